This is an optimization exercise on Yosys and OpenROAD, whose aim is small area, not a production implementation.
In this exercise RTL edits were held to simulation tests only and were not proved equivalent to the original.
Order is by start time. A run may have started before the one above it ended, and the first run may already hold edits.
Not every run is shown, and edits may drop behaviour that the tests do not exercise.
No activity file was given, so power comes from the tool's default toggle rates.

### run.sh
#!/bin/bash
# synth_recipe.tcl (not shown) runs the flow's synth.tcl, then flattens the netlist and writes it again
# the make line also repeats each setting of config.mk as NAME=value (left out here)
make -C /OpenROAD-flow-scripts/flow DESIGN_CONFIG=/design/flow/config.mk WORK_HOME=/design/flow/orfs CLKGATE_MAP_FILE= SYNTH_SCRIPT=/design/flow/synth_recipe.tcl finish
### config.mk
export PLATFORM = sky130hd
export DESIGN_NAME = UNIT_FINAL
export DESIGN_NICKNAME = UNIT_FINAL
export VERILOG_FILES = /design/flow/design.v
export SDC_FILE = /design/flow/constraint.sdc
export NUM_CORES = 4
export LEC_CHECK = 0
export CAP_MARGIN = 20
export CORE_MARGIN = 2
export CORE_UTILIZATION = 40
export SLEW_MARGIN = 20
### constraint.sdc
create_clock -name core_clock -period 6.0 [get_ports {clk}]
set_input_delay 1.2000 -clock core_clock [delete_from_list [all_inputs] [get_ports {clk}]]
set_output_delay 1.2000 -clock core_clock [all_outputs]
set_load 0.01 [all_outputs]
### design.v
module ad(clk, reset, t_data, ad_in, adclk, cs_n, volt);
    input	clk;
    input	reset;
    input	[15:0]t_data;  
    input	ad_in;
    output	adclk;
    output	cs_n;
    output	[15:0]volt;
    reg		cs_n;
    reg		adclk;
    reg		[15:0]volt;
    reg		[15:0]rsr;
    reg		[5:0]clk_div;
    reg		[4:0]ad_count;
    always@(posedge clk)
    begin
    if(reset)
        cs_n <= 1'b1;
    else if(t_data >= 16'd1 && t_data <= 16'd700)
        cs_n <= 1'b0;
    else
        cs_n <= 1'b1;
    end
    always@(posedge clk)
    begin
    if(reset || cs_n)
        clk_div <= 6'b0;
    else
        begin
        if(clk_div < 6'd39) 
            clk_div <= clk_div + 1'b1;
        else
            clk_div <= 6'b0;
        end
    end
    always@(posedge clk) 
    begin
    if(reset || cs_n)
		adclk <= 1'b1;
    else if(clk_div == 6'd19)
        adclk <= 1'b1;
    else if(clk_div == 6'd39)
        begin
        if(ad_count >= 6'd16)
            adclk <= 1'b1;
        else
            adclk <= 1'b0;
        end
    end
    always@(posedge clk)
    begin
    if(reset)
        begin
        volt <= 16'b0;
        ad_count <= 5'b0;
        end
    else if(cs_n)
        begin
        volt <= rsr;
        ad_count <= 5'b0;
        end
    else if(clk_div == 6'd39)
        begin
        if(ad_count < 5'd16)
            ad_count <= ad_count + 1'b1;
        else
            ad_count <= 5'd16;
        end
    end
    always@(posedge clk)
    begin
    if(reset)
        rsr <= 16'b0;
    else if(clk_div == 6'd19)
        begin
        if(ad_count < 5'd16)
            begin
            rsr[0] <= ad_in;
            rsr[15:1] <= rsr[14:0];
            end
        end
    end
endmodule
module rcvr(clk, reset, t, rcvd, over, tsr, clk_div, no_bits_rcvd, clk1x_en);
    input	clk;
    input	reset;
    input	[9:0]t;
    input	rcvd;
    output	over;
    output	[19:0]tsr;
    output	[1:0]clk_div;
    output	[4:0]no_bits_rcvd;
    output	clk1x_en;
    reg		over;
    reg		[19:0]tsr;
    reg		[1:0]clk_div;
    reg		[4:0]no_bits_rcvd;
    reg		clk1x_en;
    reg		error;
    reg		parity;
    reg		[11:0]tt;
    always@(posedge clk or negedge clk1x_en)
    begin
    if(!clk1x_en)
        clk_div <= 2'b0;
    else
        clk_div <= clk_div + 1'b1;
    end
	always@(posedge clk)
	begin
	if (reset)
		tt <= 12'b0;
	else if (t == 10'h3FF)
		begin
		if (tt < 12'hFFF)
			tt <= tt + 1'b1;
		else
			tt <= 12'hFFF;
		end
	else
		tt <= 12'b0;
	end
    always@(posedge clk)
    begin
    if(reset)
        clk1x_en <= 1'b0;
    else if(rcvd && tt == 12'hFFF)
        clk1x_en <= 1'b1;
    else if(error || over)
        clk1x_en <= 1'b0;
    else if(no_bits_rcvd == 5'd22 && clk_div == 2'b11)
        clk1x_en <= 1'b0;
    end
    always@(posedge clk or negedge clk1x_en)
    begin
    if(!clk1x_en)
        no_bits_rcvd <= 5'b0;
    else if(clk_div == 2'b11)
        no_bits_rcvd <= no_bits_rcvd + 1'b1;
    end
    always@(posedge clk or negedge clk1x_en)
    begin
    if(!clk1x_en)
        begin
        parity <= 1'b1;
        error <= 1'b0;
        over <= 1'b0;
        tsr <= 20'b0;
        end
    else if(clk_div == 2'b01)
        begin
        if(no_bits_rcvd == 5'b0)
            begin
            if(!rcvd)
                error <= 1'b1;
            end
        else if(no_bits_rcvd >= 5'd1 && no_bits_rcvd <= 5'd4)
            begin
            tsr[19:1] <= tsr[18:0];
            tsr[0] <= ~rcvd;
            parity <= parity^(~rcvd);
            end
        else if(no_bits_rcvd == 5'd5)
            begin
            if(tsr[3:0] == 4'b1100 || tsr[3:0] == 4'b1000)
                over <= 1'b1;
            else
                begin
                tsr[19:1] <= tsr[18:0];
                tsr[0] <= ~rcvd;
                parity <= parity^(~rcvd);
                end
            end
        else if(no_bits_rcvd >= 5'd5 && no_bits_rcvd <= 5'd20)
            begin
            tsr[19:1] <= tsr[18:0];
            tsr[0] <= ~rcvd;
            parity <= parity^(~rcvd);
            end
        else if(no_bits_rcvd == 5'd21)
            begin
            parity <= parity^(~rcvd);
            end
        else if(no_bits_rcvd == 5'd22)
            begin
            if(rcvd || parity)
                error <= 1'b1;
            end
        end
    else
        begin
        over <= 1'b0;
        error <= 1'b0;
        end
    end
endmodule
module down_deal(clk, reset, comp_tri, over, tsr, clk_div, no_bits_rcvd, clk1x_en, fault,
			start, stop, rst, check, pass,
			syn, Lockn, fre_data, pose, nege);
	input	clk;
	input	reset;
	input	[15:0]comp_tri;
	input	over;
	input	[19:0]tsr;
	input	[1:0]clk_div;
	input	[4:0]no_bits_rcvd;
	input	clk1x_en;
	input	fault;
	output	start, stop, rst, check, pass;
	output	syn;
	output	Lockn;
	output	[15:0]fre_data;
	output	[15:0]pose, nege;
	reg		start, stop, rst, check, pass;
	reg		syn;
	reg		Lockn;
	reg		[15:0]fre_data;
	reg		[15:0]pose, nege;
	reg		lock_delay;
	reg		[1:0]syn_error;
	reg		[15:0]ref_data, cmd_data;
	reg		ref_over, cmd_over;
	reg		[19:0]rsr1, rsr2;
	reg		[1:0]cs;
	reg		[15:0]cnt;
    always@(posedge clk or posedge rst)
    begin
    if(rst)
        Lockn <= 1'b1;
    else if(reset)
        Lockn <= 1'b1;
    else if(over && tsr[3:0] == 4'b1100)
        begin
        if(!(!lock_delay && Lockn))
            Lockn <= 1'b0;
        end
    end
    always@(posedge clk)
    begin
    if(reset)
        lock_delay <= 1'b0;
    else if(!rst)
        begin
        if(over && tsr[3:0] == 4'b1100)
            begin
            if(!lock_delay && Lockn)
                lock_delay <= 1'b1;
            else
                lock_delay <= 1'b0;
            end
        else if(cnt >= 16'd400)
            lock_delay <= 1'b0;
        end
    end
    always@(posedge clk)
    begin
    if(reset)
        begin
        syn_error <= 2'b0;
        syn <= 1'b0;
        end
    else if(over && tsr[3:0] == 4'b1000)
        begin
        if(!start || comp_tri <= 16'd10 || syn_error == 2'b11)
            begin
            syn_error <= 2'b0;
            syn <= 1'b1;
            end
        else
            syn_error <= syn_error + 1'b1;
        end
    else
        syn <= 1'b0;
    end
    always@(posedge clk)
    begin
    if(reset)
        begin
        cs <= 2'b0;
        ref_data <= 16'b0;
        ref_over <= 1'b0;
        cmd_data <= 16'b0;
        cmd_over <= 1'b0;
        fre_data <= 16'd40000;
        rsr1 <= 20'b0;
        rsr2 <= 20'b0;
        end
    else if(no_bits_rcvd == 5'd22 && clk_div == 2'b11)
        begin
        if(tsr == rsr1 || tsr == rsr2)
            begin
            cs <= 2'b0;
            if(tsr[19:16] == 4'b1001)
                begin
                ref_data <= tsr[15:0];
                ref_over <= 1'b1;
                end
            else if(tsr[19:16] == 4'b1010)
                begin
                cmd_data <= tsr[15:0];
                cmd_over <= 1'b1;
                end
            else if(tsr[19:16] == 4'b1011 && !start)
                begin
                fre_data <= tsr[15:0];
                end
            end
		else 
            begin
            if(cs == 2'b0)
                begin
                cs <= 2'b01;
                rsr1 <= tsr;
                end
            else if(cs == 2'b01)
                begin
                cs <= 2'b10;
                rsr2 <= tsr;
                end
            else if(cs == 2'b10)
                begin
                cs <= 2'b0;
                rsr1 <= tsr;
                end
            end
        end
    else
        begin
        ref_over <= 1'b0;
        cmd_over <= 1'b0;
        if(cnt >= 16'd400)
            begin
            cs <= 2'b0;
            rsr1 <= 20'b0;
            rsr2 <= 20'b0;
            end
        end
    end
    always@(posedge clk)
    begin
    if(reset || clk1x_en)
        cnt <= 16'd0;
    else
        begin
        if(cnt < 16'd400)
            cnt <= cnt + 1'b1;
        else
            cnt <= 16'd400;
        end
    end
	always@(posedge clk)
	begin
	if(reset || !start)
		begin
		pose <= 16'b0;
		nege <= 16'b0;
		end
	else if(ref_over)
		begin
		if(ref_data >= fre_data)
			begin
			pose <= 16'b0;
			nege <= 16'b0;
			end
		else
			begin
			pose <= fre_data - ref_data;
			nege <= ref_data;
			end
		end
	end
    always@(posedge clk)
    begin
    if(reset)
        start <= 1'b0;
    else if(cmd_over)
        begin
        if(cmd_data == 16'h1111 && !fault && Lockn)
            start <= 1'b1;
        else if(cmd_data == 16'h2222 || cmd_data == 16'h6666)
            start <= 1'b0;
        end
    else if(fault || !Lockn)
        start <= 1'b0;
    end
    always@(posedge clk)
    begin
    if(reset)
        stop <= 1'b0;
    else if(cmd_over)
        begin
        if(cmd_data == 16'h2222)
            stop <= 1'b1;
        else if(cmd_data == 16'h1111 || cmd_data == 16'h4444 || cmd_data == 16'h6666)
            stop <= 1'b0;
        end
    else if(fault || !Lockn)
        stop <= 1'b1;
    end
    always@(posedge clk)
    begin
    if(reset)
        rst <= 1'b0;
    else if(cmd_over)
        begin
        if(cmd_data == 16'h4444 && !start)
            rst <= 1'b1;
        end
    else
        rst <= 1'b0;
    end
    always@(posedge clk)
    begin
    if(reset)
        check <= 1'b0;
    else if(cmd_over)
        begin
        if(cmd_data == 16'h8888 && !start && Lockn)
            check <= 1'b1;
        else if(cmd_data == 16'h1111 || cmd_data == 16'h2222 ||
				cmd_data == 16'h4444 || cmd_data == 16'h6666)
			check <= 1'b0;
        end
    else if(!Lockn)
        check <= 1'b0;
    end
    always@(posedge clk)
    begin
    if(reset)
        pass <= 1'b0;
    else if(cmd_over)
        begin
        if(cmd_data == 16'h6666 && Lockn)
            pass <= 1'b1;
        else if(cmd_data == 16'h1111 || cmd_data == 16'h2222 || cmd_data == 16'h4444)
			pass <= 1'b0;
        end
    else if(!Lockn)
        pass <= 1'b0;
    end
endmodule
module PWM(clk, reset, syn, start, check, pass, pose, nege, fre,
            fault, fault1, fault2, fault3, fault4,
            col1, col2, col3, col4,
            K_1, K_2, K_3, K_4, comp_tri, check_data);
    input	clk;
    input	reset;
    input	syn;                   
    input	start, check, pass;
    input	[15:0]pose;        
    input	[15:0]nege;
    input	[15:0]fre;
    input	fault;
    input	fault1, fault2, fault3, fault4;
    input	col1, col2, col3, col4;
    output	K_1, K_2, K_3, K_4;
    output	[15:0]comp_tri;
    output	[15:0]check_data;
    reg		K_1, K_2, K_3, K_4;
    reg		[15:0]comp_tri;            
    reg		[15:0]check_data;
    reg		[15:0]bypass;
    reg		PA1;
    reg		PA2;
    reg		[9:0]d_data1;
    reg		[9:0]d_data2;
    reg		DIR;                     
    always@(posedge clk)
    begin
    if(reset)
        begin
        comp_tri <= 16'b0;
        DIR <= 1'b0;
        end
    else if(syn)                       
        begin
        comp_tri <= 16'b0;
        DIR <= 1'b1;
        end
    else if(DIR)                          
        begin
        if(comp_tri == fre)           
            begin
            DIR <= 1'b0;
            comp_tri <= comp_tri - 1'b1;
            end
        else
            comp_tri <= comp_tri + 1'b1;
        end
    else                             
        begin
        if(comp_tri == 16'b0)         
            begin
            DIR <= 1'b1;
            comp_tri <= comp_tri + 1'b1;
            end
        else
            comp_tri <= comp_tri - 1'b1;
        end
    end
    always@(posedge clk)
    begin
    if(reset)
        PA1 <= 1'b0;
    else if(pose < fre[15:1])
        begin
        if(DIR)
            begin
            if(comp_tri[15:1] > pose)
                PA1 <= 1'b1;
            end
        else
            begin
            if(comp_tri[15:1] < pose)
                PA1 <= 1'b0;
            end
        end
    else
        PA1 <= 1'b0;
    end
    always@(posedge clk)
    begin
    if(reset)
        PA2 <= 1'b0;
    else if(nege < fre[15:1])
        begin
        if(DIR)
            begin
            if(comp_tri[15:1] > nege)
                PA2 <= 1'b1;
            end
        else
            begin
            if(comp_tri[15:1] < nege)
                PA2 <= 1'b0;
            end
        end
    else
        PA2 <= 1'b0;
    end
    always@(posedge clk)
    begin
    if(reset || !fault)
        bypass <= 16'b0;
    else if(bypass < 16'd20000)
        bypass <= bypass + 1'b1;
    else
		bypass <= 16'd20000;
    end
    always@(posedge clk)
    begin
	if(reset)
		d_data1 <= 10'b0;
	else if(PA1)
		begin
        if(d_data1 < 10'd280)
            d_data1 <= d_data1 + 1'b1;
        else
            d_data1 <= 10'd280;
        end
    else
        begin
        if(d_data1 != 10'b0)
            d_data1 <= d_data1 - 1'b1;
        else
            d_data1 <= 10'b0;
        end
    end
    always@(posedge clk)
    begin
	if(reset)
		d_data2 <= 10'b0;
	else if(PA2)
		begin
        if(d_data2 < 10'd280)
            d_data2 <= d_data2 + 1'b1;
        else
            d_data2 <= 10'd280;
        end
    else
        begin
        if(d_data2 != 10'b0)
            d_data2 <= d_data2 - 1'b1;
        else
            d_data2 <= 10'b0;
        end
    end
    always@(posedge clk)
    begin
    if(reset)
        begin
        K_1 <= 1'b0;
        K_2 <= 1'b0;
        end
    else if(start && pose != 16'b0 && nege != 16'b0)
        begin
        if(d_data1 == 10'd280) 
			K_1 <= 1'b1;
		else
			K_1 <= 1'b0;
		if(d_data1 == 10'b0)
			K_2 <= 1'b1;
		else
			K_2 <= 1'b0;
		end
    else
        begin
        if(check)
            begin
            if(check_data <= 16'd9500 && col2)
                K_1 <= 1'b1;
            else
                K_1 <= 1'b0;
            if(check_data >= 16'd10000 && check_data <= 16'd19500 && col1)
                K_2 <= 1'b1;
            else
                K_2 <= 1'b0;
            end
        else if((bypass > 16'b0 && bypass < 16'd20000) || pass)
            begin
            if(!fault1 && !fault3 && col2 && col4)
                K_1 <= 1'b1;
            else
				begin
                K_1 <= 1'b0;
				if(!fault2 && !fault4 && col1 && col3)
					K_2 <= 1'b1;
                else
                    K_2 <= 1'b0;
                end
            end
        else
            begin
            K_1 <= 1'b0;
            K_2 <= 1'b0;
            end
        end
    end
    always@(posedge clk)
    begin
    if(reset)
        begin
        K_3 <= 1'b0;
        K_4 <= 1'b0;
        end
    else if(start && pose != 16'b0 && nege != 16'b0)
        begin
        if(d_data2 == 10'd280)
			K_3 <= 1'b1;
		else
			K_3 <= 1'b0;
		if(d_data2 == 10'b0)
			K_4 <= 1'b1;
		else
			K_4 <= 1'b0;
		end
    else
        begin
        if(check)
            begin
            if(check_data >= 16'd20000 && check_data <= 29500 && col4)
                K_3 <= 1'b1;
            else
                K_3 <= 1'b0;
            if(check_data >= 16'd30000 && check_data <= 16'd39500 && col3)
                K_4 <= 1'b1;
            else
                K_4 <= 1'b0;
            end
        else if((bypass > 16'b0 && bypass < 16'd20000) || pass)
            begin
            if(!fault1 && !fault3 && col2 && col4)
                K_3 <= 1'b1;
            else
				begin
                K_3 <= 1'b0;
				if(!fault2 && !fault4 && col1 && col3)
					K_4 <= 1'b1;
                else
                    K_4 <= 1'b0;
                end
            end
        else
            begin
            K_3 <= 1'b0;
            K_4 <= 1'b0;
            end
        end
    end
    always@(posedge clk)
    begin
    if(reset || !check)
        check_data <= 16'd0;
    else if(check_data < 16'd60000)
        check_data <= check_data + 1'b1;
    else
        check_data <= 16'd60000;
    end
endmodule
module pwm_down(clk, reset, t, rcvd,
            fault, fault1, fault2, fault3, fault4,
            col1, col2, col3, col4,
            start, stop, rst, check, pass,
			check_data, comp_tri,
			syn, Lockn, fre_data,
			K_1, K_2, K_3, K_4);
	input	clk;
	input	reset;
    input	[9:0]t;
    input	rcvd;
    input	fault;
    input	fault1, fault2, fault3, fault4;
    input	col1, col2, col3, col4;
    output	start, stop, rst, check, pass;
    output	[15:0]check_data;
	output	syn;
	output	Lockn;
	output	[15:0]fre_data;
    output	K_1, K_2, K_3, K_4;
    output	[15:0]comp_tri;
    wire	over;
    wire	[19:0]tsr;
    wire	[1:0]clk_div;
    wire	[4:0]no_bits_rcvd;
    wire	clk1x_en;
    wire	[15:0]pose, nege;
    rcvr rcvr(clk, reset, t, rcvd, over, tsr, clk_div, no_bits_rcvd, clk1x_en);
    down_deal down_deal(clk, reset, comp_tri, over, tsr, clk_div, no_bits_rcvd, clk1x_en, fault,
			start, stop, rst, check, pass,
			syn, Lockn, fre_data, pose, nege);
	PWM PWM(clk, reset, syn, start, check, pass, pose, nege, fre_data,
            fault, fault1, fault2, fault3, fault4,
            col1, col2, col3, col4,
            K_1, K_2, K_3, K_4, comp_tri, check_data);
endmodule
module sign_deal(clk, reset, start, stop, rst, check, pass, Lockn, syn, rcvd,
			tr1, tr2, tr3, tr4, ov, uv, TEM, db, col1, col2, col3, col4,
			check_data, fre_data, state, comp_tri,
            fault, fault1, fault2, fault3, fault4, call_fault,
            ov_fault, uv_fault, db_fault, TEM_fault);
	input	clk;
	input	reset;
	input	start, stop, rst, check, pass, Lockn, syn; 
	input	rcvd;
	input	[15:0]comp_tri; 
	input	tr1, tr2, tr3, tr4;
	input	ov, uv, TEM, db;
	input	col1, col2, col3, col4;
	input	[15:0]check_data, fre_data;
	output	[15:0]state;
	output	fault;
	output	fault1, fault2, fault3, fault4, call_fault;
	output	ov_fault, uv_fault, db_fault, TEM_fault;   
	wire	[15:0]state;
	wire	fault;
	reg		fault1, fault2, fault3, fault4;
	reg		[9:0]call_count1;
	reg		[3:0]call_count2;
	reg		connect;
	reg		call_fault;
	reg		ready;
	wire	switch_fault1, switch_fault2, switch_fault3, switch_fault4;
	wire	tr1_n, tr2_n, tr3_n, tr4_n;
	always@(posedge clk or posedge rst)
    begin
    if(rst)
        ready <= 1'b0;
    else if(reset)
        ready <= 1'b0;
    else if(syn || start || check)
        ready <= 1'b1;
    end
    always@(posedge clk)
    begin
    if(reset)
        call_count1 <= 10'b0;
    else if(ready)
        begin
        if(!rcvd)
            call_count1 <= 10'b0;
        else if(call_count1 < 10'd400)
            call_count1 <= call_count1 + 1'b1;
        else
            call_count1 <= 10'd400;
        end
    else
        call_count1 <= 10'b0;
    end
    always@(posedge clk)
    begin
	if(reset)
		begin
		connect <= 1'b0;
		call_count2 <= 4'b0;
		end
	else if(ready)
		begin
		if(syn)
			connect <= 1'b1;
		else if(comp_tri == fre_data)
			begin
			connect <= 1'b0;
			if(connect)
				call_count2 <= 4'b0;
			else if(call_count2 < 4'b0100)
				call_count2 <= call_count2 + 1'b1;
			else
				call_count2 <= 4'b0100;
			end
		end
	else
		call_count2 <= 4'b0;
	end
    always@(posedge clk)
    begin
    if(reset || !ready)
        call_fault <= 1'b0;
    else if(call_count1 >= 10'd400 || 
			call_count2 >= 4'b0100)
        call_fault <= 1'b1;
    end
	always@(posedge clk or posedge rst)
	begin
	if(rst)
		begin
		fault1 <= 1'b0;
		fault2 <= 1'b0;
		fault3 <= 1'b0;
		fault4 <= 1'b0;
		end
	else if(reset)
		begin
		fault1 <= 1'b0;
		fault2 <= 1'b0;
		fault3 <= 1'b0;
		fault4 <= 1'b0;
		end
	else if(check_data == 16'd5000)
        begin
        if(col1 && col2)
            fault1 <= 1'b1;
        if(!col2)
            fault2 <= 1'b1;
        if(!col3)
            fault3 <= 1'b1;
        if(!col4)
            fault4 <= 1'b1;
        end
    else if(check_data == 16'd15000)
        begin
        if(!col1)
            fault1 <= 1'b1;
        if(col2 && col1)
            fault2 <= 1'b1;
        if(!col3)
            fault3 <= 1'b1;
        if(!col4)
            fault4 <= 1'b1;
        end
    else if(check_data == 16'd25000)
        begin
        if(!col1)
            fault1 <= 1'b1;
        if(!col2)
            fault2 <= 1'b1;
        if(col3 && col4)
            fault3 <= 1'b1;
        if(!col4)
            fault4 <= 1'b1;
        end
    else if(check_data == 16'd35000)
        begin
        if(!col1)
            fault1 <= 1'b1;
        if(!col2)
            fault2 <= 1'b1;
        if(!col3)
            fault3 <= 1'b1;
        if(col4 && col3)
            fault4 <= 1'b1;
        end
    else
		begin
		if(switch_fault1)
			fault1 <= 1'b1;
		if(switch_fault2)
			fault2 <= 1'b1;
		if(switch_fault3)
			fault3 <= 1'b1;
		if(switch_fault4)
			fault4 <= 1'b1;
		end
    end
    assign state = {2'b0, pass, check, ov_fault, uv_fault, TEM_fault, db_fault,
					fault1, fault2, fault3, fault4, start, (~Lockn), 1'b0, call_fault};
    assign tr1_n = ~tr1;
    assign tr2_n = ~tr2;
    assign tr3_n = ~tr3;
    assign tr4_n = ~tr4;
    error t1(clk, reset, rst, tr1_n, switch_fault1);
    error t2(clk, reset, rst, tr2_n, switch_fault2);
    error t3(clk, reset, rst, tr3_n, switch_fault3);
    error t4(clk, reset, rst, tr4_n, switch_fault4);
 error ov_f(clk, reset, rst, ov, ov_fault);  
    alarm uv_f(clk, reset, rst, uv, uv_fault);
  error  TEM_f(clk, reset, rst, TEM, TEM_fault); 
   alarm db_f(clk, reset, rst, db, db_fault);  
    assign fault = (call_fault || ov_fault || TEM_fault || fault1 || fault2 || fault3 || fault4);
endmodule
module error(clk, reset, rst, in, out);
    input	clk;
    input	reset;
    input	rst;
    input	in;
    output	out;
    reg		out;
    reg		[3:0]count;
    always@(posedge clk)
    begin
    if(rst || reset)
        begin
        count <= 4'b0;
        out <= 1'b0;
        end
    else if(in)
        begin
        if(count < 4'b1000)
            count <= count + 1'b1;
        else
			begin
			count <= 4'b1000;
            out <= 1'b1;
            end
        end
    else begin
		count <= 4'b0;
		 out <= 1'b0;  
		end
    end
endmodule
module alarm(clk, reset, rst, in, out);
    input	clk;
    input	reset;
    input	rst;
    input	in;
    output	out;
    reg		out;
    reg		[3:0]count;
    always@(posedge clk)
    begin
    if(rst || reset)
        begin
        count <= 4'b0;
        out <= 1'b0;
        end
    else if(in)
        begin
        if(count < 4'b1000)
            count <= count + 1'b1;
        else
            begin
			count <= 4'b1000;
            out <= 1'b1;
            end
        end
    else
		begin
        if(count != 4'b0)
            count <= count - 1'b1;
        else
            begin
			count <= 4'b0;
            out <= 1'b0;
            end
        end
    end
endmodule
module up_sign(clk, reset, t_data, clk1x_en, fault,
			fault_en, fre_en, volt_en, state_en);
    input	clk;
    input	reset;
    input	[15:0]t_data;
    input	clk1x_en;
    input	fault;
    output	fault_en, fre_en, volt_en, state_en;
    reg		fault_en, fre_en, volt_en, state_en;
    reg		fault_delay1, fault_delay2, fre_en_delay, volt_en_delay, state_en_delay;
    always@(posedge clk)
    begin
    if(reset)
        begin
        fault_delay1 <= 1'b0;
        fault_delay2 <= 1'b0;
        fault_en <= 1'b0;
        end
    else
        begin
        fault_delay1 <= fault;
        fault_delay2 <= fault_delay1;
        if(fault_delay1 && !fault_delay2)
        fault_en <= 1'b1;
    else
        fault_en <= 1'b0;
        end
    end
    always@(posedge clk)
    begin
    if(reset)
        begin
        volt_en <= 1'b0;
        volt_en_delay <= 1'b0;
        end
    else if(t_data == 16'd1000)
        begin
        if(!clk1x_en)
            begin
            volt_en <= 1'b1;
            volt_en_delay <= 1'b0;
            end
        else
            volt_en_delay <= 1'b1;
        end
    else if(volt_en_delay && !clk1x_en)
        begin
        volt_en <= 1'b1;
        volt_en_delay <= 1'b0;
        end
    else
        volt_en <= 1'b0;
    end
    always@(posedge clk)
    begin
    if(reset)
        begin
        state_en <= 1'b0;
        state_en_delay <= 1'b0;
        end
    else if(t_data == 16'd2000)
        begin
        if(!clk1x_en)
            begin
            state_en <= 1'b1;
            state_en_delay <= 1'b0;
            end
        else
            state_en_delay <= 1'b1;
        end
    else if(state_en_delay && !clk1x_en)
        begin
        state_en <= 1'b1;
        state_en_delay <= 1'b0;
        end
    else
        state_en <= 1'b0;
    end
    always@(posedge clk)
    begin
    if(reset)
        begin
        fre_en <= 1'b0;
        fre_en_delay <= 1'b0;
        end
    else if(t_data == 16'd3000)
        begin
        if(!clk1x_en)
            begin
            fre_en <= 1'b1;
            fre_en_delay <= 1'b0;
            end
        else
            fre_en_delay <= 1'b1;
        end
    else if(fre_en_delay && !clk1x_en)
        begin
        fre_en <= 1'b1;
        fre_en_delay <= 1'b0;
        end
    else
        fre_en <= 1'b0;
    end
endmodule
module send(clk, reset, fault_en, fre_en, volt_en, state_en,
			fre_data, volt, state, clk1x_en, sent);
    input	clk;
    input	reset;
    input	fault_en, fre_en, volt_en, state_en;
    input	[15:0]fre_data, volt, state;
    output	clk1x_en;
    output	sent;
    reg		clk1x_en;
    reg		sent;
    reg		[7:0]no_bits_sent;
    reg		[1:0]cs;
    reg		[2:0]clk_div;
    reg		[20:0]rsr;
    reg		parity;
    reg		[20:0]tsr;
    reg		en;
    always@(posedge clk)
    begin
    if(reset || !clk1x_en)
        clk_div <= 3'b0;
    else
        clk_div <= clk_div + 1'b1;
    end
    always@(posedge clk)
    begin
    if(reset)
        begin
        cs <= 2'b0;
        clk1x_en <= 1'b0;
        rsr <= 21'b0;
        end
    else if(fault_en)
        begin
        cs <= 2'b01;
        clk1x_en <= 1'b1;
        rsr <= {5'b00101, 3'b111, 5'b00101, 3'b111, 5'b00101};
        end
    else if(fre_en)
		begin
		cs <= 2'b10;
		clk1x_en <= 1'b1;
		rsr <= {5'b00010, fre_data};
		end
    else if(state_en)
        begin
        cs <= 2'b10;
        clk1x_en <= 1'b1;
        rsr <= {5'b00100, state};
        end
    else if(volt_en)
        begin
        cs <= 2'b10;
        clk1x_en <= 1'b1;
        rsr <= {5'b00001, volt};
        end
    else if((cs == 2'b10 && no_bits_sent == 8'd75)||(cs == 2'b01 && no_bits_sent == 8'd150))
        begin
        cs <= 2'b0;
        clk1x_en <= 1'b0;
        end
    end
    always@(posedge clk)
    begin
    if(reset)
        en <= 1'b0;
    else if(clk_div == 3'b011 && (no_bits_sent == 8'b0 || no_bits_sent == 8'd25 ||
		no_bits_sent == 8'd50 || no_bits_sent == 8'd75 || no_bits_sent == 8'd100 ||
		no_bits_sent == 8'd125))
        en <= 1'b1;
    else
        en <= 1'b0;
    end
    always@(posedge clk or negedge clk1x_en)
    begin
    if(!clk1x_en)
        no_bits_sent <= 8'b0;
    else if(clk_div == 3'b111)
        no_bits_sent <= no_bits_sent + 1'b1;
    end
    always@(posedge clk or negedge clk1x_en)
    begin
    if(!clk1x_en)
        begin
        parity <= 1'b1;
        sent <= 1'b1;
        end
    else if(en)
        begin
        parity <= 1'b1;
        end
    else if(clk_div == 3'b011)
        begin
        if((no_bits_sent >= 8'd1 && no_bits_sent <= 8'd21) ||
			(no_bits_sent >= 8'd26 && no_bits_sent <= 8'd46) ||
			(no_bits_sent >= 8'd51 && no_bits_sent <= 8'd71) ||
			(no_bits_sent >= 8'd76 && no_bits_sent <= 8'd96) ||
			(no_bits_sent >= 8'd101 && no_bits_sent <= 8'd121) ||
			(no_bits_sent >= 8'd126 && no_bits_sent <= 8'd146))
            begin
            sent <= tsr[20];
            parity <= parity^tsr[20];
            end
        else if(no_bits_sent == 8'd22 || no_bits_sent == 8'd47 ||
				no_bits_sent == 8'd72 || no_bits_sent == 8'd97 ||
				no_bits_sent == 8'd122 || no_bits_sent == 8'd147)
            sent <= parity;
        else
            sent <= 1'b1;
        end
    end
    always@(posedge clk)
    begin
    if(reset)
        tsr <= 21'b0;
    else if(clk1x_en)
        begin
        if(en)
            tsr <= rsr;
        else if(clk_div == 3'b011 &&
			((no_bits_sent >= 8'd1 && no_bits_sent <= 8'd21) ||
			(no_bits_sent >= 8'd26 && no_bits_sent <= 8'd46) ||
			(no_bits_sent >= 8'd51 && no_bits_sent <= 8'd71) ||
			(no_bits_sent >= 8'd76 && no_bits_sent <= 8'd96) ||
			(no_bits_sent >= 8'd101 && no_bits_sent <= 8'd121) ||
			(no_bits_sent >= 8'd126 && no_bits_sent <= 8'd146)))
            tsr[20:1] <= tsr[19:0];
        end
    end
endmodule
module pwm_up(clk, reset, start, stop, rst, check, pass, Lockn, syn, sent, rcvd, comp_tri,
            tr1, tr2, tr3, tr4, ov, uv, TEM, db, col1, col2, col3, col4,
            check_data, volt, t_data, fre_data,
            fault, fault1, fault2, fault3, fault4, call_fault,
            ov_fault, uv_fault, db_fault, TEM_fault);
	input	clk;
	input	reset;
	input	start, stop, rst, check, pass, Lockn, syn;
	input	rcvd;
	input	[15:0]comp_tri;
	input	tr1, tr2, tr3, tr4;
	input	ov, uv, TEM, db;
	input	col1, col2, col3, col4;
	input	[15:0]check_data, volt, t_data, fre_data;
	output	sent;
	output	fault;
	output	fault1, fault2, fault3, fault4, call_fault;
	output	ov_fault, uv_fault, db_fault, TEM_fault;
	wire	[15:0]state;
	wire	clk1x_en;
	wire	fault_en, fre_en, volt_en, state_en;
	sign_deal sign_deal(clk, reset, start, stop, rst, check, pass, Lockn, syn, rcvd,
			tr1, tr2, tr3, tr4, ov, uv, TEM, db, col1, col2, col3, col4,
			check_data, fre_data, state, comp_tri,
            fault, fault1, fault2, fault3, fault4, call_fault,
            ov_fault, uv_fault, db_fault, TEM_fault);
	up_sign up_sign(clk, reset, t_data, clk1x_en, fault,
			fault_en, fre_en, volt_en, state_en);
	send send(clk, reset, fault_en, fre_en, volt_en, state_en,
			fre_data, volt, state, clk1x_en, sent);
endmodule
module UNIT_FINAL(clk, reset, tr1, tr2, tr3, tr4, ov, uv, TEM, db, col1, col2, col3, col4,
            ad_in, adclk, cs_n, K_1, K_2, K_3, K_4, K_5, rcvd, sent,
            LED1, LED2, LED3, LED4, LED5, LED6, LED7, LED8, LED9, LED10);
	input	clk;
	input	reset;
	input	tr1, tr2, tr3, tr4;
	input	ov, db, uv, TEM;
	input	col1, col2, col3, col4;
	input	rcvd;
	input	ad_in;
	output	adclk, cs_n;
	output	sent;
	output	K_1, K_2, K_3, K_4, K_5;
	output	LED1, LED2, LED3, LED4, LED5, LED6, LED7, LED8, LED9, LED10;
	wire	[15:0]check_data;
	wire	[15:0]comp_tri;
	wire	fault;
	wire	fault1, fault2, fault3, fault4, call_fault;
	wire	syn;
	wire	start, stop, rst, check, pass;
	wire	Lockn;
	wire	[15:0]fre_data;
	wire	[15:0]volt;
	wire	ov_fault, uv_fault, db_fault, TEM_fault;
	reg		LED1, LED2, LED3, LED4, LED5, LED6, LED7, LED8, LED9, LED10;
	reg		[9:0]t;
	reg		[15:0]tri_200us;
	reg		[4:0]tri_count;
	wire	K_5;
	assign	K_5 = 1'b0;
	always@(posedge clk)
	begin
	if(reset)
		begin
		LED1 <= 1'b0;
		LED2 <= 1'b0;
		LED3 <= 1'b0;
		LED4 <= 1'b0;
		LED5 <= 1'b0;
		LED6 <= 1'b0;
		LED7 <= 1'b0;
		LED8 <= 1'b0;
		LED9 <= 1'b0;
		LED10 <= 1'b0;
		end
	else if(tri_count >= 5'd30) 
		begin
		LED1 <= ~fault1;
		LED2 <= ~fault2;
		LED3 <= ~fault3;
		LED4 <= ~fault4;
		LED5 <= ~ov_fault; 
		LED6 <= ~uv_fault; 
		LED7 <= ~TEM_fault; 
		LED8 <= ~call_fault;
		LED9 <= ~start;
		LED10 <= ~stop;
		end
	else if(tri_count <= 5'd5) 
		begin
		LED1 <= 1'b0;
		LED2 <= 1'b0;
		LED3 <= 1'b0;
		LED4 <= 1'b0;
		LED5 <= 1'b0;
		LED6 <= 1'b0;
		LED7 <= 1'b0;
		LED8 <= 1'b0;
		LED9 <= 1'b0;
		LED10 <= 1'b0;
		end
	else if(tri_count <= 5'd10) 
		begin
		LED1 <= 1'b1;
		LED2 <= 1'b1;
		LED3 <= 1'b1;
		LED4 <= 1'b1;
		LED5 <= 1'b1;
		LED6 <= 1'b1;
		LED7 <= 1'b1;
		LED8 <= 1'b1;
		LED9 <= 1'b1;
		LED10 <= 1'b1;
		end
	else if(tri_count <= 5'd20) 
		begin
		LED1 <= 1'b0;
		LED2 <= 1'b0;
		LED3 <= 1'b0;
		LED4 <= 1'b0;
		LED5 <= 1'b0;
		LED6 <= 1'b0;
		LED7 <= 1'b0;
		LED8 <= 1'b0;
		LED9 <= 1'b0;
		LED10 <= 1'b0;
		end
	else
		begin
		LED1 <= 1'b1;
		LED2 <= 1'b1;
		LED3 <= 1'b1;
		LED4 <= 1'b1;
		LED5 <= 1'b1;
		LED6 <= 1'b1;
		LED7 <= 1'b1;
		LED8 <= 1'b1;
		LED9 <= 1'b1;
		LED10 <= 1'b1;
		end
	end
	always@(posedge clk)
	begin
	if(reset)
		t <= 10'b0;
	else if(t < 10'h3FF)
		t <= t + 1'b1;
	else
		t <= 10'h3FF;
	end
	always@(posedge clk)
	begin
	if(reset)
		begin
		tri_200us <= 16'b0;
		tri_count <= 5'b0;
		end
	else if(t < 10'h3FF)
		tri_200us <= 16'b0;
	else if(tri_200us < 16'd7999)
		tri_200us <= tri_200us + 1'b1;    
	else
		begin
		tri_200us <= 16'b0;
		if(tri_count < 5'd30)
			tri_count <= tri_count + 1'b1;
		else
			tri_count <= 5'd30;
		end
	end
	ad ad(clk, reset, tri_200us, ad_in, adclk, cs_n, volt);
	pwm_down pwm_down(clk, reset, t, rcvd,
            fault, fault1, fault2, fault3, fault4,
            col1, col2, col3, col4,
            start, stop, rst, check, pass,
			check_data, comp_tri,
			syn, Lockn, fre_data,
			K_1, K_2, K_3, K_4);
	pwm_up pwm_up(clk, reset, start, stop, rst, check, pass, Lockn, syn, sent, rcvd, comp_tri,
            tr1, tr2, tr3, tr4, ov, uv, TEM, db, col1, col2, col3, col4,
            check_data, volt, tri_200us, fre_data,
            fault, fault1, fault2, fault3, fault4, call_fault,
            ov_fault, uv_fault, db_fault, TEM_fault);
endmodule
==> results by group, run 1 <==
Synth
  – Async SR Flop Fraction: 0.0956
  – Synth top area share: 0.361
  – Cell taking the most area after synthesis: dfxtp_1
  – Area contributors post-synth: dfxtp_1, ha_1, mux2i_1, nor2_1, dfrtp_1
  – EDFF count, synth: 0
  – Primary FF master, synth: dfxtp_1
  – Post-Synthesis Cell Area: 24100 um^2
  – Main combinational cell family by area after synthesis: simple AND/OR/NAND/NOR gates
  – Synth Area in Compound Gates: 0.128
  – Mean Syn Cell Area: 8.71 um^2
  – Xor/xnor share of the synthesized area: 0.0647
  – Synth Instances: 2767
  – Yosys reg bits: 481
  – Post-Synth Adder-Cell Area: 0.0683
  – Yosys warning total: 10
  – Sequential area share after synthesis: 0.409
  – Simple-gate portion of the synthesized area: 0.210
  – Multiplexer share of the synthesized area: 0.0689
  – Unique masters post-synth: 87

Power
  – Logic gate share of total power: 0.153
  – Int Power: 5.95 mW
  – PD cells: 308 nW/um^2
  – Leak: 10.3 nW
  – Switching Fraction: 0.277
  – Overall power: 8.22 mW
  – Reg power frac: 0.439
  – Net Sw Power: 2.28 mW
  – Clock power frac: 0.408
  – Peak supply drop: 0.000203 V

Layout
  – Most common cell after layout, fill and taps aside: dfxtp_1
  – Synthesis-to-layout area growth: 10.9%
  – Most frequent cells in the layout: dfxtp_1, nor2_1, nand2_1
  – Net count, final: 2863
  – Ant diodes: 0
  – Ratio of cells with drive above 1 in the final layout: 0.0620
  – FILL cells: 5729

Floorplanning
  – Ports: 34
  – FP Rows: 89
  – Die Height: 249 um
  – Die Footprint: 62200 um^2
  – Die extent in x: 249 um
  – Initial Utilization: 0.407
  – Core ar.: 59200 um^2

Clock tree
  – CTS tree: built
  – CTS Root Cell: clkbuf_16
  – Htree depth: 2
  – Hold-fix buffers at CTS: 0
  – TritonCTS Buffers: 52
  – Post-CTS setup buffers: 0
  – # clock sinks: 481
  – Clk latency of the worst-skew pair: 610 ps
  – Clock slew at reported path FFs: 60 ps
  – Clk buf depth: 3
  – Post-CTS Resized: 0

Setup path
  – CP Max Fanout: 15
  – Critical Path RT: 6500 ps
  – Crit Path Class: reg2reg
  – CP most frequent cell: a211oi_1
  – Slowest stage delay, CP: 790 ps
  – Slowest cell on crit path: nor2_1
  – CP bufs+invs: 1
  – CP endpoint kind: flop
  – CP Data Arrival Time: 3760 ps
  – Cell Chain, Critical Path: ha_1 -> nand4_1 -> or3_1 -> a211oi_1 -> a211oi_1 -> nor2_1 -> buf_4 -> o311ai_0 -> o32ai_1
  – CP Launch Type: flop
  – Crit path max-delay family: simple AND/OR/NAND/NOR gates

Timing
  – Sum Neg Setup Slack: 0 ps
  – Worst Tran Pin Value: 1080 ps
  – Final hold viol count: 0
  – Final clock skew: 21.3 ps
  – Rel. slew slack: 0.276
  – Setup Viol. Count Final: 0
  – FMAX: 306 MHz
  – RSZ-0062 raised after global routing: no
  – Max-slew violation count: 0
  – Final WS setup: 2740 ps
  – Min cycle time layout: 3260 ps
  – Fin crit share: 0.544

Placed design
  – Dpl hpwl: 43900 um
  – Buffers added on ports: 32
  – Final Wtd Congestion: 0.901
  – Post-place setup slack: 2790 ps

Min path
  – Hold WC Path Type: reg2async

Detailed routing
  – Drt initial violations: 1276
  – Via density: 5.49
  – Routed WL per cell: 17.4 um
  – First-pass DRT Iterations: 5
  – # DRC: 0
  – Antenna-violating nets left: 0
  – Vias: 19404
  – WL final: 61400 um

Run
  – Max-cap violations: 0

Global route
  – Overall routing resource usage: 0.194
  – Largest net degree at the start of global routing: 125
  – Vias in the first global route: 18660
  – Grt ovf: 0
  – Global-route wire length before repair: 99300 um
  – Initial antenna violation count: 1

Run status
  – Status: finished clean
path summary, 6_finish.rpt:
check | startpoint | to | slack (ps) | cells past startpoint
max reg2reg | pwm_down.down_deal.fre_data[12]$_SDFFE_PP1P_ | pwm_down.down_deal.pose[13]$_SDFFE_PP0P_ | 2740 | 9
max | pwm_down.down_deal.fre_data[12]$_SDFFE_PP1P_ | pwm_down.down_deal.pose[13]$_SDFFE_PP0P_ | 2740 | 9
min | pwm_down.rcvr.clk1x_en$_SDFFE_PP0P_ | pwm_down.rcvr.tsr[19]$_DFFE_PN0P_ | 70 | 0
min reg2reg | pwm_down.rcvr.clk1x_en$_SDFFE_PP0P_ | pwm_down.rcvr.tsr[19]$_DFFE_PN0P_ | 70 | 0
max in group asynchronous | pwm_up.send.clk1x_en$_SDFFE_PP0P_ | pwm_up.send.no_bits_sent[0]$_DFFE_PN0N_ | 5230 | 0
min in group core_clock | pwm_up.up_sign.fault_delay2$_SDFF_PP0_ | pwm_up.up_sign.fault_en$_SDFF_PP0_ | 390 | 1
cells in the mapped netlist, types with 39 or more instances:
master and count:
nand3_1 82, o21ai_0 63, clkbuf_1 136, a211oi_1 39
xnor2_1 73, a21oi_1 167, ha_1 130, dfrtp_1 42
nor2_1 359, nor3_1 71, nand2_1 208, nand4_1 58
inv_1 141, xor2_1 105, nor4_1 52, nand2b_1 45
mux2i_1 141, dfxtp_1 435
power groups by stage:
| stage | combinational [mW] | clock (mW) | sequential (mW) |
|---|---|---|---|
| 6_report | 1.26 | 3.36 | 3.61 |
| 5_1_grt | 1.41 | 3.58 | 3.63 |
| 4_1_cts | 1.25 | 3.44 | 3.60 |
| 3_5_place_dp | 1.24 | 0 | 3.67 |
| 3_3_place_gp | 1.21 | 0 | 3.67 |
| 2_1_floorplan | 1.17 | 0 | 3.51 |
per-layer routing:
metal,up-vias,share of wire,track usage,wire length (um)
li1,9566,-,-,-
met1,9275,0.46,0.257,28100
met2,458,0.46,0.319,28000
met3,103,0.062,0.0389,3830
met4,2,0.024,0.0592,1480
met5,-,0.00020,0,12
flip-flops by register name, summed over array words and instances, names as in the netlist, 19 cells and up:
register / flops
pwm_down.rcvr.tsr: 20
pwm_down.down_deal.rsr1: 20
pwm_up.send.rsr: 19
pwm_up.send.tsr: 21
pwm_down.down_deal.rsr2: 20
metrics by stage:
stage | hold WS [ps] | std cells | util | instance area (um^2)
6_report | 65.2 | 3532 | 0.451 | 26700
5_1_grt | 90.2 | 3532 | 0.451 | 26700
4_1_cts | 70.2 | 3530 | 0.450 | 26700
3_5_place_dp | 60.3 | 3433 | 0.420 | 24900
3_3_place_gp | 64.4 | 3433 | 0.420 | 24900
2_1_floorplan | 124 | 2779 | - | 24100
area by class of cell:
class | count | area, um^2 | area share
inverter | 141 | 529 | 0.0198
sequential | 481 | 9860 | 0.369
clock inverter | 16 | 195 | 0.00731
multi-input combinational | 1993 | 13100 | 0.489
clock buffer | 81 | 1630 | 0.0612
tap | 773 | 967 | 0.0362
timing repair buffer | 47 | 454 | 0.0170
logic make-up (layout without fill, tap and decap cells):
family / count (synthesis) / after routing
DFF: 481 / 481
other: 1 / 13
buffers and inverters: 305 / 285
and+or+nand+nor: 1034 / 1034
AOI/OAI and AO/OA: 474 / 474
adders and majority gates: 131 / 131
xor gates and xnor gates: 178 / 178
muxes: 163 / 163
==> run 2: changes to the inputs <==
==> design.v (replaced) <==
module UNIT_FINAL(clk, reset, tr1, tr2, tr3, tr4, ov, uv, TEM, db, col1, col2, col3, col4,
            ad_in, adclk, cs_n, K_1, K_2, K_3, K_4, K_5, rcvd, sent,
            LED1, LED2, LED3, LED4, LED5, LED6, LED7, LED8, LED9, LED10);
	input	clk;
	input	reset;
	input	tr1, tr2, tr3, tr4;
	input	ov, db, uv, TEM;
	input	col1, col2, col3, col4;
	input	rcvd;
	input	ad_in;
	output	adclk, cs_n;
	output	sent;
	output	K_1, K_2, K_3, K_4, K_5;
	output	LED1, LED2, LED3, LED4, LED5, LED6, LED7, LED8, LED9, LED10;
	reg		LED1, LED2, LED3, LED4, LED5, LED6, LED7, LED8, LED9, LED10;
	reg		K_1, K_2, K_3, K_4;
	assign	K_5 = 1'b0;
	reg		[7:0]fh;
	reg		[5:0]fl;
	reg		[4:0]fc;         
	reg		rx_rdy;          
	always@(posedge clk)
	begin
	if(reset)
		begin
		fh <= 8'd174;
		fl <= 6'd15;
		fc <= 5'd31;
		rx_rdy <= 1'b0;
		end
	else
		begin
		if(fl == 6'd39)
			begin
			fl <= 6'd0;
			if(fh == 8'd199)
				fh <= 8'd0;
			else
				fh <= fh + 1'b1;
			end
		else
			fl <= fl + 1'b1;
		if(fh == 8'd199 && fl == 6'd37)           
			begin
			if(fc != 5'd30)
				fc <= fc + 1'b1;
			end
		if(fh == 8'd102 && fl == 6'd12)           
			rx_rdy <= 1'b1;
		end
	end
	wire	t1000 = (fh == 8'd24) && (fl == 6'd38);
	wire	t2000 = (fh == 8'd49) && (fl == 6'd38);
	wire	t3000 = (fh == 8'd74) && (fl == 6'd38);
	reg		[15:0]ad_sr;
	reg		[15:0]volt;
	assign	cs_n = ~((fh < 8'd17) || (fh == 8'd17 && fl < 6'd20));
	assign	adclk = ~((fh != 8'd0) && (fh < 8'd17) && (fl < 6'd20));
	always@(posedge clk)
	begin
	if(fh < 8'd16 && fl == 6'd19)
		ad_sr <= {ad_sr[14:0], ad_in};
	end
	always@(posedge clk)
	begin
	if(cs_n)
		volt <= ad_sr;
	end
	reg		rx_en;
	reg		[1:0]rcd;
	reg		[4:0]nb;
	reg		rx_err, over, rx_par;
	reg		[19:0]tsr;
	always@(posedge clk or negedge rx_en)
	begin
	if(!rx_en)
		rcd <= 2'b0;
	else
		rcd <= rcd + 1'b1;
	end
	always@(posedge clk or negedge rx_en)
	begin
	if(!rx_en)
		nb <= 5'b0;
	else if(rcd == 2'b11)
		nb <= nb + 1'b1;
	end
	wire	cap = (nb == 5'd22) && (rcd == 2'b11);
	wire	short_fr = (tsr[3:0] == 4'b1100 || tsr[3:0] == 4'b1000);
	wire	rx_shift = (rcd == 2'b01) &&
			((nb >= 5'd1 && nb <= 5'd4) || (nb == 5'd5 && !short_fr) ||
			 (nb >= 5'd6 && nb <= 5'd20));
	always@(posedge clk)
	begin
	if(reset)
		rx_en <= 1'b0;
	else if(rcvd && rx_rdy)
		rx_en <= 1'b1;
	else if(rx_err || over)
		rx_en <= 1'b0;
	else if(cap)
		rx_en <= 1'b0;
	end
	always@(posedge clk or negedge rx_en)
	begin
	if(!rx_en)
		begin
		rx_par <= 1'b1;
		rx_err <= 1'b0;
		over <= 1'b0;
		end
	else if(rcd == 2'b01)
		begin
		if(nb == 5'd0)
			begin
			if(!rcvd)
				rx_err <= 1'b1;
			end
		else if(nb == 5'd5 && short_fr)
			over <= 1'b1;
		else if(rx_shift || nb == 5'd21)
			rx_par <= rx_par ^ (~rcvd);
		else if(nb == 5'd22)
			begin
			if(rcvd || rx_par)
				rx_err <= 1'b1;
			end
		end
	else
		begin
		over <= 1'b0;
		rx_err <= 1'b0;
		end
	end
	always@(posedge clk)
	begin
	if(!rx_en)
		tsr <= 20'b0;
	else if(rx_shift)
		tsr <= {tsr[18:0], ~rcvd};
	end
	reg		start, stop, rst, check, pass;
	reg		syn;
	reg		Lockn;
	reg		[15:0]fre_data;
	reg		[15:0]nege;
	reg		pv;              
	reg		lock_delay;
	reg		[1:0]syn_error;
	reg		acc;             
	reg		[19:0]rsr1, rsr2;
	reg		[1:0]cs;
	reg		[8:0]cnt;
	reg		[15:0]comp_tri;
	wire	fault;
	wire	cnt_full = (cnt == 9'd400);
	wire	lock_fr = over && tsr[3:0] == 4'b1100;
	wire	syn_fr = over && tsr[3:0] == 4'b1000;
	wire	match = (tsr == rsr1) || (tsr == rsr2);
	wire	ref_over = acc && tsr[19:16] == 4'b1001;
	wire	cmd_over = acc && tsr[19:16] == 4'b1010;
	wire	[15:0]wd = tsr[15:0];
	wire	c1111 = (wd == 16'h1111);
	wire	c2222 = (wd == 16'h2222);
	wire	c4444 = (wd == 16'h4444);
	wire	c6666 = (wd == 16'h6666);
	wire	c8888 = (wd == 16'h8888);
	always@(posedge clk or posedge rst)
	begin
	if(rst)
		Lockn <= 1'b1;
	else if(reset)
		Lockn <= 1'b1;
	else if(lock_fr)
		begin
		if(!(!lock_delay && Lockn))
			Lockn <= 1'b0;
		end
	end
	always@(posedge clk)
	begin
	if(reset)
		lock_delay <= 1'b0;
	else if(!rst)
		begin
		if(lock_fr)
			lock_delay <= (!lock_delay && Lockn);
		else if(cnt_full)
			lock_delay <= 1'b0;
		end
	end
	always@(posedge clk)
	begin
	if(reset)
		begin
		syn_error <= 2'b0;
		syn <= 1'b0;
		end
	else if(syn_fr)
		begin
		if(!start || comp_tri <= 16'd10 || syn_error == 2'b11)
			begin
			syn_error <= 2'b0;
			syn <= 1'b1;
			end
		else
			syn_error <= syn_error + 1'b1;
		end
	else
		syn <= 1'b0;
	end
	always@(posedge clk)
	begin
	if(reset)
		begin
		cs <= 2'b0;
		fre_data <= 16'd40000;
		rsr1 <= 20'b0;
		rsr2 <= 20'b0;
		acc <= 1'b0;
		end
	else
		begin
		acc <= cap && match;
		if(cap)
			begin
			if(match)
				begin
				cs <= 2'b0;
				if(tsr[19:16] == 4'b1011 && !start)
					fre_data <= tsr[15:0];
				end
			else if(cs == 2'b00)
				begin
				cs <= 2'b01;
				rsr1 <= tsr;
				end
			else if(cs == 2'b01)
				begin
				cs <= 2'b10;
				rsr2 <= tsr;
				end
			else if(cs == 2'b10)
				begin
				cs <= 2'b00;
				rsr1 <= tsr;
				end
			end
		else if(cnt_full)
			begin
			cs <= 2'b0;
			rsr1 <= 20'b0;
			rsr2 <= 20'b0;
			end
		end
	end
	always@(posedge clk)
	begin
	if(reset || rx_en)
		cnt <= 9'd0;
	else if(!cnt_full)
		cnt <= cnt + 1'b1;
	end
	always@(posedge clk)
	begin
	if(reset || !start)
		begin
		nege <= 16'b0;
		pv <= 1'b0;
		end
	else if(ref_over)
		begin
		if(wd >= fre_data)
			begin
			nege <= 16'b0;
			pv <= 1'b0;
			end
		else
			begin
			nege <= wd;
			pv <= 1'b1;
			end
		end
	end
	wire	[15:0]pose = pv ? (fre_data - nege) : 16'd0;
	always@(posedge clk)
	begin
	if(reset)
		start <= 1'b0;
	else if(cmd_over)
		begin
		if(c1111 && !fault && Lockn)
			start <= 1'b1;
		else if(c2222 || c6666)
			start <= 1'b0;
		end
	else if(fault || !Lockn)
		start <= 1'b0;
	end
	always@(posedge clk)
	begin
	if(reset)
		stop <= 1'b0;
	else if(cmd_over)
		begin
		if(c2222)
			stop <= 1'b1;
		else if(c1111 || c4444 || c6666)
			stop <= 1'b0;
		end
	else if(fault || !Lockn)
		stop <= 1'b1;
	end
	always@(posedge clk)
	begin
	if(reset)
		rst <= 1'b0;
	else if(cmd_over)
		begin
		if(c4444 && !start)
			rst <= 1'b1;
		end
	else
		rst <= 1'b0;
	end
	always@(posedge clk)
	begin
	if(reset)
		check <= 1'b0;
	else if(cmd_over)
		begin
		if(c8888 && !start && Lockn)
			check <= 1'b1;
		else if(c1111 || c2222 || c4444 || c6666)
			check <= 1'b0;
		end
	else if(!Lockn)
		check <= 1'b0;
	end
	always@(posedge clk)
	begin
	if(reset)
		pass <= 1'b0;
	else if(cmd_over)
		begin
		if(c6666 && Lockn)
			pass <= 1'b1;
		else if(c1111 || c2222 || c4444)
			pass <= 1'b0;
		end
	else if(!Lockn)
		pass <= 1'b0;
	end
	reg		[15:0]check_data;
	reg		[14:0]bypass;
	reg		PA1, PA2;
	reg		[8:0]d_data1, d_data2;
	reg		DIR;
	reg		fault1, fault2, fault3, fault4;
	always@(posedge clk)
	begin
	if(reset)
		begin
		comp_tri <= 16'b0;
		DIR <= 1'b0;
		end
	else if(syn)
		begin
		comp_tri <= 16'b0;
		DIR <= 1'b1;
		end
	else if(DIR)
		begin
		if(comp_tri == fre_data)
			begin
			DIR <= 1'b0;
			comp_tri <= comp_tri - 1'b1;
			end
		else
			comp_tri <= comp_tri + 1'b1;
		end
	else
		begin
		if(comp_tri == 16'b0)
			begin
			DIR <= 1'b1;
			comp_tri <= comp_tri + 1'b1;
			end
		else
			comp_tri <= comp_tri - 1'b1;
		end
	end
	always@(posedge clk)
	begin
	if(reset)
		PA1 <= 1'b0;
	else if(pose < fre_data[15:1])
		begin
		if(DIR)
			begin
			if(comp_tri[15:1] > pose)
				PA1 <= 1'b1;
			end
		else
			begin
			if(comp_tri[15:1] < pose)
				PA1 <= 1'b0;
			end
		end
	else
		PA1 <= 1'b0;
	end
	always@(posedge clk)
	begin
	if(reset)
		PA2 <= 1'b0;
	else if(nege < fre_data[15:1])
		begin
		if(DIR)
			begin
			if(comp_tri[15:1] > nege)
				PA2 <= 1'b1;
			end
		else
			begin
			if(comp_tri[15:1] < nege)
				PA2 <= 1'b0;
			end
		end
	else
		PA2 <= 1'b0;
	end
	always@(posedge clk)
	begin
	if(reset || !fault)
		bypass <= 15'b0;
	else if(bypass != 15'd20000)
		bypass <= bypass + 1'b1;
	end
	always@(posedge clk)
	begin
	if(reset)
		d_data1 <= 9'b0;
	else if(PA1)
		begin
		if(d_data1 != 9'd280)
			d_data1 <= d_data1 + 1'b1;
		end
	else if(d_data1 != 9'b0)
		d_data1 <= d_data1 - 1'b1;
	end
	always@(posedge clk)
	begin
	if(reset)
		d_data2 <= 9'b0;
	else if(PA2)
		begin
		if(d_data2 != 9'd280)
			d_data2 <= d_data2 + 1'b1;
		end
	else if(d_data2 != 9'b0)
		d_data2 <= d_data2 - 1'b1;
	end
	wire	pwm_on = start && pv && (nege != 16'b0);
	wire	byp_on = (bypass != 15'b0 && bypass != 15'd20000) || pass;
	always@(posedge clk)
	begin
	if(reset)
		begin
		K_1 <= 1'b0;
		K_2 <= 1'b0;
		end
	else if(pwm_on)
		begin
		K_1 <= (d_data1 == 9'd280);
		K_2 <= (d_data1 == 9'd0);
		end
	else if(check)
		begin
		K_1 <= (check_data <= 16'd9500 && col2);
		K_2 <= (check_data >= 16'd10000 && check_data <= 16'd19500 && col1);
		end
	else if(byp_on)
		begin
		if(!fault1 && !fault3 && col2 && col4)
			K_1 <= 1'b1;
		else
			begin
			K_1 <= 1'b0;
			K_2 <= (!fault2 && !fault4 && col1 && col3);
			end
		end
	else
		begin
		K_1 <= 1'b0;
		K_2 <= 1'b0;
		end
	end
	always@(posedge clk)
	begin
	if(reset)
		begin
		K_3 <= 1'b0;
		K_4 <= 1'b0;
		end
	else if(pwm_on)
		begin
		K_3 <= (d_data2 == 9'd280);
		K_4 <= (d_data2 == 9'd0);
		end
	else if(check)
		begin
		K_3 <= (check_data >= 16'd20000 && check_data <= 16'd29500 && col4);
		K_4 <= (check_data >= 16'd30000 && check_data <= 16'd39500 && col3);
		end
	else if(byp_on)
		begin
		if(!fault1 && !fault3 && col2 && col4)
			K_3 <= 1'b1;
		else
			begin
			K_3 <= 1'b0;
			K_4 <= (!fault2 && !fault4 && col1 && col3);
			end
		end
	else
		begin
		K_3 <= 1'b0;
		K_4 <= 1'b0;
		end
	end
	always@(posedge clk)
	begin
	if(reset || !check)
		check_data <= 16'd0;
	else if(check_data != 16'd60000)
		check_data <= check_data + 1'b1;
	end
	reg		[8:0]call_count1;
	reg		[2:0]call_count2;
	reg		connect;
	reg		call_fault;
	reg		ready;
	wire	switch_fault1, switch_fault2, switch_fault3, switch_fault4;
	wire	ov_fault, uv_fault, TEM_fault, db_fault;
	always@(posedge clk or posedge rst)
	begin
	if(rst)
		ready <= 1'b0;
	else if(reset)
		ready <= 1'b0;
	else if(syn || start || check)
		ready <= 1'b1;
	end
	always@(posedge clk)
	begin
	if(reset || !ready || !rcvd)
		call_count1 <= 9'b0;
	else if(call_count1 != 9'd400)
		call_count1 <= call_count1 + 1'b1;
	end
	always@(posedge clk)
	begin
	if(reset)
		begin
		connect <= 1'b0;
		call_count2 <= 3'b0;
		end
	else if(ready)
		begin
		if(syn)
			connect <= 1'b1;
		else if(comp_tri == fre_data)
			begin
			connect <= 1'b0;
			if(connect)
				call_count2 <= 3'b0;
			else if(call_count2 != 3'd4)
				call_count2 <= call_count2 + 1'b1;
			end
		end
	else
		call_count2 <= 3'b0;
	end
	always@(posedge clk)
	begin
	if(reset || !ready)
		call_fault <= 1'b0;
	else if(call_count1 == 9'd400 || call_count2 == 3'd4)
		call_fault <= 1'b1;
	end
	always@(posedge clk or posedge rst)
	begin
	if(rst)
		begin
		fault1 <= 1'b0;
		fault2 <= 1'b0;
		fault3 <= 1'b0;
		fault4 <= 1'b0;
		end
	else if(reset)
		begin
		fault1 <= 1'b0;
		fault2 <= 1'b0;
		fault3 <= 1'b0;
		fault4 <= 1'b0;
		end
	else if(check_data == 16'd5000)
		begin
		if(col1 && col2)
			fault1 <= 1'b1;
		if(!col2)
			fault2 <= 1'b1;
		if(!col3)
			fault3 <= 1'b1;
		if(!col4)
			fault4 <= 1'b1;
		end
	else if(check_data == 16'd15000)
		begin
		if(!col1)
			fault1 <= 1'b1;
		if(col2 && col1)
			fault2 <= 1'b1;
		if(!col3)
			fault3 <= 1'b1;
		if(!col4)
			fault4 <= 1'b1;
		end
	else if(check_data == 16'd25000)
		begin
		if(!col1)
			fault1 <= 1'b1;
		if(!col2)
			fault2 <= 1'b1;
		if(col3 && col4)
			fault3 <= 1'b1;
		if(!col4)
			fault4 <= 1'b1;
		end
	else if(check_data == 16'd35000)
		begin
		if(!col1)
			fault1 <= 1'b1;
		if(!col2)
			fault2 <= 1'b1;
		if(!col3)
			fault3 <= 1'b1;
		if(col4 && col3)
			fault4 <= 1'b1;
		end
	else
		begin
		if(switch_fault1)
			fault1 <= 1'b1;
		if(switch_fault2)
			fault2 <= 1'b1;
		if(switch_fault3)
			fault3 <= 1'b1;
		if(switch_fault4)
			fault4 <= 1'b1;
		end
	end
	wire	fclr = rst || reset;
	uf_error t1(clk, fclr, ~tr1, switch_fault1);
	uf_error t2(clk, fclr, ~tr2, switch_fault2);
	uf_error t3(clk, fclr, ~tr3, switch_fault3);
	uf_error t4(clk, fclr, ~tr4, switch_fault4);
	uf_error ov_f(clk, fclr, ov, ov_fault);
	uf_error TEM_f(clk, fclr, TEM, TEM_fault);
	uf_alarm uv_f(clk, fclr, uv, uv_fault);
	uf_alarm db_f(clk, fclr, db, db_fault);
	assign	fault = (call_fault || ov_fault || TEM_fault || fault1 || fault2 || fault3 || fault4);
	wire	[15:0]state = {2'b0, pass, check, ov_fault, uv_fault, TEM_fault, db_fault,
					fault1, fault2, fault3, fault4, start, (~Lockn), 1'b0, call_fault};
	reg		fault_en, fre_en, volt_en, state_en;
	reg		fault_delay1, fault_delay2, fre_en_delay, volt_en_delay, state_en_delay;
	reg		tx_en;
	always@(posedge clk)
	begin
	if(reset)
		begin
		fault_delay1 <= 1'b0;
		fault_delay2 <= 1'b0;
		fault_en <= 1'b0;
		end
	else
		begin
		fault_delay1 <= fault;
		fault_delay2 <= fault_delay1;
		fault_en <= fault_delay1 && !fault_delay2;
		end
	end
	always@(posedge clk)
	begin
	if(reset)
		begin
		volt_en <= 1'b0;
		volt_en_delay <= 1'b0;
		end
	else if(t1000)
		begin
		if(!tx_en)
			begin
			volt_en <= 1'b1;
			volt_en_delay <= 1'b0;
			end
		else
			volt_en_delay <= 1'b1;
		end
	else if(volt_en_delay && !tx_en)
		begin
		volt_en <= 1'b1;
		volt_en_delay <= 1'b0;
		end
	else
		volt_en <= 1'b0;
	end
	always@(posedge clk)
	begin
	if(reset)
		begin
		state_en <= 1'b0;
		state_en_delay <= 1'b0;
		end
	else if(t2000)
		begin
		if(!tx_en)
			begin
			state_en <= 1'b1;
			state_en_delay <= 1'b0;
			end
		else
			state_en_delay <= 1'b1;
		end
	else if(state_en_delay && !tx_en)
		begin
		state_en <= 1'b1;
		state_en_delay <= 1'b0;
		end
	else
		state_en <= 1'b0;
	end
	always@(posedge clk)
	begin
	if(reset)
		begin
		fre_en <= 1'b0;
		fre_en_delay <= 1'b0;
		end
	else if(t3000)
		begin
		if(!tx_en)
			begin
			fre_en <= 1'b1;
			fre_en_delay <= 1'b0;
			end
		else
			fre_en_delay <= 1'b1;
		end
	else if(fre_en_delay && !tx_en)
		begin
		fre_en <= 1'b1;
		fre_en_delay <= 1'b0;
		end
	else
		fre_en <= 1'b0;
	end
	reg		sent;
	reg		[7:0]nbs;
	reg		[2:0]tcd;
	reg		ta, tb;          
	reg		[15:0]trd;       
	reg		tx_par;
	reg		[20:0]txr;
	wire	tx_fault = ta & tb;
	wire	[20:0]rsr_w = {2'b00, ta, ~(ta | tb), tb, trd};
	wire	slot0 = (nbs == 8'd0 || nbs == 8'd25 || nbs == 8'd50 ||
			nbs == 8'd75 || nbs == 8'd100 || nbs == 8'd125);
	wire	en = (tcd == 3'd4) && slot0;
	wire	tx_bit = (nbs >= 8'd1 && nbs <= 8'd21) ||
			(nbs >= 8'd26 && nbs <= 8'd46) ||
			(nbs >= 8'd51 && nbs <= 8'd71) ||
			(nbs >= 8'd76 && nbs <= 8'd96) ||
			(nbs >= 8'd101 && nbs <= 8'd121) ||
			(nbs >= 8'd126 && nbs <= 8'd146);
	wire	tx_pb = (nbs == 8'd22 || nbs == 8'd47 || nbs == 8'd72 ||
			nbs == 8'd97 || nbs == 8'd122 || nbs == 8'd147);
	always@(posedge clk)
	begin
	if(reset || !tx_en)
		tcd <= 3'b0;
	else
		tcd <= tcd + 1'b1;
	end
	always@(posedge clk)
	begin
	if(reset)
		tx_en <= 1'b0;
	else if(fault_en || fre_en || state_en || volt_en)
		tx_en <= 1'b1;
	else if(tx_en && (tx_fault ? (nbs == 8'd150) : (nbs == 8'd75)))
		tx_en <= 1'b0;
	end
	always@(posedge clk)
	begin
	if(fault_en)
		begin
		ta <= 1'b1;
		tb <= 1'b1;
		trd <= 16'hE5E5;
		end
	else if(fre_en)
		begin
		ta <= 1'b0;
		tb <= 1'b0;
		trd <= fre_data;
		end
	else if(state_en)
		begin
		ta <= 1'b1;
		tb <= 1'b0;
		trd <= state;
		end
	else if(volt_en)
		begin
		ta <= 1'b0;
		tb <= 1'b1;
		trd <= volt;
		end
	end
	always@(posedge clk or negedge tx_en)
	begin
	if(!tx_en)
		nbs <= 8'b0;
	else if(tcd == 3'b111)
		nbs <= nbs + 1'b1;
	end
	always@(posedge clk or negedge tx_en)
	begin
	if(!tx_en)
		begin
		tx_par <= 1'b1;
		sent <= 1'b1;
		end
	else if(en)
		tx_par <= 1'b1;
	else if(tcd == 3'b011)
		begin
		if(tx_bit)
			begin
			sent <= txr[20];
			tx_par <= tx_par ^ txr[20];
			end
		else if(tx_pb)
			sent <= tx_par;
		else
			sent <= 1'b1;
		end
	end
	always@(posedge clk)
	begin
	if(tx_en)
		begin
		if(en)
			txr <= rsr_w;
		else if(tcd == 3'b011 && tx_bit)
			txr[20:1] <= txr[19:0];
		end
	end
	wire	led_st = (fc == 5'd30);
	wire	led_on = (fc >= 5'd6 && fc <= 5'd10) || (fc >= 5'd21 && fc <= 5'd29);
	always@(posedge clk)
	begin
	if(reset)
		begin
		{LED1, LED2, LED3, LED4, LED5, LED6, LED7, LED8, LED9, LED10} <= 10'b0;
		end
	else if(led_st)
		begin
		LED1 <= ~fault1;
		LED2 <= ~fault2;
		LED3 <= ~fault3;
		LED4 <= ~fault4;
		LED5 <= ~ov_fault;
		LED6 <= ~uv_fault;
		LED7 <= ~TEM_fault;
		LED8 <= ~call_fault;
		LED9 <= ~start;
		LED10 <= ~stop;
		end
	else
		{LED1, LED2, LED3, LED4, LED5, LED6, LED7, LED8, LED9, LED10} <= {10{led_on}};
	end
endmodule
module uf_error(clk, clr, in, out);
	input	clk;
	input	clr;
	input	in;
	output	out;
	reg		[3:0]e;
	always@(posedge clk)
	begin
	if(clr || !in)
		e <= 4'b0;
	else if(e != 4'd9)
		e <= e + 1'b1;
	end
	assign	out = (e == 4'd9);
endmodule
module uf_alarm(clk, clr, in, out);
	input	clk;
	input	clr;
	input	in;
	output	out;
	reg		out;
	reg		[3:0]count;
	always@(posedge clk)
	begin
	if(clr)
		begin
		count <= 4'b0;
		out <= 1'b0;
		end
	else if(in)
		begin
		if(count != 4'd8)
			count <= count + 1'b1;
		else
			out <= 1'b1;
		end
	else
		begin
		if(count != 4'b0)
			count <= count - 1'b1;
		else
			out <= 1'b0;
		end
	end
endmodule
==> run 2 against run 1 <==
Clock-buffer cell count shrank 24. Combinational power grew 39%. Clock skew shrank 4.1 ps. Still clean. Die area shrank 12%.
==> results by group, run 2 <==
Setup path
  – CP endpoint kind: output pin
  – CP bufs+invs: 2 (+1)
  – Crit path max-delay family: buffers and inverters
  – Reg2reg path depth: 15 (+6)
  – Slowest stage delay, CP: 720 ps (-70 ps)
  – CP Data Arrival Time: 2770 ps (-990 ps)
  – Cell Chain, Critical Path: inv_1 -> ha_1 -> a21oi_1 -> o31ai_1 -> nand2_1 -> clkdlybuf4s50_1
  – Critical Path RT: 4800 ps (-1700 ps)
  – CP Launch Type: flop
  – WP depth: 6 (-3)
  – R2r endpoint: PA1$_SDFFE_PP0P_
  – Critical path launch point: fh[0]$_SDFFE_PP0P_
  – CP Max Fanout: 17 (+2)
  – R2R setup slack: 2040 ps (-700 ps)
  – Setup crit end: cs_n
  – Crit Path Class: reg2out
  – Slowest cell on crit path: clkdlybuf4s50_1
  – FF-to-FF Start: nege[0]$_SDFFE_PP0P_

Detailed routing
  – WL final: 53500 um (-13%)
  – First-pass DRT Iterations: 6 (+1)
  – Via density: 5.56 (+1.2%)
  – Vias: 16927 (-13%)
  – Routed WL per cell: 17.6 um (+1.0%)
  – # DRC: 0 (unchanged)
  – Drt initial violations: 1203 (-5.7%)
  – Antenna-violating nets left: 0 (unchanged)

Synth
  – Mean Syn Cell Area: 9.01 um^2 (+3.4%)
  – Cell taking the most area after synthesis: dfxtp_1
  – Yosys reg bits: 375 (-22%)
  – Post-Synthesis Cell Area: 21200 um^2 (-12%)
  – Most numerous cell in the Yosys netlist: dfxtp_1
  – Synth Instances: 2349 (-15%)
  – Async SR Flop Fraction: 0.0693 (-0.0263)
  – EDFF count, synth: 53 (+53)
  – Area contributors post-synth: dfxtp_1, ha_1, edfxtp_1, mux2i_1, nor2_1
  – Synth cell count leaders: dfxtp_1, nor2_1, nand2_1
  – Primary FF master, synth: dfxtp_1
  – Yosys warning total: 3 (-7)
  – Synth top area share: 0.280 (-0.0814)
  – Unique masters post-synth: 82 (-5.7%)
  – Sequential area share after synthesis: 0.386 (-0.0232)

Layout
  – Synthesis-to-layout area growth: 10.7%
  – Ratio of cells with drive above 1 in the final layout: 0.0666 (+0.00466)
  – Most frequent cells in the layout: dfxtp_1, nor2_1, nand2_1
  – Reg with most FFs: txr
  – Most common cell after layout, fill and taps aside: dfxtp_1
  – Final instance area: 23400 um^2 (-12%)
  – Max FFs per register: 21 (unchanged)
  – Net count, final: 2504 (-13%)
  – Ant diodes: 0 (unchanged)

Timing
  – FMAX: 252 MHz (-18%)
  – Fin crit share: 0.662 (+0.118)
  – RSZ-0062 raised after global routing: no
  – Rel. slew slack: 0.372 (+0.0961)
  – Setup Viol. Count Final: 0 (unchanged)
  – Max-slew violation count: 0 (unchanged)
  – Worst Tran Pin Value: 934 ps (-149 ps)
  – Final hold viol count: 0 (unchanged)
  – Sum Neg Setup Slack: 0 ps (unchanged)
  – Min cycle time layout: 3970 ps (+707 ps)
  – Final clock skew: 17.3 ps (-4.07 ps)

Clock tree
  – CTS tree: built
  – # clock sinks: 375 (-22%)
  – Post-CTS setup buffers: 0 (unchanged)
  – Clock slew at reported path FFs: 60 ps (about the same)
  – Htree depth: 2 (unchanged)
  – Hold-fix buffers at CTS: 0 (unchanged)
  – CTS Root Cell: clkbuf_16
  – Clk buf depth: 3 (unchanged)
  – Post-CTS Resized: 0 (unchanged)
  – Clk latency of the worst-skew pair: 560 ps (-50 ps)
  – TritonCTS Buffers: 43 (-17%)

Floorplanning
  – Die extent in x: 234 um (-6.2%)
  – Core ar.: 52400 um^2 (-11%)
  – Die Footprint: 54700 um^2 (-12%)
  – Initial Utilization: 0.403 (-0.00325)
  – Die Height: 234 um (-6.2%)
  – FP Rows: 84 (-5.6%)
  – Ports: 34 (unchanged)

Power
  – Peak supply drop: 0.000230 V (+14%)
  – Leak: 9.57 nW (-7.0%)
  – PD cells: 310 nW/um^2 (+0.73%)

Placed design
  – Buffers added on ports: 32 (unchanged)
  – Dpl hpwl: 39200 um (-11%)
  – Final Wtd Congestion: 0.932 (+3.5%)
  – DP Area: 22000 um^2 (-11%)

Run status
  – Status: finished clean

Global route
  – Grt ovf: 0 (unchanged)
  – Overall routing resource usage: 0.195 (+0.000663)
  – Global-route wire length before repair: 85900 um (-13%)
  – Initial antenna violation count: 0 (-1)
  – Largest net degree at the start of global routing: 72 (-42%)
  – Vias in the first global route: 16305 (-13%)

Run
  – Max-cap violations: 0 (unchanged)

Min path
  – Hold WC Path Type: reg2async
run 2: final cells by class:
class	instances	area, um^2
Timing Repair Buffer	53	473
Tap cell	688	861
Sequential cell	375	8170
Multi-Input combinational cell	1737	12100
Clock inverter	21	179
Fill cell	4997	29000
Inverter	113	424
Clock buffer	57	1210
run 2: worst register-to-register path, stage by stage (launching register included):
cell and delay [ps]:
dfxtp_1 430, ha_1 240, fa_1 240, inv_1 50, a21o_1 180, a211o_1 320, a31o_2 290, a21boi_0 370
mux2i_1 150, ha_1 320, nor2_1 50, maj3_1 340, or3_1 320, a221oi_1 260, o31ai_1 120, nor3_1 200
run 2: worst min path at each step:
stage,depth (start not counted),slack [ps],to
after detailed placement,0,120,rx_err$_DFFE_PN0P_
after CTS,0,130,rcd[0]$_DFF_PN0_
after floorplan,0,140,nb[0]$_DFFE_PN0N_
after global routing,0,150,rcd[0]$_DFF_PN0_
after global placement,0,120,rx_err$_DFFE_PN0P_
final,0,120,rcd[0]$_DFF_PN0_
run 2: per-stage QoR:
stage               hold WS [ps]   util  power (mW)  instances  worst slack [ps]
floorplan                    141      -        4.25       2349              2490
global placement             120  0.420        4.63       2965              2260
detailed placement           125  0.420        4.69       2965              2160
CTS                          129  0.446        7.32       3043              1940
global route                 150  0.447        7.68       3044              1850
finish                       119  0.447        7.27       3044              2030
run 2: power by group:
| part | switching (mW) | internal, mW |
|---|---|---|
| Sequential | 0.215 | 2.71 |
| Combinational | 0.985 | 0.764 |
| Clock | 1.08 | 1.51 |
| Total | 2.28 | 4.98 |
run 2: per-layer routing:
metal,GRT usage,wire length (um),vias to the layer above
li1,-,-,8290
met1,0.259,24800,8110
met2,0.322,24500,419
met3,0.0260,2370,108
met4,0.0714,1830,0
met5,0,0,-
run 2: cells by family after synthesis:
logic type      count (synthesis)  synth area share
compound gates                408             0.131
fa+ha+maj                     166            0.0998
buf+inv                       237            0.0438
mux                           119            0.0579
flops                         375             0.386
xor+xnor                      168            0.0695
simple gates                  875             0.212
other cells                     1          0.000177
==> run 3: changes to the inputs <==
--- a/config.mk
+++ b/config.mk
@@ -7,5 +7,8 @@
 export LEC_CHECK = 0
 export CAP_MARGIN = 20
 export CORE_MARGIN = 2
-export CORE_UTILIZATION = 40
+export CORE_UTILIZATION = 55
+export CTS_BUF_LIST = sky130_fd_sc_hd__clkbuf_8
+export CTS_CLUSTER_DIAMETER = 60
+export CTS_CLUSTER_SIZE = 16
 export SLEW_MARGIN = 20
==> run 3 against run 2 <==
Still clean. Synthesized cell count stayed put. Combinational power is 5% lower. Design area is 3.7% lower. Clock power is 35% lower. Sequential power is 1% higher. Global-route usage is 6.6 points higher. Utilization is 15 points higher. Critical path depth stayed put. Hold slack better by 210 ps. Clock-buffer cell count is 16 lower. Critical path type unchanged. Largest cell class unchanged.
==> results by group, run 3 <==
Layout
  – Final instance area: 22600 um^2 (-3.7%)
  – Net count, final: 2495 (-0.36%)
  – Most common cell after layout, fill and taps aside: dfxtp_1
  – Ratio of cells with drive above 1 in the final layout: 0.0602 (-0.00643)
  – Reg with most FFs: txr
  – Max FFs per register: 21 (unchanged)
  – Post-Layout Cell Count: 2853 (-6.3%)
  – Post-layout util: 0.598 (+0.151)
  – Most frequent cells in the layout: dfxtp_1, nor2_1, nand2_1
  – Synthesis-to-layout area growth: 6.65%
  – Ant diodes: 0 (unchanged)
  – FILL cells: 3348 (-33%)

Synth
  – Post-Synthesis Cell Area: 21200 um^2 (unchanged)
  – Primary FF master, synth: dfxtp_1
  – Most numerous cell in the Yosys netlist: dfxtp_1
  – Synth top area share: 0.280 (unchanged)
  – Sequential area share after synthesis: 0.386 (unchanged)
  – Async SR Flop Fraction: 0.0693 (unchanged)
  – Synth Instances: 2349 (unchanged)
  – Synth cell count leaders: dfxtp_1, nor2_1, nand2_1
  – Yosys reg bits: 375 (unchanged)
  – Unique masters post-synth: 82 (unchanged)
  – Yosys warning total: 3 (unchanged)
  – Area contributors post-synth: dfxtp_1, ha_1, edfxtp_1, mux2i_1, nor2_1
  – Mean Syn Cell Area: 9.01 um^2 (unchanged)
  – EDFF count, synth: 53 (unchanged)
  – Cell taking the most area after synthesis: dfxtp_1

Floorplanning
  – Die Footprint: 40100 um^2 (-27%)
  – Die Height: 200 um (-14%)
  – Die extent in x: 200 um (-14%)
  – Initial Utilization: 0.560 (+0.157)
  – Ports: 34 (unchanged)
  – FP Rows: 71 (-15%)
  – Core ar.: 37800 um^2 (-28%)

Timing
  – Setup Viol. Count Final: 0 (unchanged)
  – Rel. slew slack: 0.443 (+0.0711)
  – Max-slew violation count: 0 (unchanged)
  – Sum Neg Setup Slack: 0 ps (unchanged)
  – Final WS setup: 1960 ps (-65.8 ps)
  – Final hold viol count: 0 (unchanged)
  – FMAX: 248 MHz (-1.6%)
  – RSZ-0062 raised after global routing: no
  – Hold Slack: 331 ps (+213 ps)
  – Min cycle time layout: 4040 ps (+65.8 ps)
  – Fin crit share: 0.673 (+0.0110)
  – Final clock skew: 29.6 ps (+12.3 ps)
  – Worst Tran Pin Value: 834 ps (-100 ps)

Setup path
  – Slowest cell on crit path: clkdlybuf4s50_1
  – Reg2reg path depth: 16 (+1)
  – Slowest stage delay, CP: 680 ps (-40 ps)
  – CP Data Arrival Time: 2840 ps (+70 ps)
  – CP endpoint kind: output pin
  – CP Max Fanout: 17 (unchanged)
  – Crit Path Class: reg2out
  – Critical Path RT: 4800 ps (about the same)
  – CP Launch Type: flop
  – Cell Chain, Critical Path: inv_1 -> ha_1 -> a21oi_1 -> o31ai_1 -> nand2_1 -> clkdlybuf4s50_1

Global route
  – Vias in the first global route: 16063 (-1.5%)
  – Global-route wire length before repair: 85400 um (-0.66%)
  – Busiest grt layer: met2
  – Met3 Use GR: 0.0314 (+0.00538)
  – Met1 Use GR: 0.359 (+0.0996)
  – Initial antenna violation count: 0 (unchanged)
  – Met2 GRT Util: 0.429 (+0.107)
  – Grt ovf: 0 (unchanged)
  – Overall routing resource usage: 0.261 (+0.0661)
  – Largest net degree at the start of global routing: 47 (-35%)

Detailed routing
  – Drt initial violations: 1216 (+1.1%)
  – WL final: 52200 um (-2.4%)
  – # DRC: 0 (unchanged)
  – Antenna-violating nets left: 0 (unchanged)
  – Vias: 16764 (-0.96%)
  – First-pass DRT Iterations: 6 (unchanged)
  – Routed WL per cell: 18.3 um (+4.1%)
  – Via density: 5.88 (+5.7%)

Clock tree
  – CTS tree: built
  – CTS Root Cell: clkbuf_8
  – # clock sinks: 375 (unchanged)
  – Clock slew at reported path FFs: 90 ps (+30 ps)
  – Htree depth: 2 (unchanged)
  – TritonCTS Buffers: 37 (-14%)
  – Post-CTS setup buffers: 0 (unchanged)
  – Post-CTS Resized: 0 (unchanged)
  – Clk latency of the worst-skew pair: 630 ps (+70 ps)
  – Clk buf depth: 3 (unchanged)
  – Hold-fix buffers at CTS: 0 (unchanged)

Power
  – Clock power frac: 0.268 (-0.089)
  – Int Power: 4.13 mW (-17%)
  – Overall power: 6.30 mW (-13%)
  – Logic gate share of total power: 0.263 (+0.022)
  – PD cells: 279 nW/um^2 (-10%)
  – Leak: 9.27 nW (-3.1%)
  – Reg power frac: 0.469 (+0.067)
  – Switching Fraction: 0.345 (+0.0305)
  – Peak supply drop: 0.000237 V (+3.0%)
  – Net Sw Power: 2.17 mW (-4.9%)

Run
  – Max-cap violations: 0 (unchanged)

Min path
  – Hold WC Path Type: reg2async

Run status
  – Status: finished clean

Placed design
  – Final Wtd Congestion: 0.921 (-1.1%)
  – Dpl hpwl: 37700 um (-3.8%)
  – DP Area: 21800 um^2 (-1.1%)
  – Post-place setup slack: 2280 ps (+120 ps)
  – Placed insts: 2786 (-6.0%)
  – Buffers added on ports: 32 (unchanged)
run 3: cell counts after synthesis:
Identical to the previous run, type by type.
run 3: cells by family (layout without fill, tap and decap cells):
family,after synthesis,count (layout),share of synthesized area
flops,375,375,0.386
xor+xnor,168,168,0.0695
other cells,1,1,0.000177
buf+inv,237,230,0.0438
simple gates,875,875,0.212
mux,119,119,0.0579
compound gates,408,408,0.131
fa+ha+maj,166,166,0.0998
run 3: worst max-delay path, delay by kind of cell, from the launching register on:
family | cells | cell delay, ps
buffers and inverters | 2 | 790
AND/OR/NAND/NOR | 1 | 560
flip-flops | 1 | 430
adder cells (fa/ha/maj) | 1 | 230
AO/OA/AOI/OAI | 2 | 220
run 3: power by group through the flow:
stage / clock (mW) / combinational, mW / sequential (mW)
global route: 1.83 / 1.88 / 2.98
global placement: 0 / 1.58 / 3.00
CTS: 1.75 / 1.65 / 2.95
finish: 1.69 / 1.66 / 2.96
detailed placement: 0 / 1.64 / 3.01
floorplan: 0 / 1.38 / 2.87
run 3: worst paths after layout:
kind                                           from                  end  slack, ps
setup / recovery                 fh[0]$_SDFFE_PP0P_                 cs_n       1960
hold / removal                   tx_en$_SDFFE_PP0P_   nbs[7]$_DFFE_PN0N_        330
max in group asynchronous        tx_en$_SDFFE_PP0P_   nbs[3]$_DFFE_PN0N_       5150
hold reg to reg                  tx_en$_SDFFE_PP0P_   nbs[7]$_DFFE_PN0N_        330
min in group core_clock     fault_delay2$_SDFF_PP0_  fault_en$_SDFF_PP0_        390
setup reg to reg           fre_data[0]$_SDFFE_PP0P_     PA1$_SDFFE_PP0P_       2270
run 3: layout make-up:
cell class	count	area (um^2)	area share
clock buffer	41	564	0.0250
timing repair buffer	50	453	0.0201
tap	511	639	0.0283
inverter	113	424	0.0188
multi-input combinational	1737	12100	0.537
clock inverter	26	200	0.00887
sequential	375	8170	0.362
run 3: metal layers:
| metal | up-vias | wire length (um) | share of wire |
|---|---|---|---|
| met4 | 0 | 1330 | 0.025 |
| met2 | 368 | 23800 | 0.46 |
| met3 | 80 | 2280 | 0.044 |
| met1 | 8056 | 24800 | 0.47 |
| met5 | - | 0 | 0 |
| li1 | 8260 | - | - |
==> run 4: changes to the inputs <==
--- a/config.mk
+++ b/config.mk
@@ -8,7 +8,7 @@
 export CAP_MARGIN = 20
 export CORE_MARGIN = 2
 export CORE_UTILIZATION = 55
-export CTS_BUF_LIST = sky130_fd_sc_hd__clkbuf_8
-export CTS_CLUSTER_DIAMETER = 60
-export CTS_CLUSTER_SIZE = 16
+export CTS_BUF_LIST = sky130_fd_sc_hd__clkbuf_4
+export CTS_CLUSTER_DIAMETER = 40
+export CTS_CLUSTER_SIZE = 10
 export SLEW_MARGIN = 20
==> run 4 against run 3 <==
Cell count increased by 1.7%. Power increased by 8.0%. Sequential power about the same. Register-to-register slack got worse by 40 ps. Clock power increased by about 30%. Largest power group unchanged. Non-clock buffer count unchanged. Maximum frequency decreased by 5.4%. Sequential cell count unchanged. Combinational power about the same. Highest routed layer unchanged. Hold slack got worse by 17 ps.
==> results by group, run 4 <==
Timing
  – FMAX: 234 MHz (-5.4%)
  – Fin crit share: 0.711 (+0.0383)
  – Min cycle time layout: 4270 ps (+230 ps)
  – Setup Viol. Count Final: 0 (unchanged)
  – Worst Tran Pin Value: 839 ps (+5.28 ps)
  – Sum Neg Setup Slack: 0 ps (unchanged)
  – Max-slew violation count: 0 (unchanged)
  – Hold Slack: 314 ps (-16.9 ps)
  – Rel. slew slack: 0.440 (-0.00353)
  – Final hold viol count: 0 (unchanged)
  – Final clock skew: 51.2 ps (+21.6 ps)
  – RSZ-0062 raised after global routing: no

Global route
  – Global-route wire length before repair: 85700 um (+0.39%)
  – Largest net degree at the start of global routing: 47 (unchanged)
  – Overall routing resource usage: 0.262 (+0.00139)
  – Vias in the first global route: 16304 (+1.5%)
  – Initial antenna violation count: 1 (+1)
  – Grt ovf: 0 (unchanged)

Clock tree
  – Hold-fix buffers at CTS: 0 (unchanged)
  – Post-CTS setup buffers: 0 (unchanged)
  – Post-CTS Resized: 0 (unchanged)
  – Htree depth: 2 (unchanged)
  – CTS Root Cell: clkbuf_4
  – # clock sinks: 375 (unchanged)
  – CTS tree: built
  – TritonCTS Buffers: 60 (+62%)
  – Clk buf depth: 3 (unchanged)
  – Clock slew at reported path FFs: 110 ps (+20 ps)
  – Clk latency of the worst-skew pair: 850 ps (+220 ps)

Detailed routing
  – Antenna-violating nets left: 0 (unchanged)
  – Highest metal layer with signal wires: met4
  – M1 WL: 24800 um (about the same)
  – Routed wl met2: 23600 um (-0.92%)
  – # DRC: 0 (unchanged)
  – Routed WL per cell: 18.0 um (-1.4%)
  – First-pass DRT Iterations: 6 (unchanged)
  – Vias: 16918 (+0.92%)
  – WL final: 52300 um (+0.22%)
  – Drt initial violations: 1136 (-6.6%)
  – Routed length on met3: 2270 um (-0.44%)
  – Via density: 5.83 (-0.75%)

Synth
  – Async SR Flop Fraction: 0.0693 (unchanged)
  – Yosys reg bits: 375 (unchanged)
  – Most numerous cell in the Yosys netlist: dfxtp_1
  – Synth cell count leaders: dfxtp_1, nor2_1, nand2_1
  – Primary FF master, synth: dfxtp_1
  – Area contributors post-synth: dfxtp_1, ha_1, edfxtp_1, mux2i_1, nor2_1
  – Post-Synthesis Cell Area: 21200 um^2 (unchanged)
  – Synth Instances: 2349 (unchanged)
  – Cell taking the most area after synthesis: dfxtp_1
  – Unique masters post-synth: 82 (unchanged)
  – Synth top area share: 0.280 (unchanged)
  – EDFF count, synth: 53 (unchanged)
  – Mean Syn Cell Area: 9.01 um^2 (unchanged)
  – Sequential area share after synthesis: 0.386 (unchanged)
  – Yosys warning total: 3 (unchanged)

Placed design
  – Final Wtd Congestion: 0.921 (unchanged)
  – DP Area: 21800 um^2 (unchanged)
  – Dpl hpwl: 37700 um (unchanged)
  – Buffers added on ports: 32 (unchanged)

Run status
  – Status: finished clean

Floorplanning
  – Die extent in x: 200 um (unchanged)
  – Die Height: 200 um (unchanged)
  – Die Footprint: 40100 um^2 (unchanged)
  – FP Rows: 71 (unchanged)
  – Ports: 34 (unchanged)
  – Initial Utilization: 0.560 (unchanged)
  – Core ar.: 37800 um^2 (unchanged)

Layout
  – Ratio of cells with drive above 1 in the final layout: 0.0812 (+0.0210)
  – Max FFs per register: 21 (unchanged)
  – Net count, final: 2518 (+0.92%)
  – Most frequent cells in the layout: dfxtp_1, nor2_1, nand2_1
  – Reg with most FFs: txr
  – Synthesis-to-layout area growth: 8.26%
  – Most common cell after layout, fill and taps aside: dfxtp_1
  – Final instance area: 22900 um^2 (+1.5%)

Setup path
  – Critical Path RT: 4800 ps (about the same)
  – CP Max Fanout: 17 (unchanged)
  – CP Launch Type: flop
  – CP Data Arrival Time: 3070 ps (+230 ps)
  – CP endpoint kind: output pin
  – Crit Path Class: reg2out

Min path
  – Hold WC Path Type: reg2async

Power
  – Leak: 9.45 nW (+1.9%)
  – Peak supply drop: 0.000196 V (-18%)
  – PD cells: 297 nW/um^2 (+6.4%)

Run
  – Max-cap violations: 0 (unchanged)
## run 4: cell counts after synthesis
Identical to the previous run, type by type.
## run 4: cells by family after synthesis
family | synth area share
AO/OA/AOI/OAI | 0.131
XOR/XNOR | 0.0695
adder cells (fa/ha/maj) | 0.0998
buffers and inverters | 0.0438
flip-flops | 0.386
multiplexers | 0.0579
other | 0.000177
AND/OR/NAND/NOR | 0.212
## run 4: worst max-delay path, stage by stage, from the launching register on
cell	delay, ps
dfxtp_1	430
inv_1	110
ha_1	230
a21oi_1	140
o31ai_1	80
nand2_1	560
clkdlybuf4s50_1	680
## run 4: path summary, 6_finish.rpt
kind,startpoint,to,slack (ps),cells after the start
setup / recovery,fh[0]$_SDFFE_PP0P_,cs_n,1730,6
min in group core_clock,fault_delay2$_SDFF_PP0_,fault_en$_SDFF_PP0_,420,1
max in group asynchronous,rx_en$_SDFFE_PP0P_,rx_par$_DFFE_PN1P_,5160,1
setup reg to reg,nege[0]$_SDFFE_PP0P_,PA1$_SDFFE_PP0P_,2230,15
hold / removal,tx_en$_SDFFE_PP0P_,nbs[7]$_DFFE_PN0N_,310,0
hold reg to reg,tx_en$_SDFFE_PP0P_,nbs[7]$_DFFE_PN0N_,310,0
## run 4: report_power, final
group	internal [mW]	switching, mW
Clock	1.16	1.04
Combinational	0.745	0.912
Sequential	2.70	0.250
Total	4.61	2.20
## run 4: per-layer routing
layer  track usage  vias up
met5             0        -
met4         0.102        0
met3        0.0347      110
met2         0.423      363
met1         0.357     8101
li1              -     8344
## run 4: area by class of cell
class	instances	area (um^2)
multi-input cells	1737	12100
repair buffers	50	453
well taps	511	639
clock inverters	35	513
fillers	3322	14900
flip-flops and latches	375	8170
diodes	2	5.00
inverters	113	424
clock buffers	78	586
## run 4: through the flow
| stage | power, mW | utilization | setup WS (ps) | instances |
|---|---|---|---|---|
| after floorplan | 4.25 | - | 2490 | 2349 |
| after global placement | 4.58 | 0.577 | 2340 | 2786 |
| after detailed placement | 4.64 | 0.577 | 2280 | 2786 |
| after CTS | 6.86 | 0.606 | 1590 | 2899 |
| after global routing | 7.23 | 0.607 | 1470 | 2901 |
| final | 6.81 | 0.607 | 1730 | 2901 |
==> run 5: changes to the inputs <==
--- a/design.v
+++ b/design.v
@@ -15,6 +15,23 @@
 	reg		LED1, LED2, LED3, LED4, LED5, LED6, LED7, LED8, LED9, LED10;
 	reg		K_1, K_2, K_3, K_4;
 	assign	K_5 = 1'b0;
+	function [8:0] lfsr9;
+		input [8:0] s;
+		lfsr9 = {s[7:0], ~(s[8] ^ s[4])};
+	endfunction
+	function [13:0] lfsr14;
+		input [13:0] s;
+		lfsr14 = {s[12:0], ~(s[13] ^ s[4] ^ s[2] ^ s[0])};
+	endfunction
+	function [14:0] lfsr15;
+		input [14:0] s;
+		lfsr15 = {s[13:0], ~(s[14] ^ s[13])};
+	endfunction
+	localparam	[8:0]L9_400 = 9'h150;
+	localparam	[13:0]L14_5000 = 14'h3C07;
+	localparam	[13:0]L14_9500 = 14'h39F4;
+	localparam	[13:0]L14_9999 = 14'h3FF3;
+	localparam	[14:0]L15_20000 = 15'h45E6;
 	reg		[7:0]fh;
 	reg		[5:0]fl;
 	reg		[4:0]fc;         
@@ -150,10 +167,10 @@
 	reg		acc;             
 	reg		[19:0]rsr1, rsr2;
 	reg		[1:0]cs;
-	reg		[8:0]cnt;
+	reg		[8:0]cnt;            
 	reg		[15:0]comp_tri;
 	wire	fault;
-	wire	cnt_full = (cnt == 9'd400);
+	wire	cnt_full = (cnt == L9_400);
 	wire	lock_fr = over && tsr[3:0] == 4'b1100;
 	wire	syn_fr = over && tsr[3:0] == 4'b1000;
 	wire	match = (tsr == rsr1) || (tsr == rsr2);
@@ -259,7 +276,7 @@
 	if(reset || rx_en)
 		cnt <= 9'd0;
 	else if(!cnt_full)
-		cnt <= cnt + 1'b1;
+		cnt <= lfsr9(cnt);
 	end
 	always@(posedge clk)
 	begin
@@ -351,8 +368,10 @@
 	else if(!Lockn)
 		pass <= 1'b0;
 	end
-	reg		[15:0]check_data;
-	reg		[14:0]bypass;
+	reg		[13:0]ck_s;
+	reg		[1:0]ck_p;
+	reg		ck_w;
+	reg		[14:0]bypass;        
 	reg		PA1, PA2;
 	reg		[8:0]d_data1, d_data2;
 	reg		DIR;
@@ -434,8 +453,8 @@
 	begin
 	if(reset || !fault)
 		bypass <= 15'b0;
-	else if(bypass != 15'd20000)
-		bypass <= bypass + 1'b1;
+	else if(bypass != L15_20000)
+		bypass <= lfsr15(bypass);
 	end
 	always@(posedge clk)
 	begin
@@ -462,7 +481,7 @@
 		d_data2 <= d_data2 - 1'b1;
 	end
 	wire	pwm_on = start && pv && (nege != 16'b0);
-	wire	byp_on = (bypass != 15'b0 && bypass != 15'd20000) || pass;
+	wire	byp_on = (bypass != 15'b0 && bypass != L15_20000) || pass;
 	always@(posedge clk)
 	begin
 	if(reset)
@@ -477,8 +496,8 @@
 		end
 	else if(check)
 		begin
-		K_1 <= (check_data <= 16'd9500 && col2);
-		K_2 <= (check_data >= 16'd10000 && check_data <= 16'd19500 && col1);
+		K_1 <= (ck_p == 2'd0 && ck_w && col2);
+		K_2 <= (ck_p == 2'd1 && ck_w && col1);
 		end
 	else if(byp_on)
 		begin
@@ -510,8 +529,8 @@
 		end
 	else if(check)
 		begin
-		K_3 <= (check_data >= 16'd20000 && check_data <= 16'd29500 && col4);
-		K_4 <= (check_data >= 16'd30000 && check_data <= 16'd39500 && col3);
+		K_3 <= (ck_p == 2'd2 && ck_w && col4);
+		K_4 <= (ck_p == 2'd3 && ck_w && col3);
 		end
 	else if(byp_on)
 		begin
@@ -532,9 +551,25 @@
 	always@(posedge clk)
 	begin
 	if(reset || !check)
-		check_data <= 16'd0;
-	else if(check_data != 16'd60000)
-		check_data <= check_data + 1'b1;
+		begin
+		ck_s <= 14'd0;
+		ck_p <= 2'd0;
+		ck_w <= 1'b1;
+		end
+	else if(ck_p == 2'd3 && !ck_w)
+		;
+	else if(ck_s == L14_9999)
+		begin
+		ck_s <= 14'd0;
+		ck_p <= ck_p + 1'b1;
+		ck_w <= 1'b1;
+		end
+	else
+		begin
+		ck_s <= lfsr14(ck_s);
+		if(ck_s == L14_9500)
+			ck_w <= 1'b0;
+		end
 	end
 	reg		[8:0]call_count1;
 	reg		[2:0]call_count2;
@@ -556,8 +591,8 @@
 	begin
 	if(reset || !ready || !rcvd)
 		call_count1 <= 9'b0;
-	else if(call_count1 != 9'd400)
-		call_count1 <= call_count1 + 1'b1;
+	else if(call_count1 != L9_400)
+		call_count1 <= lfsr9(call_count1);
 	end
 	always@(posedge clk)
 	begin
@@ -586,9 +621,10 @@
 	begin
 	if(reset || !ready)
 		call_fault <= 1'b0;
-	else if(call_count1 == 9'd400 || call_count2 == 3'd4)
+	else if(call_count1 == L9_400 || call_count2 == 3'd4)
 		call_fault <= 1'b1;
 	end
+	wire	ck_at5000 = (ck_s == L14_5000);
 	always@(posedge clk or posedge rst)
 	begin
 	if(rst)
@@ -605,7 +641,7 @@
 		fault3 <= 1'b0;
 		fault4 <= 1'b0;
 		end
-	else if(check_data == 16'd5000)
+	else if(ck_at5000 && ck_p == 2'd0)
 		begin
 		if(col1 && col2)
 			fault1 <= 1'b1;
@@ -616,7 +652,7 @@
 		if(!col4)
 			fault4 <= 1'b1;
 		end
-	else if(check_data == 16'd15000)
+	else if(ck_at5000 && ck_p == 2'd1)
 		begin
 		if(!col1)
 			fault1 <= 1'b1;
@@ -627,7 +663,7 @@
 		if(!col4)
 			fault4 <= 1'b1;
 		end
-	else if(check_data == 16'd25000)
+	else if(ck_at5000 && ck_p == 2'd2)
 		begin
 		if(!col1)
 			fault1 <= 1'b1;
@@ -638,7 +674,7 @@
 		if(!col4)
 			fault4 <= 1'b1;
 		end
-	else if(check_data == 16'd35000)
+	else if(ck_at5000 && ck_p == 2'd3)
 		begin
 		if(!col1)
 			fault1 <= 1'b1;
@@ -767,25 +803,30 @@
 		fre_en <= 1'b0;
 	end
 	reg		sent;
-	reg		[7:0]nbs;
+	reg		[3:0]tx_slot;
+	reg		[4:0]tx_pos;
 	reg		[2:0]tcd;
 	reg		ta, tb;          
 	reg		[15:0]trd;       
+	reg		tf;              
+	reg		tf_cur;          
 	reg		tx_par;
-	reg		[20:0]txr;
-	wire	tx_fault = ta & tb;
-	wire	[20:0]rsr_w = {2'b00, ta, ~(ta | tb), tb, trd};
-	wire	slot0 = (nbs == 8'd0 || nbs == 8'd25 || nbs == 8'd50 ||
-			nbs == 8'd75 || nbs == 8'd100 || nbs == 8'd125);
-	wire	en = (tcd == 3'd4) && slot0;
-	wire	tx_bit = (nbs >= 8'd1 && nbs <= 8'd21) ||
-			(nbs >= 8'd26 && nbs <= 8'd46) ||
-			(nbs >= 8'd51 && nbs <= 8'd71) ||
-			(nbs >= 8'd76 && nbs <= 8'd96) ||
-			(nbs >= 8'd101 && nbs <= 8'd121) ||
-			(nbs >= 8'd126 && nbs <= 8'd146);
-	wire	tx_pb = (nbs == 8'd22 || nbs == 8'd47 || nbs == 8'd72 ||
-			nbs == 8'd97 || nbs == 8'd122 || nbs == 8'd147);
+	wire	[20:0]tx_word = tf_cur ? 21'b00101_111_00101_111_00101 :
+			{2'b00, ta, ~(ta | tb), tb, trd};
+	wire	[21:0]tx_rev;
+	genvar	gi;
+	generate
+	for(gi = 0; gi < 21; gi = gi + 1)
+		begin : g_rev
+		assign tx_rev[gi + 1] = tx_word[20 - gi];
+		end
+	endgenerate
+	assign	tx_rev[0] = 1'b0;
+	wire	txb = tx_rev[tx_pos];            
+	wire	tx_in = (tx_slot <= 4'd5);
+	wire	en = (tcd == 3'd4) && tx_in && (tx_pos == 5'd0);
+	wire	tx_bit = tx_in && (tx_pos != 5'd0) && (tx_pos <= 5'd21);
+	wire	tx_pb = tx_in && (tx_pos == 5'd22);
 	always@(posedge clk)
 	begin
 	if(reset || !tx_en)
@@ -799,42 +840,62 @@
 		tx_en <= 1'b0;
 	else if(fault_en || fre_en || state_en || volt_en)
 		tx_en <= 1'b1;
-	else if(tx_en && (tx_fault ? (nbs == 8'd150) : (nbs == 8'd75)))
+	else if(tx_en && tx_pos == 5'd0 && (tf ? (tx_slot == 4'd6) : (tx_slot == 4'd3)))
 		tx_en <= 1'b0;
 	end
 	always@(posedge clk)
 	begin
 	if(fault_en)
-		begin
-		ta <= 1'b1;
-		tb <= 1'b1;
-		trd <= 16'hE5E5;
-		end
+		tf <= 1'b1;
 	else if(fre_en)
 		begin
+		tf <= 1'b0;
 		ta <= 1'b0;
 		tb <= 1'b0;
 		trd <= fre_data;
 		end
 	else if(state_en)
 		begin
+		tf <= 1'b0;
 		ta <= 1'b1;
 		tb <= 1'b0;
 		trd <= state;
 		end
 	else if(volt_en)
 		begin
+		tf <= 1'b0;
 		ta <= 1'b0;
 		tb <= 1'b1;
 		trd <= volt;
 		end
 	end
+	always@(posedge clk)
+	begin
+	if(tx_en && en)
+		tf_cur <= tf;
+	end
 	always@(posedge clk or negedge tx_en)
 	begin
 	if(!tx_en)
-		nbs <= 8'b0;
+		begin
+		tx_slot <= 4'd0;
+		tx_pos <= 5'd0;
+		end
 	else if(tcd == 3'b111)
-		nbs <= nbs + 1'b1;
+		begin
+		if(tx_slot == 4'd10 && tx_pos == 5'd5)
+			begin
+			tx_slot <= 4'd0;
+			tx_pos <= 5'd0;
+			end
+		else if(tx_pos == 5'd24)
+			begin
+			tx_slot <= tx_slot + 1'b1;
+			tx_pos <= 5'd0;
+			end
+		else
+			tx_pos <= tx_pos + 1'b1;
+		end
 	end
 	always@(posedge clk or negedge tx_en)
 	begin
@@ -849,8 +910,8 @@
 		begin
 		if(tx_bit)
 			begin
-			sent <= txr[20];
-			tx_par <= tx_par ^ txr[20];
+			sent <= txb;
+			tx_par <= tx_par ^ txb;
 			end
 		else if(tx_pb)
 			sent <= tx_par;
@@ -858,16 +919,6 @@
 			sent <= 1'b1;
 		end
 	end
-	always@(posedge clk)
-	begin
-	if(tx_en)
-		begin
-		if(en)
-			txr <= rsr_w;
-		else if(tcd == 3'b011 && tx_bit)
-			txr[20:1] <= txr[19:0];
-		end
-	end
 	wire	led_st = (fc == 5'd30);
 	wire	led_on = (fc >= 5'd6 && fc <= 5'd10) || (fc >= 5'd21 && fc <= 5'd29);
 	always@(posedge clk)
--- a/config.mk
+++ b/config.mk
@@ -8,7 +8,7 @@
 export CAP_MARGIN = 20
 export CORE_MARGIN = 2
 export CORE_UTILIZATION = 55
-export CTS_BUF_LIST = sky130_fd_sc_hd__clkbuf_4
-export CTS_CLUSTER_DIAMETER = 40
-export CTS_CLUSTER_SIZE = 10
+export CTS_BUF_LIST = sky130_fd_sc_hd__clkbuf_8
+export CTS_CLUSTER_DIAMETER = 60
+export CTS_CLUSTER_SIZE = 16
 export SLEW_MARGIN = 20
==> run 5 against run 4 <==
Synthesized cell count decreased by 7.6%. Clock-buffer cell count fell by 42. Register-to-register slack lost 160 ps. Sequential share of layout area increased by 1.7 points. Critical path type unchanged.
==> results by group, run 5 <==
Run status
  – Status: finished clean

Layout
  – Biggest regs: rsr1: 20 flops, rsr2: 20 flops, tsr: 20 flops
  – Ratio of cells with drive above 1 in the final layout: 0.0516 (-0.0296)
  – Most frequent cells in the layout: dfxtp_1, nand2_1, nor2_1
  – Ant diodes: 0 (-2)
  – Final instance area: 20900 um^2 (-8.8%)
  – FILL cells: 3196 (-3.8%)
  – Post-layout util: 0.592 (-0.0150)
  – Synthesis-to-layout area growth: 6.92%
  – Most common cell after layout, fill and taps aside: dfxtp_1
  – Net count, final: 2327 (-7.6%)

Setup path
  – Slowest stage delay, CP: 680 ps (about the same)
  – CP endpoint kind: output pin
  – Setup crit end: cs_n
  – CP Max Fanout: 17 (unchanged)
  – Crit Path Class: reg2out
  – FF-to-FF Start: nege[1]$_SDFFE_PP0P_
  – CP Data Arrival Time: 2890 ps (-180 ps)
  – Critical path launch point: fh[0]$_SDFFE_PP0P_
  – R2r endpoint: PA1$_SDFFE_PP0P_
  – Cell Chain, Critical Path: inv_1 -> ha_1 -> a21oi_1 -> o31ai_1 -> nand2_1 -> clkdlybuf4s50_1
  – Critical Path RT: 4800 ps (about the same)
  – Reg2reg path depth: 14 (-1)
  – Slowest cell on crit path: clkdlybuf4s50_1
  – CP Launch Type: flop
  – R2R setup slack: 2070 ps (-160 ps)

Floorplanning
  – Core ar.: 35300 um^2 (-6.5%)
  – Die extent in x: 192 um (-3.8%)
  – Initial Utilization: 0.553 (-0.00705)
  – Ports: 34 (unchanged)
  – Die Footprint: 37000 um^2 (-7.5%)
  – Die Height: 192 um (-3.8%)
  – FP Rows: 69 (-2.8%)

Global route
  – Global-route wire length before repair: 78300 um (-8.6%)
  – Vias in the first global route: 14649 (-10%)
  – Overall routing resource usage: 0.267 (+0.00450)
  – Initial antenna violation count: 0 (-1)
  – Grt ovf: 0 (unchanged)
  – Largest net degree at the start of global routing: 48 (+2.1%)

Power
  – Overall power: 5.94 mW (-13%)
  – PD cells: 284 nW/um^2 (-4.3%)
  – Peak supply drop: 0.000327 V (+67%)
  – Leak: 8.78 nW (-7.0%)

Timing
  – Sum Neg Setup Slack: 0 ps (unchanged)
  – Fin crit share: 0.682 (-0.0294)
  – Min cycle time layout: 4090 ps (-177 ps)
  – Worst Tran Pin Value: 1050 ps (+208 ps)
  – Final WS setup: 1910 ps (+177 ps)
  – RSZ-0062 raised after global routing: no
  – Final clock skew: 23.9 ps (-27.3 ps)
  – Max-slew violation count: 0 (unchanged)
  – Final hold viol count: 0 (unchanged)
  – Setup Viol. Count Final: 0 (unchanged)
  – FMAX: 244 MHz (+4.3%)
  – Rel. slew slack: 0.293 (-0.147)

Clock tree
  – Post-CTS Resized: 0 (unchanged)
  – Clock slew at reported path FFs: 100 ps (about the same)
  – Hold-fix buffers at CTS: 0 (unchanged)
  – Htree depth: 2 (unchanged)
  – Clk latency of the worst-skew pair: 610 ps (-240 ps)
  – CTS tree: built
  – TritonCTS Buffers: 35 (-42%)
  – CTS Root Cell: clkbuf_8
  – Clk buf depth: 3 (unchanged)
  – # clock sinks: 358 (-4.5%)
  – Post-CTS setup buffers: 0 (unchanged)

Placed design
  – Dpl hpwl: 35100 um (-6.9%)
  – DP Area: 20100 um^2 (-7.6%)
  – Final Wtd Congestion: 0.860 (-6.7%)
  – Post-place setup slack: 2120 ps (-160 ps)
  – Buffers added on ports: 32 (unchanged)

Detailed routing
  – Antenna-violating nets left: 0 (unchanged)
  – # DRC: 0 (unchanged)
  – Routed WL per cell: 18.4 um (+1.8%)
  – Drt initial violations: 1173 (+3.3%)
  – Vias: 15463 (-8.6%)
  – WL final: 48300 um (-7.7%)
  – Via density: 5.88 (+0.78%)
  – First-pass DRT Iterations: 5 (-1)

Min path
  – Hold WC Path Type: reg2async

Synth
  – Sequential area share after synthesis: 0.400 (+0.0138)
  – Mean Syn Cell Area: 9.00 um^2 (about the same)
  – Yosys warning total: 3 (unchanged)
  – Most numerous cell in the Yosys netlist: dfxtp_1
  – Primary FF master, synth: dfxtp_1
  – EDFF count, synth: 51 (-3.8%)
  – Yosys reg bits: 358 (-4.5%)
  – Synth Instances: 2170 (-7.6%)
  – Post-Synthesis Cell Area: 19500 um^2 (-7.7%)
  – Synth cell count leaders: dfxtp_1, nand2_1, nor2_1
  – Unique masters post-synth: 90 (+9.8%)
  – Synth top area share: 0.287 (+0.00682)
  – Area contributors post-synth: dfxtp_1, ha_1, edfxtp_1, mux2i_1, xor2_1
  – Async SR Flop Fraction: 0.0754 (+0.00609)
  – Cell taking the most area after synthesis: dfxtp_1

Run
  – Max-cap violations: 0 (unchanged)
-- run 5: cell families (layout without fill, tap and decap cells) --
logic type / after synthesis / in the layout / share of synthesized area
AND/OR/NAND/NOR: 797 / 797 / 0.207
AO/OA/AOI/OAI: 419 / 419 / 0.140
flip-flops: 358 / 358 / 0.400
buffers and inverters: 220 / 220 / 0.0442
adder cells (fa/ha/maj): 164 / 164 / 0.107
XOR/XNOR: 126 / 126 / 0.0565
multiplexers: 85 / 85 / 0.0451
other: 1 / 1 / 0.000192
-- run 5: how the worst min path moves through the flow --
stage | from | to | slack [ps] | cells past startpoint
floorplan | rst$_SDFFE_PP0P_ | fault1$_DFFE_PP0P_ | 160 | 1
global placement | rx_en$_SDFFE_PP0P_ | rx_err$_DFFE_PN0P_ | 240 | 0
detailed placement | rx_en$_SDFFE_PP0P_ | rx_err$_DFFE_PN0P_ | 240 | 0
CTS | rx_en$_SDFFE_PP0P_ | rcd[1]$_DFF_PN0_ | 240 | 0
global route | rx_en$_SDFFE_PP0P_ | rcd[1]$_DFF_PN0_ | 280 | 0
finish | rx_en$_SDFFE_PP0P_ | rcd[1]$_DFF_PN0_ | 210 | 0
-- run 5: per-layer routing --
layer  wire length (um)  GRT usage
met5                  0          0
met3               2160     0.0398
met4               1360     0.0787
met1              23300      0.374
met2              21500      0.426
-- run 5: report_power, final --
part           internal [mW]  total [mW]  leakage, nW  switching, mW
Combinational          0.661        1.44         5.27          0.778
Clock                  0.763        1.69        0.407          0.926
Sequential              2.57        2.81         3.10          0.243
Total                   3.99        5.94         8.78           1.95
-- run 5: cell type report --
class,instances,area [um^2],share of cell area
inverter,112,420,0.0201
sequential,358,7820,0.374
multi-input combinational,1592,10900,0.521
timing repair buffer,48,438,0.0210
tap,461,577,0.0276
clock inverter,24,254,0.0122
clock buffer,36,495,0.0237
-- run 5: critical path: cells and delay by family, from the launching register on --
| family | cells | cell delay [ps] |
|---|---|---|
| AO/OA/AOI/OAI | 2 | 210 |
| adder cells (fa/ha/maj) | 1 | 240 |
| buffers and inverters | 2 | 770 |
| AND/OR/NAND/NOR | 1 | 640 |
| flip-flops | 1 | 420 |
-- run 5: stage by stage --
stage	hold WS, ps	std cells
floorplan	156	2170
global placement	242	2571
detailed placement	236	2571
CTS	240	2631
global route	280	2631
finish	211	2631
==> run 6: changes to the inputs <==
==> flow/run.sh (new file) <==
#!/bin/bash
# Layout flow: the standard ORFS flow, with synthesis mapped for area.
# Synthesis runs the standard script (standard.sh synth, synth_recipe.tcl)
# with three ORFS settings changed:
#  - ABC_AREA=1 with an area-only ABC script (flow/abc_area.script),
#  - ADDER_MAP_FILE empty: no full/half-adder cell extraction,
#  - SYNTH_OPERATIONS_ARGS set: no Kogge-Stone carry-lookahead mapping.
# Registers are mapped by dfflibmap before ABC, exactly as in the
# standard synthesis. Everything after synthesis is the standard flow.
set -euo pipefail
S="$PWD/scripts_area"
rm -rf "$S"
cp -r "$FLOW_HOME/scripts" "$S"
cp flow/abc_area.script "$S/abc_area.script"
bash standard.sh SCRIPTS_DIR="$S" ABC_AREA=1 ADDER_MAP_FILE= \
    SYNTH_OPERATIONS_ARGS=-nofsm synth > synth.log 2>&1
bash standard.sh > layout.log 2>&1
==> flow/abc_area.script (new file) <==
strash
dch
amap
topo
stime -c
==> standard.sh (new file) <==
#!/bin/bash
# synth_recipe.tcl (not shown) runs the flow's synth.tcl, then flattens the netlist and writes it again
# the make line also repeats each setting of config.mk as NAME=value (left out here)
make -C /OpenROAD-flow-scripts/flow DESIGN_CONFIG=/design/flow/config.mk WORK_HOME=/design/flow/orfs CLKGATE_MAP_FILE= SYNTH_SCRIPT=/design/flow/synth_recipe.tcl "${@:-finish}"
removed: run.sh
==> run 6 against run 5 <==
Still clean on timing, DRC and antenna. Sequential share of layout area increased by 6.0 points. Non-clock buffer count increased by 1. Sequential cell count unchanged. Critical path depth increased by 16. Clock skew increased by 14 ps. Cell count decreased by 3.2%. Sequential power decreased by 3%. Routed wire length decreased by 2.5%. Via count increased by 0.11%. Largest power group unchanged. Highest routed layer unchanged.
==> results by group, run 6 <==
Global route
  – Largest net degree at the start of global routing: 52 (+8.3%)
  – Initial antenna violation count: 2 (+2)
  – Overall routing resource usage: 0.298 (+0.0312)
  – Vias in the first global route: 14242 (-2.8%)
  – Global-route wire length before repair: 74900 um (-4.3%)
  – Grt ovf: 0 (unchanged)

Detailed routing
  – Via density: 6.08 (+3.4%)
  – Antenna-violating nets left: 0 (unchanged)
  – Vias: 15480 (+0.11%)
  – First-pass DRT Iterations: 6 (+1)
  – # DRC: 0 (unchanged)
  – Drt initial violations: 1328 (+13%)
  – WL final: 47100 um (-2.5%)
  – Routed WL per cell: 18.5 um (+0.69%)

Power
  – Switching Fraction: 0.336 (+0.00849)
  – Overall power: 5.33 mW (-10%)
  – Net Sw Power: 1.79 mW (-8.0%)
  – Logic gate share of total power: 0.230 (-0.012)
  – Leak: 6.22 nW (-29%)
  – Int Power: 3.54 mW (-11%)
  – Reg power frac: 0.512 (+0.038)
  – Peak supply drop: 0.000282 V (-14%)
  – Clock power frac: 0.257 (-0.027)
  – PD cells: 296 nW/um^2 (+4.1%)

Clock tree
  – CTS Root Cell: clkbuf_8
  – Post-CTS setup buffers: 0 (unchanged)
  – Post-CTS Resized: 0 (unchanged)
  – Htree depth: 1 (-1)
  – CTS tree: built
  – # clock sinks: 358 (unchanged)
  – Clk latency of the worst-skew pair: 630 ps (+20 ps)
  – TritonCTS Buffers: 30 (-14%)
  – Hold-fix buffers at CTS: 0 (unchanged)
  – Clock slew at reported path FFs: 100 ps (about the same)
  – Clk buf depth: 3 (unchanged)

Synth
  – Synth Instances: 2057 (-5.2%)
  – Primary FF master, synth: dfxtp_1
  – Synth cell count leaders: nor2_1, clkinv_1, dfxtp_1
  – EDFF count, synth: 51 (unchanged)
  – Cell taking the most area after synthesis: dfxtp_1
  – Yosys reg bits: 358 (unchanged)
  – Sequential area share after synthesis: 0.475 (+0.0748)
  – Area contributors post-synth: dfxtp_1, nor2_1, edfxtp_1, clkinv_1, a21oi_1
  – Unique masters post-synth: 55 (-39%)
  – Async SR Flop Fraction: 0.0754 (unchanged)
  – Post-Synthesis Cell Area: 16500 um^2 (-16%)
  – Synth top area share: 0.341 (+0.0536)
  – Yosys warning total: 3 (unchanged)
  – Most numerous cell in the Yosys netlist: nor2_1
  – Mean Syn Cell Area: 8.00 um^2 (-11%)

Setup path
  – CP Launch Type: flop
  – CP bufs+invs: 4 (+2)
  – CP Data Arrival Time: 5420 ps (+2530 ps)
  – Slowest stage delay, CP: 480 ps (-200 ps)
  – Crit Path Class: reg2reg
  – Critical path launch point: fre_data[1]$_SDFFE_PP0P_
  – CP Max Fanout: 9 (-8)
  – Slowest cell on crit path: a2111oi_0
  – CP endpoint kind: flop
  – Cell Chain, Critical Path: clkinv_1 -> o22ai_1 -> nor2_1 -> a21oi_1 -> nor3_1 -> nor2_1 -> nor4_1 -> nor3_1 -> clkinv_1 -> a31oi_1 -> nor2_1 -> a211oi_1 -> nor2_1 -> a2111o_1 -> a2111oi_0 -> nand3_1 -> clkinv_1 -> a222oi_1 -> o21ai_0 -> nor2b_1 -> clkinv_1 -> nor2b_1
  – Crit path max-delay family: compound AO/OA/AOI/OAI gates
  – R2R setup slack: 1120 ps (-950 ps)
  – FF-to-FF Start: fre_data[1]$_SDFFE_PP0P_
  – Critical Path RT: 6550 ps (+1750 ps)

Min path
  – Hold WC Path Type: reg2async

Timing
  – Final hold viol count: 0 (unchanged)
  – RSZ-0062 raised after global routing: no
  – Min cycle time layout: 4880 ps (+785 ps)
  – Sum Neg Setup Slack: 0 ps (unchanged)
  – Setup Viol. Count Final: 0 (unchanged)
  – Worst Tran Pin Value: 978 ps (-69.1 ps)
  – FMAX: 205 MHz (-16%)
  – Final WS setup: 1120 ps (-785 ps)
  – Max-slew violation count: 0 (unchanged)
  – Fin crit share: 0.813 (+0.131)
  – Final clock skew: 38.2 ps (+14.2 ps)
  – Rel. slew slack: 0.342 (+0.0496)

Floorplanning
  – Core ar.: 29600 um^2 (-16%)
  – FP Rows: 63 (-8.7%)
  – Ports: 34 (unchanged)
  – Initial Utilization: 0.557 (+0.00360)
  – Die Footprint: 31300 um^2 (-15%)
  – Die extent in x: 177 um (-8.0%)
  – Die Height: 177 um (-8.0%)

Layout
  – Sequential standard cell area: 7820 um^2 (unchanged)
  – Post-layout util: 0.609 (+0.0174)
  – FILL cells: 2675 (-16%)
  – Most common cell after layout, fill and taps aside: nor2_1
  – Biggest regs: rsr1: 20 flops, rsr2: 20 flops, tsr: 20 flops
  – Area occupied by multi-input gates: 7600 um^2 (-30%)
  – Synthesis-to-layout area growth: 9.36%
  – Ant diodes: 0 (unchanged)
  – Most frequent cells in the layout: nor2_1, clkinv_1, dfxtp_1
  – Ratio of cells with drive above 1 in the final layout: 0.0338 (-0.0178)
  – Net count, final: 2153 (-7.5%)

Run status
  – Status: finished clean

Placed design
  – Post-place setup slack: 1290 ps (-823 ps)
  – Dpl hpwl: 34300 um (-2.2%)
  – Final Wtd Congestion: 0.980 (+14%)
  – Buffers added on ports: 32 (unchanged)

Run
  – Max-cap violations: 0 (unchanged)
[run 6: power groups by stage]
stage	Sequential (mW)	Clock [mW]	Combinational [mW]
after CTS	2.72	1.40	1.21
after detailed placement	2.78	0	1.20
final	2.73	1.37	1.23
after floorplan	2.72	0	0.902
after global routing	2.75	1.49	1.38
after global placement	2.78	0	1.17
[run 6: per-stage QoR]
step / hold WS [ps] / cells / cell area (um^2)
global placement: 185 / 2495 / 17400
global route: 233 / 2547 / 18000
CTS: 197 / 2547 / 18000
finish: 183 / 2547 / 18000
detailed placement: 206 / 2495 / 17400
floorplan: 121 / 2057 / 16500
[run 6: cells by family after synthesis]
family | Yosys count | synth area share
AOI/OAI and AO/OA | 579 | 0.236
xor gates and xnor gates | 4 | 0.00213
buffers and inverters | 287 | 0.0657
DFF | 358 | 0.475
other | 1 | 0.000228
and+or+nand+nor | 828 | 0.221
[run 6: path summary, 6_finish.rpt]
check	to	cells past startpoint
min in group core_clock	fault_en$_SDFF_PP0_	1
setup reg to reg	PA1$_SDFFE_PP0P_	22
hold reg to reg	rcd[0]$_DFF_PN0_	0
hold / removal	rcd[0]$_DFF_PN0_	0
setup / recovery	PA1$_SDFFE_PP0P_	22
max in group asynchronous	tx_slot[1]$_DFFE_PN0P_	0
[run 6: layer usage]
metal	GRT usage	routed length, um	vias up
met2	0.501	21900	559
met4	0.0926	1410	0
met5	0	0	-
li1	-	-	7633
met1	0.393	20500	7201
met3	0.0479	3310	87
[run 6: cell type report]
type,instances,share of cell area
inverters,286,0.0596
repair buffers,49,0.0247
clock inverters,19,0.00681
well taps,390,0.0271
clock buffers,33,0.0252
flip-flops and latches,358,0.434
multi-input cells,1412,0.422
==> run 7: changes to the inputs <==
--- a/design.v
+++ b/design.v
@@ -27,6 +27,34 @@
 		input [14:0] s;
 		lfsr15 = {s[13:0], ~(s[14] ^ s[13])};
 	endfunction
+	function [15:0] updn16;
+		input [15:0] v;
+		input up;
+		integer i;
+		reg c;
+		begin
+		c = 1'b1;
+		for(i = 0; i < 16; i = i + 1)
+			begin
+			updn16[i] = v[i] ^ c;
+			c = c & (v[i] == up);
+			end
+		end
+	endfunction
+	function [8:0] updn9;
+		input [8:0] v;
+		input up;
+		integer i;
+		reg c;
+		begin
+		c = 1'b1;
+		for(i = 0; i < 9; i = i + 1)
+			begin
+			updn9[i] = v[i] ^ c;
+			c = c & (v[i] == up);
+			end
+		end
+	endfunction
 	localparam	[8:0]L9_400 = 9'h150;
 	localparam	[13:0]L14_5000 = 14'h3C07;
 	localparam	[13:0]L14_9500 = 14'h39F4;
@@ -36,6 +64,13 @@
 	reg		[5:0]fl;
 	reg		[4:0]fc;         
 	reg		rx_rdy;          
+	wire	fh_199 = fh[7] & fh[6] & fh[2] & fh[1] & fh[0];
+	wire	fl_39 = fl[5] & fl[2] & fl[1] & fl[0];
+	wire	fl_37 = fl[5] & fl[2] & ~fl[1] & fl[0];
+	wire	fl_38 = fl[5] & fl[2] & fl[1] & ~fl[0];
+	wire	fl_12 = ~fl[4] & fl[3] & fl[2] & ~fl[1] & ~fl[0];
+	wire	fl_19 = ~fl[5] & fl[4] & ~fl[3] & ~fl[2] & fl[1] & fl[0];
+	wire	fl_lt20 = ~(fl[5] | (fl[4] & (fl[3] | fl[2])));
 	always@(posedge clk)
 	begin
 	if(reset)
@@ -47,35 +82,35 @@
 		end
 	else
 		begin
-		if(fl == 6'd39)
+		if(fl_39)
 			begin
 			fl <= 6'd0;
-			if(fh == 8'd199)
+			if(fh_199)
 				fh <= 8'd0;
 			else
 				fh <= fh + 1'b1;
 			end
 		else
 			fl <= fl + 1'b1;
-		if(fh == 8'd199 && fl == 6'd37)           
+		if(fh_199 && fl_37)                       
 			begin
 			if(fc != 5'd30)
 				fc <= fc + 1'b1;
 			end
-		if(fh == 8'd102 && fl == 6'd12)           
+		if(fh == 8'd102 && fl_12)                 
 			rx_rdy <= 1'b1;
 		end
 	end
-	wire	t1000 = (fh == 8'd24) && (fl == 6'd38);
-	wire	t2000 = (fh == 8'd49) && (fl == 6'd38);
-	wire	t3000 = (fh == 8'd74) && (fl == 6'd38);
+	wire	t1000 = (fh == 8'd24) && fl_38;
+	wire	t2000 = (fh == 8'd49) && fl_38;
+	wire	t3000 = (fh == 8'd74) && fl_38;
 	reg		[15:0]ad_sr;
 	reg		[15:0]volt;
-	assign	cs_n = ~((fh < 8'd17) || (fh == 8'd17 && fl < 6'd20));
-	assign	adclk = ~((fh != 8'd0) && (fh < 8'd17) && (fl < 6'd20));
+	assign	cs_n = ~((fh < 8'd17) || (fh == 8'd17 && fl_lt20));
+	assign	adclk = ~((fh != 8'd0) && (fh < 8'd17) && fl_lt20);
 	always@(posedge clk)
 	begin
-	if(fh < 8'd16 && fl == 6'd19)
+	if(fh < 8'd16 && fl_19)
 		ad_sr <= {ad_sr[14:0], ad_in};
 	end
 	always@(posedge clk)
@@ -165,7 +200,8 @@
 	reg		lock_delay;
 	reg		[1:0]syn_error;
 	reg		acc;             
-	reg		[19:0]rsr1, rsr2;
+	reg		[19:0]rsr1, rsr2;    
+	reg		rv1, rv2;            
 	reg		[1:0]cs;
 	reg		[8:0]cnt;            
 	reg		[15:0]comp_tri;
@@ -173,7 +209,8 @@
 	wire	cnt_full = (cnt == L9_400);
 	wire	lock_fr = over && tsr[3:0] == 4'b1100;
 	wire	syn_fr = over && tsr[3:0] == 4'b1000;
-	wire	match = (tsr == rsr1) || (tsr == rsr2);
+	wire	tsr_zero = (tsr == 20'b0);
+	wire	match = (rv1 ? (tsr == rsr1) : tsr_zero) || (rv2 ? (tsr == rsr2) : tsr_zero);
 	wire	ref_over = acc && tsr[19:16] == 4'b1001;
 	wire	cmd_over = acc && tsr[19:16] == 4'b1010;
 	wire	[15:0]wd = tsr[15:0];
@@ -232,8 +269,8 @@
 		begin
 		cs <= 2'b0;
 		fre_data <= 16'd40000;
-		rsr1 <= 20'b0;
-		rsr2 <= 20'b0;
+		rv1 <= 1'b0;
+		rv2 <= 1'b0;
 		acc <= 1'b0;
 		end
 	else
@@ -250,29 +287,39 @@
 			else if(cs == 2'b00)
 				begin
 				cs <= 2'b01;
-				rsr1 <= tsr;
+				rv1 <= 1'b1;
 				end
 			else if(cs == 2'b01)
 				begin
 				cs <= 2'b10;
-				rsr2 <= tsr;
+				rv2 <= 1'b1;
 				end
 			else if(cs == 2'b10)
 				begin
 				cs <= 2'b00;
-				rsr1 <= tsr;
+				rv1 <= 1'b1;
 				end
 			end
 		else if(cnt_full)
 			begin
 			cs <= 2'b0;
-			rsr1 <= 20'b0;
-			rsr2 <= 20'b0;
+			rv1 <= 1'b0;
+			rv2 <= 1'b0;
 			end
 		end
 	end
 	always@(posedge clk)
 	begin
+	if(cap && !match)
+		begin
+		if(cs == 2'b00 || cs == 2'b10)
+			rsr1 <= tsr;
+		if(cs == 2'b01)
+			rsr2 <= tsr;
+		end
+	end
+	always@(posedge clk)
+	begin
 	if(reset || rx_en)
 		cnt <= 9'd0;
 	else if(!cnt_full)
@@ -373,9 +420,19 @@
 	reg		ck_w;
 	reg		[14:0]bypass;        
 	reg		PA1, PA2;
-	reg		[8:0]d_data1, d_data2;
+	reg		[8:0]d_data1, d_data2;      
+	wire	d1_full = d_data1[8] & d_data1[4] & d_data1[3];
+	wire	d2_full = d_data2[8] & d_data2[4] & d_data2[3];
+	wire	d1_zero = (d_data1 == 9'b0);
+	wire	d2_zero = (d_data2 == 9'b0);
 	reg		DIR;
 	reg		fault1, fault2, fault3, fault4;
+	wire	ct_top = (comp_tri == fre_data);
+	wire	ct_zero = (comp_tri == 16'b0);
+	wire	ct_up = DIR ? ~ct_top : ct_zero;
+	wire	[15:0]ct = {1'b0, comp_tri[15:1]};
+	wire	[16:0]pa1_s = {1'b0, pose} + {1'b0, ~ct} + {16'b0, DIR};
+	wire	[16:0]pa2_s = {1'b0, nege} + {1'b0, ~ct} + {16'b0, DIR};
 	always@(posedge clk)
 	begin
 	if(reset)
@@ -388,25 +445,11 @@
 		comp_tri <= 16'b0;
 		DIR <= 1'b1;
 		end
-	else if(DIR)
-		begin
-		if(comp_tri == fre_data)
-			begin
-			DIR <= 1'b0;
-			comp_tri <= comp_tri - 1'b1;
-			end
-		else
-			comp_tri <= comp_tri + 1'b1;
-		end
 	else
 		begin
-		if(comp_tri == 16'b0)
-			begin
-			DIR <= 1'b1;
-			comp_tri <= comp_tri + 1'b1;
-			end
-		else
-			comp_tri <= comp_tri - 1'b1;
+		if(DIR ? ct_top : ct_zero)
+			DIR <= ~DIR;
+		comp_tri <= updn16(comp_tri, ct_up);
 		end
 	end
 	always@(posedge clk)
@@ -415,16 +458,8 @@
 		PA1 <= 1'b0;
 	else if(pose < fre_data[15:1])
 		begin
-		if(DIR)
-			begin
-			if(comp_tri[15:1] > pose)
-				PA1 <= 1'b1;
-			end
-		else
-			begin
-			if(comp_tri[15:1] < pose)
-				PA1 <= 1'b0;
-			end
+		if(DIR ^ pa1_s[16])
+			PA1 <= DIR;
 		end
 	else
 		PA1 <= 1'b0;
@@ -435,16 +470,8 @@
 		PA2 <= 1'b0;
 	else if(nege < fre_data[15:1])
 		begin
-		if(DIR)
-			begin
-			if(comp_tri[15:1] > nege)
-				PA2 <= 1'b1;
-			end
-		else
-			begin
-			if(comp_tri[15:1] < nege)
-				PA2 <= 1'b0;
-			end
+		if(DIR ^ pa2_s[16])
+			PA2 <= DIR;
 		end
 	else
 		PA2 <= 1'b0;
@@ -460,25 +487,15 @@
 	begin
 	if(reset)
 		d_data1 <= 9'b0;
-	else if(PA1)
-		begin
-		if(d_data1 != 9'd280)
-			d_data1 <= d_data1 + 1'b1;
-		end
-	else if(d_data1 != 9'b0)
-		d_data1 <= d_data1 - 1'b1;
+	else if(!(PA1 ? d1_full : d1_zero))
+		d_data1 <= updn9(d_data1, PA1);
 	end
 	always@(posedge clk)
 	begin
 	if(reset)
 		d_data2 <= 9'b0;
-	else if(PA2)
-		begin
-		if(d_data2 != 9'd280)
-			d_data2 <= d_data2 + 1'b1;
-		end
-	else if(d_data2 != 9'b0)
-		d_data2 <= d_data2 - 1'b1;
+	else if(!(PA2 ? d2_full : d2_zero))
+		d_data2 <= updn9(d_data2, PA2);
 	end
 	wire	pwm_on = start && pv && (nege != 16'b0);
 	wire	byp_on = (bypass != 15'b0 && bypass != L15_20000) || pass;
@@ -491,8 +508,8 @@
 		end
 	else if(pwm_on)
 		begin
-		K_1 <= (d_data1 == 9'd280);
-		K_2 <= (d_data1 == 9'd0);
+		K_1 <= d1_full;
+		K_2 <= d1_zero;
 		end
 	else if(check)
 		begin
@@ -524,8 +541,8 @@
 		end
 	else if(pwm_on)
 		begin
-		K_3 <= (d_data2 == 9'd280);
-		K_4 <= (d_data2 == 9'd0);
+		K_3 <= d2_full;
+		K_4 <= d2_zero;
 		end
 	else if(check)
 		begin
@@ -605,12 +622,12 @@
 		begin
 		if(syn)
 			connect <= 1'b1;
-		else if(comp_tri == fre_data)
+		else if(ct_top)
 			begin
 			connect <= 1'b0;
 			if(connect)
 				call_count2 <= 3'b0;
-			else if(call_count2 != 3'd4)
+			else if(!call_count2[2])
 				call_count2 <= call_count2 + 1'b1;
 			end
 		end
@@ -621,7 +638,7 @@
 	begin
 	if(reset || !ready)
 		call_fault <= 1'b0;
-	else if(call_count1 == L9_400 || call_count2 == 3'd4)
+	else if(call_count1 == L9_400 || call_count2[2])
 		call_fault <= 1'b1;
 	end
 	wire	ck_at5000 = (ck_s == L14_5000);
@@ -823,10 +840,13 @@
 	endgenerate
 	assign	tx_rev[0] = 1'b0;
 	wire	txb = tx_rev[tx_pos];            
-	wire	tx_in = (tx_slot <= 4'd5);
-	wire	en = (tcd == 3'd4) && tx_in && (tx_pos == 5'd0);
-	wire	tx_bit = tx_in && (tx_pos != 5'd0) && (tx_pos <= 5'd21);
-	wire	tx_pb = tx_in && (tx_pos == 5'd22);
+	wire	tx_in = ~tx_slot[3] & ~(tx_slot[2] & tx_slot[1]);        
+	wire	tx_p0 = (tx_pos == 5'd0);
+	wire	en = (tcd == 3'd4) && tx_in && tx_p0;
+	wire	tx_bit = tx_in && !tx_p0 && !(tx_pos[4] & (tx_pos[3] | (tx_pos[2] & tx_pos[1])));
+	wire	tx_pb = tx_in && tx_pos[4] && tx_pos[2] && tx_pos[1] && !tx_pos[0];
+	wire	tx_s3 = ~tx_slot[2] & tx_slot[1] & tx_slot[0];
+	wire	tx_s6 = tx_slot[2] & tx_slot[1] & ~tx_slot[0];
 	always@(posedge clk)
 	begin
 	if(reset || !tx_en)
@@ -840,7 +860,7 @@
 		tx_en <= 1'b0;
 	else if(fault_en || fre_en || state_en || volt_en)
 		tx_en <= 1'b1;
-	else if(tx_en && tx_pos == 5'd0 && (tf ? (tx_slot == 4'd6) : (tx_slot == 4'd3)))
+	else if(tx_en && tx_p0 && (tf ? tx_s6 : tx_s3))
 		tx_en <= 1'b0;
 	end
 	always@(posedge clk)
@@ -883,12 +903,12 @@
 		end
 	else if(tcd == 3'b111)
 		begin
-		if(tx_slot == 4'd10 && tx_pos == 5'd5)
+		if(tx_slot[3] && tx_slot[1] && tx_pos == 5'd5)
 			begin
 			tx_slot <= 4'd0;
 			tx_pos <= 5'd0;
 			end
-		else if(tx_pos == 5'd24)
+		else if(tx_pos[4] && tx_pos[3])
 			begin
 			tx_slot <= tx_slot + 1'b1;
 			tx_pos <= 5'd0;
@@ -954,10 +974,10 @@
 	begin
 	if(clr || !in)
 		e <= 4'b0;
-	else if(e != 4'd9)
+	else if(!out)
 		e <= e + 1'b1;
 	end
-	assign	out = (e == 4'd9);
+	assign	out = e[3] & e[0];       
 endmodule
 module uf_alarm(clk, clr, in, out);
 	input	clk;
@@ -975,7 +995,7 @@
 		end
 	else if(in)
 		begin
-		if(count != 4'd8)
+		if(!count[3])                    
 			count <= count + 1'b1;
 		else
 			out <= 1'b1;
==> flow/abc_area.script (replaced) <==
strash
dc2
dc2
dch -f
amap -m -F 2 -A 8
topo
stime -c
==> run 7 against run 6 <==
Die area fell by 4.2%. Register-to-register slack got worse by 60 ps. Cell count fell by 12%. Maximum frequency shrank 1.2%. Synthesized area is 4.3% lower. Non-clock buffer count fell by 4. Power fell by 2.3%.
==> results by group, run 7 <==
Run status
  – Status: finished clean

Clock tree
  – Clk latency of the worst-skew pair: 630 ps (about the same)
  – Post-CTS Resized: 0 (unchanged)
  – Htree depth: 1 (unchanged)
  – Hold-fix buffers at CTS: 0 (unchanged)
  – Clk buf depth: 3 (unchanged)
  – CTS tree: built
  – Post-CTS setup buffers: 0 (unchanged)
  – CTS Root Cell: clkbuf_8
  – Clock slew at reported path FFs: 100 ps (about the same)
  – # clock sinks: 360 (+0.56%)
  – TritonCTS Buffers: 29 (-3.3%)

Timing
  – Final WS setup: 1060 ps (-59.7 ps)
  – RSZ-0062 raised after global routing: no
  – FMAX: 203 MHz (-1.2%)
  – Sum Neg Setup Slack: 0 ps (unchanged)
  – Min cycle time layout: 4940 ps (+59.7 ps)
  – Setup Viol. Count Final: 0 (unchanged)
  – Rel. slew slack: 0.307 (-0.0354)
  – Fin crit share: 0.823 (+0.00995)
  – Final hold viol count: 0 (unchanged)
  – Worst Tran Pin Value: 1030 ps (+54.4 ps)
  – Max-slew violation count: 0 (unchanged)
  – Final clock skew: 25.6 ps (-12.5 ps)

Layout
  – Most common cell after layout, fill and taps aside: nor2_1
  – Net count, final: 1867 (-13%)
  – Ratio of cells with drive above 1 in the final layout: 0.0352 (+0.00138)
  – Ant diodes: 0 (unchanged)
  – Area occupied by multi-input gates: 6610 um^2 (-13%)
  – Most frequent cells in the layout: nor2_1, clkinv_1, dfxtp_1
  – Sequential standard cell area: 8260 um^2 (+5.6%)
  – Synthesis-to-layout area growth: 10.1%
  – FILL cells: 2480 (-7.3%)
  – Biggest regs: rsr1: 20 flops, rsr2: 20 flops, tsr: 20 flops

Setup path
  – CP Data Arrival Time: 5450 ps (+30 ps)
  – Slowest stage delay, CP: 390 ps (-90 ps)
  – CP Max Fanout: 5 (-4)
  – CP Launch Type: flop
  – Slowest cell on crit path: dfxtp_1
  – CP most frequent cell: a21oi_1
  – Critical Path RT: 6520 ps (-30 ps)
  – Crit Path Class: reg2reg
  – CP endpoint kind: flop

Global route
  – Met1 Use GR: 0.382 (-0.0106)
  – Busiest grt layer: met2
  – Initial antenna violation count: 0 (-2)
  – Grt ovf: 0 (unchanged)
  – Met3 Use GR: 0.0421 (-0.00579)
  – Overall routing resource usage: 0.275 (-0.0232)
  – Largest net degree at the start of global routing: 41 (-21%)
  – Vias in the first global route: 12687 (-11%)
  – Met2 GRT Util: 0.439 (-0.0613)
  – Global-route wire length before repair: 67200 um (-10%)

Synth
  – Main combinational cell family by area after synthesis: compound AO/OA/AOI/OAI gates
  – Primary FF master, synth: dfxtp_1
  – Multiplexer share of the synthesized area: 0 (unchanged)
  – Synth Area in Compound Gates: 0.249 (+0.0126)
  – EDFF count, synth: 91 (+78%)
  – Post-Synth Adder-Cell Area: 0 (unchanged)
  – Yosys warning total: 3 (unchanged)
  – Simple-gate portion of the synthesized area: 0.167 (-0.0542)
  – Mean Syn Cell Area: 8.87 um^2 (+11%)
  – Xor/xnor share of the synthesized area: 0.000556 (-0.00157)
  – Yosys reg bits: 360 (+0.56%)
  – Synth Instances: 1776 (-14%)
  – Sequential area share after synthesis: 0.524 (+0.0492)
  – Async SR Flop Fraction: 0.0750 (-0.000419)
  – Unique masters post-synth: 55 (unchanged)
  – Cell taking the most area after synthesis: dfxtp_1
  – Synth cell count leaders: nor2_1, clkinv_1, dfxtp_1
  – Synth top area share: 0.307 (-0.0330)
  – Post-Synthesis Cell Area: 15800 um^2 (-4.3%)
  – Most numerous cell in the Yosys netlist: nor2_1
  – Area contributors post-synth: dfxtp_1, edfxtp_1, nor2_1, clkinv_1, o21ai_0

Power
  – Peak supply drop: 0.000183 V (-35%)
  – Leak: 5.86 nW (-5.7%)
  – PD cells: 300 nW/um^2 (+1.3%)

Detailed routing
  – Drt initial violations: 1339 (+0.83%)
  – First-pass DRT Iterations: 8 (+2)
  – Vias: 13961 (-9.8%)
  – # DRC: 0 (unchanged)
  – Via density: 6.20 (+2.0%)
  – Routed WL per cell: 18.8 um (+1.5%)
  – Antenna-violating nets left: 0 (unchanged)
  – WL final: 42300 um (-10%)

Floorplanning
  – Ports: 34 (unchanged)
  – FP Rows: 61 (-3.2%)
  – Die Height: 173 um (-2.1%)
  – Die Footprint: 30000 um^2 (-4.2%)
  – Initial Utilization: 0.563 (+0.00560)
  – Core ar.: 28000 um^2 (-5.2%)
  – Die extent in x: 173 um (-2.1%)

Run
  – Max-cap violations: 0 (unchanged)

Placed design
  – Dpl hpwl: 30200 um (-12%)
  – Buffers added on ports: 32 (unchanged)
  – Final Wtd Congestion: 0.941 (-4.0%)
  – Post-place setup slack: 1180 ps (-112 ps)

Min path
  – Hold WC Path Type: reg2async
==> run 7: cell count changes after synthesis, sizes merged, moves of 25 or more <==
cell	previous run	this run
nor2	436	293
nand2	144	79
a21oi	130	85
edfxtp	51	91
clkinv	286	248
dfxtp	280	242
a22oi	20	57
o21ai	110	137
o221ai	15	40
==> run 7: area by class of cell <==
type,count,share of cell area
Timing Repair Buffer,45,0.0238
Clock inverter,23,0.0141
Inverter,248,0.0536
Tap cell,378,0.0273
Multi-Input combinational cell,1167,0.381
Clock buffer,31,0.0246
Sequential cell,360,0.476
==> run 7: metal layers <==
layer  vias up  part of all wire
met5         -                 0
met1      6515              0.44
met4         0             0.034
met2       578              0.45
li1       6772                 -
met3        96             0.075
==> run 7: cell families (layout without fill, tap and decap cells) <==
logic type      count (synthesis)  in the layout
xor+xnor                        1              1
compound gates                582            582
simple gates                  583            583
flops                         360            360
buf+inv                       249            347
other cells                     1              1
==> run 7: worst paths after layout <==
check	slack, ps	cells past startpoint	from	to
setup / recovery	1060	34	nege[0]$_SDFFE_PP0P_	PA1$_SDFFE_PP0P_
hold / removal	180	1	rst$_SDFFE_PP0P_	ready$_DFFE_PP0P_
setup reg to reg	1060	34	nege[0]$_SDFFE_PP0P_	PA1$_SDFFE_PP0P_
hold reg to reg	180	1	rst$_SDFFE_PP0P_	ready$_DFFE_PP0P_
max in group asynchronous	5310	0	tx_en$_SDFFE_PP0P_	tx_pos[0]$_DFFE_PN0P_
min in group core_clock	390	1	fault_delay2$_SDFF_PP0_	fault_en$_SDFF_PP0_
==> run 7: critical path, delay by kind of cell, from the launching register on <==
family	cells	cell delay (ps)
AO/OA/AOI/OAI	23	3310
AND/OR/NAND/NOR	9	870
flip-flops	1	390
buffers and inverters	2	260
==> run 7: report_power, final <==
group | switching [mW] | internal (mW) | leakage [nW]
registers | 0.157 | 2.60 | 3.25
clock network | 0.819 | 0.707 | 0.375
logic | 0.584 | 0.342 | 2.24
total | 1.56 | 3.65 | 5.86
==> run 7: per-stage QoR <==
step | cells | hold slack [ps] | total power [mW] | instance area, um^2 | util
final | 2252 | 177 | 5.20 | 17400 | 0.619
after global routing | 2252 | 205 | 5.46 | 17400 | 0.619
after CTS | 2252 | 179 | 5.22 | 17300 | 0.619
after detailed placement | 2198 | 153 | 3.71 | 16700 | 0.595
after global placement | 2198 | 152 | 3.69 | 16700 | 0.595
after floorplan | 1776 | 74.8 | 3.45 | 15800 | -
==> run 8: changes to the inputs <==
--- a/flow/run.sh
+++ b/flow/run.sh
@@ -6,7 +6,8 @@
 #  - ADDER_MAP_FILE empty: no full/half-adder cell extraction,
 #  - SYNTH_OPERATIONS_ARGS set: no Kogge-Stone carry-lookahead mapping.
 # Registers are mapped by dfflibmap before ABC, exactly as in the
-# standard synthesis. Everything after synthesis is the standard flow.
+# standard synthesis. After synthesis the standard flow runs, with the
+# clock tree built without dummy loads (flow/cts_args).
 set -euo pipefail
 S="$PWD/scripts_area"
 rm -rf "$S"
@@ -14,4 +15,4 @@
 cp flow/abc_area.script "$S/abc_area.script"
 bash standard.sh SCRIPTS_DIR="$S" ABC_AREA=1 ADDER_MAP_FILE= \
     SYNTH_OPERATIONS_ARGS=-nofsm synth > synth.log 2>&1
-bash standard.sh > layout.log 2>&1
+bash standard.sh "CTS_ARGS=$(cat flow/cts_args)" > layout.log 2>&1
==> flow/cts_args (new file) <==
-sink_clustering_enable -repair_clock_nets -sink_clustering_size 16 -sink_clustering_max_diameter 60 -buf_list sky130_fd_sc_hd__clkbuf_8 -dont_use_dummy_load
==> run 8 against run 7 <==
Maximum frequency is 1.1% lower. Sequential cell count did not move. Via count is 0.77% lower. Power fell by 6.8%. Sequential share of layout area grew 0.76 points. Synthesized cell count is the same. Clock power down 23%. Synthesized area unchanged. Sequential power is essentially flat. First-iteration DRC count increased by 6.8%.
==> results by group, run 8 <==
Detailed routing
  – Routed WL per cell: 18.9 um (+0.84%)
  – Vias: 13853 (-0.77%)
  – Via density: 6.22 (+0.34%)
  – Antenna-violating nets left: 0 (unchanged)
  – WL final: 42200 um (-0.28%)
  – # DRC: 0 (unchanged)
  – Drt initial violations: 1430 (+6.8%)
  – First-pass DRT Iterations: 6 (-2)

Synth
  – Synth top area share: 0.307 (unchanged)
  – EDFF count, synth: 91 (unchanged)
  – Yosys warning total: 3 (unchanged)
  – Mean Syn Cell Area: 8.87 um^2 (unchanged)
  – Async SR Flop Fraction: 0.0750 (unchanged)
  – Most numerous cell in the Yosys netlist: nor2_1
  – Primary FF master, synth: dfxtp_1
  – Post-Synthesis Cell Area: 15800 um^2 (unchanged)
  – Unique masters post-synth: 55 (unchanged)
  – Synth Instances: 1776 (unchanged)
  – Synth cell count leaders: nor2_1, clkinv_1, dfxtp_1
  – Area contributors post-synth: dfxtp_1, edfxtp_1, nor2_1, clkinv_1, o21ai_0
  – Sequential area share after synthesis: 0.524 (unchanged)
  – Cell taking the most area after synthesis: dfxtp_1
  – Yosys reg bits: 360 (unchanged)

Layout
  – Biggest regs: rsr1: 20 flops, rsr2: 20 flops, tsr: 20 flops
  – Post-Layout Cell Count: 2227 (-1.1%)
  – Ant diodes: 0 (unchanged)
  – Most common cell after layout, fill and taps aside: nor2_1
  – Most frequent cells in the layout: nor2_1, clkinv_1, dfxtp_1
  – Ratio of cells with drive above 1 in the final layout: 0.0281 (-0.00710)
  – Synthesis-to-layout area growth: 8.40%
  – Net count, final: 1867 (unchanged)

Setup path
  – CP most frequent cell: a21oi_1
  – Slowest cell on crit path: dfxtp_1
  – CP Max Fanout: 5 (unchanged)
  – CP bufs+invs: 2 (unchanged)
  – Crit path max-delay family: compound AO/OA/AOI/OAI gates
  – Crit Path Class: reg2reg
  – Slowest stage delay, CP: 380 ps (about the same)
  – CP Data Arrival Time: 5480 ps (+30 ps)
  – CP endpoint kind: flop
  – Critical Path RT: 6490 ps (-30 ps)
  – CP Launch Type: flop

Clock tree
  – Post-CTS setup buffers: 0 (unchanged)
  – CTS tree: built
  – Post-CTS Resized: 0 (unchanged)
  – # clock sinks: 360 (unchanged)
  – Clk latency of the worst-skew pair: 620 ps (about the same)
  – TritonCTS Buffers: 29 (unchanged)
  – Hold-fix buffers at CTS: 0 (unchanged)
  – Clk buf depth: 3 (unchanged)
  – Htree depth: 1 (unchanged)
  – Clock slew at reported path FFs: 100 ps (about the same)
  – CTS Root Cell: clkbuf_8

Timing
  – Final clock skew: 42.0 ps (+16.3 ps)
  – RSZ-0062 raised after global routing: no
  – FMAX: 200 MHz (-1.1%)
  – Min cycle time layout: 4990 ps (+52.9 ps)
  – Worst Tran Pin Value: 1050 ps (+13.3 ps)
  – Final hold viol count: 0 (unchanged)
  – Setup Viol. Count Final: 0 (unchanged)
  – Rel. slew slack: 0.298 (-0.00896)
  – Sum Neg Setup Slack: 0 ps (unchanged)
  – Max-slew violation count: 0 (unchanged)
  – Fin crit share: 0.831 (+0.00882)

Power
  – Peak supply drop: 0.000181 V (-1.1%)
  – Reg power frac: 0.567 (+0.038)
  – PD cells: 284 nW/um^2 (-5.3%)
  – Switching Fraction: 0.306 (+0.00623)
  – Clock power frac: 0.242 (-0.051)
  – Net Sw Power: 1.48 mW (-4.8%)
  – Int Power: 3.37 mW (-7.6%)
  – Leak: 5.70 nW (-2.8%)
  – Logic gate share of total power: 0.190 (+0.012)

Min path
  – Hold WC Path Type: reg2async

Global route
  – Overall routing resource usage: 0.274 (-0.000774)
  – Busiest grt layer: met2
  – Global-route wire length before repair: 67000 um (-0.36%)
  – Largest net degree at the start of global routing: 41 (unchanged)
  – Met1 Use GR: 0.380 (-0.00262)
  – Met3 Use GR: 0.0439 (+0.00175)
  – Met2 GRT Util: 0.439 (-0.000500)
  – Vias in the first global route: 12670 (-0.13%)
  – Initial antenna violation count: 0 (unchanged)
  – Grt ovf: 0 (unchanged)

Floorplanning
  – FP Rows: 61 (unchanged)
  – Die Footprint: 30000 um^2 (unchanged)
  – Die Height: 173 um (unchanged)
  – Core ar.: 28000 um^2 (unchanged)
  – Die extent in x: 173 um (unchanged)
  – Ports: 34 (unchanged)
  – Initial Utilization: 0.563 (unchanged)

Placed design
  – Dpl hpwl: 30200 um (unchanged)
  – Placed insts: 2198 (unchanged)
  – Final Wtd Congestion: 0.941 (unchanged)
  – Buffers added on ports: 32 (unchanged)

Run status
  – Status: finished clean

Run
  – Max-cap violations: 0 (unchanged)
run 8: cell counts after synthesis:
Identical to the previous run, type by type.
run 8: kinds of logic (layout without fill, tap and decap cells):
kind of cell,count (synthesis),in the layout,synth area share
and+or+nand+nor,583,583,0.167
DFF,360,360,0.524
buffers and inverters,249,322,0.0596
AOI/OAI and AO/OA,582,582,0.249
xor gates and xnor gates,1,1,0.000556
other,1,1,0.000238
run 8: worst paths after layout:
path                                         startpoint                     to  slack (ps)  depth (start not counted)
max in group asynchronous            tx_en$_SDFFE_PP0P_  tx_pos[2]$_DFFE_PN0P_        5270                          0
worst max-delay path               nege[0]$_SDFFE_PP0P_       PA1$_SDFFE_PP0P_        1010                         34
worst min register to register         rst$_SDFFE_PP0P_      ready$_DFFE_PP0P_         180                          1
worst max register to register     nege[0]$_SDFFE_PP0P_       PA1$_SDFFE_PP0P_        1010                         34
worst min-delay path                   rst$_SDFFE_PP0P_      ready$_DFFE_PP0P_         180                          1
min in group core_clock         fault_delay2$_SDFF_PP0_    fault_en$_SDFF_PP0_         390                          1
run 8: power by group through the flow:
stage / Combinational [mW] / Clock (mW) / Sequential (mW)
final: 0.923 / 1.18 / 2.75
after global routing: 1.04 / 1.29 / 2.77
after CTS: 0.908 / 1.21 / 2.75
after detailed placement: 0.905 / 0 / 2.80
after global placement: 0.883 / 0 / 2.80
after floorplan: 0.699 / 0 / 2.75
run 8: cell type report:
| type | instances | area (um^2) |
|---|---|---|
| well taps | 378 | 473 |
| clock buffers | 29 | 399 |
| flip-flops and latches | 360 | 8260 |
| multi-input cells | 1167 | 6610 |
| repair buffers | 45 | 413 |
| fillers | 2493 | 10900 |
| inverters | 248 | 931 |
run 8: worst reg2reg max path: cells and delay by family, from the launching register on:
family | cells | cell delay (ps)
flip-flops | 1 | 380
AO/OA/AOI/OAI | 23 | 3340
AND/OR/NAND/NOR | 9 | 870
buffers and inverters | 2 | 270
run 8: through the flow:
step	hold slack [ps]	setup WS [ps]	power, mW	cell area, um^2	util
after CTS	173	1090	4.87	17100	0.609
after global routing	204	330	5.10	17100	0.610
after detailed placement	153	1180	3.71	16700	0.595
final	180	1010	4.85	17100	0.610
after global placement	152	1330	3.69	16700	0.595
after floorplan	74.8	1670	3.45	15800	-
run 8: per-layer routing:
metal,share of wire,vias up,wire [um]
met5,0,-,0
met4,0.033,0,1400
met3,0.070,90,2960
met2,0.45,541,19000
met1,0.45,6471,18800
li1,-,6751,-
==> run 9: changes to the inputs <==
--- a/flow/run.sh
+++ b/flow/run.sh
@@ -7,7 +7,8 @@
 #  - SYNTH_OPERATIONS_ARGS set: no Kogge-Stone carry-lookahead mapping.
 # Registers are mapped by dfflibmap before ABC, exactly as in the
 # standard synthesis. After synthesis the standard flow runs, with the
-# clock tree built without dummy loads (flow/cts_args).
+# clock tree built without dummy loads (flow/cts_args) and buf_1 cells
+# as the input and output port buffers.
 set -euo pipefail
 S="$PWD/scripts_area"
 rm -rf "$S"
@@ -15,4 +16,5 @@
 cp flow/abc_area.script "$S/abc_area.script"
 bash standard.sh SCRIPTS_DIR="$S" ABC_AREA=1 ADDER_MAP_FILE= \
     SYNTH_OPERATIONS_ARGS=-nofsm synth > synth.log 2>&1
-bash standard.sh "CTS_ARGS=$(cat flow/cts_args)" > layout.log 2>&1
+bash standard.sh "CTS_ARGS=$(cat flow/cts_args)" \
+    "BUFFER_PORTS_ARGS=-buffer_cell sky130_fd_sc_hd__buf_1" > layout.log 2>&1
--- a/config.mk
+++ b/config.mk
@@ -7,8 +7,9 @@
 export LEC_CHECK = 0
 export CAP_MARGIN = 20
 export CORE_MARGIN = 2
-export CORE_UTILIZATION = 55
+export CORE_UTILIZATION = 65
 export CTS_BUF_LIST = sky130_fd_sc_hd__clkbuf_8
 export CTS_CLUSTER_DIAMETER = 60
 export CTS_CLUSTER_SIZE = 16
+export GPL_TIMING_DRIVEN = 0
 export SLEW_MARGIN = 20
==> run 9 against run 8 <==
Largest cell class unchanged. Critical path type unchanged. Synthesized cell count stayed put. Still clean on timing, DRC and antenna. Synthesized area stayed put. Sequential cell count is the same. Largest power group unchanged.
==> results by group, run 9 <==
Synth
  – Area contributors post-synth: dfxtp_1, edfxtp_1, nor2_1, clkinv_1, o21ai_0
  – Xor/xnor share of the synthesized area: 0.000556 (unchanged)
  – Primary FF master, synth: dfxtp_1
  – Post-Synthesis Cell Area: 15800 um^2 (unchanged)
  – Synth cell count leaders: nor2_1, clkinv_1, dfxtp_1
  – Yosys warning total: 3 (unchanged)
  – Synth top area share: 0.307 (unchanged)
  – Mean Syn Cell Area: 8.87 um^2 (unchanged)
  – Synth Instances: 1776 (unchanged)
  – Most numerous cell in the Yosys netlist: nor2_1
  – EDFF count, synth: 91 (unchanged)
  – Cell taking the most area after synthesis: dfxtp_1
  – Post-Synth Adder-Cell Area: 0 (unchanged)
  – Async SR Flop Fraction: 0.0750 (unchanged)
  – Sequential area share after synthesis: 0.524 (unchanged)
  – Unique masters post-synth: 55 (unchanged)
  – Multiplexer share of the synthesized area: 0 (unchanged)
  – Yosys reg bits: 360 (unchanged)
  – Simple-gate portion of the synthesized area: 0.167 (unchanged)
  – Main combinational cell family by area after synthesis: compound AO/OA/AOI/OAI gates
  – Synth Area in Compound Gates: 0.249 (unchanged)

Global route
  – Grt ovf: 0 (unchanged)
  – Overall routing resource usage: 0.317 (+0.0428)
  – Largest net degree at the start of global routing: 38 (-7.3%)
  – Vias in the first global route: 12913 (+1.9%)
  – Global-route wire length before repair: 66300 um (-1.1%)
  – Initial antenna violation count: 0 (unchanged)

Timing
  – Final hold viol count: 0 (unchanged)
  – Setup Viol. Count Final: 0 (unchanged)
  – Final clock skew: 43.4 ps (+1.49 ps)
  – Fin crit share: 0.872 (+0.0410)
  – Worst Tran Pin Value: 941 ps (-104 ps)
  – FMAX: 191 MHz (-4.7%)
  – RSZ-0062 raised after global routing: no
  – Min cycle time layout: 5230 ps (+246 ps)
  – Rel. slew slack: 0.370 (+0.0725)
  – Final WS setup: 765 ps (-246 ps)
  – Max-slew violation count: 0 (unchanged)

Clock tree
  – # clock sinks: 360 (unchanged)
  – Clk latency of the worst-skew pair: 610 ps (about the same)
  – Clock slew at reported path FFs: 100 ps (about the same)
  – Clk buf depth: 3 (unchanged)
  – Hold-fix buffers at CTS: 0 (unchanged)
  – CTS Root Cell: clkbuf_8
  – Htree depth: 1 (unchanged)
  – CTS tree: built
  – TritonCTS Buffers: 28 (-3.4%)

Power
  – Switching Fraction: 0.307 (+0.00106)
  – Logic gate share of total power: 0.197 (+0.007)
  – PD cells: 288 nW/um^2 (+1.3%)
  – Peak supply drop: 0.000220 V (+21%)
  – Int Power: 3.37 mW (about the same)
  – Leak: 5.65 nW (-0.88%)
  – Clock power frac: 0.239 (-0.003)
  – Reg power frac: 0.565 (-0.002)
  – Net Sw Power: 1.49 mW (+0.50%)

Setup path
  – FF-to-FF Start: nege[0]$_SDFFE_PP0P_
  – Slowest stage delay, CP: 410 ps (+30 ps)
  – Critical Path RT: 6460 ps (-30 ps)
  – Slowest cell on crit path: dfxtp_1
  – CP Max Fanout: 5 (unchanged)
  – CP Launch Type: flop
  – R2r endpoint: PA1$_SDFFE_PP0P_
  – CP Data Arrival Time: 5700 ps (+220 ps)
  – CP endpoint kind: flop
  – CP most frequent cell: a21oi_1
  – R2R setup slack: 770 ps (-250 ps)
  – Crit Path Class: reg2reg
  – Reg2reg path depth: 34 (unchanged)

Detailed routing
  – Highest metal layer with signal wires: met4
  – WL final: 40900 um (-3.0%)
  – First-pass DRT Iterations: 6 (unchanged)
  – Via density: 6.48 (+4.1%)
  – Drt initial violations: 1608 (+12%)
  – Vias: 14063 (+1.5%)
  – # DRC: 0 (unchanged)
  – M1 WL: 17900 um (-5.2%)
  – Antenna-violating nets left: 0 (unchanged)
  – Routed length on met3: 3340 um (+13%)
  – Routed wl met2: 18600 um (-1.8%)
  – Routed WL per cell: 18.8 um (-0.45%)

Run status
  – Status: finished clean

Floorplanning
  – Die extent in x: 160 um (-7.8%)
  – Initial Utilization: 0.667 (+0.105)
  – Core ar.: 23600 um^2 (-16%)
  – Ports: 34 (unchanged)
  – Die Height: 160 um (-7.8%)
  – Die Footprint: 25500 um^2 (-15%)
  – FP Rows: 56 (-8.2%)

Placed design
  – Buffers added on ports: 32 (unchanged)
  – Placed insts: 2140 (-2.6%)
  – Final Wtd Congestion: 0.934 (-0.73%)
  – Dpl hpwl: 29500 um (-2.3%)
  – Post-place setup slack: 311 ps (-870 ps)

Layout
  – Post-layout util: 0.715 (+0.105)
  – Most common cell after layout, fill and taps aside: nor2_1
  – Synthesis-to-layout area growth: 7.14%
  – Net count, final: 1869 (+0.11%)
  – Post-Layout Cell Count: 2171 (-2.5%)
  – Most frequent cells in the layout: nor2_1, clkinv_1, dfxtp_1
  – Ratio of cells with drive above 1 in the final layout: 0.0340 (+0.00591)
  – Biggest regs: rsr1: 20 flops, rsr2: 20 flops, tsr: 20 flops
  – FILL cells: 1859 (-25%)

Min path
  – Hold WC Path Type: reg2async

Run
  – Max-cap violations: 0 (unchanged)
[run 9: cell counts after synthesis]
No cell type changed its count.
[run 9: per-stage QoR]
step	setup TNS, ps	cell area, um^2	total power [mW]	hold slack [ps]
2_1_floorplan	0	15800	3.45	74.8
3_3_place_gp	-82650	16300	3.65	121
3_5_place_dp	0	16500	3.68	120
4_1_cts	0	16800	4.81	124
5_1_grt	0	16900	5.11	146
6_report	0	16900	4.86	122
[run 9: how the worst max path moves through the flow]
stage	from	endpoint	cells past startpoint
2_1_floorplan	fre_data[4]$_SDFFE_PP0P_	comp_tri[15]$_SDFF_PP0_	23
3_3_place_gp	reset	start$_SDFFE_PP0P_	4
3_5_place_dp	fre_data[4]$_SDFFE_PP0P_	comp_tri[15]$_SDFF_PP0_	23
4_1_cts	fre_data[4]$_SDFFE_PP0P_	comp_tri[15]$_SDFF_PP0_	23
5_1_grt	nege[0]$_SDFFE_PP0P_	PA1$_SDFFE_PP0P_	34
6_report	nege[0]$_SDFFE_PP0P_	PA1$_SDFFE_PP0P_	34
[run 9: power groups by stage]
stage          clock network [mW]  registers [mW]  logic (mW)
4_1_cts                      1.18            2.74       0.896
3_5_place_dp                    0            2.79       0.889
5_1_grt                      1.27            2.76        1.09
3_3_place_gp                    0            2.79       0.856
6_report                     1.16            2.74       0.956
2_1_floorplan                   0            2.75       0.699
[run 9: repair_timing]
item	in CTS	in global routing
gates resized for setup	0	1
setup endpoints to repair	0	2
buffers inserted	0	2
[run 9: layout make-up]
cell class,instances,area (um^2),share of cell area
Sequential cell,360,8260,0.489
Timing Repair Buffer,47,268,0.0159
Tap cell,319,399,0.0236
Multi-Input combinational cell,1167,6630,0.393
Antenna cell,1,2.50,0.000148
Inverter,248,932,0.0552
Buffer,1,7.51,0.000445
Clock buffer,28,385,0.0228
[run 9: cells by family after synthesis]
family / count (synthesis)
and+or+nand+nor: 583
AOI/OAI and AO/OA: 582
DFF: 360
buffers and inverters: 249
xor gates and xnor gates: 1
other: 1
[run 9: critical path: cells and delay by family (launching register included)]
kind                   cells  cell delay [ps]
buffers and inverters      2              300
AOI/OAI and AO/OA         23             3490
DFF                        1              410
and+or+nand+nor            9              900
[run 9: layer usage]
layer	track usage	vias to the layer above
met5	0	-
met1	0.453	6546
li1	-	6776
met2	0.500	642
met4	0.0934	0
met3	0.0501	99
==> run 10: changes to the inputs <==
==> flow/cts_args (replaced) <==
-sink_clustering_enable -repair_clock_nets -sink_clustering_size 30 -sink_clustering_max_diameter 100 -buf_list sky130_fd_sc_hd__clkbuf_16 -dont_use_dummy_load
==> run 10 against run 9 <==
Sequential cell count is the same. Largest cell class unchanged. Via count shrank 0.43%. Still clean. Sequential share of layout area is essentially flat. Largest power group unchanged. Sequential power is essentially flat.
==> results by group, run 10 <==
Timing
  – Hold Slack: 129 ps (+6.46 ps)
  – RSZ-0062 raised after global routing: no
  – Final hold viol count: 0 (unchanged)
  – FMAX: 191 MHz (about the same)
  – Fin crit share: 0.872 (about the same)
  – Sum Neg Setup Slack: 0 ps (unchanged)
  – Worst Tran Pin Value: 937 ps (-4.30 ps)
  – Final clock skew: 38.4 ps (-5.00 ps)
  – Rel. slew slack: 0.370 (-0.000576)
  – Max-slew violation count: 0 (unchanged)
  – Setup Viol. Count Final: 0 (unchanged)
  – Min cycle time layout: 5230 ps (-1.56 ps)

Synth
  – Most numerous cell in the Yosys netlist: nor2_1
  – Primary FF master, synth: dfxtp_1
  – Yosys reg bits: 360 (unchanged)
  – Post-Synthesis Cell Area: 15800 um^2 (unchanged)
  – Area contributors post-synth: dfxtp_1, edfxtp_1, nor2_1, clkinv_1, o21ai_0
  – Yosys warning total: 3 (unchanged)
  – Synth cell count leaders: nor2_1, clkinv_1, dfxtp_1
  – Synth Instances: 1776 (unchanged)
  – Mean Syn Cell Area: 8.87 um^2 (unchanged)
  – Cell taking the most area after synthesis: dfxtp_1
  – EDFF count, synth: 91 (unchanged)
  – Sequential area share after synthesis: 0.524 (unchanged)
  – Synth top area share: 0.307 (unchanged)
  – Async SR Flop Fraction: 0.0750 (unchanged)
  – Unique masters post-synth: 55 (unchanged)

Layout
  – Area occupied by multi-input gates: 6630 um^2 (unchanged)
  – Synthesis-to-layout area growth: 7.23% (about the same)
  – Sequential standard cell area: 8260 um^2 (unchanged)
  – FILL cells: 1844 (-0.81%)
  – Biggest regs: rsr1: 20 flops, rsr2: 20 flops, tsr: 20 flops
  – Final instance area: 16900 um^2 (about the same)
  – Most common cell after layout, fill and taps aside: nor2_1
  – Net count, final: 1857 (-0.64%)
  – Most frequent cells in the layout: nor2_1, clkinv_1, dfxtp_1
  – Post-layout util: 0.716 (about the same)
  – Ratio of cells with drive above 1 in the final layout: 0.0277 (-0.00630)

Detailed routing
  – WL final: 40700 um (-0.55%)
  – Via density: 6.49 (+0.13%)
  – Drt initial violations: 1618 (+0.62%)
  – Antenna-violating nets left: 0 (unchanged)
  – # DRC: 0 (unchanged)
  – Vias: 14003 (-0.43%)
  – Routed WL per cell: 18.8 um (about the same)
  – First-pass DRT Iterations: 6 (unchanged)

Setup path
  – Crit Path Class: reg2reg
  – Reg2reg path depth: 34 (unchanged)
  – CP Max Fanout: 5 (unchanged)
  – CP most frequent cell: a21oi_1
  – Slowest stage delay, CP: 410 ps (about the same)
  – CP Data Arrival Time: 5610 ps (-90 ps)
  – Slowest cell on crit path: dfxtp_1
  – R2R setup slack: 770 ps (about the same)
  – FF-to-FF Start: nege[0]$_SDFFE_PP0P_
  – R2r endpoint: PA1$_SDFFE_PP0P_
  – CP endpoint kind: flop
  – CP Launch Type: flop
  – Critical Path RT: 6370 ps (-90 ps)

Global route
  – Overall routing resource usage: 0.314 (-0.00291)
  – Global-route wire length before repair: 65800 um (-0.76%)
  – Vias in the first global route: 12929 (+0.12%)
  – Grt ovf: 0 (unchanged)
  – Initial antenna violation count: 0 (unchanged)
  – Largest net degree at the start of global routing: 38 (unchanged)

Clock tree
  – Clk buf depth: 3 (unchanged)
  – TritonCTS Buffers: 16 (-43%)
  – Clk latency of the worst-skew pair: 510 ps (-100 ps)
  – # clock sinks: 360 (unchanged)
  – CTS tree: built
  – CTS Root Cell: clkbuf_16
  – Htree depth: 1 (unchanged)
  – Hold-fix buffers at CTS: 0 (unchanged)
  – Clock slew at reported path FFs: 110 ps (about the same)

Placed design
  – Buffers added on ports: 32 (unchanged)
  – DP Area: 16500 um^2 (unchanged)
  – Final Wtd Congestion: 0.934 (unchanged)
  – Dpl hpwl: 29500 um (unchanged)

Floorplanning
  – Ports: 34 (unchanged)
  – Core ar.: 23600 um^2 (unchanged)
  – Die Height: 160 um (unchanged)
  – Die Footprint: 25500 um^2 (unchanged)
  – FP Rows: 56 (unchanged)
  – Die extent in x: 160 um (unchanged)
  – Initial Utilization: 0.667 (unchanged)

Power
  – PD cells: 290 nW/um^2 (+0.73%)
  – Logic gate share of total power: 0.195 (-0.002)
  – Clock power frac: 0.245 (+0.006)
  – Peak supply drop: 0.000252 V (+15%)
  – Reg power frac: 0.560 (-0.005)
  – Int Power: 3.44 mW (+2.1%)
  – Net Sw Power: 1.46 mW (-2.0%)
  – Switching Fraction: 0.298 (-0.00849)
  – Leak: 5.64 nW (about the same)

Run status
  – Status: finished clean

Min path
  – Hold WC Path Type: reg2async

Run
  – Max-cap violations: 0 (unchanged)
run 10: through the flow:
step / power, mW / setup slack, ps / std cells
3_5_place_dp: 3.68 / 311 / 2140
6_report: 4.90 / 767 / 2159
3_3_place_gp: 3.65 / -1530 / 2127
4_1_cts: 4.84 / 209 / 2156
2_1_floorplan: 3.45 / 1670 / 1776
5_1_grt: 5.14 / 90.0 / 2158
run 10: worst max path at each step:
stage | start | endpoint | slack (ps)
3_5_place_dp | fre_data[4]$_SDFFE_PP0P_ | comp_tri[15]$_SDFF_PP0_ | 310
5_1_grt | nege[0]$_SDFFE_PP0P_ | PA1$_SDFFE_PP0P_ | 90
4_1_cts | fre_data[4]$_SDFFE_PP0P_ | comp_tri[15]$_SDFF_PP0_ | 210
3_3_place_gp | reset | start$_SDFFE_PP0P_ | -1530
6_report | nege[0]$_SDFFE_PP0P_ | PA1$_SDFFE_PP0P_ | 770
2_1_floorplan | fre_data[4]$_SDFFE_PP0P_ | comp_tri[15]$_SDFF_PP0_ | 1670
run 10: critical path: cells and delay by family (launching register included):
kind | cells | cell delay (ps)
DFF | 1 | 410
and+or+nand+nor | 9 | 890
AOI/OAI and AO/OA | 23 | 3530
buffers and inverters | 2 | 300
run 10: layout make-up:
class	instances	share of cell area
inverters	248	0.0552
clock buffers	16	0.0237
diodes	1	0.000148
multi-input cells	1167	0.392
well taps	319	0.0236
plain buffers	1	0.000444
flip-flops and latches	360	0.489
repair buffers	47	0.0158
run 10: cells by family after synthesis:
logic type | share of synthesized area
other | 0.000238
xor gates and xnor gates | 0.000556
DFF | 0.524
buffers and inverters | 0.0596
and+or+nand+nor | 0.167
AOI/OAI and AO/OA | 0.249
run 10: what timing repair did:
item	in CTS	in global routing
setup endpoints to repair	0	1
endpoints found under the hold margin	0	0
gates resized for setup	0	1
buffers inserted	0	2
run 10: per-layer routing:
| metal | global-route usage | part of all wire | vias to the layer above |
|---|---|---|---|
| met5 | 0 | 0 | - |
| li1 | - | - | 6758 |
| met4 | 0.0963 | 0.024 | 0 |
| met3 | 0.0416 | 0.077 | 83 |
| met1 | 0.449 | 0.44 | 6534 |
| met2 | 0.501 | 0.46 | 628 |
run 10: power by group through the flow:
stage          Clock [mW]  Combinational [mW]  Sequential, mW
3_5_place_dp            0               0.889            2.79
2_1_floorplan           0               0.699            2.75
3_3_place_gp            0               0.856            2.79
4_1_cts              1.21               0.895            2.74
6_report             1.20               0.955            2.74
5_1_grt              1.29                1.09            2.76
==> run 11: changes to the inputs <==
==> flow/cts_args (replaced) <==
-sink_clustering_enable -repair_clock_nets -sink_clustering_size 16 -sink_clustering_max_diameter 60 -buf_list sky130_fd_sc_hd__clkbuf_8 -dont_use_dummy_load
--- a/config.mk
+++ b/config.mk
@@ -5,11 +5,11 @@
 export SDC_FILE = /design/flow/constraint.sdc
 export NUM_CORES = 4
 export LEC_CHECK = 0
-export CAP_MARGIN = 20
+export CAP_MARGIN = 0
 export CORE_MARGIN = 2
 export CORE_UTILIZATION = 65
 export CTS_BUF_LIST = sky130_fd_sc_hd__clkbuf_8
 export CTS_CLUSTER_DIAMETER = 60
 export CTS_CLUSTER_SIZE = 16
 export GPL_TIMING_DRIVEN = 0
-export SLEW_MARGIN = 20
+export SLEW_MARGIN = 0
==> run 11 against run 10 <==
Still clean on timing, DRC and antenna. Hold slack worse by 5.5 ps. Utilization decreased by 0.20 points. Die area stayed put. Sequential cell count unchanged. Critical path type unchanged.
==> results by group, run 11 <==
Run status
  – Status: finished clean

Floorplanning
  – FP Rows: 56 (unchanged)
  – Die extent in x: 160 um (unchanged)
  – Core ar.: 23600 um^2 (unchanged)
  – Die Height: 160 um (unchanged)
  – Initial Utilization: 0.667 (unchanged)
  – Die Footprint: 25500 um^2 (unchanged)
  – Ports: 34 (unchanged)

Setup path
  – CP most frequent cell: a21oi_1
  – Reg2reg path depth: 34 (unchanged)
  – R2r endpoint: PA1$_SDFFE_PP0P_
  – Critical Path RT: 6470 ps (+100 ps)
  – Slowest stage delay, CP: 400 ps (about the same)
  – CP Max Fanout: 5 (unchanged)
  – Crit Path Class: reg2reg
  – CP endpoint kind: flop
  – FF-to-FF Start: nege[0]$_SDFFE_PP0P_
  – R2R setup slack: 770 ps (about the same)
  – Slowest cell on crit path: dfxtp_1
  – CP Data Arrival Time: 5700 ps (+90 ps)
  – CP Launch Type: flop

Synth
  – Post-Synthesis Cell Area: 15800 um^2 (unchanged)
  – Async SR Flop Fraction: 0.0750 (unchanged)
  – Synth Instances: 1776 (unchanged)
  – Synth cell count leaders: nor2_1, clkinv_1, dfxtp_1
  – Cell taking the most area after synthesis: dfxtp_1
  – EDFF count, synth: 91 (unchanged)
  – Synth top area share: 0.307 (unchanged)
  – Unique masters post-synth: 55 (unchanged)
  – Area contributors post-synth: dfxtp_1, edfxtp_1, nor2_1, clkinv_1, o21ai_0
  – Sequential area share after synthesis: 0.524 (unchanged)
  – Yosys warning total: 3 (unchanged)
  – Mean Syn Cell Area: 8.87 um^2 (unchanged)
  – Primary FF master, synth: dfxtp_1
  – Most numerous cell in the Yosys netlist: nor2_1
  – Yosys reg bits: 360 (unchanged)

Power
  – Peak supply drop: 0.000235 V (-6.8%)
  – PD cells: 288 nW/um^2 (-0.65%)
  – Leak: 5.62 nW (-0.35%)
  – Overall power: 4.85 mW (-0.93%)

Layout
  – Ratio of cells with drive above 1 in the final layout: 0.0303 (+0.00259)
  – Biggest regs: rsr1: 20 flops, rsr2: 20 flops, tsr: 20 flops
  – Net count, final: 1865 (+0.43%)
  – Synthesis-to-layout area growth: 6.94%
  – Most frequent cells in the layout: nor2_1, clkinv_1, dfxtp_1
  – Most common cell after layout, fill and taps aside: nor2_1
  – FILL cells: 1879 (+1.9%)

Clock tree
  – Clock slew at reported path FFs: 90 ps (-20 ps)
  – CTS tree: built
  – CTS Root Cell: clkbuf_8
  – Clk buf depth: 3 (unchanged)
  – # clock sinks: 360 (unchanged)
  – Htree depth: 1 (unchanged)
  – Hold-fix buffers at CTS: 0 (unchanged)
  – Clk latency of the worst-skew pair: 600 ps (+90 ps)
  – TritonCTS Buffers: 28 (+12)

Detailed routing
  – Via density: 6.45 (-0.54%)
  – # DRC: 0 (unchanged)
  – WL final: 40500 um (-0.39%)
  – Vias: 13979 (-0.17%)
  – First-pass DRT Iterations: 5 (-1)
  – Drt initial violations: 1701 (+5.1%)
  – Antenna-violating nets left: 0 (unchanged)
  – Routed WL per cell: 18.7 um (-0.76%)

Timing
  – Final WS setup: 772 ps (+4.87 ps)
  – Final clock skew: 50.1 ps (+11.7 ps)
  – FMAX: 191 MHz (about the same)
  – Setup Viol. Count Final: 0 (unchanged)
  – Final hold viol count: 0 (unchanged)
  – Worst Tran Pin Value: 1280 ps (+340 ps)
  – Min cycle time layout: 5230 ps (-4.87 ps)
  – Fin crit share: 0.871 (about the same)
  – RSZ-0062 raised after global routing: no
  – Rel. slew slack: 0.145 (-0.224)
  – Max-slew violation count: 0 (unchanged)

Placed design
  – Post-place setup slack: 269 ps (-42.4 ps)
  – Dpl hpwl: 29300 um (-0.86%)
  – Buffers added on ports: 32 (unchanged)
  – Final Wtd Congestion: 0.934 (unchanged)

Global route
  – Grt ovf: 0 (unchanged)
  – Overall routing resource usage: 0.317 (+0.00323)
  – Largest net degree at the start of global routing: 49 (+29%)
  – Global-route wire length before repair: 66200 um (+0.61%)
  – Initial antenna violation count: 1 (+1)
  – Vias in the first global route: 12931 (+0.015%)

Run
  – Max-cap violations: 0 (unchanged)

Min path
  – Hold WC Path Type: reg2async
## run 11: cell counts after synthesis
Identical to the previous run, type by type.
## run 11: metal layers
layer / GRT usage / vias to the layer above / wire length, um
met2: 0.497 / 609 / 18200
met3: 0.0486 / 111 / 3420
met5: 0 / - / 0
met1: 0.450 / 6483 / 17500
met4: 0.113 / 0 / 1420
li1: - / 6776 / -
## run 11: cell type report
class / count / area (um^2) / share of cell area
tap: 319 / 399 / 0.0237
antenna: 1 / 2.50 / 0.000149
sequential: 360 / 8260 / 0.490
clock buffer: 28 / 385 / 0.0229
timing repair buffer: 43 / 246 / 0.0146
multi-input combinational: 1167 / 6620 / 0.393
buffer: 1 / 7.51 / 0.000446
inverter: 248 / 932 / 0.0553
## run 11: metrics by stage
stage	utilization	cells	area (um^2)	setup TNS [ps]	hold WS, ps
final	0.714	2167	16800	0	123
after floorplan	-	1776	15800	0	74.8
after detailed placement	0.696	2136	16400	0	126
after CTS	0.712	2164	16800	0	132
after global placement	0.689	2127	16300	-82650	121
after global routing	0.713	2166	16800	0	151
## run 11: logic make-up (layout without fill, tap and decap cells)
group           after synthesis  count (layout)  synth area share
xor+xnor                      1               1          0.000556
flops                       360             360             0.524
compound gates              582             582             0.249
other cells                   1               2          0.000238
buf+inv                     249             320            0.0596
simple gates                583             583             0.167
## run 11: power breakdown
part / internal, mW / leakage, nW / switching, mW / total (mW)
Sequential: 2.60 / 3.25 / 0.148 / 2.74
Clock: 0.416 / 0.201 / 0.737 / 1.15
Combinational: 0.355 / 2.17 / 0.602 / 0.957
## run 11: how the worst max path moves through the flow
stage | startpoint | endpoint | slack (ps) | cells after the start
floorplan | fre_data[4]$_SDFFE_PP0P_ | comp_tri[15]$_SDFF_PP0_ | 1670 | 23
global placement | reset | start$_SDFFE_PP0P_ | -1530 | 4
detailed placement | fre_data[4]$_SDFFE_PP0P_ | comp_tri[15]$_SDFF_PP0_ | 270 | 23
CTS | fre_data[4]$_SDFFE_PP0P_ | comp_tri[15]$_SDFF_PP0_ | 130 | 23
global route | nege[0]$_SDFFE_PP0P_ | PA1$_SDFFE_PP0P_ | 70 | 32
finish | nege[0]$_SDFFE_PP0P_ | PA1$_SDFFE_PP0P_ | 770 | 34
## run 11: critical path: cells and delay by family (launching register included)
kind / cells / cell delay [ps]
AO/OA/AOI/OAI: 23 / 3500
AND/OR/NAND/NOR: 9 / 880
flip-flops: 1 / 400
buffers and inverters: 2 / 300
## run 11: repair_timing
item / 4_1_cts / 5_1_grt
endpoints found under the setup margin: 0 / 4
resized for setup: 0 / 2
buffers inserted: 0 / 2
==> run 12: changes to the inputs <==
--- a/flow/run.sh
+++ b/flow/run.sh
@@ -2,7 +2,8 @@
 # Layout flow: the standard ORFS flow, with synthesis mapped for area.
 # Synthesis runs the standard script (standard.sh synth, synth_recipe.tcl)
 # with three ORFS settings changed:
-#  - ABC_AREA=1 with an area-only ABC script (flow/abc_area.script),
+#  - ABC_AREA=1 with an area-only ABC script (flow/abc_area.script:
+#    deepsyn logic restructuring, then area-only cell mapping),
 #  - ADDER_MAP_FILE empty: no full/half-adder cell extraction,
 #  - SYNTH_OPERATIONS_ARGS set: no Kogge-Stone carry-lookahead mapping.
 # Registers are mapped by dfflibmap before ABC, exactly as in the
==> flow/abc_area.script (replaced) <==
strash
&get -n
&deepsyn -T 120
&put
dch -f
amap -m -F 2 -A 8
topo
stime -c
==> run 12 against run 11 <==
Still clean. Register-to-register slack improved by 120 ps. Synthesized cell count is 2.6% lower. Die area decreased by 2.4%. Power shrank 1.1%. Routed wire length is 5.5% lower. Critical path type unchanged. Largest cell class unchanged.
==> results by group, run 12 <==
Synth
  – Synth cell count leaders: nor2_1, clkinv_1, dfxtp_1
  – Synth top area share: 0.315 (+0.00779)
  – Sequential area share after synthesis: 0.537 (+0.0133)
  – Yosys reg bits: 360 (unchanged)
  – Most numerous cell in the Yosys netlist: nor2_1
  – Cell taking the most area after synthesis: dfxtp_1
  – Area contributors post-synth: dfxtp_1, edfxtp_1, nor2_1, clkinv_1, o21ai_0
  – Async SR Flop Fraction: 0.0750 (unchanged)
  – Yosys warning total: 3 (unchanged)
  – Synth Instances: 1729 (-2.6%)
  – Post-Synthesis Cell Area: 15400 um^2 (-2.5%)
  – EDFF count, synth: 91 (unchanged)
  – Unique masters post-synth: 57 (+3.6%)
  – Mean Syn Cell Area: 8.89 um^2 (+0.18%)
  – Primary FF master, synth: dfxtp_1

Layout
  – Most common cell after layout, fill and taps aside: nor2_1
  – Most frequent cells in the layout: nor2_1, dfxtp_1, clkinv_1
  – FILL cells: 1909 (+1.6%)
  – Ratio of cells with drive above 1 in the final layout: 0.0278 (-0.00250)
  – Biggest regs: rsr1: 20 flops, rsr2: 20 flops, tsr: 20 flops
  – Synthesis-to-layout area growth: 6.83%
  – Net count, final: 1815 (-2.7%)
  – Ant diodes: 0 (-1)

Global route
  – Overall routing resource usage: 0.304 (-0.0127)
  – Initial antenna violation count: 0 (-1)
  – Largest net degree at the start of global routing: 47 (-4.1%)
  – Vias in the first global route: 12093 (-6.5%)
  – Grt ovf: 0 (unchanged)
  – Global-route wire length before repair: 60400 um (-8.7%)

Timing
  – Max-slew violation count: 0 (unchanged)
  – Rel. slew slack: 0.217 (+0.0717)
  – Final WS setup: 887 ps (+115 ps)
  – FMAX: 196 MHz (+2.3%)
  – Min cycle time layout: 5110 ps (-115 ps)
  – Final hold viol count: 0 (unchanged)
  – Setup Viol. Count Final: 0 (unchanged)
  – Final clock skew: 103 ps (+52.6 ps)
  – Fin crit share: 0.852 (-0.0192)
  – RSZ-0062 raised after global routing: no
  – Worst Tran Pin Value: 1160 ps (-113 ps)

Run
  – Max-cap violations: 0 (unchanged)

Floorplanning
  – Core ar.: 23300 um^2 (-1.2%)
  – Die Height: 158 um (-1.2%)
  – FP Rows: 56 (unchanged)
  – Die extent in x: 158 um (-1.2%)
  – Ports: 34 (unchanged)
  – Die Footprint: 24900 um^2 (-2.4%)
  – Initial Utilization: 0.659 (-0.00866)

Detailed routing
  – Vias: 13340 (-4.6%)
  – WL final: 38300 um (-5.5%)
  – Via density: 6.30 (-2.3%)
  – # DRC: 0 (unchanged)
  – Drt initial violations: 1381 (-19%)
  – First-pass DRT Iterations: 5 (unchanged)
  – Antenna-violating nets left: 0 (unchanged)
  – Routed WL per cell: 18.1 um (-3.2%)

Setup path
  – Slowest stage delay, CP: 500 ps (+100 ps)
  – CP bufs+invs: 2 (unchanged)
  – CP most frequent cell: o21ai_0
  – WP depth: 33 (-2.9%)
  – CP Max Fanout: 7 (+2)
  – Critical Path RT: 6450 ps (-20 ps)
  – Crit path max-delay family: compound AO/OA/AOI/OAI gates
  – Reg2reg path depth: 33 (-2.9%)
  – Slowest cell on crit path: dfxtp_1
  – Crit Path Class: reg2reg
  – CP Data Arrival Time: 5560 ps (-140 ps)
  – CP Launch Type: flop
  – CP endpoint kind: flop

Clock tree
  – Clk buf depth: 3 (unchanged)
  – Htree depth: 1 (unchanged)
  – Hold-fix buffers at CTS: 0 (unchanged)
  – Clock slew at reported path FFs: 100 ps (about the same)
  – Post-CTS setup buffers: 0 (unchanged)
  – # clock sinks: 360 (unchanged)
  – CTS tree: built
  – TritonCTS Buffers: 30 (+7.1%)
  – Post-CTS Resized: 0 (unchanged)
  – CTS Root Cell: clkbuf_8
  – Clk latency of the worst-skew pair: 640 ps (+40 ps)

Power
  – Overall power: 4.80 mW (-1.1%)
  – Leak: 5.65 nW (+0.53%)
  – PD cells: 293 nW/um^2 (+1.6%)
  – Peak supply drop: 0.000210 V (-11%)

Placed design
  – Buffers added on ports: 32 (unchanged)
  – Post-place setup slack: 1080 ps (+813 ps)
  – Dpl hpwl: 28100 um (-4.0%)
  – Final Wtd Congestion: 0.935 (about the same)

Run status
  – Status: finished clean

Min path
  – Hold WC Path Type: reg2async
==> run 12: cell count changes after synthesis, sizes merged, moves of 11 or more <==
cell,before,now
nor3,70,49
a221oi,59,27
nor2,293,248
nand3,19,33
and3,6,19
o21ai,137,161
nand2,79,105
o22ai,62,105
a22oi,57,11
nand4,34,23
==> run 12: worst reg2reg max path: cells and delay by family (launching register included) <==
family,cells,cell delay (ps)
AND/OR/NAND/NOR,9,840
AO/OA/AOI/OAI,22,3170
buffers and inverters,2,440
flip-flops,1,500
==> run 12: path summary, 6_finish.rpt <==
check | from | to | slack, ps
worst max-delay path | fre_data[1]$_SDFFE_PP0P_ | PA1$_SDFFE_PP0P_ | 890
worst min-delay path | rst$_SDFFE_PP0P_ | ready$_DFFE_PP0P_ | 180
worst max register to register | fre_data[1]$_SDFFE_PP0P_ | PA1$_SDFFE_PP0P_ | 890
worst min register to register | rst$_SDFFE_PP0P_ | ready$_DFFE_PP0P_ | 180
max in group asynchronous | tx_en$_SDFFE_PP0P_ | tx_slot[2]$_DFFE_PN0P_ | 5380
min in group core_clock | cnt[8]$_SDFFE_PP0P_ | cnt[0]$_SDFFE_PP0P_ | 390
==> run 12: logic make-up after synthesis <==
group,share of synthesized area
compound gates,0.238
flops,0.537
buf+inv,0.0596
simple gates,0.165
other cells,0.000244
==> run 12: power by group <==
part / internal, mW / total [mW] / switching, mW
Clock: 0.444 / 1.18 / 0.737
Sequential: 2.61 / 2.79 / 0.178
Combinational: 0.298 / 0.835 / 0.537
==> run 12: routing by layer <==
layer  up-vias  share of wire  global-route usage
li1       6494              -                   -
met1      6245           0.44               0.431
met2       510           0.45               0.479
met3        91          0.073              0.0493
met4         0          0.034               0.101
met5         -              0                   0
==> run 12: layout make-up <==
class | instances | area (um^2) | area share
buffer | 1 | 7.51 | 0.000457
clock buffer | 30 | 413 | 0.0252
inverter | 242 | 908 | 0.0553
multi-input combinational | 1126 | 6230 | 0.379
sequential | 360 | 8260 | 0.503
tap | 319 | 399 | 0.0243
timing repair buffer | 38 | 201 | 0.0123
==> run 12: metrics by stage <==
stage	hold slack, ps	util	std cells	area [um^2]	TNS, ps
2_1_floorplan	89.4	-	1729	15400	0
3_3_place_gp	155	0.681	2080	15900	-9120
3_5_place_dp	155	0.686	2086	16000	0
4_1_cts	176	0.703	2116	16400	0
5_1_grt	214	0.704	2116	16400	0
6_report	178	0.704	2116	16400	0
==> run 13: changes to the inputs <==
--- a/design.v
+++ b/design.v
@@ -110,12 +110,16 @@
 	assign	adclk = ~((fh != 8'd0) && (fh < 8'd17) && fl_lt20);
 	always@(posedge clk)
 	begin
-	if(fh < 8'd16 && fl_19)
+	if(reset)
+		ad_sr <= 16'b0;
+	else if(fh < 8'd16 && fl_19)
 		ad_sr <= {ad_sr[14:0], ad_in};
 	end
 	always@(posedge clk)
 	begin
-	if(cs_n)
+	if(reset)
+		volt <= 16'b0;
+	else if(cs_n)
 		volt <= ad_sr;
 	end
 	reg		rx_en;
@@ -310,7 +314,12 @@
 	end
 	always@(posedge clk)
 	begin
-	if(cap && !match)
+	if(reset)
+		begin
+		rsr1 <= 20'b0;
+		rsr2 <= 20'b0;
+		end
+	else if(cap && !match)
 		begin
 		if(cs == 2'b00 || cs == 2'b10)
 			rsr1 <= tsr;
@@ -865,7 +874,14 @@
 	end
 	always@(posedge clk)
 	begin
-	if(fault_en)
+	if(reset)
+		begin
+		tf <= 1'b0;
+		ta <= 1'b0;
+		tb <= 1'b0;
+		trd <= 16'b0;
+		end
+	else if(fault_en)
 		tf <= 1'b1;
 	else if(fre_en)
 		begin
@@ -891,7 +907,9 @@
 	end
 	always@(posedge clk)
 	begin
-	if(tx_en && en)
+	if(reset)
+		tf_cur <= 1'b0;
+	else if(tx_en && en)
 		tf_cur <= tf;
 	end
 	always@(posedge clk or negedge tx_en)
==> run 13 against run 12 <==
Still clean on timing, DRC and antenna. Sequential cell count is the same. Synthesized area shrank 1.0%. Cell count grew 5.7%. Critical path depth shrank 1. Maximum frequency grew 0.18%. Utilization grew 0.60 points. Critical path type unchanged.
==> results by group, run 13 <==
Clock tree
  – CTS Root Cell: clkbuf_8
  – Hold-fix buffers at CTS: 0 (unchanged)
  – Htree depth: 1 (unchanged)
  – Clock slew at reported path FFs: 100 ps (about the same)
  – Post-CTS setup buffers: 0 (unchanged)
  – TritonCTS Buffers: 29 (-3.3%)
  – # clock sinks: 360 (unchanged)
  – CTS tree: built
  – Clk latency of the worst-skew pair: 590 ps (-50 ps)
  – Post-CTS Resized: 0 (unchanged)
  – Clk buf depth: 3 (unchanged)

Synth
  – Synth Instances: 1859 (+7.5%)
  – Primary FF master, synth: dfxtp_1
  – EDFF count, synth: 0 (-100%)
  – Area contributors post-synth: dfxtp_1, clkinv_1, o22ai_1, nor2_1, o21ai_0
  – Sequential area share after synthesis: 0.483 (-0.0543)
  – Unique masters post-synth: 51 (-11%)
  – Mean Syn Cell Area: 8.18 um^2 (-7.9%)
  – Async SR Flop Fraction: 0.0750 (unchanged)
  – Most numerous cell in the Yosys netlist: dfxtp_1
  – Post-Synthesis Cell Area: 15200 um^2 (-1.0%)
  – Yosys reg bits: 360 (unchanged)
  – Yosys warning total: 3 (unchanged)
  – Synth cell count leaders: dfxtp_1, clkinv_1, nor2_1
  – Cell taking the most area after synthesis: dfxtp_1
  – Synth top area share: 0.438 (+0.123)

Detailed routing
  – Routed WL per cell: 17.8 um (-1.7%)
  – Antenna-violating nets left: 0 (unchanged)
  – Via density: 6.34 (+0.63%)
  – # DRC: 0 (unchanged)
  – WL final: 39800 um (+3.9%)
  – First-pass DRT Iterations: 6 (+1)
  – Vias: 14185 (+6.3%)
  – Drt initial violations: 1440 (+4.3%)

Setup path
  – Crit Path Class: reg2reg
  – CP Launch Type: flop
  – Slowest cell on crit path: dfxtp_1
  – CP most frequent cell: o21ai_0
  – CP endpoint kind: flop
  – CP Max Fanout: 6 (-1)
  – CP Data Arrival Time: 5620 ps (+60 ps)
  – Slowest stage delay, CP: 510 ps (about the same)
  – Critical Path RT: 6520 ps (+70 ps)

Layout
  – Ant diodes: 0 (unchanged)
  – Post-Layout Cell Count: 2236 (+5.7%)
  – FILL cells: 1898 (-0.58%)
  – Synthesis-to-layout area growth: 6.28%
  – Most frequent cells in the layout: dfxtp_1, clkinv_1, nor2_1
  – Most common cell after layout, fill and taps aside: dfxtp_1
  – Post-layout util: 0.710 (+0.00603)
  – Biggest regs: rsr1: 20 flops, rsr2: 20 flops, tsr: 20 flops
  – Net count, final: 1941 (+6.9%)
  – Ratio of cells with drive above 1 in the final layout: 0.0208 (-0.00702)

Run
  – Max-cap violations: 0 (unchanged)

Floorplanning
  – Initial Utilization: 0.668 (+0.00911)
  – Ports: 34 (unchanged)
  – FP Rows: 55 (-1.8%)
  – Die extent in x: 157 um (-0.50%)
  – Core ar.: 22800 um^2 (-2.4%)
  – Die Footprint: 24600 um^2 (-1.0%)
  – Die Height: 157 um (-0.50%)

Timing
  – Min cycle time layout: 5100 ps (-9.14 ps)
  – RSZ-0062 raised after global routing: no
  – Worst Tran Pin Value: 1150 ps (-14.8 ps)
  – FMAX: 196 MHz (+0.18%)
  – Fin crit share: 0.851 (-0.00152)
  – Max-slew violation count: 0 (unchanged)
  – Rel. slew slack: 0.234 (+0.0165)
  – Setup Viol. Count Final: 0 (unchanged)
  – Final hold viol count: 0 (unchanged)
  – Final clock skew: 46.2 ps (-56.5 ps)
  – Sum Neg Setup Slack: 0 ps (unchanged)

Global route
  – Grt ovf: 0 (unchanged)
  – Overall routing resource usage: 0.321 (+0.0165)
  – Global-route wire length before repair: 64300 um (+6.3%)
  – Met1 Use GR: 0.432 (+0.00183)
  – Vias in the first global route: 12818 (+6.0%)
  – Met3 Use GR: 0.0441 (-0.00522)
  – Initial antenna violation count: 1 (+1)
  – Met2 GRT Util: 0.534 (+0.0556)
  – Busiest grt layer: met2
  – Largest net degree at the start of global routing: 46 (-2.1%)

Power
  – PD cells: 283 nW/um^2 (-3.2%)
  – Overall power: 4.58 mW (-4.7%)
  – Int Power: 3.20 mW (-4.5%)
  – Net Sw Power: 1.38 mW (-5.2%)
  – Clock power frac: 0.255 (+0.009)
  – Leak: 5.41 nW (-4.3%)
  – Reg power frac: 0.584 (+0.004)
  – Logic gate share of total power: 0.161 (-0.013)
  – Peak supply drop: 0.000222 V (+5.9%)
  – Switching Fraction: 0.301 (-0.00158)

Min path
  – Hold WC Path Type: reg2async

Placed design
  – Buffers added on ports: 32 (unchanged)
  – Final Wtd Congestion: 0.952 (+1.9%)
  – Placed insts: 2207 (+5.8%)
  – Dpl hpwl: 28900 um (+2.7%)

Run status
  – Status: finished clean
-- run 13: cell count changes in the layout (fill, tap and decap cells not counted), moves of 8 or more --
cell	before	now
a221oi_1	27	17
a222oi_1	1	20
o21bai_1	14	3
a22oi_1	11	29
nor4_1	29	18
edfxtp_1	91	0
clkinv_1	241	318
o22ai_1	105	185
nand2_1	105	87
o21ai_0	161	136
nor3_1	48	60
or3_1	6	14
dfxtp_1	242	333
-- run 13: power by group through the flow --
stage / Combinational [mW] / Sequential [mW] / Clock (mW)
finish: 0.737 / 2.67 / 1.17
global route: 0.827 / 2.69 / 1.27
CTS: 0.721 / 2.67 / 1.18
detailed placement: 0.718 / 2.72 / 0
global placement: 0.691 / 2.72 / 0
floorplan: 0.557 / 2.67 / 0
-- run 13: layout make-up --
type / count / area, um^2 / area share
buffer: 1 / 7.51 / 0.000464
timing repair buffer: 35 / 158 / 0.00975
multi-input combinational: 1179 / 6660 / 0.412
clock buffer: 29 / 399 / 0.0247
sequential: 360 / 7350 / 0.455
tap: 313 / 392 / 0.0242
inverter: 319 / 1200 / 0.0741
-- run 13: worst paths after layout --
check / from / end / slack, ps / cells after the start
hold reg to reg: rst$_SDFFE_PP0P_ / ready$_DFFE_PP0P_ / 150 / 1
min in group core_clock: fault_delay2$_SDFF_PP0_ / fault_en$_SDFF_PP0_ / 370 / 1
setup / recovery: fre_data[1]$_SDFFE_PP0P_ / PA1$_SDFFE_PP0P_ / 900 / 32
hold / removal: rst$_SDFFE_PP0P_ / ready$_DFFE_PP0P_ / 150 / 1
setup reg to reg: fre_data[1]$_SDFFE_PP0P_ / PA1$_SDFFE_PP0P_ / 900 / 32
max in group asynchronous: rx_en$_SDFFE_PP0P_ / nb[1]$_DFFE_PN0N_ / 5370 / 0
-- run 13: metal layers --
layer,wire (um),vias up,part of all wire
li1,-,6919,-
met1,17400,6613,0.44
met2,18300,561,0.46
met3,2920,90,0.073
met4,1130,2,0.028
met5,13,-,0.00033
-- run 13: cells by family after synthesis --
kind of cell           after synthesis  share of synthesized area
buffers and inverters              320                     0.0792
DFF                                360                      0.483
AOI/OAI and AO/OA                  635                      0.274
other                                1                   0.000247
and+or+nand+nor                    543                      0.164
-- run 13: metrics by stage --
step           instance area (um^2)  hold WS, ps  setup WS (ps)
2_1_floorplan                 15200         90.3           2000
3_3_place_gp                  15700          142          -1300
3_5_place_dp                  15800          150           1130
4_1_cts                       16200          161           1060
5_1_grt                       16200          190            402
6_report                      16200          152            896
-- run 13: critical path: cells and delay by family (launching register included) --
family	cells	cell delay [ps]
buf+inv	2	500
simple gates	10	1080
flops	1	510
compound gates	20	2940
==> run 14: changes to the inputs <==
--- a/config.mk
+++ b/config.mk
@@ -7,7 +7,7 @@
 export LEC_CHECK = 0
 export CAP_MARGIN = 0
 export CORE_MARGIN = 2
-export CORE_UTILIZATION = 65
+export CORE_UTILIZATION = 75
 export CTS_BUF_LIST = sky130_fd_sc_hd__clkbuf_8
 export CTS_CLUSTER_DIAMETER = 60
 export CTS_CLUSTER_SIZE = 16
==> run 14 against run 13 <==
Critical path type unchanged. Synthesized cell count stayed put. Power barely moved. Non-clock buffer count increased by 1. Sequential power hardly changed. Still clean on timing, DRC and antenna. Sequential share of layout area is 0.15 points higher.
==> results by group, run 14 <==
Layout
  – Most common cell after layout, fill and taps aside: dfxtp_1
  – Synthesis-to-layout area growth: 5.93%
  – Net count, final: 1942 (+0.052%)
  – FILL cells: 1423 (-25%)
  – Biggest regs: rsr1: 20 flops, rsr2: 20 flops, tsr: 20 flops
  – Post-layout util: 0.804 (+0.0944)
  – Ratio of cells with drive above 1 in the final layout: 0.0208 (about the same)
  – Area occupied by multi-input gates: 6660 um^2 (about the same)
  – Sequential standard cell area: 7350 um^2 (unchanged)
  – Final instance area: 16100 um^2 (-0.33%)
  – Most frequent cells in the layout: dfxtp_1, clkinv_1, nor2_1
  – Ant diodes: 0 (unchanged)

Synth
  – Cell taking the most area after synthesis: dfxtp_1
  – Synth top area share: 0.438 (unchanged)
  – Sequential area share after synthesis: 0.483 (unchanged)
  – Synth Instances: 1859 (unchanged)
  – Post-Synthesis Cell Area: 15200 um^2 (unchanged)
  – Synth cell count leaders: dfxtp_1, clkinv_1, nor2_1
  – EDFF count, synth: 0 (unchanged)
  – Unique masters post-synth: 51 (unchanged)
  – Yosys warning total: 3 (unchanged)
  – Area contributors post-synth: dfxtp_1, clkinv_1, o22ai_1, nor2_1, o21ai_0
  – Async SR Flop Fraction: 0.0750 (unchanged)
  – Most numerous cell in the Yosys netlist: dfxtp_1
  – Mean Syn Cell Area: 8.18 um^2 (unchanged)
  – Yosys reg bits: 360 (unchanged)
  – Primary FF master, synth: dfxtp_1

Detailed routing
  – Via density: 6.66 (+4.9%)
  – Antenna-violating nets left: 0 (unchanged)
  – Vias: 14605 (+3.0%)
  – WL final: 40900 um (+2.7%)
  – # DRC: 0 (unchanged)
  – Drt initial violations: 1507 (+4.7%)
  – Routed WL per cell: 18.6 um (+4.7%)
  – First-pass DRT Iterations: 6 (unchanged)

Clock tree
  – Clk buf depth: 3 (unchanged)
  – # clock sinks: 360 (unchanged)
  – CTS tree: built
  – Clk latency of the worst-skew pair: 600 ps (about the same)
  – Htree depth: 1 (unchanged)
  – Post-CTS setup buffers: 0 (unchanged)
  – Post-CTS Resized: 0 (unchanged)
  – Clock slew at reported path FFs: 100 ps (about the same)
  – TritonCTS Buffers: 29 (unchanged)
  – CTS Root Cell: clkbuf_8
  – Hold-fix buffers at CTS: 0 (unchanged)

Timing
  – Fin crit share: 0.859 (+0.00855)
  – Final WS setup: 845 ps (-51.3 ps)
  – RSZ-0062 raised after global routing: no
  – FMAX: 194 MHz (-0.99%)
  – Rel. slew slack: 0.248 (+0.0143)
  – Max-slew violation count: 0 (unchanged)
  – Worst Tran Pin Value: 1130 ps (-21.4 ps)
  – Setup Viol. Count Final: 0 (unchanged)
  – Final clock skew: 46.6 ps (+0.347 ps)
  – Min cycle time layout: 5160 ps (+51.3 ps)
  – Final hold viol count: 0 (unchanged)

Min path
  – Hold WC Path Type: reg2async

Setup path
  – Reg2reg path depth: 32 (unchanged)
  – CP Max Fanout: 6 (unchanged)
  – Slowest cell on crit path: dfxtp_1
  – Slowest stage delay, CP: 530 ps (+20 ps)
  – CP most frequent cell: o21ai_0
  – Critical Path RT: 6540 ps (+20 ps)
  – CP Launch Type: flop
  – CP Data Arrival Time: 5690 ps (+70 ps)
  – CP endpoint kind: flop
  – Crit Path Class: reg2reg

Floorplanning
  – Die Footprint: 21400 um^2 (-13%)
  – Initial Utilization: 0.759 (+0.0913)
  – Core ar.: 20000 um^2 (-12%)
  – FP Rows: 52 (-5.5%)
  – Die Height: 146 um (-6.7%)
  – Die extent in x: 146 um (-6.7%)
  – Ports: 34 (unchanged)

Global route
  – Overall routing resource usage: 0.374 (+0.0533)
  – Global-route wire length before repair: 66500 um (+3.5%)
  – Largest net degree at the start of global routing: 46 (unchanged)
  – Grt ovf: 0 (unchanged)
  – Vias in the first global route: 13662 (+6.6%)
  – Initial antenna violation count: 0 (-1)

Placed design
  – Post-place setup slack: 1060 ps (-68.3 ps)
  – Dpl hpwl: 29300 um (+1.5%)
  – Final Wtd Congestion: 0.955 (+0.30%)
  – DP Area: 15700 um^2 (-0.34%)
  – Buffers added on ports: 32 (unchanged)

Power
  – Peak supply drop: 0.000278 V (+25%)
  – Leak: 5.42 nW (about the same)
  – Overall power: 4.57 mW (about the same)
  – PD cells: 284 nW/um^2 (+0.27%)

Run status
  – Status: finished clean

Run
  – Max-cap violations: 0 (unchanged)
==> run 14: cell counts after synthesis <==
Identical to the previous run, type by type.
==> run 14: cell families (layout without fill, tap and decap cells) <==
kind of cell / Yosys count / in the layout / synth area share
flip-flops: 360 / 360 / 0.483
AND/OR/NAND/NOR: 543 / 543 / 0.164
AO/OA/AOI/OAI: 635 / 635 / 0.274
buffers and inverters: 320 / 385 / 0.0792
other: 1 / 1 / 0.000247
==> run 14: routing by layer <==
layer | up-vias | routed length (um) | track usage
li1 | 6921 | - | -
met2 | 743 | 18800 | 0.620
met5 | - | 0 | 0
met4 | 0 | 2050 | 0.169
met3 | 157 | 3840 | 0.0525
met1 | 6784 | 16200 | 0.490
==> run 14: critical path: cells and delay by family, from the launching register on <==
| kind | cells | cell delay (ps) |
|---|---|---|
| buf+inv | 2 | 510 |
| simple gates | 10 | 1100 |
| compound gates | 20 | 2970 |
| flops | 1 | 530 |
==> run 14: stage by stage <==
stage	instances	hold slack [ps]	TNS, ps
final	2194	156	0
after global routing	2194	168	0
after global placement	2161	136	-81810
after CTS	2193	146	0
after floorplan	1859	90.3	0
after detailed placement	2164	145	0
==> run 14: worst paths after layout <==
kind / startpoint / endpoint / slack (ps)
max: fre_data[1]$_SDFFE_PP0P_ / PA1$_SDFFE_PP0P_ / 840
min: rst$_SDFFE_PP0P_ / fault1$_DFFE_PP0P_ / 160
max reg2reg: fre_data[1]$_SDFFE_PP0P_ / PA1$_SDFFE_PP0P_ / 840
min reg2reg: rst$_SDFFE_PP0P_ / fault1$_DFFE_PP0P_ / 160
max in group asynchronous: rx_en$_SDFFE_PP0P_ / nb[2]$_DFFE_PN0N_ / 5380
min in group core_clock: fault_delay2$_SDFF_PP0_ / fault_en$_SDFF_PP0_ / 400
==> run 14: cell type report <==
cell class                      instances  share of cell area
Sequential cell                       360               0.456
Clock buffer                           29              0.0248
Inverter                              319              0.0743
Tap cell                              270              0.0210
Buffer                                  1            0.000466
Multi-Input combinational cell       1179               0.413
Timing Repair Buffer                   36              0.0103
==> run 14: power by group <==
part	total, mW	internal (mW)	leakage [nW]	switching, mW
Combinational	0.737	0.255	2.17	0.481
Clock	1.17	0.430	0.209	0.736
Sequential	2.67	2.52	3.04	0.156
==> run 15: changes to the inputs <==
--- a/design.v
+++ b/design.v
@@ -19,6 +19,10 @@
 		input [8:0] s;
 		lfsr9 = {s[7:0], ~(s[8] ^ s[4])};
 	endfunction
+	function [8:0] lfsr9_back;
+		input [8:0] s;
+		lfsr9_back = {~s[0] ^ s[5], s[8:1]};
+	endfunction
 	function [13:0] lfsr14;
 		input [13:0] s;
 		lfsr14 = {s[12:0], ~(s[13] ^ s[4] ^ s[2] ^ s[0])};
@@ -55,6 +59,7 @@
 			end
 		end
 	endfunction
+	localparam	[8:0]L9_280 = 9'h196;
 	localparam	[8:0]L9_400 = 9'h150;
 	localparam	[13:0]L14_5000 = 14'h3C07;
 	localparam	[13:0]L14_9500 = 14'h39F4;
@@ -429,9 +434,9 @@
 	reg		ck_w;
 	reg		[14:0]bypass;        
 	reg		PA1, PA2;
-	reg		[8:0]d_data1, d_data2;      
-	wire	d1_full = d_data1[8] & d_data1[4] & d_data1[3];
-	wire	d2_full = d_data2[8] & d_data2[4] & d_data2[3];
+	reg		[8:0]d_data1, d_data2;
+	wire	d1_full = (d_data1 == L9_280);
+	wire	d2_full = (d_data2 == L9_280);
 	wire	d1_zero = (d_data1 == 9'b0);
 	wire	d2_zero = (d_data2 == 9'b0);
 	reg		DIR;
@@ -497,14 +502,14 @@
 	if(reset)
 		d_data1 <= 9'b0;
 	else if(!(PA1 ? d1_full : d1_zero))
-		d_data1 <= updn9(d_data1, PA1);
+		d_data1 <= PA1 ? lfsr9(d_data1) : lfsr9_back(d_data1);
 	end
 	always@(posedge clk)
 	begin
 	if(reset)
 		d_data2 <= 9'b0;
 	else if(!(PA2 ? d2_full : d2_zero))
-		d_data2 <= updn9(d_data2, PA2);
+		d_data2 <= PA2 ? lfsr9(d_data2) : lfsr9_back(d_data2);
 	end
 	wire	pwm_on = start && pv && (nege != 16'b0);
 	wire	byp_on = (bypass != 15'b0 && bypass != L15_20000) || pass;
==> flow/abc_area.script (replaced) <==
strash
&get -n
&deepsyn -T 120
&put
dch -f
amap -m -F 4 -A 16
topo
stime -c
--- a/config.mk
+++ b/config.mk
@@ -7,7 +7,7 @@
 export LEC_CHECK = 0
 export CAP_MARGIN = 0
 export CORE_MARGIN = 2
-export CORE_UTILIZATION = 75
+export CORE_UTILIZATION = 65
 export CTS_BUF_LIST = sky130_fd_sc_hd__clkbuf_8
 export CTS_CLUSTER_DIAMETER = 60
 export CTS_CLUSTER_SIZE = 16
==> run 15 against run 14 <==
Clock skew is 5.0 ps higher. Critical path depth increased by 1. Global-route usage fell by 4.8 points. First-iteration DRC count increased by 0.73%. Maximum frequency rose by 1.3%. Design area fell by 1.6%. Clock-buffer cell count increased by 1. Sequential share of layout area increased by 0.72 points. Die area up 13%. Register-to-register slack improved by 60 ps.
==> results by group, run 15 <==
Run status
  – Status: finished clean

Timing
  – FMAX: 196 MHz (+1.3%)
  – Fin crit share: 0.848 (-0.0107)
  – Max-slew violation count: 0 (unchanged)
  – Final clock skew: 51.5 ps (+4.95 ps)
  – RSZ-0062 raised after global routing: no
  – Min cycle time layout: 5090 ps (-64.4 ps)
  – Worst Tran Pin Value: 1030 ps (-101 ps)
  – Setup Viol. Count Final: 0 (unchanged)
  – Hold Slack: 205 ps (+48.3 ps)
  – Final hold viol count: 0 (unchanged)
  – Final WS setup: 909 ps (+64.4 ps)
  – Rel. slew slack: 0.314 (+0.0656)
  – Sum Neg Setup Slack: 0 ps (unchanged)

Detailed routing
  – Drt initial violations: 1518 (+0.73%)
  – Via density: 6.54 (-1.7%)
  – WL final: 40000 um (-2.2%)
  – Routed WL per cell: 18.4 um (-1.1%)
  – First-pass DRT Iterations: 9 (+3)
  – Antenna-violating nets left: 0 (unchanged)
  – # DRC: 0 (unchanged)
  – Vias: 14196 (-2.8%)

Clock tree
  – Clk buf depth: 3 (unchanged)
  – Post-CTS Resized: 0 (unchanged)
  – TritonCTS Buffers: 30 (+3.4%)
  – Clock slew at reported path FFs: 100 ps (about the same)
  – CTS tree: built
  – Hold-fix buffers at CTS: 0 (unchanged)
  – Htree depth: 1 (unchanged)
  – Clk latency of the worst-skew pair: 610 ps (about the same)
  – # clock sinks: 360 (unchanged)
  – Post-CTS setup buffers: 0 (unchanged)
  – CTS Root Cell: clkbuf_8

Setup path
  – CP Data Arrival Time: 5610 ps (-80 ps)
  – Slowest cell on crit path: dfxtp_1
  – R2r endpoint: PA1$_SDFFE_PP0P_
  – CP Max Fanout: 7 (+1)
  – WP depth: 33 (+3.1%)
  – Slowest stage delay, CP: 440 ps (-90 ps)
  – CP Launch Type: flop
  – Crit Path Class: reg2reg
  – Crit path max-delay family: compound AO/OA/AOI/OAI gates
  – Critical Path RT: 6520 ps (-20 ps)
  – CP endpoint kind: flop
  – CP bufs+invs: 1 (-1)
  – Reg2reg path depth: 33 (+3.1%)
  – Critical path launch point: fre_data[1]$_SDFFE_PP0P_
  – CP most frequent cell: o21ai_0
  – Setup crit end: PA1$_SDFFE_PP0P_
  – R2R setup slack: 910 ps (+60 ps)
  – FF-to-FF Start: fre_data[1]$_SDFFE_PP0P_

Layout
  – Most common cell after layout, fill and taps aside: dfxtp_1
  – Ratio of cells with drive above 1 in the final layout: 0.0213 (+0.000464)
  – Biggest regs: rsr1: 20 flops, rsr2: 20 flops, tsr: 20 flops
  – Post-Layout Cell Count: 2169 (-1.1%)
  – Synthesis-to-layout area growth: 6.13%
  – Most frequent cells in the layout: dfxtp_1, clkinv_1, o22ai_1
  – Net count, final: 1900 (-2.2%)
  – Post-layout util: 0.703 (-0.101)

Min path
  – Hold WC Path Type: reg2async

Synth
  – Area contributors post-synth: dfxtp_1, o22ai_1, clkinv_1, o21ai_0, nor2_1
  – Primary FF master, synth: dfxtp_1
  – Yosys reg bits: 360 (unchanged)
  – EDFF count, synth: 0 (unchanged)
  – Async SR Flop Fraction: 0.0750 (unchanged)
  – Most numerous cell in the Yosys netlist: dfxtp_1
  – Synth top area share: 0.446 (+0.00774)
  – Cell taking the most area after synthesis: dfxtp_1
  – Post-Synthesis Cell Area: 14900 um^2 (-1.7%)
  – Synth cell count leaders: dfxtp_1, clkinv_1, o22ai_1
  – Unique masters post-synth: 51 (unchanged)
  – Yosys warning total: 3 (unchanged)
  – Synth Instances: 1818 (-2.2%)
  – Mean Syn Cell Area: 8.22 um^2 (+0.48%)
  – Sequential area share after synthesis: 0.492 (+0.00853)

Global route
  – Largest net degree at the start of global routing: 57 (+24%)
  – Global-route wire length before repair: 65000 um (-2.3%)
  – Met3 Use GR: 0.0681 (+0.0156)
  – Busiest grt layer: met2
  – Met1 Use GR: 0.452 (-0.0386)
  – Vias in the first global route: 13008 (-4.8%)
  – Met2 GRT Util: 0.518 (-0.102)
  – Overall routing resource usage: 0.326 (-0.0479)
  – Initial antenna violation count: 1 (+1)
  – Grt ovf: 0 (unchanged)

Placed design
  – Buffers added on ports: 32 (unchanged)
  – Dpl hpwl: 29200 um (-0.25%)
  – Placed insts: 2137 (-1.2%)
  – Post-place setup slack: 1160 ps (+100 ps)
  – Final Wtd Congestion: 0.973 (+1.9%)

Floorplanning
  – Initial Utilization: 0.662 (-0.0969)
  – FP Rows: 55 (+5.8%)
  – Die extent in x: 156 um (+6.3%)
  – Die Footprint: 24200 um^2 (+13%)
  – Core ar.: 22600 um^2 (+13%)
  – Ports: 34 (unchanged)
  – Die Height: 156 um (+6.3%)

Power
  – Leak: 5.31 nW (-2.0%)
  – Peak supply drop: 0.000179 V (-35%)
  – PD cells: 278 nW/um^2 (-2.0%)

Run
  – Max-cap violations: 0 (unchanged)
## run 15: cell types whose count changed after synthesis, sizes merged, moves of 12 or more
cell   previous run  this run
or2              15         3
o22ai           185       213
nor2            243       204
nand3            26        44
a21oi            86        66
o21ai           137       163
nor4             18        31
## run 15: area by class of cell
type / count / area (um^2)
Antenna cell: 2 / 5.00
Buffer: 1 / 7.51
Clock buffer: 30 / 413
Fill cell: 1925 / 6710
Inverter: 319 / 1200
Multi-Input combinational cell: 1138 / 6400
Sequential cell: 360 / 7350
Tap cell: 285 / 357
Timing Repair Buffer: 34 / 134
## run 15: metal layers
metal	routed length [um]	vias to the layer above
met5	60	-
met4	1230	2
met3	3620	106
met2	17800	669
met1	17300	6628
li1	-	6791
## run 15: power by group
| part | leakage [nW] | switching (mW) | internal, mW |
|---|---|---|---|
| clock network | 0.216 | 0.737 | 0.445 |
| registers | 3.04 | 0.139 | 2.49 |
| logic | 2.05 | 0.401 | 0.206 |
| total | 5.31 | 1.28 | 3.14 |
## run 15: logic make-up after synthesis
logic type / share of synthesized area
DFF: 0.492
and+or+nand+nor: 0.153
AOI/OAI and AO/OA: 0.275
buffers and inverters: 0.0806
other: 0.000251
## run 15: how the worst min path moves through the flow
stage,startpoint,endpoint,slack (ps),depth (start not counted)
global placement,rx_en$_SDFFE_PP0P_,rx_err$_DFFE_PN0P_,210,0
finish,rx_en$_SDFFE_PP0P_,rx_err$_DFFE_PN0P_,200,0
CTS,rx_en$_SDFFE_PP0P_,rx_err$_DFFE_PN0P_,210,0
floorplan,rst$_SDFFE_PP0P_,fault1$_DFFE_PP0P_,120,1
detailed placement,rx_en$_SDFFE_PP0P_,rcd[0]$_DFF_PN0_,210,0
global route,rx_en$_SDFFE_PP0P_,nb[0]$_DFFE_PN0N_,260,0
## run 15: worst reg2reg max path: cells and delay by family (launching register included)
| kind | cells | cell delay (ps) |
|---|---|---|
| simple gates | 8 | 1030 |
| compound gates | 24 | 3260 |
| buf+inv | 1 | 320 |
| flops | 1 | 440 |
## run 15: per-stage QoR
stage / area, um^2 / total power [mW]
3_5_place_dp: 15400 / 3.26
4_1_cts: 15900 / 4.41
5_1_grt: 15900 / 4.59
3_3_place_gp: 15400 / 3.24
2_1_floorplan: 14900 / 3.08
6_report: 15900 / 4.41
==> run 16: changes to the inputs <==
--- a/design.v
+++ b/design.v
@@ -122,9 +122,7 @@
 	end
 	always@(posedge clk)
 	begin
-	if(reset)
-		volt <= 16'b0;
-	else if(cs_n)
+	if(cs_n)
 		volt <= ad_sr;
 	end
 	reg		rx_en;
@@ -319,12 +317,7 @@
 	end
 	always@(posedge clk)
 	begin
-	if(reset)
-		begin
-		rsr1 <= 20'b0;
-		rsr2 <= 20'b0;
-		end
-	else if(cap && !match)
+	if(cap && !match)
 		begin
 		if(cs == 2'b00 || cs == 2'b10)
 			rsr1 <= tsr;
==> run 16 against run 15 <==
Still clean on timing, DRC and antenna. Sequential cell count unchanged. Synthesized cell count down 3.5%. Non-clock buffer count grew 1. Utilization is 0.31 points higher. Clock skew down 15 ps. Design area rose by 1.1%. Register-to-register slack worse by 70 ps. Die area grew 0.97%. Critical path type unchanged.
==> results by group, run 16 <==
Clock tree
  – # clock sinks: 360 (unchanged)
  – Clk latency of the worst-skew pair: 600 ps (about the same)
  – CTS tree: built
  – Htree depth: 1 (unchanged)
  – Post-CTS Resized: 0 (unchanged)
  – Post-CTS setup buffers: 0 (unchanged)
  – Clock slew at reported path FFs: 100 ps (about the same)
  – TritonCTS Buffers: 29 (-3.3%)
  – Clk buf depth: 3 (unchanged)
  – CTS Root Cell: clkbuf_8
  – Hold-fix buffers at CTS: 0 (unchanged)

Setup path
  – CP endpoint kind: flop
  – Cell Chain, Critical Path: clkinv_1 -> o22ai_1 -> o221ai_1 -> nor3_1 -> nand4_1 -> a21oi_1 -> clkinv_1 -> nor2_1 -> nand2_1 -> nor2_1 -> nand2_1 -> nor2_1 -> o22ai_1 -> or3_1 -> o22ai_1 -> clkinv_1 -> nor2_1 -> clkinv_1 -> nor2_1 -> o221ai_1 -> o21ai_0 -> a21oi_1
  – Crit Path Class: reg2reg
  – CP Launch Type: flop
  – Slowest stage delay, CP: 610 ps (+170 ps)
  – CP bufs+invs: 4 (+3)
  – R2R setup slack: 840 ps (-70 ps)
  – CP most frequent cell: nor2_1
  – Crit path max-delay family: simple AND/OR/NAND/NOR gates
  – FF-to-FF Start: fre_data[12]$_SDFFE_PP1P_
  – Critical Path RT: 6490 ps (-30 ps)
  – Slowest cell on crit path: a21oi_1
  – CP Max Fanout: 7 (unchanged)
  – Reg2reg path depth: 22 (-33%)
  – R2r endpoint: comp_tri[15]$_SDFF_PP0_
  – CP Data Arrival Time: 5640 ps (+30 ps)

Placed design
  – Buffers added on ports: 32 (unchanged)
  – Final Wtd Congestion: 0.958 (-1.6%)
  – Dpl hpwl: 28000 um (-4.1%)
  – Post-place setup slack: 1050 ps (-112 ps)

Global route
  – Initial antenna violation count: 0 (-1)
  – Overall routing resource usage: 0.315 (-0.0114)
  – Met1 Use GR: 0.460 (+0.00806)
  – Met2 GRT Util: 0.478 (-0.0396)
  – Grt ovf: 0 (unchanged)
  – Largest net degree at the start of global routing: 50 (-12%)
  – Vias in the first global route: 12231 (-6.0%)
  – Met3 Use GR: 0.0537 (-0.0143)
  – Busiest grt layer: met2
  – Global-route wire length before repair: 62300 um (-4.1%)

Floorplanning
  – Die extent in x: 156 um (+0.49%)
  – FP Rows: 55 (unchanged)
  – Die Footprint: 24500 um^2 (+0.97%)
  – Ports: 34 (unchanged)
  – Initial Utilization: 0.665 (+0.00254)
  – Die Height: 156 um (+0.49%)
  – Core ar.: 22700 um^2 (+0.61%)

Synth
  – Synth Instances: 1754 (-3.5%)
  – Unique masters post-synth: 52 (+2.0%)
  – Async SR Flop Fraction: 0.0750 (unchanged)
  – Post-Synthesis Cell Area: 15100 um^2 (+1.0%)
  – Synth top area share: 0.367 (-0.0787)
  – Most numerous cell in the Yosys netlist: dfxtp_1
  – Area contributors post-synth: dfxtp_1, edfxtp_1, clkinv_1, nor2_1, o21ai_0
  – Primary FF master, synth: dfxtp_1
  – Sequential area share after synthesis: 0.524 (+0.0323)
  – Yosys reg bits: 360 (unchanged)
  – Cell taking the most area after synthesis: dfxtp_1
  – Synth cell count leaders: dfxtp_1, clkinv_1, nor2_1
  – Mean Syn Cell Area: 8.61 um^2 (+4.7%)
  – Yosys warning total: 3 (unchanged)
  – EDFF count, synth: 56 (+56)

Run status
  – Status: finished clean

Layout
  – Most frequent cells in the layout: dfxtp_1, clkinv_1, nor2_1
  – Area occupied by multi-input gates: 6150 um^2 (-3.8%)
  – Biggest regs: rsr1: 20 flops, rsr2: 20 flops, tsr: 20 flops
  – Sequential standard cell area: 7910 um^2 (+7.6%)
  – Most common cell after layout, fill and taps aside: dfxtp_1
  – Synthesis-to-layout area growth: 6.19% (about the same)
  – Ant diodes: 0 (-2)
  – Ratio of cells with drive above 1 in the final layout: 0.0220 (+0.000748)
  – Net count, final: 1836 (-3.4%)
  – FILL cells: 1845 (-4.2%)

Timing
  – Setup Viol. Count Final: 0 (unchanged)
  – Worst Tran Pin Value: 1290 ps (+263 ps)
  – RSZ-0062 raised after global routing: no
  – Max-slew violation count: 0 (unchanged)
  – Final hold viol count: 0 (unchanged)
  – Fin crit share: 0.859 (+0.0109)
  – Rel. slew slack: 0.135 (-0.179)
  – Sum Neg Setup Slack: 0 ps (unchanged)
  – Final clock skew: 36.1 ps (-15.4 ps)
  – Final WS setup: 843 ps (-65.6 ps)
  – FMAX: 194 MHz (-1.3%)
  – Min cycle time layout: 5160 ps (+65.6 ps)
  – Hold Slack: 207 ps (+2.75 ps)

Run
  – Max-cap violations: 0 (unchanged)

Power
  – PD cells: 277 nW/um^2 (-0.59%)
  – Peak supply drop: 0.000275 V (+53%)
  – Leak: 5.45 nW (+2.8%)

Detailed routing
  – Via density: 6.37 (-2.7%)
  – Routed WL per cell: 18.3 um (-0.88%)
  – WL final: 38400 um (-3.9%)
  – Drt initial violations: 1480 (-2.5%)
  – # DRC: 0 (unchanged)
  – Vias: 13395 (-5.6%)
  – Antenna-violating nets left: 0 (unchanged)
  – First-pass DRT Iterations: 7 (-2)

Min path
  – Hold WC Path Type: reg2async
run 16: power breakdown:
group / internal [mW] / switching, mW / total (mW)
Sequential: 2.55 / 0.128 / 2.67
Clock: 0.430 / 0.732 / 1.16
Combinational: 0.199 / 0.399 / 0.597
run 16: worst max-delay path by stage:
stage / startpoint / endpoint / slack, ps / depth (start not counted)
3_5_place_dp: fre_data[12]$_SDFFE_PP1P_ / comp_tri[15]$_SDFF_PP0_ / 1050 / 22
4_1_cts: fre_data[12]$_SDFFE_PP1P_ / comp_tri[15]$_SDFF_PP0_ / 1050 / 22
5_1_grt: fre_data[12]$_SDFFE_PP1P_ / comp_tri[15]$_SDFF_PP0_ / 450 / 22
3_3_place_gp: reset / trd[14]$_SDFFE_PP0P_ / -880 / 6
2_1_floorplan: nege[0]$_SDFFE_PP0P_ / PA1$_SDFFE_PP0P_ / 2190 / 33
6_report: fre_data[12]$_SDFFE_PP1P_ / comp_tri[15]$_SDFF_PP0_ / 840 / 22
run 16: metal layers:
| metal | vias to the layer above | wire (um) |
|---|---|---|
| met3 | 77 | 3500 |
| li1 | 6576 | - |
| met2 | 538 | 16600 |
| met1 | 6204 | 17200 |
| met5 | - | 0 |
| met4 | 0 | 1140 |
run 16: area by class of cell:
class,instances,share of cell area
Inverter,275,0.0644
Tap cell,285,0.0222
Buffer,1,0.000468
Multi-Input combinational cell,1118,0.384
Timing Repair Buffer,35,0.0107
Clock buffer,29,0.0249
Sequential cell,360,0.493
run 16: logic make-up (layout without fill, tap and decap cells):
group                  count (synthesis)  count (layout)  share of synthesized area
AO/OA/AOI/OAI                        603             603                      0.254
buffers and inverters                276             340                     0.0689
flip-flops                           360             360                      0.524
other                                  1               1                   0.000248
AND/OR/NAND/NOR                      514             514                      0.153
run 16: worst reg2reg max path, cell delays in order (launching register included):
cell      delay [ps]
dfxtp_1          460
clkinv_1         270
o22ai_1          250
o221ai_1         150
nor3_1           160
nand4_1          230
a21oi_1          610
clkinv_1         290
nor2_1           190
nand2_1           90
nor2_1           120
nand2_1           80
nor2_1           230
o22ai_1          160
or3_1            410
o22ai_1          240
clkinv_1         130
nor2_1           230
clkinv_1         130
nor2_1           230
o221ai_1         170
o21ai_0          190
a21oi_1           50
run 16: metrics by stage:
step | total power, mW | cell area, um^2 | instances | utilization
after global routing | 4.62 | 16000 | 2103 | 0.706
after floorplan | 3.11 | 15100 | 1754 | -
after CTS | 4.43 | 16000 | 2103 | 0.706
after global placement | 3.29 | 15600 | 2071 | 0.686
after detailed placement | 3.30 | 15600 | 2074 | 0.688
final | 4.43 | 16000 | 2103 | 0.706
==> run 17: changes to the inputs <==
--- a/design.v
+++ b/design.v
@@ -122,7 +122,9 @@
 	end
 	always@(posedge clk)
 	begin
-	if(cs_n)
+	if(reset)
+		volt <= 16'b0;
+	else if(cs_n)
 		volt <= ad_sr;
 	end
 	reg		rx_en;
@@ -317,7 +319,12 @@
 	end
 	always@(posedge clk)
 	begin
-	if(cap && !match)
+	if(reset)
+		begin
+		rsr1 <= 20'b0;
+		rsr2 <= 20'b0;
+		end
+	else if(cap && !match)
 		begin
 		if(cs == 2'b00 || cs == 2'b10)
 			rsr1 <= tsr;
==> flow/cts_args (replaced) <==
-sink_clustering_enable -repair_clock_nets -sink_clustering_size 19 -sink_clustering_max_diameter 60 -buf_list sky130_fd_sc_hd__clkbuf_8 -dont_use_dummy_load
==> run 17 against run 16 <==
Register-to-register slack better by 100 ps. Clock power hardly changed. Synthesized cell count is 3.6% higher. Via count is 5.3% higher. Power is 0.60% lower. Sequential share of layout area is 3.0 points lower. Maximum frequency is 2.0% higher. Utilization is 0.40 points lower. Critical path type unchanged.
==> results by group, run 17 <==
Synth
  – Area contributors post-synth: dfxtp_1, o22ai_1, clkinv_1, o21ai_0, nor2_1
  – Sequential area share after synthesis: 0.492 (-0.0323)
  – Primary FF master, synth: dfxtp_1
  – Yosys warning total: 3 (unchanged)
  – Synth cell count leaders: dfxtp_1, clkinv_1, o22ai_1
  – Most numerous cell in the Yosys netlist: dfxtp_1
  – Unique masters post-synth: 51 (-1.9%)
  – Synth top area share: 0.446 (+0.0787)
  – Yosys reg bits: 360 (unchanged)
  – EDFF count, synth: 0 (-100%)
  – Post-Synthesis Cell Area: 14900 um^2 (-0.99%)
  – Synth Instances: 1818 (+3.6%)
  – Cell taking the most area after synthesis: dfxtp_1
  – Async SR Flop Fraction: 0.0750 (unchanged)
  – Mean Syn Cell Area: 8.22 um^2 (-4.5%)

Power
  – Peak supply drop: 0.000212 V (-23%)
  – Leak: 5.30 nW (-2.8%)
  – PD cells: 278 nW/um^2 (+0.57%)
  – Overall power: 4.41 mW (-0.60%)

Timing
  – Final clock skew: 50.2 ps (+14.1 ps)
  – Min cycle time layout: 5060 ps (-99.8 ps)
  – FMAX: 198 MHz (+2.0%)
  – Sum Neg Setup Slack: 0 ps (unchanged)
  – RSZ-0062 raised after global routing: no
  – Worst Tran Pin Value: 1060 ps (-233 ps)
  – Fin crit share: 0.843 (-0.0166)
  – Setup Viol. Count Final: 0 (unchanged)
  – Final hold viol count: 0 (unchanged)
  – Final WS setup: 943 ps (+99.8 ps)
  – Hold Slack: 170 ps (-37.4 ps)
  – Rel. slew slack: 0.295 (+0.160)
  – Max-slew violation count: 0 (unchanged)

Floorplanning
  – Core ar.: 22600 um^2 (-0.61%)
  – FP Rows: 55 (unchanged)
  – Die extent in x: 156 um (-0.48%)
  – Die Height: 156 um (-0.48%)
  – Ports: 34 (unchanged)
  – Initial Utilization: 0.662 (-0.00254)
  – Die Footprint: 24200 um^2 (-0.96%)

Clock tree
  – Clk buf depth: 3 (unchanged)
  – TritonCTS Buffers: 29 (unchanged)
  – CTS Root Cell: clkbuf_8
  – Hold-fix buffers at CTS: 0 (unchanged)
  – # clock sinks: 360 (unchanged)
  – Htree depth: 1 (unchanged)
  – Clk latency of the worst-skew pair: 620 ps (+20 ps)
  – CTS tree: built
  – Post-CTS Resized: 0 (unchanged)
  – Post-CTS setup buffers: 0 (unchanged)
  – Clock slew at reported path FFs: 120 ps (+20 ps)

Setup path
  – CP Launch Type: flop
  – CP most frequent cell: o21ai_0
  – CP Data Arrival Time: 5580 ps (-60 ps)
  – Crit Path Class: reg2reg
  – Slowest stage delay, CP: 430 ps (-180 ps)
  – CP Max Fanout: 7 (unchanged)
  – CP endpoint kind: flop
  – FF-to-FF Start: fre_data[1]$_SDFFE_PP0P_
  – Critical path launch point: fre_data[1]$_SDFFE_PP0P_
  – Slowest cell on crit path: dfxtp_1
  – Critical Path RT: 6520 ps (+30 ps)

Run status
  – Status: finished clean

Global route
  – Initial antenna violation count: 1 (+1)
  – Overall routing resource usage: 0.329 (+0.0140)
  – Largest net degree at the start of global routing: 57 (+14%)
  – Grt ovf: 0 (unchanged)
  – Global-route wire length before repair: 65300 um (+4.7%)
  – Vias in the first global route: 13004 (+6.3%)

Detailed routing
  – # DRC: 0 (unchanged)
  – Antenna-violating nets left: 0 (unchanged)
  – First-pass DRT Iterations: 6 (-1)
  – WL final: 40200 um (+4.7%)
  – Vias: 14105 (+5.3%)
  – Routed WL per cell: 18.6 um (+1.7%)
  – Via density: 6.51 (+2.2%)
  – Drt initial violations: 1620 (+9.5%)

Layout
  – Post-Layout Cell Count: 2166 (+3.0%)
  – Biggest regs: rsr1: 20 flops, rsr2: 20 flops, tsr: 20 flops
  – Post-layout util: 0.702 (-0.00396)
  – Most frequent cells in the layout: dfxtp_1, clkinv_1, o22ai_1
  – Most common cell after layout, fill and taps aside: dfxtp_1
  – Final instance area: 15800 um^2 (-1.2%)
  – Synthesis-to-layout area growth: 6.00%
  – Ratio of cells with drive above 1 in the final layout: 0.0207 (-0.00127)
  – Net count, final: 1899 (+3.4%)
  – Ant diodes: 0 (unchanged)

Min path
  – Hold WC Path Type: reg2async

Run
  – Max-cap violations: 0 (unchanged)

Placed design
  – Placed insts: 2137 (+3.0%)
  – Dpl hpwl: 29200 um (+4.2%)
  – DP Area: 15400 um^2 (-1.2%)
  – Post-place setup slack: 1160 ps (+112 ps)
  – Buffers added on ports: 32 (unchanged)
  – Final Wtd Congestion: 0.973 (+1.6%)
run 17: worst paths after layout:
kind	end	slack, ps	cells past startpoint
max	PA1$_SDFFE_PP0P_	940	31
min	nb[4]$_DFFE_PN0N_	170	0
max reg2reg	PA1$_SDFFE_PP0P_	940	31
min reg2reg	nb[4]$_DFFE_PN0N_	170	0
max in group asynchronous	tx_slot[1]$_DFFE_PN0P_	5360	0
min in group core_clock	fault_en$_SDFF_PP0_	390	1
run 17: cell families (layout without fill, tap and decap cells):
family	after synthesis	count (layout)	share of synthesized area
other cells	1	1	0.000251
flops	360	360	0.492
buf+inv	320	383	0.0806
compound gates	636	636	0.275
simple gates	501	501	0.153
run 17: final cells by class:
class                   instances  area [um^2]
flip-flops and latches        360         7350
fillers                      1934         6730
multi-input cells            1138         6400
inverters                     319         1200
clock buffers                  29          399
well taps                     285          357
repair buffers                 34          134
plain buffers                   1         7.51
run 17: power by group:
group / switching (mW) / internal [mW]
clock network: 0.741 / 0.430
logic: 0.402 / 0.206
registers: 0.141 / 2.49
total: 1.28 / 3.12
run 17: per-layer routing:
layer  routed length [um]  GRT usage  up-vias
li1                     -          -     6784
met4                 1190      0.105        0
met3                 3880     0.0708      100
met1                17200      0.451     6581
met5                    0          0        -
met2                17900      0.521      640
run 17: critical path, delay by kind of cell, from the launching register on:
| kind | cells | cell delay, ps |
|---|---|---|
| AOI/OAI and AO/OA | 23 | 3270 |
| and+or+nand+nor | 6 | 840 |
| buffers and inverters | 2 | 450 |
| DFF | 1 | 430 |

-- static timing again, ports no longer ideal --
How much do the figures lean on ideal ports? The routed layouts below were timed once more, with nothing changed but the port constraints.
Step 1 sets driving cells, clkbuf_16 on the clock port and buf_2 on the other inputs (assumed; they add their load-dependent delay and slew).
Step 2, shift: input delay + t, output delay - t, t = (earliest + latest rising clock arrival at the registers) / 2. This alone moves slack from input paths to output paths.
a / b / c = no drivers / after step 1 / after step 2; a / b = the first two.
| run | t (ns) | slack for setup (ns) | worst setup path at the end | worst register clock-pin slew, ns | cell pins on the clock port's net |
|---|---|---|---|---|---|
| run 1 | 0.653 | 2.736 / 2.736 / 2.736 | register to register | 0.06 / 0.06 | 1 |
| run 2 | 0.612 | 2.028 / 1.971 / 2.045 | register to register | 0.07 / 0.07 | 1 |
| run 3 | 0.672 | 1.962 / 1.910 / 2.268 | register to register | 0.11 / 0.11 | 1 |
| run 4 | 0.881 | 1.733 / 1.680 / 2.234 | register to register | 0.12 / 0.12 | 1 |
| run 5 | 0.657 | 1.909 / 1.855 / 2.070 | register to register | 0.11 / 0.11 | 1 |
| run 6 | 0.660 | 1.124 / 1.124 / 1.124 | register to register | 0.11 / 0.11 | 1 |
| run 7 | 0.665 | 1.064 / 1.064 / 1.064 | register to register | 0.11 / 0.11 | 1 |
| run 8 | 0.647 | 1.011 / 1.011 / 1.011 | register to register | 0.10 / 0.10 | 1 |
| run 9 | 0.639 | 0.765 / 0.765 / 0.765 | register to register | 0.10 / 0.10 | 1 |
| run 10 | 0.543 | 0.767 / 0.767 / 0.767 | register to register | 0.11 / 0.11 | 1 |
| run 11 | 0.631 | 0.772 / 0.772 / 0.772 | register to register | 0.11 / 0.11 | 1 |
| run 12 | 0.629 | 0.887 / 0.887 / 0.887 | register to register | 0.10 / 0.10 | 1 |
| run 13 | 0.622 | 0.896 / 0.896 / 0.896 | register to register | 0.11 / 0.11 | 1 |
| run 14 | 0.619 | 0.845 / 0.845 / 0.845 | register to register | 0.10 / 0.10 | 1 |
| run 15 | 0.624 | 0.909 / 0.909 / 0.909 | register to register | 0.10 / 0.10 | 1 |
| run 16 | 0.629 | 0.843 / 0.843 / 0.843 | register to register | 0.10 / 0.10 | 1 |
| run 17 | 0.639 | 0.943 / 0.943 / 0.943 | register to register | 0.12 / 0.12 | 1 |
After both steps setup and hold are still met in every run listed.
